What follows belongs to an exercise in optimizing a design on an open flow for small area and a short achievable clock period; a production flow would make more cautious choices.
RTL that was checked went through simulation tests only; none was proved equivalent to the original.
Order is by start time. A run may have started before the one above it ended, and the first run may already hold edits.
Not every run is shown, and edits may drop behaviour that the tests do not exercise.
For runs 7, 14 and 17, only the layout was checked, not whether the RTL still works.
In runs 20 to 23 the design's own scripts or RTL, not TritonCTS, make the clock network.
No driver is modelled on the clock port, so clock power and skew are understated where the tree is cut down; a real chip needs a root buffer or a tree.
Power figures rest on the tool's default switching activity, not on a simulated workload.

==> design.v <==
`timescale 1ns/10ps
module IOTDF( clk, rst, in_en, iot_in, fn_sel, busy, valid, iot_out);
input          clk;
input          rst;
input          in_en;
input  [7:0]   iot_in;
input  [2:0]   fn_sel;
output         busy;
output         valid;
output [127:0] iot_out;
reg  [127:0] x;         
reg  [127:0] y;         
reg  [2:0]   s3;        
reg          carry;     
reg          r;         
reg          ones;      
reg          copy_r;    
reg          emit_r;    
reg          valid_r;
reg  [3:0]   cnt;       
reg          started;   
reg          have;      
reg  [2:0]   pos;       
reg          r0done;    
wire ph0  = (cnt == 4'd0);
wire ph1  = (cnt == 4'd1);
wire ph15 = (cnt == 4'd15);
wire f_max  = (fn_sel == 3'b001);
wire f_min  = (fn_sel == 3'b010);
wire f_avg  = (fn_sel == 3'b011);
wire f_ext  = (fn_sel == 3'b100);
wire f_exc  = (fn_sel == 3'b101);
wire f_peak = (fn_sel[2:1] == 2'b11);
wire f_less = (fn_sel == 3'b010) | (fn_sel == 3'b111);
wire [7:0] a = x[127:120];
wire [7:0] b = y[127:120];
wire r_prev = ph1 ? 1'b0 : r;
wire r_next = (a == b) ? r_prev : ((a > b) ^ f_less);
wire ones_next = (a == 8'hFF) & (ph1 | ones);
wire better = r_next;
wire first  = (pos == 3'd0) & ~(f_peak & r0done);
wire last   = (pos == 3'd7);
wire ext_ok = (a >= 8'h70) & ((a < 8'hAF) | ((a == 8'hAF) & ~ones));
wire exc_ok = (a < 8'h7F) | ((a == 8'h7F) & ~ones) | (a >= 8'hC0);
wire copy_now = f_ext | f_exc | first | better;
wire emit_now = have & ((f_max | f_min | f_avg) ? last :
                        f_peak ? (r0done ? better : last) :
                        f_ext  ? ext_ok :
                        f_exc  ? exc_ok : 1'b0);
wire copy = ph0 ? copy_now : copy_r;
wire [3:0] low  = (first ? 3'd0 : s3) + x[2:0];
wire       cin  = ph0 ? low[3] : carry;
wire [7:0] addend = {ph15 ? 3'd0 : x[10:8], x[7:3]};
wire [8:0] asum = (first ? 8'd0 : y[7:0]) + addend + cin;
wire [7:0] yin = f_avg ? asum[7:0] : (copy ? x[7:0] : y[7:0]);
assign busy    = 1'b0;
assign valid   = valid_r;
assign iot_out = y;
always @(posedge clk) begin
	x <= {iot_in, x[127:8]};
	y <= {yin, y[127:8]};
	r <= r_next;
	ones <= ones_next;
	carry <= asum[8];
	if (ph0) begin
		s3     <= low[2:0];
		copy_r <= copy_now;
		emit_r <= emit_now;
	end
end
always @(posedge clk or posedge rst) begin
	if (rst) begin
		valid_r <= 1'b0;
		cnt     <= 4'd0;
		started <= 1'b0;
		have    <= 1'b0;
		pos     <= 3'd0;
		r0done  <= 1'b0;
	end
	else begin
		valid_r <= ph15 & emit_r;
		if (in_en | started)
			cnt <= cnt + 4'd1;
		if (in_en)
			started <= 1'b1;
		if (ph15) begin
			have <= in_en;
			if (have) begin
				pos <= pos + 3'd1;
				if (last)
					r0done <= 1'b1;
			end
		end
	end
end
endmodule
==> run.sh <==
#!/bin/bash
# synth_recipe.tcl (not shown) runs the flow's synth.tcl, then flattens the netlist and writes it again
# the make line also repeats each setting of config.mk as NAME=value (left out here)
make -C /OpenROAD-flow-scripts/flow DESIGN_CONFIG=/design/flow/config.mk WORK_HOME=/design/flow/orfs CLKGATE_MAP_FILE= SYNTH_SCRIPT=/design/flow/synth_recipe.tcl finish
==> config.mk <==
export PLATFORM = sky130hd
export DESIGN_NAME = IOTDF
export DESIGN_NICKNAME = IOTDF
export VERILOG_FILES = /design/flow/design.v
export SDC_FILE = /design/flow/constraint.sdc
export NUM_CORES = 4
export LEC_CHECK = 0
export CAP_MARGIN = 20
export CORE_MARGIN = 2
export CORE_UTILIZATION = 40
export SETUP_SLACK_MARGIN = 0.3
export SLEW_MARGIN = 20
==> constraint.sdc <==
create_clock -name core_clock -period 10.0 [get_ports {clk}]
set_input_delay 2.0000 -clock core_clock [delete_from_list [all_inputs] [get_ports {clk}]]
set_output_delay 2.0000 -clock core_clock [all_outputs]
set_load 0.01 [all_outputs]
==> results of run 1 <==
[worst max-delay path by stage]
stage          depth (start not counted)  slack [ns]     end
2_1_floorplan                         18        4.99  y[127]
3_3_place_gp                          17        4.08  y[127]
3_5_place_dp                          18        4.01  y[126]
4_1_cts                               17        4.53  y[127]
5_1_grt                               18        4.14  y[126]
6_report                              17        4.45  y[127]
[flip-flops by register name, summed over array words and instances, names as in the netlist, 3 cells and up]
| register | flops |
|---|---|
| x | 128 |
| y | 128 |
| cnt | 4 |
| pos | 3 |
| s3 | 3 |
[through the flow]
step / setup WS, ns / utilization, % / instance area, sq um
after global routing: 4.14 / 55.8 / 9640
after CTS: 4.53 / 55.8 / 9640
after floorplan: 4.99 / - / 7090
after detailed placement: 4.01 / 50.6 / 8750
final: 4.45 / 55.8 / 9640
after global placement: 4.08 / 50.6 / 8750
[layer usage]
metal	wire length (um)	track usage, %	vias up
met5	0	0	-
met4	284	3.95	0
met3	762	3.33	23
met2	5920	21.8	120
met1	6010	17.9	1860
li1	-	-	1964
[cells in the final DEF, fill, tap and decap left out, drive strengths merged, types with 3 or more instances in the layout]
cell             n
and3             5
nor2             9
a31o             4
or2              4
xnor2            6
o221a            6
nand2b           5
ha              24
or4              3
nor3b            3
dfrtp           11
edfxtp           4
inv             27
dfxtp          260
o21a             5
o211ai           3
clkbuf          37
and2            12
nand2           20
o221ai           6
clkdlybuf4s50  142
o21ai           14
nand4            3
a21oi            9
clkinv           6
fa               3
o22ai            3
[cell type report]
cell class | count | share of cell area, %
flip-flops and latches | 275 | 58.1
inverters | 24 | 0.934
clock buffers | 37 | 8.02
multi-input cells | 178 | 14.1
clock inverters | 12 | 1.26
repair buffers | 142 | 14.7
well taps | 225 | 2.92
[cells by family (layout without fill, tap and decap cells)]
kind of cell,count (synthesis),in the layout
adder cells (fa/ha/maj),27,27
flip-flops,275,275
other,1,1
AO/OA/AOI/OAI,67,67
AND/OR/NAND/NOR,74,74
XOR/XNOR,7,7
multiplexers,2,2
buffers and inverters,31,215
[report_power, final]
part / switching, mW / internal [mW] / total, mW
Combinational: 0.415 / 0.567 / 0.982
Sequential: 0.183 / 1.42 / 1.60
Clock: 0.390 / 0.593 / 0.984
[worst reg2reg max path: cells and delay by family, from the launching register on]
| kind | cells | cell delay, ns |
|---|---|---|
| buf+inv | 2 | 0.13 |
| flops | 1 | 0.40 |
| fa+ha+maj | 3 | 0.68 |
| simple gates | 5 | 1.21 |
| compound gates | 7 | 1.43 |
==> flow_metrics.env, run 1 <==
export IMPL_leakage_nw=4.03
export IMPL_crit_path_frequent_cell="nand2_1"
export IMPL_drt_iter0_drc=120
export IMPL_syn_nets=525
export IMPL_fin_cells=893
export IMPL_vias=3967
export IMPL_hold_buffers=0
export IMPL_hold_start="x[73]"
export IMPL_synthMuxAreaShare_pct=0.318
export IMPL_synthSimpleGateAreaFrac_pct=5.84
export IMPL_die_w_um=137
export IMPL_dieHeight_um=137
export IMPL_critical_path_required_ns=10.46
export IMPL_rows=48
export IMPL_antenna_found_initial=0
export IMPL_rsz0062_at_grt="no"
export IMPL_arrival_ns=6.00
export IMPL_ys_ff_latch=275
export IMPL_synthToLayoutAreaGrowth_pct=36.1
export IMPL_final_antenna_net_count=0
export IMPL_hold_path_class="register to register"
export IMPL_vdd_drop_max_uv=226
export IMPL_cp_cell_sequence="clkdlybuf4s50_1 -> nand3_1 -> nand3b_1 -> nand2_1 -> inv_1 -> ha_1 -> a21o_1 -> a21oi_1 -> nand2_1 -> o21ai_0 -> fa_1 -> nor2b_1 -> o31a_1 -> or4_1 -> a2111o_1 -> o211ai_1 -> o221a_1"
export IMPL_maxSlewViolCount=0
export IMPL_ys_types=57
export IMPL_cp_end_kind="register"
export IMPL_power_mw=3.57
export IMPL_grt_max_degree=16
export IMPL_layout_drive_gt1_share_pct=8.08
export IMPL_start_util_pct=41.0
export IMPL_rr_worst_depth=17
export IMPL_avgSynthCellArea_sq_um=14.6
export IMPL_path_clk_slew_ns=0.06
export IMPL_synth_edff_count=4
export IMPL_postCtsSetupBuffers=0
export IMPL_port_buffers=142
export IMPL_yosysTopAreaCell="dfxtp_1"
export IMPL_power_density_nw_per_um2=370
export IMPL_drt_vias_per_instance=4.44
export IMPL_whs_path_depth=0
export IMPL_r2r_start="pos[0]"
export IMPL_synth_ff_type="dfxtp_1"
export IMPL_synth_area_sq_um=7090
export IMPL_wirelength_mm=13.0
export IMPL_synth_compound_area_share_pct=6.98
export IMPL_gp_congestion=0.810
export IMPL_worst_slew_pin_slew_ns=0.892
export IMPL_timing_final_crit_share_pct=55.5
export IMPL_multi_input_area_sq_um=1360
export IMPL_pin_count=144
export IMPL_crit_type="primary input to register"
export IMPL_path_buf_inv=2
export IMPL_wire_per_inst_um=14.5
export IMPL_grt_pass1_vias=3831
export IMPL_setup_viol=0
export IMPL_cts_tree="yes"
export IMPL_min_period_ns=5.55
export IMPL_grt_pass1_wl_mm=19.7
export IMPL_clock_path_buffers=3
export IMPL_synth_most_common_cell="dfxtp_1"
export IMPL_nFillCells=1405
export IMPL_hold_path_endpoint="x[65]"
export IMPL_slowest_stage="clkdlybuf4s50_1"
export IMPL_r2r_slack_ns=6.08
export IMPL_core_area_sq_um=17300
export IMPL_yosysWarnings=1
export IMPL_maxCapViolCount=0
export IMPL_nNetsFinal=689
export IMPL_clk_latency_ns=0.52
export IMPL_yosysTopAreaCellShare_pct=73.5
export IMPL_fmax_ghz=0.180
export IMPL_numCtsBuffers=27
export IMPL_outcome="complete, no violations"
export IMPL_relSlewSlack_pct=40.5
export IMPL_seqCellArea_sq_um=5600
export IMPL_die_area_sq_um=18800
export IMPL_crit_family="compound AO/OA/AOI/OAI gates"
export IMPL_diodes=0
export IMPL_post_place_cells=844
export IMPL_synthArstFlopShare_pct=4.00
export IMPL_synthAdderAreaFrac_pct=5.09
export IMPL_finClkSkew_ns=0.00778
export IMPL_drc=0
export IMPL_r2r_end="y[127]"
export IMPL_startpoint="fn_sel[2]"
export IMPL_netlist_instances=484
export IMPL_synth_area_leaders="dfxtp_1, ha_1, dfrtp_1"
export IMPL_synth_top_family_by_area="compound AO/OA/AOI/OAI gates"
export IMPL_whs_ns=0.322
export IMPL_cts_root_buf="clkbuf_16"
export IMPL_path_max_fanout=13
export IMPL_start_kind="primary input"
export IMPL_drtPass1Iterations=4
export IMPL_synth_xor_area_share_pct=0.865
export IMPL_synth_seq_area_share_pct=79.0
export IMPL_dpl_hpwl_mm=9.05
export IMPL_h_tree_depth=1
export IMPL_cts_resized_gates=0
export IMPL_gr_total_overflow=0
export IMPL_numClockSinks=275
export IMPL_setup_tns_ns=0
export IMPL_synth_common_cells="dfxtp_1, ha_1, inv_1, nand2_1, o21ai_0"
export IMPL_hold_violations=0
export IMPL_cp_slowest_stage_delay_ns=0.65
export IMPL_globalRouteTotalUtil_pct=13.5
==> run 2, diff against run 1 <==
--- a/design.v
+++ b/design.v
@@ -17,4 +17,5 @@
 reg          copy_r;    
 reg          emit_r;    
+reg  [2:0]   fn;        
 reg          valid_r;
 reg  [3:0]   cnt;       
@@ -26,11 +27,11 @@
 wire ph1  = (cnt == 4'd1);
 wire ph15 = (cnt == 4'd15);
-wire f_max  = (fn_sel == 3'b001);
-wire f_min  = (fn_sel == 3'b010);
-wire f_avg  = (fn_sel == 3'b011);
-wire f_ext  = (fn_sel == 3'b100);
-wire f_exc  = (fn_sel == 3'b101);
-wire f_peak = (fn_sel[2:1] == 2'b11);
-wire f_less = (fn_sel == 3'b010) | (fn_sel == 3'b111);
+wire f_max  = (fn == 3'b001);
+wire f_min  = (fn == 3'b010);
+wire f_avg  = (fn == 3'b011);
+wire f_ext  = (fn == 3'b100);
+wire f_exc  = (fn == 3'b101);
+wire f_peak = (fn[2:1] == 2'b11);
+wire f_less = (fn == 3'b010) | (fn == 3'b111);
 wire [7:0] a = x[127:120];
 wire [7:0] b = y[127:120];
@@ -49,8 +50,8 @@
                         f_exc  ? exc_ok : 1'b0);
 wire copy = ph0 ? copy_now : copy_r;
-wire [3:0] low  = (first ? 3'd0 : s3) + x[2:0];
-wire       cin  = ph0 ? low[3] : carry;
+wire       first_in = ~have | last;     
+wire [3:0] low    = (first_in ? 3'd0 : s3) + x[10:8];
 wire [7:0] addend = {ph15 ? 3'd0 : x[10:8], x[7:3]};
-wire [8:0] asum = (first ? 8'd0 : y[7:0]) + addend + cin;
+wire [8:0] asum   = (first ? 8'd0 : y[7:0]) + addend + carry;
 wire [7:0] yin = f_avg ? asum[7:0] : (copy ? x[7:0] : y[7:0]);
 assign busy    = 1'b0;
@@ -60,9 +61,14 @@
 	x <= {iot_in, x[127:8]};
 	y <= {yin, y[127:8]};
+	fn <= fn_sel;
 	r <= r_next;
 	ones <= ones_next;
-	carry <= asum[8];
+	if (ph15) begin
+		carry <= low[3];
+		s3    <= low[2:0];
+	end
+	else
+		carry <= asum[8];
 	if (ph0) begin
-		s3     <= low[2:0];
 		copy_r <= copy_now;
 		emit_r <= emit_now;
==> flow/run.sh (new file) <==
#!/bin/bash
# The standard layout, with plain sky130_fd_sc_hd__buf_1 cells as the port buffers.
set -euo pipefail
export BUFFER_PORTS_ARGS="-buffer_cell sky130_fd_sc_hd__buf_1"
bash standard.sh > flow_standard.log 2>&1
==> standard.sh (new file) <==
#!/bin/bash
# synth_recipe.tcl (not shown) runs the flow's synth.tcl, then flattens the netlist and writes it again
# the make line also repeats each setting of config.mk as NAME=value (left out here)
make -C /OpenROAD-flow-scripts/flow DESIGN_CONFIG=/design/flow/config.mk WORK_HOME=/design/flow/orfs CLKGATE_MAP_FILE= SYNTH_SCRIPT=/design/flow/synth_recipe.tcl "${@:-finish}"
removed: run.sh
==> flow_metrics.env, run 2 <==
export IMPL_antenna_found_initial=0
export IMPL_final_antenna_net_count=0
export IMPL_finClkSkew_ns=0.0210
export IMPL_netlist_instances=491
export IMPL_maxSlewViolCount=0
export IMPL_cp_slowest_stage_delay_ns=0.42
export IMPL_hold_violations=0
export IMPL_drtPass1Iterations=4
export IMPL_min_period_ns=3.16
export IMPL_dpl_hpwl_mm=8.53
export IMPL_start_util_pct=41.0
export IMPL_gr_usage_met1_pct=16.5
export IMPL_timing_final_crit_share_pct=31.6
export IMPL_port_buffers=142
export IMPL_ys_ff_latch=278
export IMPL_synth_seq_area_share_pct=79.5
export IMPL_numClockSinks=278
export IMPL_synth_ff_type="dfxtp_1"
export IMPL_synth_edff_count=4
export IMPL_numCtsBuffers=27
export IMPL_layout_commonest_cell="dfxtp_1"
export IMPL_power_frac_comb_pct=20.0
export IMPL_synth_common_cells="dfxtp_1, inv_1, ha_1, nand2_1, and2_1"
export IMPL_hold_start="x[12]"
export IMPL_cts_tree="yes"
export IMPL_power_mw=3.15
export IMPL_relSlewSlack_pct=61.9
export IMPL_drt_vias_per_instance=4.40
export IMPL_pin_count=144
export IMPL_clock_path_buffers=3
export IMPL_gp_congestion=0.813
export IMPL_power_density_nw_per_um2=362
export IMPL_wirelength_mm=11.9
export IMPL_die_w_um=137
export IMPL_leakage_nw=3.60
export IMPL_startpoint="y[124]"
export IMPL_rsz0062_at_grt="no"
export IMPL_utilization_pct=50.1
export IMPL_diodes=0
export IMPL_grtUsageMet3_pct=3.46
export IMPL_post_place_cells=851
export IMPL_hold_path_class="register to register"
export IMPL_slowest_stage="dfxtp_1"
export IMPL_arrival_ns=1.16
export IMPL_grt_pass1_vias=3892
export IMPL_yosysWarnings=1
export IMPL_hold_buffers=0
export IMPL_clkPwrFrac_pct=28.6
export IMPL_maxCapViolCount=0
export IMPL_pwr_share_seq_pct=51.3
export IMPL_reg_top3="x (128), y (128), cnt (4)"
export IMPL_crit_family="flip-flops"
export IMPL_layout_drive_gt1_share_pct=7.30
export IMPL_cp_cell_sequence="buf_1"
export IMPL_wire_per_inst_um=13.3
export IMPL_drt_iter0_drc=174
export IMPL_vdd_drop_max_uv=211
export IMPL_final_cell_mix="dfxtp_1, buf_1, inv_1"
export IMPL_cts_resized_gates=0
export IMPL_cts_root_buf="clkbuf_16"
export IMPL_fmax_ghz=0.317
export IMPL_yosysTopAreaCell="dfxtp_1"
export IMPL_clk_latency_ns=0.52
export IMPL_nFillCells=1506
export IMPL_switching_share_pct=30.3
export IMPL_yosysTopAreaCellShare_pct=74.0
export IMPL_path_clk_slew_ns=0.06
export IMPL_die_area_sq_um=18900
export IMPL_top_usage_layer="met2"
export IMPL_critical_path_required_ns=8.00
export IMPL_postCtsSetupBuffers=0
export IMPL_r2r_slack_ns=6.95
export IMPL_grtUsageMet2_pct=19.5
export IMPL_outcome="complete, no violations"
export IMPL_synth_area_sq_um=7120
export IMPL_synthToLayoutAreaGrowth_pct=22.1
export IMPL_cp_end_kind="primary output"
export IMPL_syn_nets=532
export IMPL_setup_tns_ns=0
export IMPL_path_buf_inv=1
export IMPL_core_area_sq_um=17400
export IMPL_p_int_mw=2.19
export IMPL_avgSynthCellArea_sq_um=14.5
export IMPL_rows=48
export IMPL_nNetsFinal=696
export IMPL_start_kind="register"
export IMPL_path_max_fanout=3
export IMPL_h_tree_depth=1
export IMPL_grt_max_degree=15
export IMPL_setup_viol=0
export IMPL_synthArstFlopShare_pct=3.96
export IMPL_grt_pass1_wl_mm=18.7
export IMPL_globalRouteTotalUtil_pct=12.5
export IMPL_dieHeight_um=137
export IMPL_p_switching_uw=955
export IMPL_synth_area_leaders="dfxtp_1, ha_1, dfrtp_1"
export IMPL_drc=0
export IMPL_crit_type="register to primary output"
export IMPL_vias=3941
export IMPL_gr_total_overflow=0
export IMPL_fin_cells=896
export IMPL_worst_slew_pin_slew_ns=0.558
export IMPL_r2r_start="pos[0]"
export IMPL_ys_types=50
export IMPL_synth_most_common_cell="dfxtp_1"
[run 2: metrics by stage]
| step | hold slack (ns) | area, sq um | worst slack, ns |
|---|---|---|---|
| floorplan | 0.310 | 7120 | 7.26 |
| global placement | 0.310 | 7890 | 7.08 |
| detailed placement | 0.312 | 7890 | 7.02 |
| CTS | 0.319 | 8690 | 6.81 |
| global route | 0.328 | 8690 | 6.60 |
| finish | 0.312 | 8690 | 6.84 |
[run 2: layout make-up]
| cell class | instances | area (sq um) | area share, % |
|---|---|---|---|
| timing repair buffer | 142 | 533 | 6.13 |
| inverter | 28 | 105 | 1.21 |
| sequential | 278 | 5660 | 65.1 |
| tap | 225 | 282 | 3.24 |
| clock buffer | 39 | 761 | 8.76 |
| clock inverter | 6 | 37.5 | 0.432 |
| multi-input combinational | 178 | 1310 | 15.1 |
[run 2: metal layers]
layer / vias up / routed length (um)
met1: 1813 / 5550
met2: 144 / 5120
met4: 0 / 248
li1: 1963 / -
met3: 21 / 982
met5: - / 0
[run 2: path summary, 6_finish.rpt]
path | end | cells past startpoint
worst max-delay path | iot_out[124] | 1
max in group asynchronous | pos[2] | 2
worst min-delay path | x[4] | 0
min in group asynchronous | valid_r | 2
worst max register to register | y[126] | 13
worst min register to register | x[4] | 0
[run 2: logic make-up (layout without fill, tap and decap cells)]
| family | after synthesis | in the layout | synth area share [%] |
|---|---|---|---|
| buffers and inverters | 35 | 215 | 2.07 |
| AOI/OAI and AO/OA | 57 | 57 | 5.59 |
| and+or+nand+nor | 83 | 83 | 6.38 |
| other | 1 | 1 | 0.0527 |
| xor gates and xnor gates | 7 | 7 | 0.861 |
| adders and majority gates | 27 | 27 | 5.06 |
| muxes | 3 | 3 | 0.457 |
| DFF | 278 | 278 | 79.5 |
[run 2: worst reg2reg max path, delay by kind of cell, from the launching register on]
family	cells	cell delay [ns]
flip-flops	1	0.38
adder cells (fa/ha/maj)	3	0.98
buffers and inverters	1	0.06
AO/OA/AOI/OAI	5	0.96
AND/OR/NAND/NOR	4	0.62
[run 2: power by group through the flow]
stage | Combinational, mW | Sequential, mW | Clock [mW]
after global placement | 0.631 | 1.63 | 0
after CTS | 0.637 | 1.62 | 0.931
after global routing | 0.717 | 1.66 | 0.980
final | 0.631 | 1.62 | 0.902
after detailed placement | 0.634 | 1.64 | 0
after floorplan | 0.248 | 1.72 | 0
==> run 3, diff against run 2 <==
==> run.sh (new file) <==
#!/bin/bash
# synth_recipe.tcl (not shown) runs the flow's synth.tcl, then flattens the netlist and writes it again
# the make line also repeats each setting of config.mk as NAME=value (left out here)
make -C /OpenROAD-flow-scripts/flow DESIGN_CONFIG=/design/flow/config.mk WORK_HOME=/design/flow/orfs CLKGATE_MAP_FILE= SYNTH_SCRIPT=/design/flow/synth_recipe.tcl finish
removed: flow/run.sh
removed: standard.sh
==> flow_metrics.env, run 3 <==
export IMPL_antenna_found_initial=0
export IMPL_vias=4032
export IMPL_critical_path_required_ns=8.00
export IMPL_power_density_nw_per_um2=363
export IMPL_synthToLayoutAreaGrowth_pct=35.0
export IMPL_globalRouteTotalUtil_pct=12.7
export IMPL_min_period_ns=3.55
export IMPL_maxCapViolCount=0
export IMPL_rows=48
export IMPL_die_w_um=137
export IMPL_whs_ns=0.323
export IMPL_final_antenna_net_count=0
export IMPL_cp_end_kind="primary output"
export IMPL_drc=0
export IMPL_slowest_stage="clkdlybuf4s50_1"
export IMPL_nFillCells=1431
export IMPL_crit_family="buffers and inverters"
export IMPL_gp_congestion=0.776
export IMPL_layout_commonest_cell="dfxtp_1"
export IMPL_synth_area_leaders="dfxtp_1, ha_1, dfrtp_1"
export IMPL_ys_ff_latch=278
export IMPL_vdd_drop_max_uv=221
export IMPL_hold_path_class="register to register"
export IMPL_setup_viol=0
export IMPL_syn_nets=532
export IMPL_fmax_ghz=0.282
export IMPL_wirelength_mm=12.1
export IMPL_clk_latency_ns=0.51
export IMPL_synth_edff_count=4
export IMPL_yosysTopAreaCell="dfxtp_1"
export IMPL_finClkSkew_ns=0.00902
export IMPL_start_util_pct=41.0
export IMPL_grt_pass1_vias=3983
export IMPL_reg_top3="x (128), y (128), cnt (4)"
export IMPL_setup_tns_ns=0
export IMPL_cp_slowest_stage_delay_ns=0.59
export IMPL_worst_slew_pin_slew_ns=0.522
export IMPL_cp_cell_sequence="clkdlybuf4s50_1"
export IMPL_netlist_instances=491
export IMPL_hold_violations=0
export IMPL_port_buffers=142
export IMPL_seqCellArea_sq_um=5660
export IMPL_cts_resized_gates=0
export IMPL_synth_most_common_cell="dfxtp_1"
export IMPL_dieHeight_um=137
export IMPL_layout_setup_ws_ns=6.45
export IMPL_layout_drive_gt1_share_pct=7.60
export IMPL_gr_total_overflow=0
export IMPL_relSlewSlack_pct=64.3
export IMPL_yosysTopAreaCellShare_pct=74.0
export IMPL_drtPass1Iterations=4
export IMPL_core_area_sq_um=17400
export IMPL_dpl_hpwl_mm=8.84
export IMPL_synth_ff_type="dfxtp_1"
export IMPL_multi_input_area_sq_um=1310
export IMPL_h_tree_depth=1
export IMPL_ys_types=50
export IMPL_synth_area_sq_um=7120
export IMPL_wire_per_inst_um=13.5
export IMPL_arrival_ns=1.55
export IMPL_hold_buffers=0
export IMPL_leakage_nw=3.99
export IMPL_path_clk_slew_ns=0.06
export IMPL_avgSynthCellArea_sq_um=14.5
export IMPL_final_cell_mix="dfxtp_1, clkdlybuf4s50_1, inv_1"
export IMPL_yosysWarnings=1
export IMPL_grt_max_degree=14
export IMPL_numClockSinks=278
export IMPL_cts_tree="yes"
export IMPL_cts_root_buf="clkbuf_16"
export IMPL_synthArstFlopShare_pct=3.96
export IMPL_nNetsFinal=696
export IMPL_outcome="complete, no violations"
export IMPL_grt_pass1_wl_mm=19.2
export IMPL_clock_path_buffers=3
export IMPL_drt_iter0_drc=178
export IMPL_postCtsSetupBuffers=0
export IMPL_path_max_fanout=4
export IMPL_place_ws_ns=6.92
export IMPL_path_buf_inv=1
export IMPL_timing_final_crit_share_pct=35.5
export IMPL_synth_seq_area_share_pct=79.5
export IMPL_rsz0062_at_grt="no"
export IMPL_die_area_sq_um=18900
export IMPL_drt_vias_per_instance=4.49
export IMPL_crit_type="register to primary output"
export IMPL_synth_common_cells="dfxtp_1, inv_1, ha_1, nand2_1, and2_1"
export IMPL_maxSlewViolCount=0
export IMPL_start_kind="register"
export IMPL_numCtsBuffers=27
export IMPL_pin_count=144
-- run 3: cell counts after synthesis --
Identical to the previous run, type by type.
-- run 3: layout make-up --
type | instances | share of cell area (%)
Clock inverter | 5 | 0.326
Sequential cell | 278 | 58.9
Tap cell | 225 | 2.93
Antenna cell | 1 | 0.0260
Multi-Input combinational cell | 178 | 13.6
Clock buffer | 40 | 8.27
Timing Repair Buffer | 142 | 14.8
Inverter | 28 | 1.09
-- run 3: final timing paths --
check	depth (start not counted)	to	slack [ns]	from
min in group asynchronous	2	started	1.78	rst
min reg2reg	0	x[60]	0.32	x[68]
min	0	x[60]	0.32	x[68]
max reg2reg	13	y[126]	6.94	pos[0]
max	1	iot_out[121]	6.45	y[121]
max in group asynchronous	2	pos[0]	7.93	rst
-- run 3: logic make-up (layout without fill, tap and decap cells) --
group,after synthesis,count (layout),share of synthesized area (%)
buffers and inverters,35,215,2.07
other,1,2,0.0527
xor gates and xnor gates,7,7,0.861
AOI/OAI and AO/OA,57,57,5.59
adders and majority gates,27,27,5.06
muxes,3,3,0.457
DFF,278,278,79.5
and+or+nand+nor,83,83,6.38
-- run 3: routing by layer --
layer	share of wire [%]	wire (um)	global-route usage, %	vias to the layer above
met3	8.8	1070	4.16	24
li1	-	-	-	1964
met4	1.8	219	4.47	0
met1	45	5440	16.8	1882
met2	44	5380	19.7	162
met5	0	0	0	-
-- run 3: through the flow --
step | cells | util, % | power, mW | instance area (sq um)
global route | 896 | 55.3 | 3.69 | 9600
finish | 897 | 55.3 | 3.49 | 9610
CTS | 896 | 55.3 | 3.54 | 9600
floorplan | 491 | - | 1.97 | 7120
global placement | 851 | 50.6 | 2.59 | 8780
detailed placement | 851 | 50.6 | 2.61 | 8780
-- run 3: report_power, final --
group	internal [mW]	switching, mW
Sequential	1.43	0.180
Clock	0.544	0.371
Combinational	0.558	0.400
Total	2.54	0.951
-- run 3: worst reg2reg max path: cells and delay by family, from the launching register on --
family	cells	cell delay, ns
adders and majority gates	3	0.99
and+or+nand+nor	4	0.63
buffers and inverters	1	0.06
AOI/OAI and AO/OA	5	0.93
DFF	1	0.39
==> run 4, diff against run 3 <==
==> flow/run.sh (new file) <==
#!/bin/bash
# The standard layout, with plain sky130_fd_sc_hd__buf_1 cells as the port buffers.
set -euo pipefail
export BUFFER_PORTS_ARGS="-buffer_cell sky130_fd_sc_hd__buf_1"
bash standard.sh > flow_standard.log 2>&1
==> standard.sh (new file) <==
#!/bin/bash
# synth_recipe.tcl (not shown) runs the flow's synth.tcl, then flattens the netlist and writes it again
# the make line also repeats each setting of config.mk as NAME=value (left out here)
make -C /OpenROAD-flow-scripts/flow DESIGN_CONFIG=/design/flow/config.mk WORK_HOME=/design/flow/orfs CLKGATE_MAP_FILE= SYNTH_SCRIPT=/design/flow/synth_recipe.tcl "${@:-finish}"
--- a/config.mk
+++ b/config.mk
@@ -8,5 +8,9 @@
 export CAP_MARGIN = 20
 export CORE_MARGIN = 2
-export CORE_UTILIZATION = 40
+export CORE_UTILIZATION = 65
+export CTS_BUF_LIST = sky130_fd_sc_hd__clkbuf_8
+export CTS_CLUSTER_DIAMETER = 50
+export CTS_CLUSTER_SIZE = 22
+export PLACE_DENSITY = 0.75
 export SETUP_SLACK_MARGIN = 0.3
 export SLEW_MARGIN = 20
removed: run.sh
==> flow_metrics.env, run 4 <==
export IMPL_cp_end_kind="primary output"
export IMPL_numCtsBuffers=16
export IMPL_synthArstFlopShare_pct=3.96
export IMPL_path_max_fanout=4
export IMPL_wire_per_inst_um=15.0
export IMPL_post_place_cells=766
export IMPL_synth_common_cells="dfxtp_1, inv_1, ha_1, nand2_1, and2_1"
export IMPL_hold_path_class="register to register"
export IMPL_postPlaceCellArea_sq_um=7780
export IMPL_ys_ff_latch=278
export IMPL_die_area_sq_um=11800
export IMPL_dieHeight_um=109
export IMPL_final_cell_mix="dfxtp_1, buf_1, inv_1"
export IMPL_grt_pass1_wl_mm=18.1
export IMPL_clk_latency_ns=0.51
export IMPL_rr_worst_depth=13
export IMPL_synth_edff_count=4
export IMPL_cp_slowest_stage_delay_ns=0.48
export IMPL_synth_area_sq_um=7120
export IMPL_rows=38
export IMPL_clock_path_buffers=3
export IMPL_fmax_ghz=0.316
export IMPL_hold_path_endpoint="x[107]"
export IMPL_avgSynthCellArea_sq_um=14.5
export IMPL_setup_viol=0
export IMPL_postCtsSetupBuffers=0
export IMPL_cts_root_buf="clkbuf_8"
export IMPL_finClkSkew_ns=0.0342
export IMPL_netlist_instances=491
export IMPL_yosysWarnings=1
export IMPL_place_ws_ns=7.02
export IMPL_drt_vias_per_instance=4.93
export IMPL_arrival_ns=1.16
export IMPL_final_antenna_net_count=0
export IMPL_hold_violations=0
export IMPL_crit_type="register to primary output"
export IMPL_synthToLayoutAreaGrowth_pct=13.3
export IMPL_syn_nets=532
export IMPL_vias=3886
export IMPL_synth_seq_area_share_pct=79.5
export IMPL_drc=0
export IMPL_rsz0062_at_grt="no"
export IMPL_maxCapViolCount=0
export IMPL_cts_resized_gates=0
export IMPL_r2r_end="y[126]"
export IMPL_min_period_ns=3.16
export IMPL_timing_final_crit_share_pct=31.6
export IMPL_worst_slew_pin_slew_ns=0.671
export IMPL_worst_path_stages=1
export IMPL_fin_area_sq_um=8060
export IMPL_whs_path_depth=0
export IMPL_hold_start="x[115]"
export IMPL_setup_tns_ns=0
export IMPL_h_tree_depth=1
export IMPL_relSlewSlack_pct=54.1
export IMPL_seqCellArea_sq_um=5660
export IMPL_antenna_found_initial=1
export IMPL_fin_cells=788
export IMPL_ys_types=50
export IMPL_layout_commonest_cell="dfxtp_1"
export IMPL_cts_tree="yes"
export IMPL_port_buffers=142
export IMPL_core_area_sq_um=10700
export IMPL_layout_setup_ws_ns=6.84
export IMPL_gp_congestion=0.874
export IMPL_cp_cell_sequence="buf_1"
export IMPL_r2r_start="pos[0]"
export IMPL_reg_top3="x (128), y (128), cnt (4)"
export IMPL_multi_input_area_sq_um=1310
export IMPL_grt_pass1_vias=3799
export IMPL_crit_family="flip-flops"
export IMPL_critical_path_required_ns=8.00
export IMPL_nNetsFinal=685
export IMPL_layout_drive_gt1_share_pct=4.78
export IMPL_gr_total_overflow=0
export IMPL_vdd_drop_max_uv=209
export IMPL_hold_buffers=0
export IMPL_maxSlewViolCount=0
export IMPL_slowest_stage="dfxtp_1"
export IMPL_dpl_hpwl_mm=8.75
export IMPL_numClockSinks=278
export IMPL_leakage_nw=3.36
export IMPL_start_kind="register"
export IMPL_wirelength_mm=11.9
export IMPL_synth_ff_type="dfxtp_1"
export IMPL_die_w_um=109
export IMPL_outcome="complete, no violations"
export IMPL_diodes=0
export IMPL_globalRouteTotalUtil_pct=20.0
export IMPL_nFillCells=729
export IMPL_drt_iter0_drc=154
export IMPL_yosysTopAreaCell="dfxtp_1"
export IMPL_start_util_pct=66.2
export IMPL_path_clk_slew_ns=0.12
export IMPL_synth_most_common_cell="dfxtp_1"
export IMPL_yosysTopAreaCellShare_pct=74.0
export IMPL_synth_area_leaders="dfxtp_1, ha_1, dfrtp_1"
export IMPL_pin_count=144
export IMPL_whs_ns=0.317
export IMPL_power_density_nw_per_um2=338
export IMPL_r2r_slack_ns=6.96
export IMPL_path_buf_inv=1
export IMPL_drtPass1Iterations=4
export IMPL_grt_max_degree=24
==> run 4: worst max-delay path by stage <==
stage                      end    from  slack [ns]
floorplan               y[126]  pos[0]        7.26
global placement        y[126]  pos[0]        7.09
detailed placement      y[126]  pos[0]        7.02
CTS                 iot_out[5]    y[5]        6.83
global route            y[126]  pos[0]        6.68
finish              iot_out[5]    y[5]        6.84
==> run 4: area by class of cell <==
| cell class | count | area share, % |
|---|---|---|
| Clock buffer | 17 | 2.90 |
| Clock inverter | 5 | 0.574 |
| Inverter | 28 | 1.30 |
| Multi-Input combinational cell | 178 | 16.2 |
| Sequential cell | 278 | 70.2 |
| Tap cell | 140 | 2.17 |
| Timing Repair Buffer | 142 | 6.61 |
==> run 4: cells by family (layout without fill, tap and decap cells) <==
kind of cell,count (synthesis),after routing,share of synthesized area [%]
AO/OA/AOI/OAI,57,57,5.59
adder cells (fa/ha/maj),27,27,5.06
other,1,1,0.0527
buffers and inverters,35,192,2.07
flip-flops,278,278,79.5
XOR/XNOR,7,7,0.861
multiplexers,3,3,0.457
AND/OR/NAND/NOR,83,83,6.38
==> run 4: per-layer routing <==
metal  wire, um  vias up  global-route usage, %
li1           -     1926                      -
met1       5180     1819                   24.7
met2       5750      123                   35.6
met3        692       18                   3.83
met4        231        0                   5.77
met5          0        -                      0
==> run 4: power breakdown <==
group	leakage [nW]	internal (mW)	total, mW	switching [mW]
clock	0.156	0.183	0.479	0.296
sequential	2.39	1.43	1.61	0.182
combinational	0.820	0.237	0.634	0.396
total	3.36	1.85	2.72	0.874
==> run 4: through the flow <==
| stage | power [mW] | utilization [%] |
|---|---|---|
| finish | 2.72 | 75.0 |
| global route | 2.89 | 75.0 |
| CTS | 2.75 | 75.0 |
| detailed placement | 2.28 | 72.4 |
| global placement | 2.25 | 72.4 |
| floorplan | 1.97 | - |
==> run 5, diff against run 4 <==
--- a/config.mk
+++ b/config.mk
@@ -10,6 +10,6 @@
 export CORE_UTILIZATION = 65
 export CTS_BUF_LIST = sky130_fd_sc_hd__clkbuf_8
-export CTS_CLUSTER_DIAMETER = 50
-export CTS_CLUSTER_SIZE = 22
+export CTS_CLUSTER_DIAMETER = 60
+export CTS_CLUSTER_SIZE = 18
 export PLACE_DENSITY = 0.75
 export SETUP_SLACK_MARGIN = 0.3
==> flow_metrics.env, run 5 <==
export IMPL_power_density_nw_per_um2=340
export IMPL_numClockSinks=278
export IMPL_hold_path_class="register to register"
export IMPL_path_clk_slew_ns=0.10
export IMPL_rr_worst_depth=13
export IMPL_ys_types=50
export IMPL_synth_most_common_cell="dfxtp_1"
export IMPL_syn_nets=532
export IMPL_synth_area_sq_um=7120
export IMPL_yosysTopAreaCell="dfxtp_1"
export IMPL_die_w_um=109
export IMPL_gr_total_overflow=0
export IMPL_worst_path_stages=1
export IMPL_netlist_instances=491
export IMPL_gp_congestion=0.874
export IMPL_relSlewSlack_pct=57.7
export IMPL_whs_ns=0.327
export IMPL_rows=38
export IMPL_globalRouteTotalUtil_pct=20.3
export IMPL_yosysWarnings=1
export IMPL_synth_common_cells="dfxtp_1, inv_1, ha_1, nand2_1, and2_1"
export IMPL_cts_tree="yes"
export IMPL_path_buf_inv=1
export IMPL_min_period_ns=3.14
export IMPL_avgSynthCellArea_sq_um=14.5
export IMPL_outcome="complete, no violations"
export IMPL_critical_path_required_ns=8.00
export IMPL_wirelength_mm=12.0
export IMPL_cp_slowest_stage_delay_ns=0.46
export IMPL_reg_top3="x (128), y (128), cnt (4)"
export IMPL_synthArstFlopShare_pct=3.96
export IMPL_diodes=0
export IMPL_setup_tns_ns=0
export IMPL_start_kind="register"
export IMPL_final_cell_mix="dfxtp_1, buf_1, inv_1"
export IMPL_drt_iter0_drc=145
export IMPL_slowest_stage="dfxtp_1"
export IMPL_vias=3924
export IMPL_postPlaceCellArea_sq_um=7780
export IMPL_cts_resized_gates=0
export IMPL_h_tree_depth=1
export IMPL_leakage_nw=3.39
export IMPL_synth_seq_area_share_pct=79.5
export IMPL_utilization_pct=75.4
export IMPL_power_mw=2.75
export IMPL_whs_path_depth=0
export IMPL_r2r_start="pos[0]"
export IMPL_cts_root_buf="clkbuf_8"
export IMPL_grt_pass1_wl_mm=18.4
export IMPL_post_place_cells=766
export IMPL_fin_area_sq_um=8100
export IMPL_rsz0062_at_grt="no"
export IMPL_startpoint="y[120]"
export IMPL_crit_type="register to primary output"
export IMPL_synth_ff_type="dfxtp_1"
export IMPL_synthToLayoutAreaGrowth_pct=13.8
export IMPL_wire_per_inst_um=15.1
export IMPL_grt_pass1_vias=3797
export IMPL_timing_final_crit_share_pct=31.4
export IMPL_drtPass1Iterations=4
export IMPL_layout_drive_gt1_share_pct=5.06
export IMPL_port_buffers=142
export IMPL_hold_violations=0
export IMPL_dieHeight_um=109
export IMPL_cp_endpoint="iot_out[120]"
export IMPL_synth_area_leaders="dfxtp_1, ha_1, dfrtp_1"
export IMPL_r2r_end="y[126]"
export IMPL_r2r_slack_ns=6.94
export IMPL_pin_count=144
export IMPL_numCtsBuffers=19
export IMPL_final_antenna_net_count=0
export IMPL_layout_setup_ws_ns=6.86
export IMPL_place_ws_ns=7.02
export IMPL_nNetsFinal=688
export IMPL_maxCapViolCount=0
export IMPL_drc=0
export IMPL_hold_buffers=0
export IMPL_drt_vias_per_instance=4.95
export IMPL_setup_viol=0
export IMPL_fin_cells=792
export IMPL_clock_path_buffers=3
export IMPL_synth_edff_count=4
export IMPL_start_util_pct=66.2
export IMPL_cp_end_kind="primary output"
export IMPL_cp_cell_sequence="buf_1"
export IMPL_layout_commonest_cell="dfxtp_1"
export IMPL_nFillCells=722
export IMPL_die_area_sq_um=11800
export IMPL_yosysTopAreaCellShare_pct=74.0
export IMPL_clk_latency_ns=0.51
export IMPL_crit_family="flip-flops"
export IMPL_core_area_sq_um=10700
export IMPL_postCtsSetupBuffers=0
export IMPL_worst_slew_pin_slew_ns=0.619
export IMPL_vdd_drop_max_uv=205
export IMPL_maxSlewViolCount=0
export IMPL_antenna_found_initial=1
export IMPL_ys_ff_latch=278
export IMPL_finClkSkew_ns=0.0144
export IMPL_dpl_hpwl_mm=8.75
export IMPL_grt_max_degree=20
export IMPL_fmax_ghz=0.318
export IMPL_arrival_ns=1.14
export IMPL_path_max_fanout=3
run 5: cell counts after synthesis:
No cell type changed its count.
run 5: cell families (layout without fill, tap and decap cells):
group           after synthesis  count (layout)  share of synthesized area [%]
simple gates                 83              83                           6.38
compound gates               57              57                           5.59
flops                       278             278                           79.5
buf+inv                      35             196                           2.07
fa+ha+maj                    27              27                           5.06
xor+xnor                      7               7                          0.861
other cells                   1               1                         0.0527
mux                           3               3                          0.457
run 5: layout make-up:
cell class	instances	area (sq um)	share of cell area (%)
Timing Repair Buffer	142	533	6.58
Clock buffer	19	262	3.23
Tap cell	140	175	2.16
Clock inverter	7	57.6	0.710
Sequential cell	278	5660	69.9
Inverter	28	105	1.30
Multi-Input combinational cell	178	1310	16.2
run 5: power breakdown:
group          switching [mW]  leakage [nW]  internal, mW
sequential              0.182          2.39          1.43
clock                   0.305         0.181         0.203
combinational           0.397         0.820         0.238
run 5: worst min-delay path by stage:
stage	startpoint	to	slack [ns]
after detailed placement	x[25]	x[17]	0.31
after CTS	x[16]	x[8]	0.33
after floorplan	x[108]	x[100]	0.31
after global placement	x[76]	x[68]	0.31
after global routing	x[90]	x[82]	0.33
final	x[90]	x[82]	0.33
run 5: metal layers:
layer / track usage, % / routed length, um
met5: 0 / 0
met2: 35.7 / 5770
met4: 6.59 / 313
met3: 3.83 / 754
met1: 25.5 / 5150
==> run 6, diff against run 5 <==
==> flow/run.sh (replaced) <==
#!/bin/bash
# The standard layout, with plain sky130_fd_sc_hd__buf_1 cells as the port buffers
# and timing repair aiming for a larger setup slack than the default.
set -euo pipefail
export BUFFER_PORTS_ARGS="-buffer_cell sky130_fd_sc_hd__buf_1"
export SETUP_SLACK_MARGIN=7.0
bash standard.sh > flow_standard.log 2>&1
--- a/config.mk
+++ b/config.mk
@@ -13,4 +13,3 @@
 export CTS_CLUSTER_SIZE = 18
 export PLACE_DENSITY = 0.75
-export SETUP_SLACK_MARGIN = 0.3
 export SLEW_MARGIN = 20
==> flow_metrics.env, run 6 <==
export IMPL_outcome="complete, no violations"
export IMPL_nNetsFinal=710
export IMPL_dpl_hpwl_mm=8.75
export IMPL_synth_edff_count=4
export IMPL_drt_iter0_drc=202
export IMPL_layout_drive_gt1_share_pct=45.3
export IMPL_nFillCells=563
export IMPL_synth_area_sq_um=7120
export IMPL_die_area_sq_um=11800
export IMPL_globalRouteTotalUtil_pct=21.4
export IMPL_hold_path_class="register to register"
export IMPL_hold_buffers=0
export IMPL_wirelength_mm=14.4
export IMPL_wire_per_inst_um=17.7
export IMPL_path_buf_inv=1
export IMPL_slowest_stage="dfxtp_4"
export IMPL_start_util_pct=66.2
export IMPL_utilization_pct=83.1
export IMPL_dieHeight_um=109
export IMPL_power_density_nw_per_um2=352
export IMPL_path_max_fanout=2
export IMPL_cts_tree="yes"
export IMPL_syn_nets=532
export IMPL_synth_ff_type="dfxtp_1"
export IMPL_reg_top3="x (128), y (128), cnt (4)"
export IMPL_yosysTopAreaCellShare_pct=74.0
export IMPL_fmax_ghz=0.332
export IMPL_rows=38
export IMPL_maxCapViolCount=0
export IMPL_setup_tns_ns=0
export IMPL_layout_commonest_cell="dfxtp_1"
export IMPL_core_area_sq_um=10700
export IMPL_synthToLayoutAreaGrowth_pct=25.4
export IMPL_grt_pass1_wl_mm=19.4
export IMPL_clk_latency_ns=0.51
export IMPL_leakage_nw=3.99
export IMPL_vdd_drop_max_uv=227
export IMPL_worst_slew_pin_slew_ns=0.603
export IMPL_cp_cell_sequence="buf_6"
export IMPL_drtPass1Iterations=4
export IMPL_numClockSinks=278
export IMPL_synth_common_cells="dfxtp_1, inv_1, ha_1, nand2_1, and2_1"
export IMPL_pin_count=144
export IMPL_setup_viol=0
export IMPL_path_clk_slew_ns=0.11
export IMPL_cts_root_buf="clkbuf_8"
export IMPL_crit_type="register to primary output"
export IMPL_finClkSkew_ns=0.0150
export IMPL_antenna_found_initial=0
export IMPL_synth_most_common_cell="dfxtp_1"
export IMPL_hold_violations=0
export IMPL_grt_max_degree=20
export IMPL_avgSynthCellArea_sq_um=14.5
export IMPL_drt_vias_per_instance=5.01
export IMPL_cp_slowest_stage_delay_ns=0.38
export IMPL_rsz0062_at_grt="yes"
export IMPL_maxSlewViolCount=0
export IMPL_synthArstFlopShare_pct=3.96
export IMPL_h_tree_depth=1
export IMPL_drc=0
export IMPL_clock_path_buffers=3
export IMPL_yosysWarnings=1
export IMPL_relSlewSlack_pct=58.8
export IMPL_numCtsBuffers=19
export IMPL_ys_types=50
export IMPL_layout_setup_ws_ns=6.99
export IMPL_gp_congestion=0.874
export IMPL_yosysTopAreaCell="dfxtp_1"
export IMPL_start_kind="register"
export IMPL_grt_pass1_vias=3945
export IMPL_min_period_ns=3.01
export IMPL_netlist_instances=491
export IMPL_die_w_um=109
export IMPL_place_ws_ns=7.02
export IMPL_vias=4075
export IMPL_diodes=0
export IMPL_ys_ff_latch=278
export IMPL_arrival_ns=1.01
export IMPL_final_cell_mix="dfxtp_1, dfxtp_2, buf_2"
export IMPL_power_mw=3.14
export IMPL_synth_seq_area_share_pct=79.5
export IMPL_timing_final_crit_share_pct=30.1
export IMPL_final_antenna_net_count=0
export IMPL_critical_path_required_ns=8.00
export IMPL_synth_area_leaders="dfxtp_1, ha_1, dfrtp_1"
export IMPL_port_buffers=142
export IMPL_gr_total_overflow=0
export IMPL_cp_end_kind="primary output"
export IMPL_crit_family="flip-flops"
[run 6: what timing repair did]
item	4_1_cts	5_1_grt
resized for setup	164	150
pin swaps	0	2
buffers inserted	13	9
setup endpoints to repair	107	122
[run 6: worst paths after layout]
check                        from            to  slack, ns  depth (start not counted)
max in group asynchronous     rst        cnt[0]       8.23                          2
hold / removal              x[32]         x[24]       0.33                          0
setup / recovery           y[121]  iot_out[121]       6.99                          1
min in group asynchronous     rst        cnt[3]       1.45                          2
setup reg to reg           pos[0]        y[126]       7.12                         13
hold reg to reg             x[32]         x[24]       0.33                          0
[run 6: cells by family after synthesis]
family,share of synthesized area [%]
buf+inv,2.07
other cells,0.0527
simple gates,6.38
flops,79.5
fa+ha+maj,5.06
xor+xnor,0.861
mux,0.457
compound gates,5.59
[run 6: power breakdown]
part           internal [mW]  total, mW  switching [mW]
clock                  0.203      0.523           0.320
sequential              1.49       1.69           0.197
combinational          0.480      0.930           0.450
[run 6: stage by stage]
| step | std cells | hold slack, ns | cell area, sq um |
|---|---|---|---|
| floorplan | 491 | 0.310 | 7120 |
| global placement | 766 | 0.310 | 7780 |
| detailed placement | 766 | 0.312 | 7780 |
| CTS | 805 | 0.330 | 8460 |
| global route | 814 | 0.326 | 8930 |
| finish | 814 | 0.327 | 8930 |
[run 6: metal layers]
layer  vias to the layer above  track usage, %  wire, um
met1                      1944            26.4      5940
met2                       125            38.3      7540
met5                         -               0         0
met4                         0            6.59       284
li1                       1985               -         -
met3                        21            4.06       639
[run 6: cell type report]
type	instances	area, sq um	share of cell area [%]
Clock buffer	19	262	2.93
Clock inverter	7	57.6	0.645
Inverter	28	105	1.18
Multi-Input combinational cell	178	1320	14.8
Sequential cell	278	5830	65.3
Tap cell	140	175	1.96
Timing Repair Buffer	164	1180	13.2
==> run 7, diff against run 6 <==
--- a/design.v
+++ b/design.v
@@ -36,12 +36,24 @@
 wire [7:0] a = x[127:120];
 wire [7:0] b = y[127:120];
-wire r_prev = ph1 ? 1'b0 : r;
-wire r_next = (a == b) ? r_prev : ((a > b) ^ f_less);
+wire r_prev = ~ph1 & r;
+wire [8:0] g;
+assign g[0] = 1'b0;
+genvar k;
+generate
+	for (k = 0; k < 8; k = k + 1) begin : cmp
+		assign g[k+1] = (a[k] & ~b[k]) | (~(a[k] ^ b[k]) & g[k]);
+	end
+endgenerate
+wire r_next = (a == b) ? r_prev : (g[8] ^ f_less);
 wire ones_next = (a == 8'hFF) & (ph1 | ones);
 wire better = r_next;
 wire first  = (pos == 3'd0) & ~(f_peak & r0done);
 wire last   = (pos == 3'd7);
-wire ext_ok = (a >= 8'h70) & ((a < 8'hAF) | ((a == 8'hAF) & ~ones));
-wire exc_ok = (a < 8'h7F) | ((a == 8'h7F) & ~ones) | (a >= 8'hC0);
+wire ge70   = a[7] | (a[6] & a[5] & a[4]);
+wire ltAF   = ~a[7] | (~a[6] & (~a[5] | (~a[4] & ~(&a[3:0]))));
+wire lt7F   = ~a[7] & ~(&a[6:0]);
+wire geC0   = a[7] & a[6];
+wire ext_ok = ge70 & (ltAF | ((a == 8'hAF) & ~ones));
+wire exc_ok = lt7F | ((a == 8'h7F) & ~ones) | geC0;
 wire copy_now = f_ext | f_exc | first | better;
 wire emit_now = have & ((f_max | f_min | f_avg) ? last :
@@ -51,8 +63,24 @@
 wire copy = ph0 ? copy_now : copy_r;
 wire       first_in = ~have | last;     
-wire [3:0] low    = (first_in ? 3'd0 : s3) + x[10:8];
-wire [7:0] addend = {ph15 ? 3'd0 : x[10:8], x[7:3]};
-wire [8:0] asum   = (first ? 8'd0 : y[7:0]) + addend + carry;
-wire [7:0] yin = f_avg ? asum[7:0] : (copy ? x[7:0] : y[7:0]);
+wire [2:0] s3m    = s3 & {3{~first_in}};
+wire [3:0] lc;
+wire [2:0] low;
+wire [7:0] addend = {x[10:8] & {3{~ph15}}, x[7:3]};
+wire [7:0] ym     = y[7:0] & {8{~first}};
+wire [8:0] ac;
+wire [7:0] asum;
+assign lc[0] = 1'b0;
+assign ac[0] = carry;
+generate
+	for (k = 0; k < 3; k = k + 1) begin : lowadd
+		assign low[k]  = s3m[k] ^ x[8+k] ^ lc[k];
+		assign lc[k+1] = (s3m[k] & x[8+k]) | (lc[k] & (s3m[k] ^ x[8+k]));
+	end
+	for (k = 0; k < 8; k = k + 1) begin : add
+		assign asum[k] = ym[k] ^ addend[k] ^ ac[k];
+		assign ac[k+1] = (ym[k] & addend[k]) | (ac[k] & (ym[k] ^ addend[k]));
+	end
+endgenerate
+wire [7:0] yin = f_avg ? asum : (copy ? x[7:0] : y[7:0]);
 assign busy    = 1'b0;
 assign valid   = valid_r;
@@ -65,9 +93,9 @@
 	ones <= ones_next;
 	if (ph15) begin
-		carry <= low[3];
-		s3    <= low[2:0];
+		carry <= lc[3];
+		s3    <= low;
 	end
 	else
-		carry <= asum[8];
+		carry <= ac[8];
 	if (ph0) begin
 		copy_r <= copy_now;
==> flow/run.sh (replaced) <==
#!/bin/bash
# The standard layout, with plain sky130_fd_sc_hd__buf_1 cells as the port buffers.
set -euo pipefail
export BUFFER_PORTS_ARGS="-buffer_cell sky130_fd_sc_hd__buf_1"
bash standard.sh > flow_standard.log 2>&1
--- a/config.mk
+++ b/config.mk
@@ -13,3 +13,4 @@
 export CTS_CLUSTER_SIZE = 18
 export PLACE_DENSITY = 0.75
+export SETUP_SLACK_MARGIN = 0.3
 export SLEW_MARGIN = 20
==> flow_metrics.env, run 7 <==
export IMPL_arrival_ns=4.70
export IMPL_outcome="complete, no violations"
export IMPL_drc=0
export IMPL_dieHeight_um=107
export IMPL_hold_path_class="register to register"
export IMPL_layout_setup_ws_ns=5.74
export IMPL_cp_slowest_stage_delay_ns=0.43
export IMPL_relSlewSlack_pct=60.7
export IMPL_antenna_found_initial=0
export IMPL_power_mw=2.60
export IMPL_slowest_stage="dfrtp_1"
export IMPL_gr_usage_met1_pct=24.5
export IMPL_ys_types=44
export IMPL_die_area_sq_um=11400
export IMPL_syn_nets=494
export IMPL_nNetsFinal=650
export IMPL_finClkSkew_ns=0.0159
export IMPL_ys_ff_latch=278
export IMPL_path_clk_slew_ns=0.11
export IMPL_yosysTopAreaCellShare_pct=76.5
export IMPL_timing_final_crit_share_pct=42.6
export IMPL_rsz0062_at_grt="no"
export IMPL_drt_vias_per_instance=4.86
export IMPL_drtPass1Iterations=4
export IMPL_grt_max_degree=20
export IMPL_vdd_drop_max_uv=259
export IMPL_pin_count=144
export IMPL_gp_congestion=0.838
export IMPL_r2r_slack_ns=5.74
export IMPL_utilization_pct=75.9
export IMPL_maxSlewViolCount=0
export IMPL_hold_buffers=0
export IMPL_synth_compound_area_share_pct=4.51
export IMPL_top_usage_layer="met2"
export IMPL_synth_xor_area_share_pct=0.636
export IMPL_final_cell_mix="dfxtp_1, buf_1, inv_1"
export IMPL_hold_violations=0
export IMPL_fmax_ghz=0.235
export IMPL_power_density_nw_per_um2=332
export IMPL_synth_most_common_cell="dfxtp_1"
export IMPL_synth_common_cells="dfxtp_1, inv_1, nand2_1, ha_1, nor2_1"
export IMPL_synthMuxAreaShare_pct=0.473
export IMPL_seqCellArea_sq_um=5660
export IMPL_maxCapViolCount=0
export IMPL_crit_type="register to register"
export IMPL_cts_root_buf="clkbuf_8"
export IMPL_yosysTopAreaCell="dfxtp_1"
export IMPL_diodes=0
export IMPL_dpl_hpwl_mm=7.80
export IMPL_avgSynthCellArea_sq_um=15.1
export IMPL_netlist_instances=455
export IMPL_clock_path_buffers=3
export IMPL_synth_seq_area_share_pct=82.3
export IMPL_drt_iter0_drc=211
export IMPL_setup_tns_ns=0
export IMPL_multi_input_area_sq_um=1080
export IMPL_die_w_um=107
export IMPL_synthToLayoutAreaGrowth_pct=13.9
export IMPL_synth_top_family_by_area="adder cells"
export IMPL_numCtsBuffers=19
export IMPL_synthArstFlopShare_pct=3.96
export IMPL_critical_path_required_ns=10.43
export IMPL_wire_per_inst_um=14.3
export IMPL_synth_edff_count=4
export IMPL_synthAdderAreaFrac_pct=5.64
export IMPL_path_max_fanout=9
export IMPL_synth_area_sq_um=6880
export IMPL_setup_viol=0
export IMPL_h_tree_depth=1
export IMPL_synth_area_leaders="dfxtp_1, dfrtp_1, fa_1"
export IMPL_wirelength_mm=10.7
export IMPL_grt_pass1_wl_mm=16.7
export IMPL_reg_top3="x (128), y (128), cnt (4)"
export IMPL_gr_total_overflow=0
export IMPL_min_period_ns=4.26
export IMPL_clk_latency_ns=0.51
export IMPL_synthSimpleGateAreaFrac_pct=4.38
export IMPL_cp_end_kind="register"
export IMPL_start_kind="register"
export IMPL_postCtsSetupBuffers=0
export IMPL_grt_pass1_vias=3459
export IMPL_synth_ff_type="dfxtp_1"
export IMPL_grtUsageMet2_pct=31.0
export IMPL_start_util_pct=66.7
export IMPL_numClockSinks=278
export IMPL_cts_tree="yes"
export IMPL_place_ws_ns=5.82
export IMPL_cts_resized_gates=0
export IMPL_leakage_nw=3.30
export IMPL_globalRouteTotalUtil_pct=18.8
export IMPL_core_area_sq_um=10300
export IMPL_crit_path_frequent_cell="fa_1"
export IMPL_worst_slew_pin_slew_ns=0.587
export IMPL_cp_cell_sequence="inv_1 -> ha_1 -> nand3b_1 -> nand2_1 -> fa_1 -> fa_1 -> inv_1 -> fa_1 -> fa_1 -> fa_1 -> fa_1 -> fa_1 -> inv_1 -> fa_1 -> a22oi_1"
export IMPL_port_buffers=142
export IMPL_layout_drive_gt1_share_pct=4.07
export IMPL_final_antenna_net_count=0
export IMPL_grtUsageMet3_pct=4.56
export IMPL_rows=37
export IMPL_yosysWarnings=1
export IMPL_nFillCells=672
export IMPL_vias=3649
export IMPL_layout_commonest_cell="dfxtp_1"
[run 7: path summary, 6_finish.rpt]
check,start,to,depth (start not counted)
max,pos[0],y[127],15
min,x[76],x[68],0
max reg2reg,pos[0],y[127],15
min reg2reg,x[76],x[68],0
max in group asynchronous,rst,cnt[1],2
min in group asynchronous,rst,r0done,2
[run 7: layer usage]
metal,vias to the layer above,routed length [um],part of all wire [%]
met4,0,248,2.3
li1,1769,-,-
met1,1711,4590,43
met2,150,5090,47
met5,-,0,0
met3,19,814,7.6
[run 7: power by group]
part	switching [mW]	internal, mW	total [mW]
clock network	0.307	0.177	0.484
registers	0.163	1.41	1.57
logic	0.347	0.195	0.541
[run 7: through the flow]
step	hold WS, ns	instances	cell area (sq um)
finish	0.319	751	7840
detailed placement	0.312	726	7540
CTS	0.321	751	7840
floorplan	0.310	455	6880
global placement	0.310	726	7540
global route	0.319	751	7840
[run 7: kinds of logic after synthesis]
kind of cell             count (synthesis)
other                                    1
AND/OR/NAND/NOR                         61
multiplexers                             3
XOR/XNOR                                 5
adder cells (fa/ha/maj)                 25
AO/OA/AOI/OAI                           48
flip-flops                             278
buffers and inverters                   34
[run 7: cell type report]
type                    count  area share (%)
repair buffers            142            6.80
flip-flops and latches    278            72.2
clock buffers              19            3.34
well taps                 136            2.17
clock inverters             6           0.383
inverters                  27            1.29
multi-input cells         143            13.8
[run 7: critical path: cells and delay by family (launching register included)]
kind                       cells  cell delay [ns]
adders and majority gates      9             2.90
AOI/OAI and AO/OA              1             0.19
buffers and inverters          3             0.23
DFF                            1             0.43
and+or+nand+nor                2             0.45
==> run 8, diff against run 7 <==
==> design.v (replaced) <==
`timescale 1ns/10ps
module IOTDF( clk, rst, in_en, iot_in, fn_sel, busy, valid, iot_out);
input          clk;
input          rst;
input          in_en;
input  [7:0]   iot_in;
input  [2:0]   fn_sel;
output         busy;
output         valid;
output [127:0] iot_out;
reg  [127:0] x;         
reg  [127:0] y;         
reg  [2:0]   s3;        
reg          carry;     
reg          r;         
reg          ones;      
reg          copy_r;    
reg          emit_r;    
reg          first_r;   
reg          valid_r;
reg  [3:0]   cnt;       
reg          have;      
reg  [2:0]   pos;       
reg          r0done;    
wire ph0  = (cnt == 4'd0);
wire ph1  = (cnt == 4'd1);
wire ph15 = (cnt == 4'd15);
wire f_mma  = (fn_sel == 3'b001) | (fn_sel == 3'b010) | (fn_sel == 3'b011);
wire f_avg  = (fn_sel == 3'b011);
wire f_ext  = (fn_sel == 3'b100);
wire f_exc  = (fn_sel == 3'b101);
wire f_peak = (fn_sel[2:1] == 2'b11);
wire f_less = (fn_sel == 3'b010) | (fn_sel == 3'b111);
wire [7:0] a = x[127:120];
wire [7:0] b = y[127:120];
wire r_prev = ~ph1 & r;
wire r_next = (a == b) ? r_prev : ((a > b) ^ f_less);
wire ones_next = (a == 8'hFF) & (ph1 | ones);
wire better = r_next;
wire last   = (pos == 3'd7);
wire ge70   = a[7] | (a[6] & a[5] & a[4]);
wire ltAF   = ~a[7] | (~a[6] & (~a[5] | (~a[4] & ~(&a[3:0]))));
wire lt7F   = ~a[7] & ~(&a[6:0]);
wire geC0   = a[7] & a[6];
wire ext_ok = ge70 & (ltAF | ((a == 8'hAF) & ~ones));
wire exc_ok = lt7F | ((a == 8'h7F) & ~ones) | geC0;
wire copy_now = f_ext | f_exc | first_r | better;
wire emit_now = have & ((f_mma & last) |
                        (f_peak & (r0done ? better : last)) |
                        (f_ext & ext_ok) |
                        (f_exc & exc_ok));
wire copy = ph0 ? copy_now : copy_r;
wire       first_in = ~have | last;     
wire [3:0] low    = (s3 & {3{~first_in}}) + x[10:8];
wire [7:0] addend = {x[10:8] & {3{~ph15}}, x[7:3]};
wire [8:0] asum   = (y[7:0] & {8{~first_r}}) + addend + carry;
wire sel_a = f_avg;
wire sel_x = ~f_avg & copy;
wire sel_y = ~f_avg & ~copy;
wire [7:0] yin = (asum[7:0] & {8{sel_a}}) | (x[7:0] & {8{sel_x}}) | (y[7:0] & {8{sel_y}});
assign busy    = 1'b0;
assign valid   = valid_r;
assign iot_out = y;
always @(posedge clk) begin
	x <= {iot_in, x[127:8]};
	y <= {yin, y[127:8]};
	r <= r_next;
	ones <= ones_next;
	if (ph15) begin
		carry   <= low[3];
		s3      <= low[2:0];
		first_r <= have ? (last & ~f_peak) : ((pos == 3'd0) & ~(f_peak & r0done));
	end
	else
		carry <= asum[8];
	if (ph0) begin
		copy_r <= copy_now;
		emit_r <= emit_now;
	end
end
always @(posedge clk or posedge rst) begin
	if (rst) begin
		valid_r <= 1'b0;
		cnt     <= 4'd0;
		have    <= 1'b0;
		pos     <= 3'd0;
		r0done  <= 1'b0;
	end
	else begin
		valid_r <= ph15 & emit_r;
		if (in_en | have | ~ph0)
			cnt <= cnt + 4'd1;
		if (ph15) begin
			have <= in_en;
			if (have) begin
				pos <= pos + 3'd1;
				if (last)
					r0done <= 1'b1;
			end
		end
	end
end
endmodule
--- a/config.mk
+++ b/config.mk
@@ -6,4 +6,5 @@
 export NUM_CORES = 4
 export LEC_CHECK = 0
+export ABC_AREA = 1
 export CAP_MARGIN = 20
 export CORE_MARGIN = 2
==> flow_metrics.env, run 8 <==
export IMPL_outcome="complete, no violations"
export IMPL_utilization_pct=75.2
export IMPL_power_mw=2.52
export IMPL_rows=38
export IMPL_drt_iter0_drc=211
export IMPL_startpoint="y[122]"
export IMPL_reg_top3="x (128), y (128), cnt (4)"
export IMPL_synth_ff_type="dfxtp_1"
export IMPL_yosysTopAreaCellShare_pct=72.8
export IMPL_drtPass1Iterations=5
export IMPL_die_area_sq_um=11900
export IMPL_grt_max_degree=21
export IMPL_grt_pass1_vias=3782
export IMPL_avgSynthCellArea_sq_um=13.4
export IMPL_maxCapViolCount=0
export IMPL_globalRouteTotalUtil_pct=19.6
export IMPL_path_clk_slew_ns=0.11
export IMPL_start_util_pct=66.2
export IMPL_dieHeight_um=109
export IMPL_synth_common_cells="dfxtp_1, inv_1, nand2_1, nor2_1, ha_1"
export IMPL_cts_root_buf="clkbuf_8"
export IMPL_synth_area_leaders="dfxtp_1, ha_1, dfrtp_1"
export IMPL_grt_pass1_wl_mm=18.0
export IMPL_drt_vias_per_instance=4.80
export IMPL_synthSimpleGateAreaFrac_pct=9.68
export IMPL_yosysTopAreaCell="dfxtp_1"
export IMPL_synthMuxAreaShare_pct=0.158
export IMPL_cp_cell_sequence="buf_1"
export IMPL_numClockSinks=275
export IMPL_vias=4006
export IMPL_cp_endpoint="iot_out[122]"
export IMPL_numCtsBuffers=19
export IMPL_netlist_instances=533
export IMPL_hold_buffers=0
export IMPL_synthToLayoutAreaGrowth_pct=13.6
export IMPL_syn_nets=574
export IMPL_vdd_drop_max_uv=257
export IMPL_whs_ns=0.324
export IMPL_synth_edff_count=5
export IMPL_pin_count=144
export IMPL_ys_types=37
export IMPL_cp_end_kind="primary output"
export IMPL_dpl_hpwl_mm=8.57
export IMPL_synth_most_common_cell="dfxtp_1"
export IMPL_finClkSkew_ns=0.0131
export IMPL_r2r_start="cnt[0]"
export IMPL_wl_met2_mm=5.48
export IMPL_r2r_slack_ns=7.13
export IMPL_arrival_ns=1.14
export IMPL_synth_top_family_by_area="simple AND/OR/NAND/NOR gates"
export IMPL_path_buf_inv=1
export IMPL_diodes=0
export IMPL_core_area_sq_um=10800
export IMPL_r2r_end="y[127]"
export IMPL_gp_congestion=0.836
export IMPL_synth_compound_area_share_pct=2.52
export IMPL_antenna_found_initial=0
export IMPL_timing_final_crit_share_pct=31.4
export IMPL_cp_slowest_stage_delay_ns=0.46
export IMPL_relSlewSlack_pct=55.7
export IMPL_clock_path_buffers=3
export IMPL_crit_type="register to primary output"
export IMPL_layout_commonest_cell="dfxtp_1"
export IMPL_yosysWarnings=1
export IMPL_h_tree_depth=1
export IMPL_nFillCells=732
export IMPL_port_buffers=142
export IMPL_ys_ff_latch=275
export IMPL_synth_area_sq_um=7150
export IMPL_synth_xor_area_share_pct=0.490
export IMPL_cts_resized_gates=0
export IMPL_worst_slew_pin_slew_ns=0.663
export IMPL_cts_tree="yes"
export IMPL_synth_seq_area_share_pct=78.4
export IMPL_setup_tns_ns=0
export IMPL_final_antenna_net_count=0
export IMPL_die_w_um=109
export IMPL_rr_worst_depth=13
export IMPL_worst_path_stages=1
export IMPL_nNetsFinal=732
export IMPL_crit_family="flip-flops"
export IMPL_synthArstFlopShare_pct=3.64
export IMPL_layout_drive_gt1_share_pct=7.34
export IMPL_leakage_nw=3.61
export IMPL_hold_violations=0
export IMPL_postCtsSetupBuffers=0
export IMPL_synthAdderAreaFrac_pct=5.04
export IMPL_wirelength_mm=11.6
export IMPL_setup_viol=0
export IMPL_power_density_nw_per_um2=310
export IMPL_final_cell_mix="dfxtp_1, buf_1, inv_1"
export IMPL_wl_met1_mm=5.25
export IMPL_dr_wl_met3_um=637
export IMPL_wire_per_inst_um=13.9
export IMPL_path_max_fanout=3
export IMPL_clk_latency_ns=0.50
export IMPL_rsz0062_at_grt="no"
export IMPL_maxSlewViolCount=0
export IMPL_min_period_ns=3.14
export IMPL_critical_path_required_ns=8.00
export IMPL_drc=0
export IMPL_start_kind="register"
export IMPL_routed_top_layer="met4"
export IMPL_slowest_stage="dfxtp_1"
export IMPL_fmax_ghz=0.319
export IMPL_gr_total_overflow=0
export IMPL_hold_path_class="register to register"
-- run 8: cell types whose count changed after synthesis, sizes merged, moves of 4 or more --
cell	before	now
inv	27	61
nand2	21	52
nand3	4	33
nor2	12	25
and2	9	0
ha	15	24
a31oi	8	1
fa	10	3
nand4	5	10
a22oi	4	0
o211ai	5	1
xnor2	5	1
-- run 8: logic make-up after synthesis --
group,count (synthesis)
flops,275
simple gates,128
buf+inv,66
compound gates,31
fa+ha+maj,27
xor+xnor,4
other cells,1
mux,1
-- run 8: final cells by class --
| type | instances | area [sq um] | area share (%) |
|---|---|---|---|
| Inverter | 61 | 229 | 2.82 |
| Multi-Input combinational cell | 192 | 1280 | 15.8 |
| Clock buffer | 19 | 262 | 3.22 |
| Sequential cell | 275 | 5610 | 69.0 |
| Tap cell | 140 | 175 | 2.16 |
| Clock inverter | 6 | 35.0 | 0.431 |
| Timing Repair Buffer | 142 | 533 | 6.56 |
-- run 8: metal layers --
metal / vias up / global-route usage (%)
li1: 1999 / -
met1: 1860 / 27.1
met2: 125 / 31.6
met3: 22 / 3.83
met4: 0 / 5.86
met5: - / 0
-- run 8: through the flow --
stage | instances | instance area (sq um) | setup WS [ns]
final | 835 | 8120 | 6.86
after global routing | 835 | 8120 | 6.81
after CTS | 835 | 8120 | 6.83
after detailed placement | 810 | 7830 | 6.62
after global placement | 810 | 7830 | 6.71
after floorplan | 533 | 7150 | 7.10
-- run 8: worst min path at each step --
stage	from	endpoint	slack, ns	cells after the start
finish	x[17]	x[9]	0.32	0
floorplan	x[108]	x[100]	0.31	0
CTS	x[73]	x[65]	0.33	0
global placement	x[66]	x[58]	0.31	0
detailed placement	x[109]	x[101]	0.31	0
global route	x[57]	x[49]	0.33	0
-- run 8: report_power, final --
group | internal (mW) | switching, mW
sequential | 1.37 | 0.157
combinational | 0.181 | 0.333
clock | 0.178 | 0.303
total | 1.72 | 0.793
==> run 9, diff against run 8 <==
==> flow/run.sh (replaced) <==
#!/bin/bash
set -euo pipefail
here=$(pwd)
export BUFFER_PORTS_ARGS="-buffer_cell sky130_fd_sc_hd__buf_1"
export POST_CTS_TCL="$here/flow/post_cts.tcl"
bash standard.sh > flow_standard.log 2>&1
==> flow/post_cts.tcl (new file) <==
source [file join [file dirname [info script]] reroot.tcl]
reroot_clock_tree sky130_fd_sc_hd__clkbuf_16
detailed_placement
check_placement -verbose
==> flow/reroot.tcl (new file) <==
proc reroot_clock_tree {root_cell} {
  set db [ord::get_db]
  set block [ord::get_db_block]
  set clknet [[$block findBTerm clk] getNet]
  # walk the tree from the port: collect buffers, and the leaves (buffers
  # whose loads are not buffers)
  set bufs {}
  set leaves {}
  set front {}
  foreach it [$clknet getITerms] { lappend front [$it getInst] }
  while {[llength $front] > 0} {
    set next {}
    foreach inst $front {
      set mname [[$inst getMaster] getName]
      if {![string match "*clkbuf*" $mname]} continue
      lappend bufs $inst
      set onet [[$inst findITerm X] getNet]
      set child_bufs {}
      foreach it [$onet getITerms] {
        if {![$it isInputSignal]} continue
        if {[string match "*clkbuf*" [[[$it getInst] getMaster] getName]]} { lappend child_bufs [$it getInst] }
      }
      if {[llength $child_bufs] == 0} { lappend leaves $inst } else { set next [concat $next $child_bufs] }
    }
    set front $next
  }
  set uppers {}
  foreach b $bufs { if {[lsearch -exact $leaves $b] < 0} { lappend uppers $b } }
  puts "reroot: [llength $leaves] leaves, [llength $uppers] upper buffers"
  # centre of the leaves
  set sx 0; set sy 0
  foreach l $leaves { set bb [$l getBBox]; set sx [expr {$sx + (([$bb xMin]+[$bb xMax])/2)}]; set sy [expr {$sy + (([$bb yMin]+[$bb yMax])/2)}] }
  set cx [expr {$sx / [llength $leaves]}]; set cy [expr {$sy / [llength $leaves]}]
  # quadrants
  array set grp {}
  foreach l $leaves {
    set bb [$l getBBox]
    set q [expr {((([$bb xMin]+[$bb xMax])/2) >= $cx ? 1 : 0) + ((([$bb yMin]+[$bb yMax])/2) >= $cy ? 2 : 0)}]
    lappend grp($q) $l
  }
  # remove the upper buffers and their nets
  foreach u $uppers {
    set onet [[$u findITerm X] getNet]
    foreach it [$u getITerms] { if {[$it getNet] ne "NULL"} { $it disconnect } }
    odb::dbInst_destroy $u
    if {$onet ne "NULL" && $onet ne $clknet} { odb::dbNet_destroy $onet }
  }
  set master [$db findMaster $root_cell]
  set n 0
  foreach q [lsort [array names grp]] {
    set ls $grp($q)
    set sx 0; set sy 0
    foreach l $ls { set bb [$l getBBox]; set sx [expr {$sx + (([$bb xMin]+[$bb xMax])/2)}]; set sy [expr {$sy + (([$bb yMin]+[$bb yMax])/2)}] }
    set x [expr {$sx / [llength $ls]}]; set y [expr {$sy / [llength $ls]}]
    set inst [odb::dbInst_create $block $master "clkroot_$q"]
    $inst setLocation $x $y
    $inst setPlacementStatus PLACED
    set net [odb::dbNet_create $block "clknet_root_$q"]
    $net setSigType CLOCK
    [$inst findITerm A] connect $clknet
    [$inst findITerm X] connect $net
    foreach l $ls { [$l findITerm A] disconnect; [$l findITerm A] connect $net }
    incr n
    puts "reroot: root $q drives [llength $ls] leaves"
  }
}
==> flow_metrics.env, run 9 <==
export IMPL_postPlaceCellArea_sq_um=7830
export IMPL_nNetsFinal=733
export IMPL_multi_input_area_sq_um=1280
export IMPL_final_cell_mix="dfxtp_1, buf_1, inv_1"
export IMPL_yosysTopAreaCell="dfxtp_1"
export IMPL_drt_iter0_drc=208
export IMPL_ys_types=37
export IMPL_setup_tns_ns=0
export IMPL_path_clk_slew_ns=0.11
export IMPL_fmax_ghz=0.318
export IMPL_gr_total_overflow=0
export IMPL_path_max_fanout=20
export IMPL_power_density_nw_per_um2=312
export IMPL_wire_per_inst_um=13.9
export IMPL_synthToLayoutAreaGrowth_pct=14.5
export IMPL_vias=4003
export IMPL_die_area_sq_um=11900
export IMPL_synth_compound_area_share_pct=2.52
export IMPL_synth_area_leaders="dfxtp_1, ha_1, dfrtp_1"
export IMPL_place_ws_ns=6.62
export IMPL_layout_commonest_cell="dfxtp_1"
export IMPL_synth_area_sq_um=7150
export IMPL_hold_violations=0
export IMPL_grt_pass1_vias=3788
export IMPL_critical_path_required_ns=10.24
export IMPL_rsz0062_at_grt="no"
export IMPL_startpoint="fn_sel[2]"
export IMPL_gp_congestion=0.836
export IMPL_seqCellArea_sq_um=5610
export IMPL_synthAdderAreaFrac_pct=5.04
export IMPL_yosysWarnings=1
export IMPL_synthMuxAreaShare_pct=0.158
export IMPL_port_buffers=142
export IMPL_slowest_stage="nor2_1"
export IMPL_synth_seq_area_share_pct=78.4
export IMPL_synth_ff_type="dfxtp_1"
export IMPL_wirelength_mm=11.7
export IMPL_syn_nets=574
export IMPL_setup_viol=0
export IMPL_synth_top_family_by_area="simple AND/OR/NAND/NOR gates"
export IMPL_rows=38
export IMPL_outcome="complete, no violations"
export IMPL_min_period_ns=3.15
export IMPL_path_buf_inv=3
export IMPL_synth_most_common_cell="dfxtp_1"
export IMPL_avgSynthCellArea_sq_um=13.4
export IMPL_clk_latency_ns=0.30
export IMPL_pin_count=144
export IMPL_r2r_start="cnt[0]"
export IMPL_start_util_pct=66.2
export IMPL_reg_top3="x (128), y (128), cnt (4)"
export IMPL_start_kind="primary input"
export IMPL_post_place_cells=810
export IMPL_synth_edff_count=5
export IMPL_synthArstFlopShare_pct=3.64
export IMPL_cp_cell_sequence="buf_1 -> inv_2 -> nand2_2 -> nor2_1 -> inv_2 -> or2_1 -> nand3_2"
export IMPL_fin_cells=837
export IMPL_die_w_um=109
export IMPL_hold_path_class="register to register"
export IMPL_leakage_nw=3.64
export IMPL_maxSlewViolCount=0
export IMPL_finClkSkew_ns=0.0153
export IMPL_synth_xor_area_share_pct=0.490
export IMPL_cp_end_kind="register"
export IMPL_cp_slowest_stage_delay_ns=0.40
export IMPL_final_antenna_net_count=0
export IMPL_dpl_hpwl_mm=8.57
export IMPL_worst_slew_pin_slew_ns=0.641
export IMPL_grt_pass1_wl_mm=18.2
export IMPL_hold_start="x[17]"
export IMPL_core_area_sq_um=10800
export IMPL_arrival_ns=3.38
export IMPL_synth_common_cells="dfxtp_1, inv_1, nand2_1, nor2_1, ha_1"
export IMPL_maxCapViolCount=0
export IMPL_synthSimpleGateAreaFrac_pct=9.68
export IMPL_antenna_found_initial=0
export IMPL_crit_path_frequent_cell="inv_2"
export IMPL_crit_type="primary input to register"
export IMPL_nFillCells=718
export IMPL_relSlewSlack_pct=57.1
export IMPL_timing_final_crit_share_pct=31.5
export IMPL_cts_tree="yes"
export IMPL_globalRouteTotalUtil_pct=20.1
export IMPL_ys_ff_latch=275
export IMPL_vdd_drop_max_uv=260
export IMPL_crit_family="simple AND/OR/NAND/NOR gates"
export IMPL_grt_max_degree=21
export IMPL_utilization_pct=75.8
export IMPL_layout_setup_ws_ns=6.85
export IMPL_yosysTopAreaCellShare_pct=72.8
export IMPL_numClockSinks=275
export IMPL_dieHeight_um=109
export IMPL_drtPass1Iterations=4
export IMPL_fin_area_sq_um=8180
export IMPL_drc=0
export IMPL_layout_drive_gt1_share_pct=7.47
export IMPL_drt_vias_per_instance=4.78
export IMPL_netlist_instances=533
## run 9: cell counts after synthesis
No cell type changed its count.
## run 9: power breakdown
part	leakage, nW	total [mW]	switching, mW	internal, mW
Sequential	2.36	1.52	0.159	1.37
Clock	0.198	0.517	0.294	0.223
Combinational	1.08	0.515	0.333	0.181
Total	3.64	2.56	0.786	1.77
## run 9: path summary, 6_finish.rpt
path	end	depth (start not counted)	slack [ns]
max	y[121]	7	6.85
min in group asynchronous	have	2	1.64
max in group asynchronous	cnt[2]	2	8.07
max reg2reg	y[127]	13	7.13
min	x[9]	0	0.32
min reg2reg	x[9]	0	0.32
## run 9: area by class of cell, clock buffers not listed
class                      count  area share, %
antenna                        1         0.0306
buffer                         4           1.22
clock inverter                 6          0.428
inverter                      61           2.80
multi-input combinational    192           15.7
sequential                   275           68.5
tap                          140           2.14
timing repair buffer         142           6.51
## run 9: logic make-up (layout without fill, tap and decap cells)
group	Yosys count	after routing
flops	275	275
simple gates	128	128
buf+inv	66	229
compound gates	31	31
fa+ha+maj	27	27
xor+xnor	4	4
other cells	1	2
mux	1	1
## run 9: metrics by stage
| step | power [mW] | hold WS (ns) |
|---|---|---|
| after global routing | 2.71 | 0.332 |
| after floorplan | 1.81 | 0.310 |
| final | 2.56 | 0.322 |
| after detailed placement | 2.06 | 0.312 |
| after global placement | 2.04 | 0.310 |
## run 9: metal layers
metal	share of wire (%)	GRT usage (%)	vias up
met5	0	0	-
met4	2.0	6.14	0
met3	6.6	5.08	18
met2	47	31.9	137
met1	44	27.4	1846
li1	-	-	2002
==> run 10, diff against run 9 <==
==> flow/run.sh (replaced) <==
#!/bin/bash
# The standard layout, with these changes:
#  - plain sky130_fd_sc_hd__buf_1 cells as the port buffers;
#  - timing repair aims at a period of 10 - SETUP_SLACK_MARGIN ns, and runs
#    after global routing only, once the clock tree has its final form.
set -euo pipefail
here=$(pwd)
export BUFFER_PORTS_ARGS="-buffer_cell sky130_fd_sc_hd__buf_1"
export POST_CTS_TCL="$here/flow/post_cts.tcl"
export SKIP_CTS_REPAIR_TIMING=1
export SETUP_SLACK_MARGIN=7.0
bash standard.sh > flow_standard.log 2>&1
--- a/config.mk
+++ b/config.mk
@@ -14,4 +14,3 @@
 export CTS_CLUSTER_SIZE = 18
 export PLACE_DENSITY = 0.75
-export SETUP_SLACK_MARGIN = 0.3
 export SLEW_MARGIN = 20
==> flow_metrics.env, run 10 <==
export IMPL_drt_vias_per_instance=4.80
export IMPL_r2r_slack_ns=7.37
export IMPL_antenna_found_initial=0
export IMPL_reg_top3="x (128), y (128), cnt (4)"
export IMPL_cp_end_kind="primary output"
export IMPL_yosysWarnings=1
export IMPL_grt_max_degree=21
export IMPL_gr_total_overflow=0
export IMPL_whs_ns=0.321
export IMPL_globalRouteTotalUtil_pct=20.1
export IMPL_drtPass1Iterations=4
export IMPL_synth_seq_area_share_pct=78.4
export IMPL_synthToLayoutAreaGrowth_pct=15.5
export IMPL_postPlaceCellArea_sq_um=7830
export IMPL_outcome="complete, no violations"
export IMPL_synth_edff_count=5
export IMPL_ys_types=37
export IMPL_cp_cell_sequence="buf_1"
export IMPL_crit_type="register to primary output"
export IMPL_clk_latency_ns=0.30
export IMPL_yosysTopAreaCellShare_pct=72.8
export IMPL_rsz0062_at_grt="no"
export IMPL_rows=38
export IMPL_setup_viol=0
export IMPL_start_util_pct=66.2
export IMPL_arrival_ns=0.94
export IMPL_maxCapViolCount=0
export IMPL_finClkSkew_ns=0.0150
export IMPL_layout_commonest_cell="dfxtp_1"
export IMPL_cp_slowest_stage_delay_ns=0.46
export IMPL_timing_final_crit_share_pct=29.4
export IMPL_core_area_sq_um=10800
export IMPL_netlist_instances=533
export IMPL_fin_cells=840
export IMPL_drc=0
export IMPL_syn_nets=574
export IMPL_final_cell_mix="dfxtp_1, buf_1, inv_1"
export IMPL_path_max_fanout=3
export IMPL_dieHeight_um=109
export IMPL_fmax_ghz=0.340
export IMPL_wirelength_mm=11.9
export IMPL_leakage_nw=3.67
export IMPL_slowest_stage="dfxtp_1"
export IMPL_synth_common_cells="dfxtp_1, inv_1, nand2_1, nor2_1, ha_1"
export IMPL_dpl_hpwl_mm=8.57
export IMPL_wire_per_inst_um=14.1
export IMPL_start_kind="register"
export IMPL_layout_drive_gt1_share_pct=8.71
export IMPL_ys_ff_latch=275
export IMPL_pin_count=144
export IMPL_die_area_sq_um=11900
export IMPL_vias=4036
export IMPL_yosysTopAreaCell="dfxtp_1"
export IMPL_final_antenna_net_count=0
export IMPL_post_place_cells=810
export IMPL_critical_path_required_ns=8.00
export IMPL_maxSlewViolCount=0
export IMPL_setup_tns_ns=0
export IMPL_avgSynthCellArea_sq_um=13.4
export IMPL_gp_congestion=0.836
export IMPL_synthArstFlopShare_pct=3.64
export IMPL_path_clk_slew_ns=0.11
export IMPL_synth_area_leaders="dfxtp_1, ha_1, dfrtp_1"
export IMPL_min_period_ns=2.94
export IMPL_power_density_nw_per_um2=311
export IMPL_vdd_drop_max_uv=260
export IMPL_die_w_um=109
export IMPL_drt_iter0_drc=248
export IMPL_grt_pass1_vias=3788
export IMPL_fin_area_sq_um=8250
export IMPL_numClockSinks=275
export IMPL_hold_path_class="register to register"
export IMPL_diodes=0
export IMPL_port_buffers=142
export IMPL_synth_most_common_cell="dfxtp_1"
export IMPL_path_buf_inv=1
export IMPL_synth_area_sq_um=7150
export IMPL_synth_ff_type="dfxtp_1"
export IMPL_grt_pass1_wl_mm=18.2
export IMPL_hold_violations=0
export IMPL_nNetsFinal=737
export IMPL_cts_tree="yes"
export IMPL_crit_family="flip-flops"
export IMPL_utilization_pct=76.5
## run 10: stage by stage
step	setup slack [ns]	total power [mW]
after floorplan	7.10	1.81
final	7.06	2.57
after global routing	7.01	2.73
after global placement	6.71	2.04
after detailed placement	6.62	2.06
## run 10: cell type report, clock buffers not listed
type | instances | area [sq um]
repair buffers | 144 | 553
flip-flops and latches | 275 | 5610
well taps | 140 | 175
inverters | 61 | 231
multi-input cells | 194 | 1330
clock inverters | 6 | 35.0
fillers | 707 | 2540
plain buffers | 4 | 100
## run 10: power by group
group	switching (mW)	total, mW	internal, mW
registers	0.159	1.52	1.37
logic	0.341	0.528	0.187
clock network	0.294	0.517	0.223
## run 10: routing by layer
metal  vias up  track usage [%]  share of wire, %
met3        16             5.08               7.1
met4         0             6.14               1.8
met5         -                0                 0
met2       130             31.9                47
li1       2016                -                 -
met1      1874             27.4                44
## run 10: cell families after synthesis
logic type | after synthesis | synth area share [%]
compound gates | 31 | 2.52
simple gates | 128 | 9.68
fa+ha+maj | 27 | 5.04
flops | 275 | 78.4
xor+xnor | 4 | 0.490
mux | 1 | 0.157
buf+inv | 66 | 3.66
other cells | 1 | 0.0525
## run 10: final timing paths
check,from,endpoint,depth (start not counted)
worst min register to register,x[17],x[9],0
worst max register to register,cnt[0],y[127],13
worst max-delay path,y[122],iot_out[122],1
max in group asynchronous,rst,cnt[2],2
worst min-delay path,x[17],x[9],0
min in group asynchronous,rst,have,2
==> run 11, diff against run 10 <==
--- a/flow/run.sh
+++ b/flow/run.sh
@@ -9,4 +9,4 @@
 export POST_CTS_TCL="$here/flow/post_cts.tcl"
 export SKIP_CTS_REPAIR_TIMING=1
-export SETUP_SLACK_MARGIN=7.0
+export SETUP_SLACK_MARGIN=7.1
 bash standard.sh > flow_standard.log 2>&1
==> flow_metrics.env, run 11 <==
export IMPL_syn_nets=574
export IMPL_setup_tns_ns=0
export IMPL_timing_final_crit_share_pct=29.0
export IMPL_power_density_nw_per_um2=312
export IMPL_cts_tree="yes"
export IMPL_drtPass1Iterations=4
export IMPL_layout_commonest_cell="dfxtp_1"
export IMPL_synthMuxAreaShare_pct=0.158
export IMPL_antenna_found_initial=0
export IMPL_synth_edff_count=5
export IMPL_synth_most_common_cell="dfxtp_1"
export IMPL_critical_path_required_ns=10.20
export IMPL_hold_violations=0
export IMPL_whs_path_depth=0
export IMPL_grt_pass1_wl_mm=18.5
export IMPL_diodes=0
export IMPL_leakage_nw=3.67
export IMPL_ys_types=37
export IMPL_dieHeight_um=109
export IMPL_drc=0
export IMPL_vdd_drop_max_uv=254
export IMPL_rr_worst_depth=13
export IMPL_synth_seq_area_share_pct=78.4
export IMPL_outcome="complete, no violations"
export IMPL_die_w_um=109
export IMPL_grt_pass1_vias=3854
export IMPL_r2r_slack_ns=7.45
export IMPL_globalRouteTotalUtil_pct=20.6
export IMPL_nFillCells=714
export IMPL_core_area_sq_um=10800
export IMPL_fin_area_sq_um=8280
export IMPL_setup_viol=0
export IMPL_synth_top_family_by_area="simple AND/OR/NAND/NOR gates"
export IMPL_routed_top_layer="met4"
export IMPL_synth_xor_area_share_pct=0.490
export IMPL_maxSlewViolCount=0
export IMPL_wirelength_mm=12.3
export IMPL_arrival_ns=3.10
export IMPL_numClockSinks=275
export IMPL_wire_per_inst_um=14.6
export IMPL_place_ws_ns=6.62
export IMPL_yosysWarnings=1
export IMPL_synth_compound_area_share_pct=2.52
export IMPL_synth_common_cells="dfxtp_1, inv_1, nand2_1, nor2_1, ha_1"
export IMPL_r2r_end="y[127]"
export IMPL_start_kind="primary input"
export IMPL_cp_end_kind="register"
export IMPL_die_area_sq_um=11900
export IMPL_hold_path_class="register to register"
export IMPL_dr_wl_met3_um=758
export IMPL_synth_area_leaders="dfxtp_1, ha_1, dfrtp_1"
export IMPL_rsz0062_at_grt="yes"
export IMPL_netlist_instances=533
export IMPL_synthArstFlopShare_pct=3.64
export IMPL_path_clk_slew_ns=0.11
export IMPL_path_max_fanout=4
export IMPL_layout_setup_ws_ns=7.10
export IMPL_vias=4005
export IMPL_pin_count=144
export IMPL_synthToLayoutAreaGrowth_pct=15.8
export IMPL_hold_start="x[26]"
export IMPL_fmax_ghz=0.345
export IMPL_start_util_pct=66.2
export IMPL_wl_met1_mm=5.42
export IMPL_avgSynthCellArea_sq_um=13.4
export IMPL_yosysTopAreaCell="dfxtp_1"
export IMPL_gr_total_overflow=0
export IMPL_drt_iter0_drc=242
export IMPL_synthAdderAreaFrac_pct=5.04
export IMPL_yosysTopAreaCellShare_pct=72.8
export IMPL_final_cell_mix="dfxtp_1, buf_1, inv_1"
export IMPL_final_antenna_net_count=0
export IMPL_ys_ff_latch=275
export IMPL_hold_path_endpoint="x[18]"
export IMPL_layout_drive_gt1_share_pct=11.4
export IMPL_maxCapViolCount=0
export IMPL_synth_area_sq_um=7150
export IMPL_rows=38
export IMPL_reg_top3="x (128), y (128), cnt (4)"
export IMPL_r2r_start="cnt[0]"
export IMPL_grt_max_degree=21
export IMPL_min_period_ns=2.90
export IMPL_postPlaceCellArea_sq_um=7830
export IMPL_port_buffers=142
export IMPL_clk_latency_ns=0.31
export IMPL_dpl_hpwl_mm=8.82
export IMPL_synthSimpleGateAreaFrac_pct=9.68
export IMPL_synth_ff_type="dfxtp_1"
export IMPL_gp_congestion=0.849
export IMPL_drt_vias_per_instance=4.77
export IMPL_finClkSkew_ns=0.0344
export IMPL_wl_met2_mm=5.90
export IMPL_nNetsFinal=737
export IMPL_crit_type="primary input to register"
## run 11: changes by cell type in the layout (fill, tap and decap cells not counted), moves of 3 or more
cell      delta
clkbuf_2     +3
buf_1        -3
dfxtp_1     -15
dfxtp_2     +15
## run 11: metrics by stage
stage | hold WS [ns] | power (mW) | util, % | std cells
after floorplan | 0.310 | 1.81 | - | 533
final | 0.317 | 2.58 | 76.7 | 840
after detailed placement | 0.312 | 2.07 | 72.5 | 810
after global routing | 0.328 | 2.74 | 76.7 | 840
after global placement | 0.310 | 2.04 | 72.5 | 810
## run 11: how the worst max path moves through the flow
stage              to      start  slack, ns
3_5_place_dp   y[122]  fn_sel[1]       6.62
2_1_floorplan  y[122]  fn_sel[2]       7.11
6_report       y[124]  fn_sel[1]       7.10
3_3_place_gp   y[123]  fn_sel[2]       6.72
5_1_grt        y[124]  fn_sel[1]       7.05
## run 11: report_power, final
group	switching, mW	total, mW	internal (mW)	leakage [nW]
Sequential	0.160	1.53	1.37	2.36
Combinational	0.341	0.529	0.187	1.12
Clock	0.298	0.521	0.223	0.190
## run 11: layout make-up, clock buffers not listed
| cell class | count | area (sq um) | area share (%) |
|---|---|---|---|
| inverters | 61 | 231 | 2.80 |
| clock inverters | 6 | 31.3 | 0.378 |
| well taps | 140 | 175 | 2.12 |
| flip-flops and latches | 275 | 5620 | 67.9 |
| multi-input cells | 194 | 1340 | 16.1 |
| plain buffers | 4 | 100 | 1.21 |
| repair buffers | 144 | 561 | 6.77 |
## run 11: metal layers
| metal | track usage (%) | vias to the layer above |
|---|---|---|
| met2 | 32.8 | 113 |
| met1 | 28.1 | 1874 |
| met4 | 5.22 | 0 |
| li1 | - | 2001 |
| met5 | 0 | - |
| met3 | 5.50 | 17 |
## run 11: logic make-up after synthesis
kind of cell,count (synthesis)
muxes,1
and+or+nand+nor,128
xor gates and xnor gates,4
DFF,275
other,1
AOI/OAI and AO/OA,31
buffers and inverters,66
adders and majority gates,27
## run 11: worst max-delay path: stages
cell and delay [ns]:
clkbuf_2 0.13, inv_1 0.13, a211oi_4 0.29, buf_4 0.17
nand3_2 0.12, nand4_1 0.16, nand3_2 0.09
==> run 12, diff against run 11 <==
--- a/config.mk
+++ b/config.mk
@@ -6,11 +6,11 @@
 export NUM_CORES = 4
 export LEC_CHECK = 0
-export ABC_AREA = 1
+export ABC_AREA = 0
 export CAP_MARGIN = 20
 export CORE_MARGIN = 2
-export CORE_UTILIZATION = 65
+export CORE_UTILIZATION = 75
 export CTS_BUF_LIST = sky130_fd_sc_hd__clkbuf_8
 export CTS_CLUSTER_DIAMETER = 60
 export CTS_CLUSTER_SIZE = 18
-export PLACE_DENSITY = 0.75
+export PLACE_DENSITY = 0.8
 export SLEW_MARGIN = 20
==> flow_metrics.env, run 12 <==
export IMPL_outcome="did not finish"
export IMPL_lastStage="clock tree synthesis (4_1_cts)"
export IMPL_error_line="Error: cts.tcl, 90 invalid command name \"NULL\""
export IMPL_die_w_um=101
export IMPL_synth_compound_area_share_pct=6.63
export IMPL_synth_common_cells="dfxtp_1, ha_1, inv_1, nand2_1, nor2_1"
export IMPL_synth_xor_area_share_pct=1.09
export IMPL_synth_area_leaders="dfxtp_1, ha_1, dfrtp_1"
export IMPL_yosysTopAreaCell="dfxtp_1"
export IMPL_yosysTopAreaCellShare_pct=73.2
export IMPL_synth_area_sq_um=7110
export IMPL_pin_count=144
export IMPL_synthSimpleGateAreaFrac_pct=6.12
export IMPL_synth_edff_count=5
export IMPL_synth_most_common_cell="dfxtp_1"
export IMPL_synthArstFlopShare_pct=3.64
export IMPL_syn_nets=528
export IMPL_dpl_hpwl_mm=10.1
export IMPL_gp_congestion=0.894
export IMPL_numClockSinks=275
export IMPL_netlist_instances=487
export IMPL_yosysWarnings=1
export IMPL_port_buffers=142
export IMPL_synth_ff_type="dfxtp_1"
export IMPL_ys_ff_latch=275
export IMPL_postPlaceCellArea_sq_um=7780
export IMPL_place_ws_ns=5.77
export IMPL_synthMuxAreaShare_pct=0.317
export IMPL_ys_types=60
export IMPL_synthAdderAreaFrac_pct=5.07
export IMPL_synth_top_family_by_area="compound AO/OA/AOI/OAI gates"
export IMPL_rows=35
export IMPL_start_util_pct=77.0
export IMPL_synth_seq_area_share_pct=78.8
export IMPL_avgSynthCellArea_sq_um=14.6
export IMPL_dieHeight_um=101
==> run 12: cell families after synthesis <==
group | Yosys count
XOR/XNOR | 8
AND/OR/NAND/NOR | 79
other | 1
AO/OA/AOI/OAI | 64
flip-flops | 275
multiplexers | 2
buffers and inverters | 31
adder cells (fa/ha/maj) | 27
==> run 12: through the flow <==
stage	utilization [%]	power (mW)	hold WS, ns	instances
floorplan	-	1.94	0.310	487
global placement	84.2	2.21	0.310	752
detailed placement	84.2	2.27	0.312	752
==> run 12: power by group through the flow <==
| stage | Sequential, mW | Combinational (mW) | Clock, mW |
|---|---|---|---|
| 3_5_place_dp | 1.64 | 0.628 | 0 |
| 3_3_place_gp | 1.62 | 0.595 | 0 |
| 2_1_floorplan | 1.71 | 0.237 | 0 |
==> run 12: worst max-delay path by stage <==
stage / from / depth (start not counted) / to / slack, ns
2_1_floorplan: fn_sel[0] / 8 / y[122] / 6.57
3_3_place_gp: fn_sel[0] / 7 / y[122] / 5.89
3_5_place_dp: fn_sel[0] / 7 / y[124] / 5.77
==> run 13, diff against run 12 <==
==> flow/reroot.tcl (replaced) <==
proc inst_center {inst} {
  set bb [$inst getBBox]
  return [list [expr {([$bb xMin] + [$bb xMax]) / 2}] [expr {([$bb yMin] + [$bb yMax]) / 2}]]
}

proc is_clock_buffer {inst} {
  return [string match "sky130_fd_sc_hd__clkbuf_*" [[$inst getMaster] getName]]
}

proc reroot_clock_tree {root_cell} {
  set db [ord::get_db]
  set block [ord::get_db_block]
  set clknet [[$block findBTerm clk] getNet]
  set bufs {}
  set leaves {}
  set dummies {}
  set front {}
  foreach it [$clknet getITerms] { lappend front [$it getInst] }
  while {[llength $front] > 0} {
    set next {}
    foreach inst $front {
      if {![is_clock_buffer $inst]} {
        error "reroot: clock net drives [[$inst getMaster] getName] [$inst getName] outside the buffer tree"
      }
      set onet [[$inst findITerm X] getNet]
      if {$onet eq "NULL"} { lappend dummies $inst; continue }
      lappend bufs $inst
      set child_bufs {}
      set child_other 0
      foreach it [$onet getITerms] {
        if {[$it getIoType] ne "INPUT"} {
          if {[$it getInst] ne $inst} { error "reroot: net [$onet getName] has a second driver" }
          continue
        }
        set c [$it getInst]
        if {![is_clock_buffer $c]} {
          incr child_other
        } elseif {[[$c findITerm X] getNet] eq "NULL"} {
          lappend dummies $c
        } else {
          lappend child_bufs $c
        }
      }
      if {[llength $child_bufs] == 0} {
        lappend leaves $inst
      } else {
        if {$child_other > 0} { error "reroot: buffer [$inst getName] drives both buffers and sinks" }
        set next [concat $next $child_bufs]
      }
    }
    set front $next
  }
  set uppers {}
  foreach b $bufs { if {[lsearch -exact $leaves $b] < 0} { lappend uppers $b } }
  puts "reroot: [llength $leaves] leaves, [llength $uppers] upper buffers, [llength $dummies] dummy loads"
  if {[llength $leaves] < 2} { puts "reroot: nothing to do"; return }
  foreach d $dummies {
    foreach it [$d getITerms] { if {[$it getNet] ne "NULL"} { $it disconnect } }
    odb::dbInst_destroy $d
  }
  # centre of the leaves, and their quadrants around it
  set sx 0; set sy 0
  foreach l $leaves { lassign [inst_center $l] x y; set sx [expr {$sx + $x}]; set sy [expr {$sy + $y}] }
  set cx [expr {$sx / [llength $leaves]}]; set cy [expr {$sy / [llength $leaves]}]
  array set grp {}
  foreach l $leaves {
    lassign [inst_center $l] x y
    lappend grp([expr {($x >= $cx ? 1 : 0) + ($y >= $cy ? 2 : 0)}]) $l
  }
  # remove the upper buffers and their output nets
  foreach u $uppers {
    set onet [[$u findITerm X] getNet]
    foreach it [$u getITerms] { if {[$it getNet] ne "NULL"} { $it disconnect } }
    odb::dbInst_destroy $u
    if {$onet ne "NULL" && $onet ne $clknet} { odb::dbNet_destroy $onet }
  }
  set master [$db findMaster $root_cell]
  foreach q [lsort [array names grp]] {
    set ls $grp($q)
    set sx 0; set sy 0
    foreach l $ls { lassign [inst_center $l] x y; set sx [expr {$sx + $x}]; set sy [expr {$sy + $y}] }
    set inst [odb::dbInst_create $block $master "clkroot_$q"]
    $inst setLocation [expr {$sx / [llength $ls]}] [expr {$sy / [llength $ls]}]
    $inst setPlacementStatus PLACED
    set net [odb::dbNet_create $block "clknet_root_$q"]
    $net setSigType CLOCK
    [$inst findITerm A] connect $clknet
    [$inst findITerm X] connect $net
    foreach l $ls { [$l findITerm A] disconnect; [$l findITerm A] connect $net }
    puts "reroot: root $q drives [llength $ls] leaves"
  }
}
==> flow_metrics.env, run 13 <==
export IMPL_synth_seq_area_share_pct=78.8
export IMPL_slowest_stage="a211oi_4"
export IMPL_yosysTopAreaCellShare_pct=73.2
export IMPL_drt_iter0_drc=349
export IMPL_start_util_pct=77.0
export IMPL_maxCapViolCount=0
export IMPL_clk_latency_ns=0.31
export IMPL_critical_path_required_ns=10.19
export IMPL_layout_drive_gt1_share_pct=12.6
export IMPL_vias=4499
export IMPL_crit_path_frequent_cell="buf_4"
export IMPL_synth_most_common_cell="dfxtp_1"
export IMPL_min_period_ns=3.47
export IMPL_hold_path_endpoint="x[49]"
export IMPL_fmax_ghz=0.288
export IMPL_dpl_hpwl_mm=10.1
export IMPL_path_buf_inv=4
export IMPL_ys_ff_latch=275
export IMPL_synthArstFlopShare_pct=3.64
export IMPL_netlist_instances=487
export IMPL_worst_slew_pin_slew_ns=0.705
export IMPL_gr_total_overflow=0
export IMPL_synth_area_leaders="dfxtp_1, ha_1, dfrtp_1"
export IMPL_outcome="complete, no violations"
export IMPL_crit_type="primary input to register"
export IMPL_arrival_ns=3.66
export IMPL_die_w_um=101
export IMPL_grt_max_degree=20
export IMPL_r2r_slack_ns=7.07
export IMPL_port_buffers=142
export IMPL_vdd_drop_max_uv=249
export IMPL_antenna_found_initial=0
export IMPL_drc=0
export IMPL_ys_types=60
export IMPL_diodes=0
export IMPL_yosysTopAreaCell="dfxtp_1"
export IMPL_wire_per_inst_um=22.0
export IMPL_layout_setup_ws_ns=6.53
export IMPL_timing_final_crit_share_pct=34.7
export IMPL_rr_worst_depth=9
export IMPL_power_density_nw_per_um2=348
export IMPL_avgSynthCellArea_sq_um=14.6
export IMPL_numClockSinks=275
export IMPL_hold_start="x[57]"
export IMPL_leakage_nw=3.52
export IMPL_core_area_sq_um=9240
export IMPL_wirelength_mm=17.3
export IMPL_synth_ff_type="dfxtp_1"
export IMPL_nNetsFinal=695
export IMPL_dieHeight_um=101
export IMPL_place_ws_ns=5.77
export IMPL_die_area_sq_um=10300
export IMPL_pin_count=144
export IMPL_synth_edff_count=5
export IMPL_postPlaceCellArea_sq_um=7780
export IMPL_whs_path_depth=0
export IMPL_start_kind="primary input"
export IMPL_crit_family="compound AO/OA/AOI/OAI gates"
export IMPL_path_max_fanout=7
export IMPL_rows=35
export IMPL_hold_path_class="register to register"
export IMPL_cts_tree="yes"
export IMPL_grt_pass1_wl_mm=22.7
export IMPL_drt_vias_per_instance=5.72
export IMPL_finClkSkew_ns=0.0325
export IMPL_final_cell_mix="dfxtp_1, buf_1, inv_1"
export IMPL_layout_commonest_cell="dfxtp_1"
export IMPL_grt_pass1_vias=4295
export IMPL_maxSlewViolCount=0
export IMPL_rsz0062_at_grt="yes"
export IMPL_yosysWarnings=1
export IMPL_synthToLayoutAreaGrowth_pct=17.2
export IMPL_relSlewSlack_pct=52.5
export IMPL_r2r_end="y[120]"
export IMPL_syn_nets=528
export IMPL_utilization_pct=90.2
export IMPL_r2r_start="y[123]"
export IMPL_final_antenna_net_count=0
export IMPL_fin_area_sq_um=8330
export IMPL_globalRouteTotalUtil_pct=29.9
export IMPL_synth_common_cells="dfxtp_1, ha_1, inv_1, nand2_1, nor2_1"
export IMPL_gp_congestion=0.894
export IMPL_hold_violations=0
export IMPL_path_clk_slew_ns=0.11
export IMPL_cp_cell_sequence="buf_12 -> xnor2_4 -> o2bb2ai_2 -> a211oi_2 -> buf_4 -> a211oi_4 -> buf_4 -> inv_4 -> o311a_1"
export IMPL_reg_top3="x (128), y (128), cnt (4)"
export IMPL_cp_end_kind="register"
export IMPL_drtPass1Iterations=5
export IMPL_setup_tns_ns=0
export IMPL_setup_viol=0
export IMPL_synth_area_sq_um=7110
export IMPL_cp_slowest_stage_delay_ns=0.42
## run 13: cells by family after synthesis
kind of cell | count (synthesis) | synth area share (%)
flip-flops | 275 | 78.8
AND/OR/NAND/NOR | 79 | 6.12
AO/OA/AOI/OAI | 64 | 6.63
buffers and inverters | 31 | 1.88
adder cells (fa/ha/maj) | 27 | 5.07
XOR/XNOR | 8 | 1.09
multiplexers | 2 | 0.317
other | 1 | 0.0527
## run 13: power breakdown
group / switching [mW] / total (mW) / internal [mW]
Clock: 0.310 / 0.534 / 0.223
Sequential: 0.225 / 1.65 / 1.43
Combinational: 0.452 / 0.714 / 0.262
## run 13: metal layers
layer	wire length, um	part of all wire [%]	global-route usage (%)
met1	6070	35	34.1
met2	8730	50	54.0
met3	1660	9.6	6.90
met4	826	4.8	12.8
met5	0	0	0
## run 13: stage by stage
stage	hold WS, ns	std cells	power [mW]
after global routing	0.313	787	3.02
final	0.306	787	2.90
after floorplan	0.310	487	1.94
after global placement	0.310	752	2.21
after detailed placement	0.312	752	2.27
## run 13: worst register-to-register path, stage by stage, from the launching register on
cell and delay [ns]:
dfxtp_2 0.40, inv_1 0.12, ha_1 0.37, nand4_1 0.29, nor2_1 0.51, nor3_4 0.13, a211oi_4 0.49, buf_4 0.20
inv_4 0.03, o311a_1 0.28
## run 13: layout make-up, clock buffers not listed
class                      count  area [sq um]
tap                          129           161
buffer                         4           100
fill                         351           906
inverter                      25          96.3
sequential                   275          5630
clock inverter                 6          35.0
multi-input combinational    182          1460
timing repair buffer         150           638
## run 13: how the worst max path moves through the flow
stage | endpoint | cells after the start | slack [ns] | start
after global routing | y[120] | 9 | 6.52 | fn_sel[2]
final | y[120] | 9 | 6.53 | fn_sel[2]
after floorplan | y[122] | 8 | 6.57 | fn_sel[0]
after global placement | y[122] | 7 | 5.89 | fn_sel[0]
after detailed placement | y[124] | 7 | 5.77 | fn_sel[0]
==> run 14, diff against run 13 <==
--- a/design.v
+++ b/design.v
@@ -35,5 +35,14 @@
 wire [7:0] b = y[127:120];
 wire r_prev = ~ph1 & r;
-wire r_next = (a == b) ? r_prev : ((a > b) ^ f_less);
+wire [7:0] gk = a & ~b;
+wire [7:0] pk = a | ~b;
+wire g10 = gk[1] | (pk[1] & gk[0]), p10 = pk[1] & pk[0];
+wire g32 = gk[3] | (pk[3] & gk[2]), p32 = pk[3] & pk[2];
+wire g54 = gk[5] | (pk[5] & gk[4]), p54 = pk[5] & pk[4];
+wire g76 = gk[7] | (pk[7] & gk[6]), p76 = pk[7] & pk[6];
+wire g30 = g32 | (p32 & g10), p30 = p32 & p10;
+wire g74 = g76 | (p76 & g54), p74 = p76 & p54;
+wire g70 = g74 | (p74 & g30), p70 = p74 & p30;
+wire r_next = f_less ^ (g70 | (p70 & (r_prev ^ f_less)));
 wire ones_next = (a == 8'hFF) & (ph1 | ones);
 wire better = r_next;
--- a/config.mk
+++ b/config.mk
@@ -9,8 +9,8 @@
 export CAP_MARGIN = 20
 export CORE_MARGIN = 2
-export CORE_UTILIZATION = 75
+export CORE_UTILIZATION = 65
 export CTS_BUF_LIST = sky130_fd_sc_hd__clkbuf_8
 export CTS_CLUSTER_DIAMETER = 60
 export CTS_CLUSTER_SIZE = 18
-export PLACE_DENSITY = 0.8
+export PLACE_DENSITY = 0.75
 export SLEW_MARGIN = 20
==> flow_metrics.env, run 14 <==
export IMPL_outcome="did not finish"
export IMPL_lastStage="clock tree synthesis (4_1_cts)"
export IMPL_error_line="Error: cts.tcl, 90 reroot: buffer clkbuf_1_1__f_clk drives both buffers and sinks"
export IMPL_syn_nets=498
export IMPL_gp_congestion=0.850
export IMPL_yosysTopAreaCellShare_pct=75.3
export IMPL_ys_ff_latch=275
export IMPL_yosysWarnings=1
export IMPL_dpl_hpwl_mm=8.07
export IMPL_numClockSinks=275
export IMPL_pin_count=144
export IMPL_yosysTopAreaCell="dfxtp_1"
export IMPL_synth_common_cells="dfxtp_1, inv_1, ha_1, nand2_1"
export IMPL_synth_most_common_cell="dfxtp_1"
export IMPL_dieHeight_um=107
export IMPL_synth_edff_count=5
export IMPL_avgSynthCellArea_sq_um=14.9
export IMPL_netlist_instances=465
export IMPL_start_util_pct=66.9
export IMPL_synth_area_leaders="dfxtp_1, dfrtp_1, ha_1"
export IMPL_rows=37
export IMPL_synth_ff_type="dfxtp_1"
export IMPL_die_w_um=107
export IMPL_synth_seq_area_share_pct=81.1
export IMPL_ys_types=46
export IMPL_port_buffers=142
export IMPL_synth_area_sq_um=6910
export IMPL_synthArstFlopShare_pct=3.64
==> run 14: cell types whose count changed after synthesis, sizes merged, moves of 3 or more <==
cell	delta
a211oi	-3
a221oi	-3
buf	-3
ha	-8
inv	-4
mux2i	+11
nand2b	+6
nor2b	+4
nor3	-7
o21a	-4
o21ai	-3
o221ai	-5
or3	-3
xnor2	+3
==> run 14: power by group through the flow <==
stage / combinational [mW] / clock, mW / sequential [mW]
3_5_place_dp: 0.422 / 0 / 1.49
2_1_floorplan: 0.166 / 0 / 1.53
3_3_place_gp: 0.413 / 0 / 1.48
==> run 14: worst min-delay path by stage <==
stage	start	to	slack, ns	cells after the start
2_1_floorplan	x[108]	x[100]	0.31	0
3_3_place_gp	x[73]	x[65]	0.31	0
3_5_place_dp	x[109]	x[101]	0.31	0
==> run 14: metrics by stage <==
step	hold slack, ns	worst slack [ns]	cells	instance area [sq um]
2_1_floorplan	0.310	6.95	465	6920
3_5_place_dp	0.312	6.22	739	7600
3_3_place_gp	0.310	6.37	739	7600
==> run 14: logic make-up after synthesis <==
group           Yosys count  synth area share [%]
flops                   275                  81.1
xor+xnor                 10                  1.27
simple gates             80                  6.30
buf+inv                  25                  1.52
other cells               1                0.0543
mux                      14                  2.08
fa+ha+maj                19                  3.77
compound gates           41                  3.91
==> run 15, diff against run 14 <==
--- a/design.v
+++ b/design.v
@@ -17,5 +17,5 @@
 reg          copy_r;    
 reg          emit_r;    
-reg          first_r;   
+reg  [2:0]   fn;        
 reg          valid_r;
 reg  [3:0]   cnt;       
@@ -24,15 +24,14 @@
 reg          r0done;    
 wire ph0  = (cnt == 4'd0);
-wire ph1  = (cnt == 4'd1);
 wire ph15 = (cnt == 4'd15);
-wire f_mma  = (fn_sel == 3'b001) | (fn_sel == 3'b010) | (fn_sel == 3'b011);
-wire f_avg  = (fn_sel == 3'b011);
-wire f_ext  = (fn_sel == 3'b100);
-wire f_exc  = (fn_sel == 3'b101);
-wire f_peak = (fn_sel[2:1] == 2'b11);
-wire f_less = (fn_sel == 3'b010) | (fn_sel == 3'b111);
+wire f_mma  = (fn == 3'b001) | (fn == 3'b010) | (fn == 3'b011);
+wire f_avg  = (fn == 3'b011);
+wire f_ext  = (fn == 3'b100);
+wire f_exc  = (fn == 3'b101);
+wire f_peak = (fn[2:1] == 2'b11);
+wire f_less = (fn == 3'b010) | (fn == 3'b111);
 wire [7:0] a = x[127:120];
 wire [7:0] b = y[127:120];
-wire r_prev = ~ph1 & r;
+wire r_prev = r;
 wire [7:0] gk = a & ~b;
 wire [7:0] pk = a | ~b;
@@ -45,7 +44,8 @@
 wire g70 = g74 | (p74 & g30), p70 = p74 & p30;
 wire r_next = f_less ^ (g70 | (p70 & (r_prev ^ f_less)));
-wire ones_next = (a == 8'hFF) & (ph1 | ones);
+wire ones_next = (a == 8'hFF) & ones;
 wire better = r_next;
 wire last   = (pos == 3'd7);
+wire first  = (pos == 3'd0) & ~(f_peak & r0done);    
 wire ge70   = a[7] | (a[6] & a[5] & a[4]);
 wire ltAF   = ~a[7] | (~a[6] & (~a[5] | (~a[4] & ~(&a[3:0]))));
@@ -54,5 +54,5 @@
 wire ext_ok = ge70 & (ltAF | ((a == 8'hAF) & ~ones));
 wire exc_ok = lt7F | ((a == 8'h7F) & ~ones) | geC0;
-wire copy_now = f_ext | f_exc | first_r | better;
+wire copy_now = f_ext | f_exc | first | better;
 wire emit_now = have & ((f_mma & last) |
                         (f_peak & (r0done ? better : last)) |
@@ -63,5 +63,5 @@
 wire [3:0] low    = (s3 & {3{~first_in}}) + x[10:8];
 wire [7:0] addend = {x[10:8] & {3{~ph15}}, x[7:3]};
-wire [8:0] asum   = (y[7:0] & {8{~first_r}}) + addend + carry;
+wire [8:0] asum   = (y[7:0] & {8{~first}}) + addend + carry;
 wire sel_a = f_avg;
 wire sel_x = ~f_avg & copy;
@@ -73,11 +73,11 @@
 always @(posedge clk) begin
 	x <= {iot_in, x[127:8]};
+	fn <= fn_sel;
 	y <= {yin, y[127:8]};
-	r <= r_next;
-	ones <= ones_next;
+	r <= ~ph0 & r_next;
+	ones <= ph0 | ones_next;
 	if (ph15) begin
 		carry   <= low[3];
 		s3      <= low[2:0];
-		first_r <= have ? (last & ~f_peak) : ((pos == 3'd0) & ~(f_peak & r0done));
 	end
 	else
--- a/flow/reroot.tcl
+++ b/flow/reroot.tcl
@@ -6,4 +6,12 @@
 proc is_clock_buffer {inst} {
   return [string match "sky130_fd_sc_hd__clkbuf_*" [[$inst getMaster] getName]]
+}
+
+# a cell whose outputs drive nothing: CTS adds such cells to balance loads
+proc is_dummy_load {inst} {
+  foreach it [$inst getITerms] {
+    if {[$it getIoType] eq "OUTPUT" && [$it getNet] ne "NULL"} { return 0 }
+  }
+  return 1
 }
 
@@ -34,10 +42,10 @@
         }
         set c [$it getInst]
-        if {![is_clock_buffer $c]} {
+        if {[is_dummy_load $c]} {
+          lappend dummies $c
+        } elseif {[is_clock_buffer $c]} {
+          lappend child_bufs $c
+        } else {
           incr child_other
-        } elseif {[[$c findITerm X] getNet] eq "NULL"} {
-          lappend dummies $c
-        } else {
-          lappend child_bufs $c
         }
       }
@@ -59,12 +67,19 @@
     odb::dbInst_destroy $d
   }
-  # centre of the leaves, and their quadrants around it
-  set sx 0; set sy 0
-  foreach l $leaves { lassign [inst_center $l] x y; set sx [expr {$sx + $x}]; set sy [expr {$sy + $y}] }
-  set cx [expr {$sx / [llength $leaves]}]; set cy [expr {$sy / [llength $leaves]}]
+  # four groups of leaves of (nearly) equal size: split at the median x, then
+  # each half at its median y
+  set keyed {}
+  foreach l $leaves { lassign [inst_center $l] x y; lappend keyed [list $x $y $l] }
+  set keyed [lsort -real -index 0 $keyed]
+  set h [expr {[llength $keyed] / 2}]
   array set grp {}
-  foreach l $leaves {
-    lassign [inst_center $l] x y
-    lappend grp([expr {($x >= $cx ? 1 : 0) + ($y >= $cy ? 2 : 0)}]) $l
+  set q 0
+  foreach half [list [lrange $keyed 0 [expr {$h - 1}]] [lrange $keyed $h end]] {
+    set half [lsort -real -index 1 $half]
+    set hh [expr {[llength $half] / 2}]
+    foreach part [list [lrange $half 0 [expr {$hh - 1}]] [lrange $half $hh end]] {
+      foreach e $part { lappend grp($q) [lindex $e 2] }
+      incr q
+    }
   }
   # remove the upper buffers and their output nets
--- a/config.mk
+++ b/config.mk
@@ -9,8 +9,8 @@
 export CAP_MARGIN = 20
 export CORE_MARGIN = 2
-export CORE_UTILIZATION = 65
+export CORE_UTILIZATION = 72
 export CTS_BUF_LIST = sky130_fd_sc_hd__clkbuf_8
 export CTS_CLUSTER_DIAMETER = 60
 export CTS_CLUSTER_SIZE = 18
-export PLACE_DENSITY = 0.75
+export PLACE_DENSITY = 0.8
 export SLEW_MARGIN = 20
==> flow_metrics.env, run 15 <==
export IMPL_hold_path_class="register to register"
export IMPL_port_buffers=142
export IMPL_drtPass1Iterations=5
export IMPL_diodes=0
export IMPL_yosysTopAreaCellShare_pct=75.8
export IMPL_outcome="complete, no violations"
export IMPL_reg_top3="x (128), y (128), cnt (4)"
export IMPL_synth_area_sq_um=6950
export IMPL_start_util_pct=74.8
export IMPL_yosysTopAreaCell="dfxtp_1"
export IMPL_cp_cell_sequence="clkbuf_2"
export IMPL_leakage_nw=3.38
export IMPL_power_frac_comb_pct=22.9
export IMPL_fmax_ghz=0.347
export IMPL_path_max_fanout=3
export IMPL_ys_ff_latch=277
export IMPL_hold_path_endpoint="x[64]"
export IMPL_ys_types=51
export IMPL_start_kind="register"
export IMPL_crit_family="flip-flops"
export IMPL_power_density_nw_per_um2=338
export IMPL_final_antenna_net_count=0
export IMPL_slowest_stage="dfxtp_1"
export IMPL_clk_latency_ns=0.29
export IMPL_grtUsageMet3_pct=6.09
export IMPL_rows=35
export IMPL_drt_iter0_drc=149
export IMPL_rr_worst_depth=13
export IMPL_r2r_slack_ns=7.24
export IMPL_rsz0062_at_grt="no"
export IMPL_synth_most_common_cell="dfxtp_1"
export IMPL_gr_total_overflow=0
export IMPL_layout_drive_gt1_share_pct=8.67
export IMPL_setup_viol=0
export IMPL_grt_pass1_vias=3894
export IMPL_path_clk_slew_ns=0.10
export IMPL_synthArstFlopShare_pct=3.61
export IMPL_grtUsageMet2_pct=44.2
export IMPL_startpoint="y[2]"
export IMPL_fin_cells=752
export IMPL_avgSynthCellArea_sq_um=15.0
export IMPL_synth_edff_count=4
export IMPL_post_place_cells=731
export IMPL_whs_path_depth=0
export IMPL_antenna_found_initial=1
export IMPL_die_area_sq_um=10500
export IMPL_crit_type="register to primary output"
export IMPL_synthToLayoutAreaGrowth_pct=15.1
export IMPL_utilization_pct=86.1
export IMPL_maxCapViolCount=0
export IMPL_nNetsFinal=657
export IMPL_top_usage_layer="met2"
export IMPL_pin_count=144
export IMPL_synth_area_leaders="dfxtp_1, dfrtp_1, ha_1"
export IMPL_gr_usage_met1_pct=29.3
export IMPL_hold_start="x[72]"
export IMPL_die_w_um=102
export IMPL_vias=3882
export IMPL_grt_max_degree=19
export IMPL_timing_final_crit_share_pct=28.8
export IMPL_wirelength_mm=12.9
export IMPL_synth_seq_area_share_pct=81.1
export IMPL_cp_end_kind="primary output"
export IMPL_switching_share_pct=31.2
export IMPL_vdd_drop_max_uv=226
export IMPL_path_buf_inv=1
export IMPL_setup_tns_ns=0
export IMPL_layout_commonest_cell="dfxtp_1"
export IMPL_gp_congestion=0.903
export IMPL_p_switching_uw=842
export IMPL_p_int_mw=1.86
export IMPL_relSlewSlack_pct=55.5
export IMPL_r2r_end="y[126]"
export IMPL_finClkSkew_ns=0.0390
export IMPL_dieHeight_um=102
export IMPL_netlist_instances=462
export IMPL_arrival_ns=0.88
export IMPL_synth_common_cells="dfxtp_1, inv_1, ha_1, a21oi_1"
export IMPL_fin_area_sq_um=7990
export IMPL_min_period_ns=2.88
export IMPL_clkPwrFrac_pct=18.7
export IMPL_globalRouteTotalUtil_pct=24.7
export IMPL_drt_vias_per_instance=5.16
export IMPL_cp_slowest_stage_delay_ns=0.41
export IMPL_wire_per_inst_um=17.1
export IMPL_nFillCells=444
export IMPL_synth_ff_type="dfxtp_1"
export IMPL_worst_slew_pin_slew_ns=0.666
export IMPL_final_cell_mix="dfxtp_1, buf_1, inv_1"
export IMPL_syn_nets=494
export IMPL_grt_pass1_wl_mm=19.4
export IMPL_drc=0
export IMPL_maxSlewViolCount=0
export IMPL_yosysWarnings=1
export IMPL_critical_path_required_ns=8.00
export IMPL_core_area_sq_um=9280
export IMPL_pwr_share_seq_pct=58.4
export IMPL_numClockSinks=277
export IMPL_postPlaceCellArea_sq_um=7630
export IMPL_r2r_start="pos[0]"
export IMPL_hold_violations=0
export IMPL_dpl_hpwl_mm=8.51
==> run 15: cell count changes after synthesis, sizes merged, moves of 3 or more <==
cell,delta
nand2b,-4
nand3,-3
and2,+5
dfxtp,+3
nand2,-3
==> run 15: how the worst max path moves through the flow <==
stage / endpoint / cells past startpoint / slack, ns
detailed placement: y[126] / 13 / 7.26
global placement: iot_out[125] / 1 / 7.36
global route: y[126] / 13 / 7.07
floorplan: cnt[1] / 4 / 7.53
finish: iot_out[2] / 1 / 7.12
==> run 15: layout make-up, clock buffers not listed <==
type                    count  area, sq um  area share [%]
well taps                 129          161            2.02
inverters                  22         85.1            1.06
plain buffers               4          100            1.25
flip-flops and latches    277         5660            70.8
multi-input cells         161         1220            15.2
repair buffers            143          548            6.86
==> run 15: metrics by stage <==
| step | setup WS, ns | total power [mW] | hold WS [ns] |
|---|---|---|---|
| 2_1_floorplan | 7.53 | 1.90 | 0.310 |
| 3_3_place_gp | 7.36 | 2.14 | 0.310 |
| 3_5_place_dp | 7.26 | 2.18 | 0.312 |
| 5_1_grt | 7.07 | 2.84 | 0.295 |
| 6_report | 7.12 | 2.70 | 0.290 |
==> run 15: layer usage <==
metal	up-vias	wire, um
li1	1812	-
met1	1845	4890
met2	191	6640
met3	34	988
met4	0	346
met5	-	0
==> run 15: kinds of logic (layout without fill, tap and decap cells) <==
kind of cell / after synthesis / count (layout) / synth area share (%)
flops: 277 / 277 / 81.1
mux: 12 / 12 / 1.77
fa+ha+maj: 19 / 19 / 3.71
compound gates: 44 / 44 / 4.34
xor+xnor: 9 / 9 / 1.13
other cells: 1 / 1 / 0.0540
simple gates: 76 / 76 / 6.48
buf+inv: 24 / 185 / 1.39
==> run 15: power by group through the flow <==
stage | registers (mW) | logic (mW) | clock network, mW
6_report | 1.58 | 0.619 | 0.506
2_1_floorplan | 1.66 | 0.239 | 0
3_5_place_dp | 1.59 | 0.594 | 0
5_1_grt | 1.61 | 0.678 | 0.554
3_3_place_gp | 1.57 | 0.571 | 0
==> run 16, diff against run 15 <==
--- a/config.mk
+++ b/config.mk
@@ -9,8 +9,8 @@
 export CAP_MARGIN = 20
 export CORE_MARGIN = 2
-export CORE_UTILIZATION = 72
+export CORE_UTILIZATION = 65
 export CTS_BUF_LIST = sky130_fd_sc_hd__clkbuf_8
 export CTS_CLUSTER_DIAMETER = 60
 export CTS_CLUSTER_SIZE = 18
-export PLACE_DENSITY = 0.8
+export PLACE_DENSITY = 0.75
 export SLEW_MARGIN = 20
==> flow_metrics.env, run 16 <==
export IMPL_critical_path_required_ns=8.00
export IMPL_pwr_share_seq_pct=58.9
export IMPL_dpl_hpwl_mm=7.80
export IMPL_synth_most_common_cell="dfxtp_1"
export IMPL_numClockSinks=277
export IMPL_switching_share_pct=30.1
export IMPL_fin_area_sq_um=8010
export IMPL_grt_pass1_vias=3581
export IMPL_synth_edff_count=4
export IMPL_maxCapViolCount=0
export IMPL_power_density_nw_per_um2=332
export IMPL_synthArstFlopShare_pct=3.61
export IMPL_layout_drive_gt1_share_pct=8.16
export IMPL_synth_ff_type="dfxtp_1"
export IMPL_utilization_pct=77.2
export IMPL_path_buf_inv=1
export IMPL_crit_family="flip-flops"
export IMPL_drtPass1Iterations=4
export IMPL_fmax_ghz=0.349
export IMPL_pin_count=144
export IMPL_hold_violations=0
export IMPL_crit_type="register to primary output"
export IMPL_synth_seq_area_share_pct=81.1
export IMPL_cp_cell_sequence="clkbuf_2"
export IMPL_slowest_stage="dfxtp_2"
export IMPL_syn_nets=494
export IMPL_hold_path_class="register to register"
export IMPL_synth_area_sq_um=6950
export IMPL_globalRouteTotalUtil_pct=19.1
export IMPL_layout_commonest_cell="dfxtp_1"
export IMPL_core_area_sq_um=10400
export IMPL_finClkSkew_ns=0.0344
export IMPL_nNetsFinal=659
export IMPL_gr_total_overflow=0
export IMPL_arrival_ns=0.86
export IMPL_setup_tns_ns=0
export IMPL_multi_input_area_sq_um=1220
export IMPL_seqCellArea_sq_um=5650
export IMPL_start_util_pct=67.0
export IMPL_r2r_slack_ns=7.34
export IMPL_diodes=0
export IMPL_port_buffers=142
export IMPL_leakage_nw=3.38
export IMPL_final_antenna_net_count=0
export IMPL_synth_area_leaders="dfxtp_1, dfrtp_1, ha_1"
export IMPL_ys_types=51
export IMPL_ys_ff_latch=277
export IMPL_p_switching_uw=802
export IMPL_die_area_sq_um=11500
export IMPL_rsz0062_at_grt="no"
export IMPL_avgSynthCellArea_sq_um=15.0
export IMPL_synthToLayoutAreaGrowth_pct=15.3
export IMPL_synth_common_cells="dfxtp_1, inv_1, ha_1, a21oi_1"
export IMPL_netlist_instances=462
export IMPL_vdd_drop_max_uv=257
export IMPL_die_w_um=107
export IMPL_path_clk_slew_ns=0.10
export IMPL_yosysTopAreaCellShare_pct=75.8
export IMPL_cp_end_kind="primary output"
export IMPL_drt_vias_per_instance=4.80
export IMPL_p_int_mw=1.86
export IMPL_dieHeight_um=107
export IMPL_yosysWarnings=1
export IMPL_clkPwrFrac_pct=19.0
export IMPL_rows=37
export IMPL_start_kind="register"
export IMPL_nFillCells=679
export IMPL_power_mw=2.66
export IMPL_grt_pass1_wl_mm=17.1
export IMPL_drt_iter0_drc=110
export IMPL_postPlaceCellArea_sq_um=7640
export IMPL_power_frac_comb_pct=22.1
export IMPL_maxSlewViolCount=0
export IMPL_timing_final_crit_share_pct=28.6
export IMPL_setup_viol=0
export IMPL_relSlewSlack_pct=60.3
export IMPL_wirelength_mm=11.1
export IMPL_wire_per_inst_um=14.6
export IMPL_worst_slew_pin_slew_ns=0.593
export IMPL_cp_slowest_stage_delay_ns=0.42
export IMPL_path_max_fanout=4
export IMPL_antenna_found_initial=0
export IMPL_clk_latency_ns=0.30
export IMPL_min_period_ns=2.86
export IMPL_vias=3656
export IMPL_reg_top3="x (128), y (128), cnt (4)"
export IMPL_gp_congestion=0.841
export IMPL_final_cell_mix="dfxtp_1, buf_1, inv_1"
export IMPL_outcome="complete, no violations"
export IMPL_drc=0
export IMPL_grt_max_degree=19
export IMPL_yosysTopAreaCell="dfxtp_1"
-- run 16: cell counts after synthesis --
Identical to the previous run, type by type.
-- run 16: cell families after synthesis --
| family | share of synthesized area [%] |
|---|---|
| other | 0.0540 |
| AOI/OAI and AO/OA | 4.34 |
| and+or+nand+nor | 6.48 |
| adders and majority gates | 3.71 |
| buffers and inverters | 1.39 |
| muxes | 1.77 |
| xor gates and xnor gates | 1.13 |
| DFF | 81.1 |
-- run 16: per-stage QoR --
stage	hold slack, ns	worst slack [ns]	instances
2_1_floorplan	0.310	7.53	462
3_3_place_gp	0.310	7.36	738
3_5_place_dp	0.312	7.27	738
5_1_grt	0.303	7.09	761
6_report	0.301	7.14	761
-- run 16: cell type report, clock buffers not listed --
cell class,count,share of cell area [%]
buffer,4,1.25
inverter,22,1.06
multi-input combinational,161,15.2
sequential,277,70.6
tap,136,2.12
timing repair buffer,145,6.98
-- run 16: power groups by stage --
| stage | logic (mW) | clock network, mW | registers (mW) |
|---|---|---|---|
| floorplan | 0.239 | 0 | 1.66 |
| global placement | 0.569 | 0 | 1.57 |
| detailed placement | 0.577 | 0 | 1.59 |
| global route | 0.648 | 0.557 | 1.60 |
| finish | 0.587 | 0.507 | 1.57 |
-- run 16: worst paths after layout --
kind / endpoint / depth (start not counted) / start
worst max-delay path: iot_out[125] / 1 / y[125]
worst min-delay path: x[32] / 0 / x[40]
worst max register to register: y[126] / 13 / pos[0]
worst min register to register: x[32] / 0 / x[40]
max in group asynchronous: cnt[0] / 2 / rst
min in group asynchronous: cnt[2] / 2 / rst
-- run 16: routing by layer --
| layer | vias up | track usage [%] | part of all wire, % |
|---|---|---|---|
| li1 | 1824 | - | - |
| met1 | 1692 | 25.0 | 45 |
| met2 | 119 | 31.2 | 47 |
| met3 | 21 | 5.08 | 6.7 |
| met4 | 0 | 6.50 | 2.1 |
| met5 | - | 0 | 0 |
==> run 17, diff against run 16 <==
--- a/design.v
+++ b/design.v
@@ -16,5 +16,4 @@
 reg          ones;      
 reg          copy_r;    
-reg          emit_r;    
 reg  [2:0]   fn;        
 reg          valid_r;
@@ -22,4 +21,5 @@
 reg          have;      
 reg  [2:0]   pos;       
+reg          first_r;   
 reg          r0done;    
 wire ph0  = (cnt == 4'd0);
@@ -47,5 +47,5 @@
 wire better = r_next;
 wire last   = (pos == 3'd7);
-wire first  = (pos == 3'd0) & ~(f_peak & r0done);    
+wire first  = first_r;
 wire ge70   = a[7] | (a[6] & a[5] & a[4]);
 wire ltAF   = ~a[7] | (~a[6] & (~a[5] | (~a[4] & ~(&a[3:0]))));
@@ -54,10 +54,8 @@
 wire ext_ok = ge70 & (ltAF | ((a == 8'hAF) & ~ones));
 wire exc_ok = lt7F | ((a == 8'h7F) & ~ones) | geC0;
-wire copy_now = f_ext | f_exc | first | better;
-wire emit_now = have & ((f_mma & last) |
-                        (f_peak & (r0done ? better : last)) |
-                        (f_ext & ext_ok) |
-                        (f_exc & exc_ok));
-wire copy = ph0 ? copy_now : copy_r;
+wire copy_now = (f_ext & ext_ok) | (f_exc & exc_ok) | (~f_ext & ~f_exc & (first | better));
+wire copy = (f_ext | f_exc) | (ph0 ? copy_now : copy_r);
+wire emit = have & (((f_mma | (f_peak & ~r0done)) & last) |
+                    ((f_ext | f_exc | (f_peak & r0done)) & copy_r));
 wire       first_in = ~have | last;     
 wire [3:0] low    = (s3 & {3{~first_in}}) + x[10:8];
@@ -78,4 +76,5 @@
 	ones <= ph0 | ones_next;
 	if (ph15) begin
+		first_r <= have ? (last & ~f_peak) : ((pos == 3'd0) & ~(f_peak & r0done));
 		carry   <= low[3];
 		s3      <= low[2:0];
@@ -85,5 +84,4 @@
 	if (ph0) begin
 		copy_r <= copy_now;
-		emit_r <= emit_now;
 	end
 end
@@ -97,5 +95,5 @@
 	end
 	else begin
-		valid_r <= ph15 & emit_r;
+		valid_r <= ph15 & emit;
 		if (in_en | have | ~ph0)
 			cnt <= cnt + 4'd1;
==> flow_metrics.env, run 17 <==
export IMPL_drt_iter0_drc=166
export IMPL_synthArstFlopShare_pct=3.61
export IMPL_outcome="complete, no violations"
export IMPL_place_ws_ns=7.23
export IMPL_path_max_fanout=4
export IMPL_start_util_pct=67.1
export IMPL_syn_nets=501
export IMPL_power_mw=2.66
export IMPL_nFillCells=683
export IMPL_hold_violations=0
export IMPL_relSlewSlack_pct=39.9
export IMPL_worst_slew_pin_slew_ns=0.899
export IMPL_whs_path_depth=0
export IMPL_nNetsFinal=660
export IMPL_maxSlewViolCount=0
export IMPL_hold_path_endpoint="x[87]"
export IMPL_wire_per_inst_um=15.2
export IMPL_clk_latency_ns=0.29
export IMPL_power_frac_comb_pct=21.4
export IMPL_setup_viol=0
export IMPL_clkPwrFrac_pct=18.7
export IMPL_vias=3770
export IMPL_synth_common_cells="dfxtp_1, inv_1, nand2_1, ha_1, nor2b_1"
export IMPL_synthToLayoutAreaGrowth_pct=14.6
export IMPL_yosysWarnings=1
export IMPL_gp_congestion=0.944
export IMPL_critical_path_required_ns=8.00
export IMPL_dieHeight_um=107
export IMPL_ys_types=52
export IMPL_final_cell_mix="dfxtp_1, buf_1, inv_1"
export IMPL_post_place_cells=742
export IMPL_r2r_start="first_r"
export IMPL_finClkSkew_ns=0.0408
export IMPL_gr_total_overflow=0
export IMPL_hold_path_class="register to register"
export IMPL_globalRouteTotalUtil_pct=20.3
export IMPL_yosysTopAreaCell="dfxtp_1"
export IMPL_diodes=0
export IMPL_die_area_sq_um=11500
export IMPL_r2r_end="y[126]"
export IMPL_wirelength_mm=11.6
export IMPL_synth_edff_count=4
export IMPL_multi_input_area_sq_um=1220
export IMPL_synth_ff_type="dfxtp_1"
export IMPL_die_w_um=107
export IMPL_drtPass1Iterations=4
export IMPL_maxCapViolCount=0
export IMPL_power_density_nw_per_um2=334
export IMPL_pin_count=144
export IMPL_synth_area_leaders="dfxtp_1, dfrtp_1, ha_1"
export IMPL_layout_commonest_cell="dfxtp_1"
export IMPL_p_switching_uw=812
export IMPL_top_usage_layer="met2"
export IMPL_rows=37
export IMPL_crit_family="flip-flops"
export IMPL_grt_max_degree=19
export IMPL_leakage_nw=3.30
export IMPL_switching_share_pct=30.5
export IMPL_cp_end_kind="primary output"
export IMPL_dpl_hpwl_mm=8.33
export IMPL_antenna_found_initial=0
export IMPL_r2r_slack_ns=7.42
export IMPL_grt_pass1_wl_mm=18.1
export IMPL_netlist_instances=469
export IMPL_layout_drive_gt1_share_pct=6.55
export IMPL_slowest_stage="dfxtp_2"
export IMPL_cp_slowest_stage_delay_ns=0.42
export IMPL_timing_final_crit_share_pct=29.0
export IMPL_start_kind="register"
export IMPL_grtUsageMet2_pct=34.9
export IMPL_yosysTopAreaCellShare_pct=75.7
export IMPL_layout_setup_ws_ns=7.10
export IMPL_path_buf_inv=1
export IMPL_final_antenna_net_count=0
export IMPL_seqCellArea_sq_um=5650
export IMPL_gr_usage_met1_pct=25.5
export IMPL_synth_seq_area_share_pct=81.0
export IMPL_reg_top3="x (128), y (128), cnt (4)"
export IMPL_path_clk_slew_ns=0.10
export IMPL_grt_pass1_vias=3743
export IMPL_hold_start="x[95]"
export IMPL_p_int_mw=1.85
export IMPL_numClockSinks=277
export IMPL_setup_tns_ns=0
export IMPL_cp_cell_sequence="buf_1"
export IMPL_rr_worst_depth=11
export IMPL_grtUsageMet3_pct=4.72
export IMPL_avgSynthCellArea_sq_um=14.8
export IMPL_ys_ff_latch=277
export IMPL_vdd_drop_max_uv=270
export IMPL_crit_type="register to primary output"
export IMPL_rsz0062_at_grt="yes"
export IMPL_min_period_ns=2.90
export IMPL_arrival_ns=0.90
export IMPL_synth_most_common_cell="dfxtp_1"
export IMPL_port_buffers=142
export IMPL_core_area_sq_um=10400
export IMPL_drt_vias_per_instance=4.95
export IMPL_fin_cells=762
export IMPL_synth_area_sq_um=6960
export IMPL_drc=0
export IMPL_pwr_share_seq_pct=59.8
export IMPL_fmax_ghz=0.345
==> run 17: changes by cell type in the layout (fill, tap and decap cells not counted), moves of 5 or more <==
cell     change
nand2_1      +5
mux2i_1      -8
a21oi_1      -5
a31oi_1      +7
o21ai_0      +5
==> run 17: power by group through the flow <==
stage          Combinational, mW  Clock, mW  Sequential, mW
2_1_floorplan              0.212          0            1.69
3_3_place_gp               0.559          0            1.59
3_5_place_dp               0.569          0            1.61
5_1_grt                    0.629      0.552            1.63
6_report                   0.571      0.499            1.59
==> run 17: routing by layer <==
metal / wire (um) / up-vias / share of wire [%]
li1: - / 1844 / -
met1: 4980 / 1761 / 43
met2: 5680 / 144 / 49
met3: 736 / 21 / 6.3
met4: 210 / 0 / 1.8
met5: 0 / - / 0
==> run 17: worst max-delay path by stage <==
stage / startpoint / to / slack, ns / cells past startpoint
finish: y[124] / iot_out[124] / 7.10 / 1
global route: y[124] / iot_out[124] / 7.06 / 1
detailed placement: in_en / cnt[1] / 7.23 / 4
global placement: in_en / cnt[1] / 7.24 / 4
floorplan: in_en / cnt[2] / 7.34 / 2
==> run 17: per-stage QoR <==
step           utilization (%)  hold slack (ns)  area (sq um)
2_1_floorplan                -            0.310          6960
3_3_place_gp              73.7            0.310          7640
6_report                  76.9            0.279          7970
3_5_place_dp              73.7            0.312          7640
5_1_grt                   76.9            0.279          7970
==> run 17: final cells by class, clock buffers not listed <==
cell class                 instances  area share, %
buffer                             4           1.26
inverter                          21          0.989
multi-input combinational        166           15.3
sequential                       277           70.8
tap                              136           2.13
timing repair buffer             142           6.72
==> run 17: cells by family (layout without fill, tap and decap cells) <==
family	after synthesis	count (layout)	synth area share, %
AOI/OAI and AO/OA	58	58	6.01
and+or+nand+nor	72	72	5.39
buffers and inverters	26	183	1.47
muxes	6	6	1.15
other	1	1	0.0539
adders and majority gates	18	18	3.56
xor gates and xnor gates	11	11	1.38
DFF	277	277	81.0
==> run 18, diff against run 17 <==
--- a/design.v
+++ b/design.v
@@ -21,5 +21,4 @@
 reg          have;      
 reg  [2:0]   pos;       
-reg          first_r;   
 reg          r0done;    
 wire ph0  = (cnt == 4'd0);
@@ -47,5 +46,5 @@
 wire better = r_next;
 wire last   = (pos == 3'd7);
-wire first  = first_r;
+wire first  = (pos == 3'd0) & ~(f_peak & r0done);    
 wire ge70   = a[7] | (a[6] & a[5] & a[4]);
 wire ltAF   = ~a[7] | (~a[6] & (~a[5] | (~a[4] & ~(&a[3:0]))));
@@ -76,5 +75,4 @@
 	ones <= ph0 | ones_next;
 	if (ph15) begin
-		first_r <= have ? (last & ~f_peak) : ((pos == 3'd0) & ~(f_peak & r0done));
 		carry   <= low[3];
 		s3      <= low[2:0];
==> flow_metrics.env, run 18 <==
export IMPL_outcome="complete, no violations"
export IMPL_slowest_stage="dfxtp_2"
export IMPL_fin_area_sq_um=8000
export IMPL_crit_family="flip-flops"
export IMPL_grt_pass1_vias=3864
export IMPL_setup_viol=0
export IMPL_globalRouteTotalUtil_pct=22.1
export IMPL_wire_per_inst_um=16.4
export IMPL_dieHeight_um=107
export IMPL_layout_drive_gt1_share_pct=9.58
export IMPL_rsz0062_at_grt="yes"
export IMPL_synth_area_sq_um=6920
export IMPL_layout_setup_ws_ns=7.12
export IMPL_hold_path_class="register to register"
export IMPL_synth_seq_area_share_pct=81.1
export IMPL_nNetsFinal=660
export IMPL_start_util_pct=67.0
export IMPL_critical_path_required_ns=8.00
export IMPL_maxCapViolCount=0
export IMPL_wirelength_mm=12.5
export IMPL_yosysTopAreaCellShare_pct=76.1
export IMPL_relSlewSlack_pct=57.2
export IMPL_synth_most_common_cell="dfxtp_1"
export IMPL_fmax_ghz=0.348
export IMPL_path_max_fanout=5
export IMPL_min_period_ns=2.88
export IMPL_cp_end_kind="primary output"
export IMPL_final_antenna_net_count=0
export IMPL_postPlaceCellArea_sq_um=7610
export IMPL_dpl_hpwl_mm=8.72
export IMPL_reg_top3="x (128), y (128), cnt (4)"
export IMPL_die_w_um=107
export IMPL_hold_violations=0
export IMPL_cp_slowest_stage_delay_ns=0.40
export IMPL_pin_count=144
export IMPL_place_ws_ns=7.13
export IMPL_nFillCells=639
export IMPL_path_clk_slew_ns=0.10
export IMPL_port_buffers=142
export IMPL_synthArstFlopShare_pct=3.62
export IMPL_synth_area_leaders="dfxtp_1, dfrtp_1, ha_1"
export IMPL_drt_iter0_drc=156
export IMPL_layout_commonest_cell="dfxtp_1"
export IMPL_clk_latency_ns=0.29
export IMPL_yosysWarnings=1
export IMPL_path_buf_inv=1
export IMPL_syn_nets=493
export IMPL_avgSynthCellArea_sq_um=15.0
export IMPL_drc=0
export IMPL_worst_slew_pin_slew_ns=0.641
export IMPL_grt_pass1_wl_mm=19.3
export IMPL_core_area_sq_um=10300
export IMPL_rows=37
export IMPL_die_area_sq_um=11500
export IMPL_synth_edff_count=3
export IMPL_setup_tns_ns=0
export IMPL_leakage_nw=3.33
export IMPL_grt_max_degree=19
export IMPL_final_cell_mix="dfxtp_1, buf_1, inv_1"
export IMPL_numClockSinks=276
export IMPL_vdd_drop_max_uv=280
export IMPL_power_density_nw_per_um2=350
export IMPL_antenna_found_initial=0
export IMPL_vias=3792
export IMPL_finClkSkew_ns=0.0384
export IMPL_synthToLayoutAreaGrowth_pct=15.7
export IMPL_utilization_pct=77.5
export IMPL_arrival_ns=0.88
export IMPL_timing_final_crit_share_pct=28.8
export IMPL_ys_ff_latch=276
export IMPL_yosysTopAreaCell="dfxtp_1"
export IMPL_maxSlewViolCount=0
export IMPL_synth_ff_type="dfxtp_1"
export IMPL_synth_common_cells="dfxtp_1, inv_1, nand2_1, ha_1, and2_1"
export IMPL_netlist_instances=461
export IMPL_drt_vias_per_instance=4.98
export IMPL_drtPass1Iterations=5
export IMPL_gr_total_overflow=0
export IMPL_cp_cell_sequence="buf_1"
export IMPL_ys_types=50
export IMPL_diodes=0
export IMPL_start_kind="register"
export IMPL_power_mw=2.80
export IMPL_gp_congestion=0.883
export IMPL_crit_type="register to primary output"
==> run 18: kinds of logic (layout without fill, tap and decap cells) <==
family / count (synthesis) / in the layout / synth area share, %
other cells: 1 / 1 / 0.0542
simple gates: 66 / 66 / 5.17
mux: 6 / 6 / 1.16
xor+xnor: 12 / 12 / 1.52
fa+ha+maj: 18 / 18 / 3.58
compound gates: 57 / 57 / 6.04
flops: 276 / 276 / 81.1
buf+inv: 25 / 190 / 1.41
==> run 18: worst paths after layout <==
| check | startpoint | slack (ns) | cells after the start | end |
|---|---|---|---|---|
| setup reg to reg | pos[1] | 7.31 | 12 | y[127] |
| hold / removal | x[58] | 0.29 | 0 | x[50] |
| min in group asynchronous | rst | 1.64 | 2 | have |
| max in group asynchronous | rst | 8.07 | 2 | valid_r |
| setup / recovery | y[123] | 7.12 | 1 | iot_out[123] |
| hold reg to reg | x[58] | 0.29 | 0 | x[50] |
==> run 18: power by group <==
group	internal [mW]	total [mW]	switching, mW
registers	1.43	1.61	0.183
clock network	0.217	0.510	0.293
logic	0.268	0.683	0.415
total	1.91	2.80	0.891
==> run 18: final cells by class, clock buffers not listed <==
| cell class | instances | area [sq um] | share of cell area (%) |
|---|---|---|---|
| Tap cell | 136 | 170 | 2.13 |
| Inverter | 23 | 86.3 | 1.08 |
| Timing Repair Buffer | 147 | 578 | 7.23 |
| Multi-Input combinational cell | 160 | 1220 | 15.2 |
| Sequential cell | 276 | 5630 | 70.3 |
| Buffer | 4 | 100 | 1.25 |
==> run 18: layer usage <==
metal  wire (um)  up-vias  GRT usage [%]  part of all wire (%)
met5           0        -              0                     0
met4         281        0           7.61                   2.2
met3         889       26           5.84                   7.1
met2        6210      137           37.7                    50
met1        5130     1781           27.3                    41
li1            -     1848              -                     -
==> run 18: metrics by stage <==
step / hold WS (ns) / instances
after floorplan: 0.310 / 461
after global placement: 0.309 / 737
after detailed placement: 0.312 / 737
after global routing: 0.282 / 762
final: 0.289 / 762
==> run 19, diff against run 18 <==
--- a/flow/run.sh
+++ b/flow/run.sh
@@ -9,4 +9,4 @@
 export POST_CTS_TCL="$here/flow/post_cts.tcl"
 export SKIP_CTS_REPAIR_TIMING=1
-export SETUP_SLACK_MARGIN=7.1
+export SETUP_SLACK_MARGIN=7.0
 bash standard.sh > flow_standard.log 2>&1
==> flow_metrics.env, run 19 <==
export IMPL_outcome="complete, no violations"
export IMPL_synth_most_common_cell="dfxtp_1"
export IMPL_layout_commonest_cell="dfxtp_1"
export IMPL_post_place_cells=737
export IMPL_crit_family="flip-flops"
export IMPL_wire_per_inst_um=16.4
export IMPL_diodes=0
export IMPL_r2r_end="y[126]"
export IMPL_whs_path_depth=0
export IMPL_vdd_drop_max_uv=281
export IMPL_hold_path_class="register to register"
export IMPL_timing_final_crit_share_pct=29.4
export IMPL_start_kind="register"
export IMPL_arrival_ns=0.94
export IMPL_final_antenna_net_count=0
export IMPL_slowest_stage="dfxtp_1"
export IMPL_rows=37
export IMPL_critical_path_required_ns=8.00
export IMPL_fmax_ghz=0.340
export IMPL_relSlewSlack_pct=57.9
export IMPL_maxCapViolCount=0
export IMPL_r2r_start="pos[0]"
export IMPL_dpl_hpwl_mm=8.72
export IMPL_pin_count=144
export IMPL_grt_max_degree=19
export IMPL_drc=0
export IMPL_die_area_sq_um=11500
export IMPL_worst_path_stages=1
export IMPL_crit_type="register to primary output"
export IMPL_cp_slowest_stage_delay_ns=0.46
export IMPL_drt_iter0_drc=178
export IMPL_synth_seq_area_share_pct=81.1
export IMPL_worst_slew_pin_slew_ns=0.631
export IMPL_gp_congestion=0.883
export IMPL_power_mw=2.79
export IMPL_vias=3804
export IMPL_leakage_nw=3.31
export IMPL_drt_vias_per_instance=5.01
export IMPL_setup_tns_ns=0
export IMPL_hold_violations=0
export IMPL_fin_area_sq_um=7960
export IMPL_syn_nets=493
export IMPL_reg_top3="x (128), y (128), cnt (4)"
export IMPL_cp_end_kind="primary output"
export IMPL_final_cell_mix="dfxtp_1, buf_1, inv_1"
export IMPL_rr_worst_depth=13
export IMPL_yosysWarnings=1
export IMPL_path_clk_slew_ns=0.11
export IMPL_startpoint="y[127]"
export IMPL_synthToLayoutAreaGrowth_pct=15.0
export IMPL_wl_met2_mm=6.15
export IMPL_cp_cell_sequence="buf_1"
export IMPL_cp_endpoint="iot_out[127]"
export IMPL_synth_common_cells="dfxtp_1, inv_1, nand2_1, ha_1, and2_1"
export IMPL_ys_types=50
export IMPL_antenna_found_initial=0
export IMPL_yosysTopAreaCellShare_pct=76.1
export IMPL_core_area_sq_um=10300
export IMPL_drtPass1Iterations=5
export IMPL_globalRouteTotalUtil_pct=22.1
export IMPL_netlist_instances=461
export IMPL_clk_latency_ns=0.29
export IMPL_rsz0062_at_grt="no"
export IMPL_fin_cells=760
export IMPL_wirelength_mm=12.5
export IMPL_path_max_fanout=4
export IMPL_finClkSkew_ns=0.0404
export IMPL_avgSynthCellArea_sq_um=15.0
export IMPL_yosysTopAreaCell="dfxtp_1"
export IMPL_start_util_pct=67.0
export IMPL_synth_area_sq_um=6920
export IMPL_power_density_nw_per_um2=350
export IMPL_min_period_ns=2.94
export IMPL_layout_drive_gt1_share_pct=6.57
export IMPL_synth_area_leaders="dfxtp_1, dfrtp_1, ha_1"
export IMPL_numClockSinks=276
export IMPL_ys_ff_latch=276
export IMPL_die_w_um=107
export IMPL_setup_viol=0
export IMPL_path_buf_inv=1
export IMPL_grt_pass1_vias=3864
export IMPL_synth_edff_count=3
export IMPL_nNetsFinal=658
export IMPL_port_buffers=142
export IMPL_dr_wl_met3_um=947
export IMPL_routed_top_layer="met4"
export IMPL_dieHeight_um=107
export IMPL_synth_ff_type="dfxtp_1"
export IMPL_wl_met1_mm=5.10
export IMPL_maxSlewViolCount=0
export IMPL_postPlaceCellArea_sq_um=7610
export IMPL_grt_pass1_wl_mm=19.3
export IMPL_gr_total_overflow=0
export IMPL_synthArstFlopShare_pct=3.62
export IMPL_r2r_slack_ns=7.24
run 19: metrics by stage:
| stage | util (%) | hold WS [ns] | setup WS, ns |
|---|---|---|---|
| 2_1_floorplan | - | 0.310 | 7.34 |
| 3_3_place_gp | 73.7 | 0.309 | 7.22 |
| 3_5_place_dp | 73.7 | 0.312 | 7.13 |
| 5_1_grt | 77.1 | 0.282 | 7.01 |
| 6_report | 77.1 | 0.288 | 7.06 |
run 19: how the worst min path moves through the flow:
stage,from,end,slack [ns]
5_1_grt,x[62],x[54],0.28
3_5_place_dp,x[117],x[109],0.31
6_report,x[58],x[50],0.29
3_3_place_gp,x[89],x[81],0.31
2_1_floorplan,x[108],x[100],0.31
run 19: logic make-up (layout without fill, tap and decap cells):
family / after synthesis / count (layout) / synth area share [%]
buf+inv: 25 / 188 / 1.41
simple gates: 66 / 66 / 5.17
other cells: 1 / 1 / 0.0542
compound gates: 57 / 57 / 6.04
xor+xnor: 12 / 12 / 1.52
flops: 276 / 276 / 81.1
mux: 6 / 6 / 1.16
fa+ha+maj: 18 / 18 / 3.58
run 19: cell type report, clock buffers not listed:
type	instances	area, sq um
buffer	4	100
fill	645	2370
inverter	23	86.3
multi-input combinational	160	1210
sequential	276	5610
tap	136	170
timing repair buffer	145	556
run 19: report_power, final:
group / total (mW) / leakage (nW) / switching (mW) / internal, mW
logic: 0.673 / 0.770 / 0.414 / 0.259
clock network: 0.511 / 0.164 / 0.293 / 0.217
registers: 1.60 / 2.37 / 0.184 / 1.42
run 19: metal layers:
| metal | track usage, % | vias up |
|---|---|---|
| met2 | 37.7 | 155 |
| met3 | 5.84 | 29 |
| met1 | 27.3 | 1775 |
| li1 | - | 1845 |
| met4 | 7.61 | 0 |
| met5 | 0 | - |
==> run 20, diff against run 19 <==
==> flow/run.sh (replaced) <==
#!/bin/bash
# The standard layout, with these changes:
#  - plain sky130_fd_sc_hd__buf_1 cells as the port buffers;
#  - after CTS, the clock tree is rebuilt with four root buffers on the clock
#    port, each driving two leaf buffers (flow/rebuild.tcl);
#  - timing repair aims at a period of 10 - SETUP_SLACK_MARGIN ns, and runs
#    after global routing only, once the clock tree has its final form.
set -euo pipefail
here=$(pwd)
export BUFFER_PORTS_ARGS="-buffer_cell sky130_fd_sc_hd__buf_1"
export POST_CTS_TCL="$here/flow/post_cts.tcl"
export SKIP_CTS_REPAIR_TIMING=1
export SETUP_SLACK_MARGIN=7.1
bash standard.sh > flow_standard.log 2>&1
==> flow/post_cts.tcl (replaced) <==
# Run by ORFS at the end of its CTS step (POST_CTS_TCL): replace the clock tree
# with a two-level one (flow/rebuild.tcl), then legalise the new cells.
source [file join [file dirname [info script]] rebuild.tcl]
rebuild_clock_tree 4 sky130_fd_sc_hd__clkbuf_8 2 sky130_fd_sc_hd__clkbuf_16
detailed_placement
check_placement -verbose
==> flow/rebuild.tcl (new file) <==
proc inst_center {inst} {
  set bb [$inst getBBox]
  return [list [expr {([$bb xMin] + [$bb xMax]) / 2}] [expr {([$bb yMin] + [$bb yMax]) / 2}]]
}

# split a list of {x y item} into n groups (n a power of two), alternating cuts
proc split_groups {keyed n axis} {
  if {$n <= 1} { return [list $keyed] }
  set keyed [lsort -real -index $axis $keyed]
  set h [expr {[llength $keyed] / 2}]
  set a [lrange $keyed 0 [expr {$h - 1}]]
  set b [lrange $keyed $h end]
  set next [expr {1 - $axis}]
  return [concat [split_groups $a [expr {$n / 2}] $next] [split_groups $b [expr {$n / 2}] $next]]
}

proc centroid {keyed} {
  set sx 0; set sy 0
  foreach e $keyed { set sx [expr {$sx + [lindex $e 0]}]; set sy [expr {$sy + [lindex $e 1]}] }
  return [list [expr {$sx / [llength $keyed]}] [expr {$sy / [llength $keyed]}]]
}

proc place_buffer {block master name x y innet} {
  set inst [odb::dbInst_create $block $master $name]
  $inst setLocation [expr {int($x)}] [expr {int($y)}]
  $inst setPlacementStatus PLACED
  set net [odb::dbNet_create $block "${name}_net"]
  $net setSigType CLOCK
  [$inst findITerm A] connect $innet
  [$inst findITerm X] connect $net
  return $net
}

proc rebuild_clock_tree {nroots root_cell leaf_per_root leaf_cell} {
  set db [ord::get_db]
  set block [ord::get_db_block]
  set clknet [[$block findBTerm clk] getNet]
  # walk the tree: every cell on it is a buffer or inverter CTS added, or a sink
  set tree {}
  set sinks {}
  set front [list $clknet]
  while {[llength $front] > 0} {
    set next {}
    foreach net $front {
      foreach it [$net getITerms] {
        if {[$it getIoType] ne "INPUT"} continue
        set inst [$it getInst]
        set m [[$inst getMaster] getName]
        if {[string match "sky130_fd_sc_hd__clk*" $m] || [string match "sky130_fd_sc_hd__inv_*" $m] || [string match "sky130_fd_sc_hd__buf_*" $m]} {
          lappend tree $inst
          foreach o [$inst getITerms] {
            if {[$o getIoType] eq "OUTPUT" && [$o getNet] ne "NULL"} { lappend next [$o getNet] }
          }
        } else {
          lappend sinks $it
        }
      }
    }
    set front $next
  }
  puts "rebuild: [llength $tree] tree cells removed, [llength $sinks] sinks"
  foreach inst $tree {
    set nets {}
    foreach o [$inst getITerms] {
      if {[$o getIoType] eq "OUTPUT" && [$o getNet] ne "NULL"} { lappend nets [$o getNet] }
    }
    foreach o [$inst getITerms] { if {[$o getNet] ne "NULL"} { $o disconnect } }
    odb::dbInst_destroy $inst
    foreach n $nets { if {$n ne $clknet} { odb::dbNet_destroy $n } }
  }
  set keyed {}
  foreach it $sinks {
    lassign [inst_center [$it getInst]] x y
    lappend keyed [list $x $y $it]
    if {[$it getNet] ne "NULL"} { $it disconnect }
  }
  set rmaster [$db findMaster $root_cell]
  set lmaster [$db findMaster $leaf_cell]
  set r 0
  foreach g [split_groups $keyed $nroots 0] {
    lassign [centroid $g] x y
    set rnet [place_buffer $block $rmaster "clkroot_$r" $x $y $clknet]
    if {$leaf_per_root <= 1} {
      foreach e $g { [lindex $e 2] connect $rnet }
      puts "rebuild: root $r drives [llength $g] sinks"
    } else {
      set l 0
      foreach lg [split_groups $g $leaf_per_root [expr {$nroots == 2 ? 1 : 0}]] {
        lassign [centroid $lg] lx ly
        set lnet [place_buffer $block $lmaster "clkleaf_${r}_$l" $lx $ly $rnet]
        foreach e $lg { [lindex $e 2] connect $lnet }
        incr l
      }
      puts "rebuild: root $r drives $l leaves, [llength $g] sinks"
    }
    incr r
  }
}
removed: flow/reroot.tcl
==> flow_metrics.env, run 20 <==
export IMPL_setup_tns_ns=0
export IMPL_leakage_nw=3.32
export IMPL_antenna_found_initial=0
export IMPL_path_buf_inv=1
export IMPL_grt_max_degree=36
export IMPL_cp_slowest_stage_delay_ns=0.41
export IMPL_core_area_sq_um=10300
export IMPL_timing_final_crit_share_pct=28.7
export IMPL_syn_nets=493
export IMPL_die_area_sq_um=11500
export IMPL_fin_cells=754
export IMPL_drtPass1Iterations=4
export IMPL_synthArstFlopShare_pct=3.62
export IMPL_worst_path_stages=1
export IMPL_vias=3766
export IMPL_clk_latency_ns=0.31
export IMPL_maxCapViolCount=0
export IMPL_grt_pass1_vias=3806
export IMPL_arrival_ns=0.87
export IMPL_multi_input_area_sq_um=1220
export IMPL_globalRouteTotalUtil_pct=21.5
export IMPL_yosysTopAreaCell="dfxtp_1"
export IMPL_layout_commonest_cell="dfxtp_1"
export IMPL_post_place_cells=737
export IMPL_numClockSinks=276
export IMPL_dpl_hpwl_mm=8.72
export IMPL_synth_ff_type="dfxtp_1"
export IMPL_diodes=0
export IMPL_synth_common_cells="dfxtp_1, inv_1, nand2_1, ha_1, and2_1"
export IMPL_reg_top3="x (128), y (128), cnt (4)"
export IMPL_setup_viol=0
export IMPL_synth_area_leaders="dfxtp_1, dfrtp_1, ha_1"
export IMPL_vdd_drop_max_uv=255
export IMPL_ys_types=50
export IMPL_yosysTopAreaCellShare_pct=76.1
export IMPL_whs_path_depth=0
export IMPL_synth_seq_area_share_pct=81.1
export IMPL_maxSlewViolCount=0
export IMPL_rr_worst_depth=13
export IMPL_min_period_ns=2.87
export IMPL_drt_vias_per_instance=4.99
export IMPL_dieHeight_um=107
export IMPL_start_util_pct=67.0
export IMPL_yosysWarnings=1
export IMPL_pin_count=144
export IMPL_path_clk_slew_ns=0.11
export IMPL_synth_area_sq_um=6920
export IMPL_grt_pass1_wl_mm=18.9
export IMPL_hold_violations=0
export IMPL_whs_ns=0.329
export IMPL_critical_path_required_ns=8.00
export IMPL_path_max_fanout=4
export IMPL_relSlewSlack_pct=55.8
export IMPL_wirelength_mm=12.2
export IMPL_synth_most_common_cell="dfxtp_1"
export IMPL_nNetsFinal=652
export IMPL_cp_cell_sequence="clkbuf_2"
export IMPL_layout_drive_gt1_share_pct=9.87
export IMPL_crit_family="flip-flops"
export IMPL_synthToLayoutAreaGrowth_pct=15.1
export IMPL_final_antenna_net_count=0
export IMPL_worst_slew_pin_slew_ns=0.662
export IMPL_cp_end_kind="primary output"
export IMPL_drt_iter0_drc=143
export IMPL_outcome="complete, no violations"
export IMPL_gr_total_overflow=0
export IMPL_gp_congestion=0.883
export IMPL_rows=37
export IMPL_finClkSkew_ns=0.0119
export IMPL_die_w_um=107
export IMPL_fmax_ghz=0.349
export IMPL_slowest_stage="dfxtp_4"
export IMPL_start_kind="register"
export IMPL_power_density_nw_per_um2=347
export IMPL_netlist_instances=461
export IMPL_wire_per_inst_um=16.2
export IMPL_rsz0062_at_grt="no"
export IMPL_ys_ff_latch=276
export IMPL_avgSynthCellArea_sq_um=15.0
export IMPL_nFillCells=638
export IMPL_seqCellArea_sq_um=5630
export IMPL_drc=0
export IMPL_hold_path_class="register to register"
export IMPL_synth_edff_count=3
export IMPL_port_buffers=142
export IMPL_crit_type="register to primary output"
export IMPL_final_cell_mix="dfxtp_1, buf_1, inv_1"
run 20: changes by cell type in the layout (fill, tap and decap cells not counted):
cell       delta
fa_2          +1
buf_4         +2
clkbuf_16     +4
dfxtp_1      -12
clkbuf_8     -12
buf_6         +1
fa_1          -1
dfxtp_2       +8
dfxtp_4       +4
a2111oi_0     -1
buf_1        -13
clkbuf_2     +12
a2111oi_1     +1
run 20: worst paths after layout:
kind	startpoint	to	slack (ns)
max in group asynchronous	rst	r0done	8.10
min in group asynchronous	rst	valid_r	1.62
hold reg to reg	x[80]	x[72]	0.33
hold / removal	x[80]	x[72]	0.33
setup reg to reg	pos[1]	y[127]	7.30
setup / recovery	y[124]	iot_out[124]	7.13
run 20: cells by family after synthesis:
kind of cell,count (synthesis),synth area share (%)
DFF,276,81.1
and+or+nand+nor,66,5.17
AOI/OAI and AO/OA,57,6.04
buffers and inverters,25,1.41
adders and majority gates,18,3.58
xor gates and xnor gates,12,1.52
muxes,6,1.16
other,1,0.0542
run 20: power breakdown:
part | total (mW) | leakage [nW] | internal, mW | switching [mW]
combinational | 0.689 | 0.820 | 0.275 | 0.414
clock | 0.457 | 0.127 | 0.184 | 0.274
sequential | 1.61 | 2.37 | 1.43 | 0.186
total | 2.76 | 3.32 | 1.89 | 0.874
run 20: worst register-to-register path: stages (launching register included):
cell,delay (ns)
dfrtp_1,0.42
inv_1,0.06
ha_1,0.13
nand3b_1,0.23
nand2_1,0.20
inv_1,0.06
ha_1,0.26
nor2b_1,0.13
o21ai_1,0.18
a21oi_1,0.13
a2111oi_1,0.35
o21bai_1,0.12
xnor2_1,0.14
a22oi_1,0.22
run 20: cell type report:
class,count,share of cell area [%]
flip-flops and latches,276,70.8
multi-input cells,160,15.3
repair buffers,147,7.45
plain buffers,12,3.21
well taps,136,2.14
inverters,23,1.09
run 20: routing by layer:
metal  global-route usage [%]  routed length (um)  vias up
met1                     26.9                5110     1761
met5                        0                   0        -
met2                     36.8                5970      148
met4                     7.14                 272        0
li1                         -                   -     1830
met3                     4.98                 837       27
run 20: through the flow:
stage	utilization (%)	worst slack (ns)	instance area, sq um	total power [mW]
floorplan	-	7.34	6920	1.97
global placement	73.7	7.22	7610	2.26
detailed placement	73.7	7.13	7610	2.29
global route	77.1	7.10	7960	2.91
finish	77.1	7.13	7960	2.76
==> run 21, diff against run 20 <==
--- a/flow/run.sh
+++ b/flow/run.sh
@@ -11,4 +11,4 @@
 export POST_CTS_TCL="$here/flow/post_cts.tcl"
 export SKIP_CTS_REPAIR_TIMING=1
-export SETUP_SLACK_MARGIN=7.1
+export SETUP_SLACK_MARGIN=7.2
 bash standard.sh > flow_standard.log 2>&1
==> flow_metrics.env, run 21 <==
export IMPL_hold_path_class="register to register"
export IMPL_yosysTopAreaCellShare_pct=76.1
export IMPL_numClockSinks=276
export IMPL_vias=4018
export IMPL_min_period_ns=2.84
export IMPL_path_buf_inv=1
export IMPL_ys_types=50
export IMPL_synth_common_cells="dfxtp_1, inv_1, nand2_1, ha_1, and2_1"
export IMPL_power_mw=3.18
export IMPL_setup_viol=0
export IMPL_gp_congestion=0.883
export IMPL_cp_slowest_stage_delay_ns=0.41
export IMPL_vdd_drop_max_uv=280
export IMPL_slowest_stage="dfxtp_4"
export IMPL_rsz0062_at_grt="yes"
export IMPL_dpl_hpwl_mm=8.72
export IMPL_crit_family="flip-flops"
export IMPL_netlist_instances=461
export IMPL_yosysWarnings=1
export IMPL_cp_end_kind="primary output"
export IMPL_arrival_ns=0.84
export IMPL_globalRouteTotalUtil_pct=21.5
export IMPL_nFillCells=463
export IMPL_ys_ff_latch=276
export IMPL_synth_area_sq_um=6920
export IMPL_wl_met2_mm=8.11
export IMPL_reg_top3="x (128), y (128), cnt (4)"
export IMPL_p_switching_uw=979
export IMPL_power_density_nw_per_um2=360
export IMPL_pwr_share_seq_pct=53.3
export IMPL_synth_ff_type="dfxtp_1"
export IMPL_wirelength_mm=15.0
export IMPL_synth_most_common_cell="dfxtp_1"
export IMPL_cp_cell_sequence="buf_6"
export IMPL_drt_vias_per_instance=5.14
export IMPL_die_w_um=107
export IMPL_synth_seq_area_share_pct=81.1
export IMPL_nNetsFinal=679
export IMPL_hold_violations=0
export IMPL_synth_area_leaders="dfxtp_1, dfrtp_1, ha_1"
export IMPL_critical_path_required_ns=8.00
export IMPL_p_int_mw=2.20
export IMPL_layout_drive_gt1_share_pct=49.3
export IMPL_diodes=0
export IMPL_grt_pass1_wl_mm=18.9
export IMPL_clk_latency_ns=0.32
export IMPL_leakage_nw=3.92
export IMPL_synthArstFlopShare_pct=3.62
export IMPL_layout_commonest_cell="dfxtp_1"
export IMPL_grt_pass1_vias=3806
export IMPL_worst_slew_pin_slew_ns=0.684
export IMPL_timing_final_crit_share_pct=28.4
export IMPL_grt_max_degree=36
export IMPL_wl_met1_mm=5.68
export IMPL_fmax_ghz=0.352
export IMPL_pin_count=144
export IMPL_setup_tns_ns=0
export IMPL_dr_wl_met3_um=797
export IMPL_antenna_found_initial=0
export IMPL_maxCapViolCount=0
export IMPL_path_max_fanout=4
export IMPL_port_buffers=142
export IMPL_rows=37
export IMPL_syn_nets=493
export IMPL_drtPass1Iterations=4
export IMPL_drc=0
export IMPL_power_frac_comb_pct=32.1
export IMPL_drt_iter0_drc=226
export IMPL_dieHeight_um=107
export IMPL_start_util_pct=67.0
export IMPL_avgSynthCellArea_sq_um=15.0
export IMPL_die_area_sq_um=11500
export IMPL_outcome="complete, no violations"
export IMPL_synthToLayoutAreaGrowth_pct=28.1
export IMPL_maxSlewViolCount=0
export IMPL_synth_edff_count=3
export IMPL_final_antenna_net_count=0
export IMPL_yosysTopAreaCell="dfxtp_1"
export IMPL_finClkSkew_ns=0.0170
export IMPL_core_area_sq_um=10300
export IMPL_crit_type="register to primary output"
export IMPL_relSlewSlack_pct=54.4
export IMPL_switching_share_pct=30.8
export IMPL_start_kind="register"
export IMPL_path_clk_slew_ns=0.12
export IMPL_final_cell_mix="dfxtp_1, dfxtp_2, buf_6"
export IMPL_wire_per_inst_um=19.1
export IMPL_routed_top_layer="met4"
export IMPL_clkPwrFrac_pct=14.6
export IMPL_gr_total_overflow=0
## run 21: cell counts after synthesis
Identical to the previous run, type by type.
## run 21: cell type report
type | count | area [sq um] | share of cell area (%)
Tap cell | 136 | 170 | 1.92
Timing Repair Buffer | 174 | 1340 | 15.1
Sequential cell | 276 | 5790 | 65.3
Inverter | 23 | 86.3 | 0.975
Multi-Input combinational cell | 160 | 1220 | 13.8
Buffer | 12 | 255 | 2.88
## run 21: final timing paths
kind / startpoint / end / slack [ns] / depth (start not counted)
min reg2reg: x[80] / x[72] / 0.33 / 0
max: y[125] / iot_out[125] / 7.16 / 1
max reg2reg: pos[0] / y[127] / 7.20 / 12
min in group asynchronous: rst / valid_r / 1.62 / 2
min: x[80] / x[72] / 0.33 / 0
max in group asynchronous: rst / r0done / 8.10 / 2
## run 21: kinds of logic (layout without fill, tap and decap cells)
logic type	count (synthesis)	count (layout)	synth area share [%]
compound gates	57	57	6.04
flops	276	276	81.1
simple gates	66	66	5.17
xor+xnor	12	12	1.52
mux	6	6	1.16
buf+inv	25	209	1.41
other cells	1	1	0.0542
fa+ha+maj	18	18	3.58
## run 21: layer usage
| metal | global-route usage (%) | up-vias |
|---|---|---|
| met1 | 26.9 | 1950 |
| met5 | 0 | - |
| met2 | 36.8 | 156 |
| met3 | 4.98 | 33 |
| li1 | - | 1879 |
| met4 | 7.14 | 0 |
## run 21: power groups by stage
stage	clock network (mW)	registers, mW	logic [mW]
final	0.466	1.70	1.02
after global routing	0.509	1.73	1.09
after detailed placement	0	1.63	0.660
after global placement	0	1.61	0.654
after floorplan	0	1.70	0.271
## run 21: metrics by stage
step	worst slack [ns]	hold WS (ns)	util (%)	cell area [sq um]	instances
after floorplan	7.34	0.310	-	6920	461
final	7.16	0.329	85.8	8860	781
after global routing	7.01	0.336	85.8	8860	781
after global placement	7.22	0.309	73.7	7610	737
after detailed placement	7.13	0.312	73.7	7610	737
==> run 22, diff against run 21 <==
--- a/flow/run.sh
+++ b/flow/run.sh
@@ -11,4 +11,4 @@
 export POST_CTS_TCL="$here/flow/post_cts.tcl"
 export SKIP_CTS_REPAIR_TIMING=1
-export SETUP_SLACK_MARGIN=7.2
+export SETUP_SLACK_MARGIN=7.1
 bash standard.sh > flow_standard.log 2>&1
--- a/config.mk
+++ b/config.mk
@@ -9,8 +9,8 @@
 export CAP_MARGIN = 20
 export CORE_MARGIN = 2
-export CORE_UTILIZATION = 65
+export CORE_UTILIZATION = 55
 export CTS_BUF_LIST = sky130_fd_sc_hd__clkbuf_8
 export CTS_CLUSTER_DIAMETER = 60
 export CTS_CLUSTER_SIZE = 18
-export PLACE_DENSITY = 0.75
+export PLACE_DENSITY = 0.7
 export SLEW_MARGIN = 20
==> flow_metrics.env, run 22 <==
export IMPL_synth_most_common_cell="dfxtp_1"
export IMPL_whs_path_depth=0
export IMPL_grt_max_degree=36
export IMPL_die_area_sq_um=13500
export IMPL_gr_total_overflow=0
export IMPL_numClockSinks=276
export IMPL_netlist_instances=461
export IMPL_port_buffers=142
export IMPL_globalRouteTotalUtil_pct=16.4
export IMPL_drtPass1Iterations=4
export IMPL_gp_congestion=0.862
export IMPL_hold_path_class="register to register"
export IMPL_synth_common_cells="dfxtp_1, inv_1, nand2_1, ha_1, and2_1"
export IMPL_reg_top3="x (128), y (128), cnt (4)"
export IMPL_layout_drive_gt1_share_pct=8.29
export IMPL_setup_viol=0
export IMPL_slowest_stage="dfxtp_2"
export IMPL_antenna_found_initial=0
export IMPL_synth_ff_type="dfxtp_1"
export IMPL_start_kind="register"
export IMPL_power_frac_comb_pct=24.4
export IMPL_worst_slew_pin_slew_ns=1.03
export IMPL_final_cell_mix="dfxtp_1, buf_1, inv_1"
export IMPL_drt_iter0_drc=165
export IMPL_p_switching_uw=858
export IMPL_leakage_nw=3.29
export IMPL_hold_violations=0
export IMPL_wire_per_inst_um=14.2
export IMPL_path_max_fanout=4
export IMPL_crit_family="flip-flops"
export IMPL_vdd_drop_max_uv=222
export IMPL_nFillCells=945
export IMPL_dpl_hpwl_mm=8.27
export IMPL_critical_path_required_ns=8.00
export IMPL_synth_area_leaders="dfxtp_1, dfrtp_1, ha_1"
export IMPL_p_int_mw=1.88
export IMPL_pin_count=144
export IMPL_start_util_pct=56.9
export IMPL_ys_ff_latch=276
export IMPL_drc=0
export IMPL_yosysWarnings=1
export IMPL_wirelength_mm=11.2
export IMPL_fin_area_sq_um=7960
export IMPL_rr_worst_depth=14
export IMPL_setup_tns_ns=0
export IMPL_cp_end_kind="primary output"
export IMPL_min_period_ns=2.87
export IMPL_synth_area_sq_um=6920
export IMPL_cp_slowest_stage_delay_ns=0.40
export IMPL_relSlewSlack_pct=31.2
export IMPL_worst_path_stages=1
export IMPL_yosysTopAreaCell="dfxtp_1"
export IMPL_rsz0062_at_grt="yes"
export IMPL_core_area_sq_um=12200
export IMPL_avgSynthCellArea_sq_um=15.0
export IMPL_synth_seq_area_share_pct=81.1
export IMPL_clk_latency_ns=0.32
export IMPL_pwr_share_seq_pct=58.9
export IMPL_layout_commonest_cell="dfxtp_1"
export IMPL_switching_share_pct=31.4
export IMPL_syn_nets=493
export IMPL_path_clk_slew_ns=0.12
export IMPL_maxCapViolCount=0
export IMPL_grt_pass1_vias=3560
export IMPL_grt_pass1_wl_mm=17.0
export IMPL_synthArstFlopShare_pct=3.62
export IMPL_synth_edff_count=3
export IMPL_crit_type="register to primary output"
export IMPL_clkPwrFrac_pct=16.7
export IMPL_rows=40
export IMPL_maxSlewViolCount=0
export IMPL_diodes=0
export IMPL_path_buf_inv=1
export IMPL_finClkSkew_ns=0.0138
export IMPL_synthToLayoutAreaGrowth_pct=15.1
export IMPL_timing_final_crit_share_pct=28.7
export IMPL_outcome="complete, no violations"
export IMPL_dieHeight_um=116
export IMPL_die_w_um=116
export IMPL_drt_vias_per_instance=4.72
export IMPL_ys_types=50
export IMPL_yosysTopAreaCellShare_pct=76.1
export IMPL_fmax_ghz=0.348
export IMPL_final_antenna_net_count=0
export IMPL_vias=3699
export IMPL_nNetsFinal=649
export IMPL_power_density_nw_per_um2=343
export IMPL_arrival_ns=0.87
export IMPL_postPlaceCellArea_sq_um=7650
export IMPL_cp_cell_sequence="buf_1"
## run 22: cell counts after synthesis
No cell type changed its count.
## run 22: cell type report
cell class	instances	area (sq um)	area share, %
Buffer	12	255	3.21
Inverter	23	86.3	1.08
Multi-Input combinational cell	160	1210	15.2
Sequential cell	276	5640	70.8
Tap cell	168	210	2.64
Timing Repair Buffer	144	557	6.99
## run 22: cells by family after synthesis
family / synth area share [%]
fa+ha+maj: 3.58
other cells: 0.0542
compound gates: 6.04
xor+xnor: 1.52
simple gates: 5.17
buf+inv: 1.41
mux: 1.16
flops: 81.1
## run 22: metrics by stage
stage          setup WS, ns  utilization (%)  power [mW]  hold WS (ns)  cells
2_1_floorplan          7.34                -        1.97         0.310    461
3_3_place_gp           7.25             62.9        2.26         0.310    769
6_report               7.13             65.5        2.73         0.329    783
3_5_place_dp           7.16             62.9        2.28         0.312    769
5_1_grt                7.06             65.5        2.90         0.337    783
## run 22: worst paths after layout
| path | slack (ns) | end | from |
|---|---|---|---|
| setup / recovery | 7.13 | iot_out[121] | y[121] |
| hold / removal | 0.33 | x[26] | x[34] |
| setup reg to reg | 7.22 | y[126] | pos[0] |
| hold reg to reg | 0.33 | x[26] | x[34] |
| max in group asynchronous | 8.09 | cnt[3] | rst |
| min in group asynchronous | 1.62 | have | rst |
## run 22: power by group through the flow
stage | combinational [mW] | sequential (mW) | clock (mW)
detailed placement | 0.656 | 1.63 | 0
floorplan | 0.271 | 1.70 | 0
global route | 0.744 | 1.65 | 0.508
finish | 0.667 | 1.61 | 0.456
global placement | 0.652 | 1.61 | 0
## run 22: layer usage
layer | GRT usage (%) | vias to the layer above | share of wire (%)
met1 | 21.3 | 1748 | 44
met3 | 3.06 | 7 | 5.9
met2 | 28.0 | 122 | 49
li1 | - | 1822 | -
met5 | 0 | - | 0
met4 | 5.00 | 0 | 1.1
==> run 23, diff against run 22 <==
--- a/config.mk
+++ b/config.mk
@@ -9,8 +9,8 @@
 export CAP_MARGIN = 20
 export CORE_MARGIN = 2
-export CORE_UTILIZATION = 55
+export CORE_UTILIZATION = 65
 export CTS_BUF_LIST = sky130_fd_sc_hd__clkbuf_8
 export CTS_CLUSTER_DIAMETER = 60
 export CTS_CLUSTER_SIZE = 18
-export PLACE_DENSITY = 0.7
+export PLACE_DENSITY = 0.6
 export SLEW_MARGIN = 20
==> flow_metrics.env, run 23 <==
export IMPL_drc=0
export IMPL_start_kind="register"
export IMPL_syn_nets=493
export IMPL_final_cell_mix="dfxtp_1, buf_1, inv_1"
export IMPL_antenna_found_initial=0
export IMPL_core_area_sq_um=10300
export IMPL_whs_path_depth=0
export IMPL_rows=37
export IMPL_worst_path_stages=1
export IMPL_diodes=0
export IMPL_clk_latency_ns=0.31
export IMPL_synth_most_common_cell="dfxtp_1"
export IMPL_drt_iter0_drc=155
export IMPL_path_max_fanout=4
export IMPL_drtPass1Iterations=5
export IMPL_maxCapViolCount=0
export IMPL_p_int_mw=1.88
export IMPL_grt_max_degree=36
export IMPL_power_frac_comb_pct=24.9
export IMPL_gp_congestion=0.881
export IMPL_synth_area_sq_um=6920
export IMPL_arrival_ns=0.88
export IMPL_finClkSkew_ns=0.0110
export IMPL_gr_total_overflow=0
export IMPL_wirelength_mm=11.4
export IMPL_synth_common_cells="dfxtp_1, inv_1, nand2_1, ha_1, and2_1"
export IMPL_post_place_cells=737
export IMPL_rsz0062_at_grt="no"
export IMPL_fmax_ghz=0.348
export IMPL_netlist_instances=461
export IMPL_leakage_nw=3.31
export IMPL_synth_seq_area_share_pct=81.1
export IMPL_synthToLayoutAreaGrowth_pct=14.8
export IMPL_globalRouteTotalUtil_pct=20.1
export IMPL_path_buf_inv=1
export IMPL_start_util_pct=67.0
export IMPL_vias=3724
export IMPL_yosysTopAreaCellShare_pct=76.1
export IMPL_cp_cell_sequence="clkbuf_2"
export IMPL_wire_per_inst_um=15.1
export IMPL_vdd_drop_max_uv=288
export IMPL_hold_path_class="register to register"
export IMPL_outcome="complete, no violations"
export IMPL_die_area_sq_um=11500
export IMPL_final_antenna_net_count=0
export IMPL_synth_area_leaders="dfxtp_1, dfrtp_1, ha_1"
export IMPL_synth_edff_count=3
export IMPL_nNetsFinal=652
export IMPL_dpl_hpwl_mm=8.02
export IMPL_die_w_um=107
export IMPL_setup_viol=0
export IMPL_reg_top3="x (128), y (128), cnt (4)"
export IMPL_grt_pass1_vias=3621
export IMPL_numClockSinks=276
export IMPL_cp_end_kind="primary output"
export IMPL_p_switching_uw=864
export IMPL_pwr_share_seq_pct=58.4
export IMPL_clkPwrFrac_pct=16.7
export IMPL_drt_vias_per_instance=4.94
export IMPL_slowest_stage="dfxtp_2"
export IMPL_critical_path_required_ns=8.00
export IMPL_layout_drive_gt1_share_pct=8.90
export IMPL_switching_share_pct=31.5
export IMPL_ys_types=50
export IMPL_hold_violations=0
export IMPL_yosysWarnings=1
export IMPL_power_density_nw_per_um2=346
export IMPL_port_buffers=142
export IMPL_rr_worst_depth=13
export IMPL_layout_commonest_cell="dfxtp_1"
export IMPL_setup_tns_ns=0
export IMPL_min_period_ns=2.88
export IMPL_path_clk_slew_ns=0.12
export IMPL_ys_ff_latch=276
export IMPL_synthArstFlopShare_pct=3.62
export IMPL_synth_ff_type="dfxtp_1"
export IMPL_fin_cells=754
export IMPL_yosysTopAreaCell="dfxtp_1"
export IMPL_relSlewSlack_pct=27.2
export IMPL_grt_pass1_wl_mm=17.7
export IMPL_maxSlewViolCount=0
export IMPL_avgSynthCellArea_sq_um=15.0
export IMPL_cp_slowest_stage_delay_ns=0.41
export IMPL_dieHeight_um=107
export IMPL_crit_type="register to primary output"
export IMPL_pin_count=144
export IMPL_crit_family="flip-flops"
export IMPL_worst_slew_pin_slew_ns=1.09
export IMPL_power_mw=2.75
export IMPL_timing_final_crit_share_pct=28.8
-- run 23: power by group through the flow --
stage	Clock [mW]	Sequential [mW]	Combinational (mW)
final	0.459	1.61	0.683
after floorplan	0	1.70	0.271
after global routing	0.505	1.64	0.754
after global placement	0	1.60	0.650
after detailed placement	0	1.62	0.655
-- run 23: worst paths after layout --
check,from,end,slack [ns]
min in group asynchronous,rst,cnt[0],1.62
min reg2reg,x[14],x[6],0.33
max,y[126],iot_out[126],7.12
max in group asynchronous,rst,r0done,8.09
min,x[14],x[6],0.33
max reg2reg,pos[1],y[126],7.31
-- run 23: per-stage QoR --
stage / utilization (%) / instance area [sq um] / setup slack, ns / hold slack [ns]
after floorplan: - / 6920 / 7.34 / 0.310
after global placement: 73.7 / 7610 / 7.24 / 0.310
after detailed placement: 73.7 / 7610 / 7.20 / 0.312
after global routing: 76.9 / 7940 / 7.10 / 0.334
final: 76.9 / 7940 / 7.12 / 0.328
-- run 23: routing by layer --
metal  wire (um)  GRT usage [%]  up-vias
li1            -              -     1825
met1        4940           25.9     1744
met2        5470           33.1      137
met3         787           5.17       18
met4         229           6.59        0
met5           0              0        -
-- run 23: final cells by class --
type,instances,area [sq um]
buffer,12,255
fill,648,2380
inverter,23,86.3
multi-input combinational,160,1220
sequential,276,5630
tap,136,170
timing repair buffer,147,582
-- run 23: logic make-up (layout without fill, tap and decap cells) --
family | after synthesis | after routing | share of synthesized area [%]
other | 1 | 1 | 0.0542
multiplexers | 6 | 6 | 1.16
AO/OA/AOI/OAI | 57 | 57 | 6.04
buffers and inverters | 25 | 182 | 1.41
AND/OR/NAND/NOR | 66 | 66 | 5.17
XOR/XNOR | 12 | 12 | 1.52
adder cells (fa/ha/maj) | 18 | 18 | 3.58
flip-flops | 276 | 276 | 81.1

re-timing with driven ports:
Ports are ideal in the flow. The routed layouts listed here were re-timed in OpenROAD.
Step 1, drivers: a clkbuf_16 drives clk and a buf_2 each remaining input, both assumed.
Step 2 adds t to the input delays and takes it off the output delays; t is the mean of the earliest and latest rising clock arrival at the registers after step 1. Input paths then give back, and output paths get back, about the clock's delay inside the block.
Three values: ideal, step 1, step 2; two values: the first two.
run	t, ns	setup WS [ns]	latest minus earliest clock arrival (ns)	worst register clock-pin slew, ns	worst data-port slew with drivers (ns)
run 1	0.550	4.454 / 4.471 / 3.922	0.009 / 0.009	0.06 / 0.06	0.03
run 2	0.554	6.845 / 6.801 / 6.953	0.022 / 0.022	0.06 / 0.06	0.04
run 3	0.545	6.448 / 6.406 / 6.911	0.010 / 0.010	0.06 / 0.06	0.04
run 4	0.528	6.836 / 6.801 / 6.962	0.034 / 0.035	0.12 / 0.12	0.04
run 5	0.539	6.855 / 6.817 / 6.942	0.016 / 0.016	0.11 / 0.11	0.04
run 6	0.536	6.989 / 6.952 / 7.120	0.017 / 0.016	0.11 / 0.11	0.04
run 7	0.538	5.736 / 5.736 / 5.736	0.017 / 0.017	0.11 / 0.11	0.03
run 8	0.526	6.862 / 6.829 / 6.548	0.015 / 0.015	0.11 / 0.11	0.03
run 9	0.374	6.853 / 6.916 / 6.542	0.016 / 0.017	0.11 / 0.11	0.03
run 10	0.374	7.061 / 6.978 / 6.797	0.017 / 0.018	0.11 / 0.11	0.03
run 11	0.375	7.099 / 7.032 / 6.782	0.034 / 0.034	0.11 / 0.11	0.04
run 13	0.381	6.529 / 6.553 / 6.173	0.033 / 0.033	0.12 / 0.12	0.08
run 15	0.363	7.121 / 7.034 / 7.245	0.054 / 0.054	0.11 / 0.11	0.05
run 16	0.368	7.135 / 7.052 / 7.342	0.036 / 0.036	0.11 / 0.11	0.04
run 17	0.354	7.100 / 7.019 / 7.265	0.049 / 0.049	0.10 / 0.10	0.03
run 18	0.364	7.124 / 7.035 / 7.257	0.052 / 0.053	0.11 / 0.11	0.04
run 19	0.364	7.056 / 6.968 / 7.241	0.055 / 0.054	0.11 / 0.11	0.04
run 20	0.375	7.134 / 7.067 / 7.236	0.014 / 0.014	0.11 / 0.11	0.04
run 21	0.381	7.156 / 7.088 / 7.201	0.020 / 0.020	0.12 / 0.12	0.04
run 22	0.374	7.127 / 7.061 / 7.220	0.020 / 0.020	0.12 / 0.12	0.03
run 23	0.377	7.125 / 7.058 / 7.231	0.014 / 0.014	0.12 / 0.12	0.04
After both steps every run listed still meets setup and hold. The setup slack of run 1, which loses most, moves by +0.017 ns with the drivers and by -0.532 ns with both steps.
